Context: an optimization exercise on an open-source flow, tuned for small area. The choices shown serve that exercise and are no tape-out recipe. At most, simulation tests tie the RTL to the original design; equivalence was not proved. Order is by start time. A run may have started before the one above it ended, and the first run may already hold edits. Some runs may be left out. An edit can pass the tests and still lose a function that they never use. For run 4, only the layout was checked, not whether the RTL still works. Power is estimated from default activity; no workload was simulated.

<file path="design/flow/design.v">
`timescale 1ns / 1ns
module mc6809i
#(
    parameter ILLEGAL_INSTRUCTIONS="GHOST"
) 
(
    input   clk,
    input   [7:0]  D,
    output  [7:0]  DOut,
    output  [15:0] ADDR,
    output  RnW,
    output  BS,
    output  BA,
    input   nIRQ,
    input   nFIRQ,
    input   nNMI,
    output  AVMA,
    output  BUSY,
    output  LIC,
    input   nHALT,
    input   nRESET,
    input   nDMABREQ
);
reg     [7:0]  DOutput;
assign DOut = DOutput;
reg     RnWOut;          
reg     rLIC;
assign LIC = rLIC;
reg     rAVMA;
assign AVMA = rAVMA;
reg     rBUSY;
assign BUSY = rBUSY;
assign RnW = RnWOut;
reg     [7:0]           a;
reg     [7:0]           b;
reg     [15:0]          x;
reg     [15:0]          y;
reg     [15:0]          u;
reg     [15:0]          s;
reg     [15:0]          pc;
reg     [7:0]           dp;
reg     [7:0]           cc;
reg     [15:0]          tmp;
reg     [15:0]          addr;
reg     [15:0]          ea;
reg     [7:0]           a_nxt;
reg     [7:0]           b_nxt;
reg     [15:0]          x_nxt;
reg     [15:0]          y_nxt;
reg     [15:0]          u_nxt;
reg     [15:0]          s_nxt;
reg     [15:0]          pc_nxt;
reg     [7:0]           dp_nxt;
reg     [7:0]           cc_nxt;
reg     [15:0]          addr_nxt;
reg     [15:0]          ea_nxt;
reg     [15:0]          tmp_nxt;
reg                     BS_nxt;
reg                     BA_nxt;
assign BS = BS_nxt;
assign BA = BA_nxt;
assign ADDR=addr_nxt;
localparam CC_E=  8'H80;
localparam CC_F=  8'H40;
localparam CC_H=  8'H20;
localparam CC_I=  8'H10;
localparam CC_N=  8'H08;
localparam CC_Z=  8'H04;
localparam CC_V=  8'H02;
localparam CC_C=  8'H01;
localparam CC_E_BIT=  3'd7;
localparam CC_F_BIT=  3'd6;
localparam CC_H_BIT=  3'd5;
localparam CC_I_BIT=  3'd4;
localparam CC_N_BIT=  3'd3;
localparam CC_Z_BIT=  3'd2;
localparam CC_V_BIT=  3'd1;
localparam CC_C_BIT=  3'd0;
reg     [15:0] pc_p1;
reg     [15:0] pc_p2;
reg     [15:0] pc_p3;
reg     [15:0] s_p1;
reg     [15:0] s_m1;
reg     [15:0] u_p1;
reg     [15:0] u_m1;
reg     [15:0] addr_p1;
reg     [15:0] ea_p1;
reg     NMIMask;
reg     NMILatched;
reg     NMISample;
reg     NMISample2;
reg     NMIClear;
reg     NMIClear_nxt;
wire    wNMIClear = NMIClear;
reg     IRQLatched;
reg     IRQSample;
reg     IRQSample2;
reg     FIRQLatched;
reg     FIRQSample;
reg     FIRQSample2;
reg     HALTLatched;
reg     HALTSample;
reg     HALTSample2;
reg     DMABREQLatched;
reg     DMABREQSample;
reg     DMABREQSample2;
localparam INTTYPE_NMI      = 3'H0 ;
localparam INTTYPE_IRQ      = 3'H1 ;
localparam INTTYPE_FIRQ     = 3'H2 ;
localparam INTTYPE_SWI      = 3'H3 ;
localparam INTTYPE_SWI2     = 3'H4 ;
localparam INTTYPE_SWI3     = 3'H5 ;
reg [2:0] IntType;
reg [2:0] IntType_nxt;
reg     InstPage2;
reg     InstPage3;
reg     InstPage2_nxt;
reg     InstPage3_nxt;
reg     [7:0]        Inst1;
reg     [7:0]        Inst2;
reg     [7:0]        Inst3;
reg     [7:0]        Inst1_nxt;
reg     [7:0]        Inst2_nxt;
reg     [7:0]        Inst3_nxt;
localparam CPUSTATE_RESET      =  7'd0;
localparam CPUSTATE_RESET0     =  7'd1;
localparam CPUSTATE_RESET2     =  7'd3;
localparam CPUSTATE_FETCH_I1   =  7'd4;
localparam CPUSTATE_FETCH_I1V2 =  7'd5;     
localparam CPUSTATE_FETCH_I2   =  7'd8;
localparam CPUSTATE_LBRA_OFFSETLOW =  7'd17;
localparam CPUSTATE_LBRA_DONTCARE  =  7'd18;
localparam CPUSTATE_LBRA_DONTCARE2 =  7'd19;
localparam CPUSTATE_BRA_DONTCARE   =  7'd20;
localparam CPUSTATE_BSR_DONTCARE1  =  7'd21;
localparam CPUSTATE_BSR_DONTCARE2  =  7'd22;
localparam CPUSTATE_BSR_RETURNLOW  =  7'd23;
localparam CPUSTATE_BSR_RETURNHIGH =  7'd24;
localparam CPUSTATE_TFR_DONTCARE1  =  7'd26;
localparam CPUSTATE_TFR_DONTCARE2  =  7'd27;
localparam CPUSTATE_TFR_DONTCARE3  =  7'd28;
localparam CPUSTATE_TFR_DONTCARE4  =  7'd29;
localparam CPUSTATE_EXG_DONTCARE1      =    7'd30;
localparam CPUSTATE_EXG_DONTCARE2      =    7'd31;
localparam CPUSTATE_EXG_DONTCARE3      =    7'd32;
localparam CPUSTATE_EXG_DONTCARE4      =    7'd33;
localparam CPUSTATE_EXG_DONTCARE5      =    7'd34;
localparam CPUSTATE_EXG_DONTCARE6      =    7'd35;
localparam CPUSTATE_ABX_DONTCARE       =    7'd36;
localparam  CPUSTATE_RTS_HI            =    7'd38;
localparam  CPUSTATE_RTS_LO            =    7'd39;     
localparam  CPUSTATE_RTS_DONTCARE2     =    7'd40;          
localparam  CPUSTATE_16IMM_LO          =    7'd41;
localparam CPUSTATE_ALU16_DONTCARE     =    7'd42;
localparam CPUSTATE_DIRECT_DONTCARE    =    7'd43;
localparam CPUSTATE_ALU_EA             =    7'd44;
localparam CPUSTATE_ALU_DONTCARE       =    7'd46;
localparam CPUSTATE_ALU_WRITEBACK      =    7'd47;
localparam CPUSTATE_LD16_LO            =    7'd48;
localparam CPUSTATE_ST16_LO            =    7'd49;
localparam CPUSTATE_ALU16_LO           =    7'd50;
localparam CPUSTATE_JSR_DONTCARE       =    7'd53;
localparam CPUSTATE_JSR_RETLO          =    7'd54;
localparam CPUSTATE_JSR_RETHI          =    7'd55;      
localparam CPUSTATE_EXTENDED_ADDRLO    =    7'd56;
localparam CPUSTATE_EXTENDED_DONTCARE  =    7'd57;      
localparam CPUSTATE_INDEXED_BASE       =    7'd58;                
localparam CPUSTATE_IDX_DONTCARE3      =    7'd60;
localparam CPUSTATE_IDX_OFFSET_LO      =    7'd61;
localparam CPUSTATE_IDX_16OFFSET_LO    =    7'd62;
localparam CPUSTATE_IDX_16OFF_DONTCARE0=    7'd63;
localparam CPUSTATE_IDX_16OFF_DONTCARE1=    7'd64;
localparam CPUSTATE_IDX_16OFF_DONTCARE2=    7'd65;
localparam CPUSTATE_IDX_16OFF_DONTCARE3=    7'd66;
localparam CPUSTATE_IDX_DOFF_DONTCARE1 =    7'd68;
localparam CPUSTATE_IDX_DOFF_DONTCARE2 =    7'd69;
localparam CPUSTATE_IDX_DOFF_DONTCARE3 =    7'd70;
localparam CPUSTATE_IDX_PC16OFF_DONTCARE =  7'd71;
localparam CPUSTATE_IDX_EXTIND_LO =         7'd72;
localparam CPUSTATE_IDX_EXTIND_DONTCARE =   7'd73;
localparam CPUSTATE_INDIRECT_HI         =   7'd74;
localparam CPUSTATE_INDIRECT_LO         =   7'd75;
localparam CPUSTATE_INDIRECT_DONTCARE   =   7'd76;
localparam CPUSTATE_MUL_ACTION          =   7'd77;
localparam CPUSTATE_PSH_DONTCARE1       =   7'd80;
localparam CPUSTATE_PSH_DONTCARE2       =   7'd81;
localparam CPUSTATE_PSH_DONTCARE3       =   7'd82;
localparam CPUSTATE_PSH_ACTION          =   7'd83;
localparam CPUSTATE_PUL_DONTCARE1       =   7'd84;
localparam CPUSTATE_PUL_DONTCARE2       =   7'd85;
localparam CPUSTATE_PUL_ACTION          =   7'd86;
localparam CPUSTATE_NMI_START           =   7'd87;
localparam CPUSTATE_IRQ_DONTCARE        =   7'd88;
localparam CPUSTATE_IRQ_START           =   7'd89;
localparam CPUSTATE_IRQ_DONTCARE2       =   7'd90;
localparam CPUSTATE_IRQ_VECTOR_HI       =   7'd91;
localparam CPUSTATE_IRQ_VECTOR_LO       =   7'd92;
localparam CPUSTATE_FIRQ_START          =   7'd93;
localparam CPUSTATE_CC_DONTCARE         =   7'd94;
localparam CPUSTATE_SWI_START           =   7'd95;
localparam CPUSTATE_TST_DONTCARE1       =   7'd96;
localparam CPUSTATE_TST_DONTCARE2       =   7'd97;
localparam CPUSTATE_DEBUG               =   7'd98;
localparam CPUSTATE_16IMM_DONTCARE      =   7'd99;
localparam CPUSTATE_HALTED              =  7'd100;
localparam CPUSTATE_HALT_EXIT2          =  7'd102;
localparam CPUSTATE_STOP                =  7'd105;
localparam CPUSTATE_STOP2               =  7'd106;
localparam CPUSTATE_STOP3               =  7'd107;
localparam CPUSTATE_CWAI                =  7'd108;
localparam CPUSTATE_CWAI_DONTCARE1      =  7'd109;
localparam CPUSTATE_CWAI_POST           =  7'd110;
localparam CPUSTATE_DMABREQ             =  7'd111;
localparam CPUSTATE_DMABREQ_EXIT        =  7'd112;
localparam CPUSTATE_SYNC                =  7'd113;
localparam CPUSTATE_SYNC_EXIT           =  7'd114;
localparam CPUSTATE_INT_DONTCARE        =  7'd115;
reg     [6:0]    CpuState;
reg     [6:0]    CpuState_nxt;
reg     [1:0]    NextState;
reg     [1:0]    NextState_nxt;
wire    [6:0]    PostIllegalState;
generate
if (ILLEGAL_INSTRUCTIONS=="STOP")
begin : postillegal
    assign PostIllegalState = CPUSTATE_STOP; 
end
else
begin
    assign PostIllegalState = CPUSTATE_FETCH_I1;
end
endgenerate
function [7:0] MapInstruction(input [7:0] i);
reg [3:0] topnyb;
reg [3:0] btmnyb;
reg [7:0] newinst;
begin
    newinst = i;
    topnyb = i[7:4];
    btmnyb = i[3:0];
    if ( (topnyb == 4'H0) || 
         (topnyb == 4'H4) || 
         (topnyb == 4'H5) || 
         (topnyb == 4'H6) ||
         (topnyb == 4'H7) 
        )
    begin
        if (btmnyb == 4'H1)
            newinst = {topnyb, 4'H0};
        if (btmnyb == 4'H2)
            newinst = {topnyb, 4'H3};
        if (btmnyb == 4'H5)
            newinst = {topnyb, 4'H4};
        if (btmnyb == 4'HB)
            newinst = {topnyb, 4'HA};
    end
    MapInstruction = newinst;
end
endfunction
wire [7:0] MappedInstruction;
generate
if (ILLEGAL_INSTRUCTIONS=="GHOST")
begin : ghost
    assign MappedInstruction = MapInstruction(D);  
end
else
begin
    assign MappedInstruction = D;
end
endgenerate
function IllegalInstruction(input [7:0] i);
reg [3:0] hi;
reg [3:0] lo;
reg       illegal;
begin
    illegal = 1'b0;
    hi = i[7:4];
    lo = i[3:0];
    if ( (hi == 4'H0) || (hi == 4'H4) || (hi == 4'H5) || (hi == 4'H6) || (hi == 4'H7) )
    begin
        if ( (lo == 4'H1) || (lo == 4'H2) || (lo == 4'H5) || (lo == 4'HB) )
            illegal = 1'b1;
        if (lo == 4'HE)
            if ( (hi == 4'H4) || (hi == 4'H5) )
                illegal = 1'b1;
    end
    if (hi == 4'H3)
    begin
        if ( (lo == 4'H8) || (lo == 4'HE) )
            illegal = 1'b1;
    end
    if (hi == 4'H1)
    begin
        if ( (lo == 4'H4) || (lo == 4'H5) || (lo == 4'H8) || (lo == 4'HB) )
            illegal = 1'b1;
    end
    if ( (hi == 4'H8) || (hi == 4'HC) )
    begin
        if ( (lo == 4'H7) || (lo == 4'HF) )
            illegal = 1'b1;
        if ( lo == 4'HD )
            if (hi == 4'HC)
                illegal = 1'b1;
    end
    IllegalInstruction = illegal;
end
endfunction
wire IsIllegalInstruction;
generate
if (ILLEGAL_INSTRUCTIONS=="GHOST")
begin : never_illegal
    assign IsIllegalInstruction = 1'b0; 
end
else
begin
    assign IsIllegalInstruction = IllegalInstruction(Inst1);
end
endgenerate
wire [6:0] IllegalInstructionState;
generate
if (ILLEGAL_INSTRUCTIONS=="IGNORE")
begin : illegal_state
    assign IllegalInstructionState = CPUSTATE_FETCH_I1;
end
else if (ILLEGAL_INSTRUCTIONS=="STOP")
begin
    assign IllegalInstructionState = CPUSTATE_STOP;
end
else
begin
    assign IllegalInstructionState = 7'd0;
end
endgenerate
reg rnRESET;  
reg     [15:0]  s_cmp;
reg             s_cmp_en;
wire    nmi_unmask = s_cmp_en && (s != s_cmp) && (CpuState != CPUSTATE_RESET);
wire NMIClear_new = rnRESET ? NMIClear_nxt : 1'b0;
wire NMIMask_new  = rnRESET ? (nmi_unmask ? 1'b0 : NMIMask) : 1'b1;
always @(posedge clk)
begin
    if (rnRESET == 0)
        NMILatched <= 1;
    else if (NMIClear_new == 1)
        NMILatched <= 1;
    else if ((NMISample2 == 1) && (NMISample == 0))
        NMILatched <= NMIMask_new;
end
always @(posedge clk)
begin
    NMISample <= nNMI;
    IRQSample <= nIRQ;
    FIRQSample <= nFIRQ;
    HALTSample <= nHALT;
    DMABREQSample <= nDMABREQ;
end
always @(posedge clk)
begin
    rnRESET <= nRESET;
    NMISample2 <= NMISample;
    IRQSample2 <= IRQSample;
    IRQLatched <= IRQSample2;
    FIRQSample2 <= FIRQSample;
    FIRQLatched <= FIRQSample2;
    HALTSample2 <= HALTSample;
    HALTLatched <= HALTSample2;
    DMABREQSample2 <= DMABREQSample;
    DMABREQLatched <= DMABREQSample2;
    a <= a_nxt;
    b <= b_nxt;
    x <= x_nxt;
    y <= y_nxt;
    s <= s_nxt;
    u <= u_nxt;
    cc <= cc_nxt;
    dp <= dp_nxt;
    pc <= pc_nxt;
    tmp <= tmp_nxt;
    ea <= ea_nxt;
    InstPage2 <= InstPage2_nxt;
    InstPage3 <= InstPage3_nxt;
    Inst1 <= Inst1_nxt;
    Inst2 <= Inst2_nxt;
    NextState <= NextState_nxt;
    IntType <= IntType_nxt;
    if (rnRESET == 1)
    begin
        CpuState <= CpuState_nxt;
        NMIClear <= NMIClear_nxt;
        if (nmi_unmask)
            NMIMask <= 1'b0;
    end
    else
    begin
        CpuState <= CPUSTATE_RESET; 
        NMIMask <= 1'b1;  
        NMIClear <= 1'b0;  
    end
end
localparam IDX_REG_X   =  3'd0;
localparam IDX_REG_Y   =  3'd1;
localparam IDX_REG_U   =  3'd2;
localparam IDX_REG_S   =  3'd3;
localparam IDX_REG_PC  =  3'd4;
localparam IDX_MODE_POSTINC1   =  4'd0;
localparam IDX_MODE_POSTINC2   =  4'd1;
localparam IDX_MODE_PREDEC1    =  4'd2;
localparam IDX_MODE_PREDEC2    =  4'd3;
localparam IDX_MODE_NOOFFSET   =  4'd4;
localparam IDX_MODE_B_OFFSET   =  4'd5;
localparam IDX_MODE_A_OFFSET   =  4'd6;
localparam IDX_MODE_5BIT_OFFSET=  4'd7;     
localparam IDX_MODE_8BIT_OFFSET=  4'd8;
localparam IDX_MODE_16BIT_OFFSET   =  4'd9;
localparam IDX_MODE_D_OFFSET       =  4'd11;
localparam IDX_MODE_8BIT_OFFSET_PC =  4'd12;
localparam IDX_MODE_16BIT_OFFSET_PC=  4'd13;
localparam IDX_MODE_EXTENDED_INDIRECT  =  4'd15;
function [7:0] IndexDecode(input   [7:0] postbyte);
reg     [2:0]  regnum;
reg     indirect;
reg     [3:0]  mode;
begin
    indirect   =  0;
    mode       =  0;
    if (postbyte[7] == 0)            
    begin
        mode   =  IDX_MODE_5BIT_OFFSET;
    end
    else
    begin
        mode   =  postbyte[3:0];
        indirect   =  postbyte[4];
    end            
    if ((mode != IDX_MODE_8BIT_OFFSET_PC) && (mode != IDX_MODE_16BIT_OFFSET_PC))
        regnum[2:0]    =  postbyte[6:5];
    else
        regnum[2:0]    =  IDX_REG_PC;
    IndexDecode    =  {indirect, mode, regnum};
end
endfunction
wire    [3:0]  IndexedMode;
wire    IndexedIndirect;
wire    [2:0]  IndexedRegister;
assign  {IndexedIndirect, IndexedMode, IndexedRegister}    =  IndexDecode(Inst2);
function IsJMP(input   [7:0] inst);
reg     [3:0] hi;
reg     [3:0] lo;
begin
    hi =  inst[7:4];
    lo =  inst[3:0];
    IsJMP  =  0;
    if ((hi == 4'H0) || (hi == 4'H6) || (hi == 4'H7))
        if (lo == 4'HE)
            IsJMP  =  1;
end
endfunction
localparam ST8_REG_A   =  1'b0;
localparam ST8_REG_B   =  1'b1;
function [1:0] IsST8(input   [7:0] inst);
reg     regnum;
reg     IsStore;
begin
    IsStore        =  1'b0;
    regnum =  1'b1;
    if ( (Inst1 == 8'H97) || (Inst1 == 8'HA7) || (Inst1 == 8'HB7) )
    begin
        IsStore    =  1'b1;
        regnum     =  1'b0;
    end
    else if ( (Inst1 == 8'HD7) || (Inst1 == 8'HE7) || (Inst1 == 8'HF7) )
    begin
        IsStore    =  1'b1;
        regnum     =  1'b1;
    end
    IsST8  =  {IsStore, regnum};
end
endfunction
wire    IsStore8;
wire    Store8RegisterNum;
assign  {IsStore8, Store8RegisterNum}  =  IsST8(Inst1);        
localparam ST16_REG_X  =  3'd0;
localparam ST16_REG_Y  =  3'd1;
localparam ST16_REG_U  =  3'd2;
localparam ST16_REG_S  =  3'd3;
localparam ST16_REG_D  =  3'd4;
function [3:0] IsST16(input   [7:0] inst);
reg     [3:0] hi;
reg     [3:0] lo;
reg     [2:0] regnum;
reg     IsStore;
begin
    hi =  inst[7:4];
    lo =  inst[3:0];
    IsStore    =  1'b0;
    regnum     =  3'b111;
    if ((inst == 8'H9F) || (inst == 8'HAF) || (inst == 8'HBF))
    begin
        IsStore    =  1;
        if (~InstPage2)
            regnum =  ST16_REG_X;
        else
            regnum =  ST16_REG_Y;
    end
    else if ((inst == 8'HDF) || (inst == 8'HEF) || (inst == 8'HFF))
    begin
        IsStore        =  1;
        if (~InstPage2)
            regnum =  ST16_REG_U;
        else
            regnum =  ST16_REG_S;
    end
    else if ((inst == 8'HDD) || (inst == 8'HED) || (inst == 8'HFD))
    begin
        IsStore        =  1;
        regnum =  ST16_REG_D;
    end
    IsST16 =  {IsStore, regnum};
end
endfunction
wire    IsStore16;
wire    [2:0] StoreRegisterNum;
assign  {IsStore16, StoreRegisterNum}  =  IsST16(Inst1);
function IsSpecialImm(input   [7:0] inst);
reg     is;
reg     [3:0] hi;
reg     [3:0] lo;
begin
    hi =  inst[7:4];
    lo =  inst[3:0];
    is =  0;
    if (hi == 4'H1)
    begin
        if ( (lo == 4'HA) || (lo == 4'HC) || (lo == 4'HE) || (lo == 4'HF) )      
            is =  1;
    end
    else if (hi == 4'H3)
    begin
        if ( (lo >= 4'H3) && (lo <= 4'H7) )      
            is =  1;
    end
    else
        is =  0;
    IsSpecialImm   =  is;
end
endfunction
wire    IsSpecialImmediate =  IsSpecialImm(Inst1);
function IsOneByteInstruction(input   [7:0] inst);
reg     is;
reg     [3:0] hi;
reg     [3:0] lo;
begin
    hi =  inst[7:4];
    lo =  inst[3:0];
    is = 1'b0;
    if ( (hi == 4'H4) || (hi == 4'H5) )
        is =  1'b1;
    else if ( hi == 4'H1)
    begin
        if ( (lo == 4'H2) || (lo == 4'H3) || (lo == 4'H9) || (lo == 4'HD) )
            is =  1'b1;
    end
    else if (hi == 4'H3)
    begin
        if ( (lo >= 4'H9) && (lo != 4'HC) )
            is =  1'b1;
    end
    else
        is =  1'b0;
    IsOneByteInstruction   =  is;           
end
endfunction 
localparam ALU16_REG_X =  3'd0;
localparam ALU16_REG_Y =  3'd1;
localparam ALU16_REG_U =  3'd2;
localparam ALU16_REG_S =  3'd3;
localparam ALU16_REG_D =  3'd4;
function [2:0] ALU16RegFromInst(input   Page2, input   Page3, input   [7:0] inst);
reg     [2:0] srcreg;
begin
    srcreg =  3'b111;        
    casex ({Page2, Page3, inst})  
        10'b1010xx0011:          
            srcreg =  ALU16_REG_D;
        10'b1010xx1100:          
            srcreg =  ALU16_REG_Y;
        10'b0110xx0011:          
            srcreg =  ALU16_REG_U;
        10'b0110xx1100:          
            srcreg =  ALU16_REG_S;
        10'b0010xx1100:          
            srcreg =  ALU16_REG_X;
        10'b0011xx0011:          
            srcreg =  ALU16_REG_D;
        10'b0011xx1100:          
            srcreg =  ALU16_REG_D;            
        10'b0010xx1110:          
            srcreg =  ALU16_REG_X;
        10'b0011xx1110:          
            srcreg =  ALU16_REG_U;        
        10'b1010xx1110:          
            srcreg =  ALU16_REG_Y;
        10'b1011xx1110:          
            srcreg =  ALU16_REG_S;               
        10'b0010xx0011:          
            srcreg =  ALU16_REG_D;
        10'H03A:                 
            srcreg =  ALU16_REG_X;
        10'H030:                 
            srcreg =  ALU16_REG_X;
        10'H031:                 
            srcreg =  ALU16_REG_Y;
        10'H032:                 
            srcreg =  ALU16_REG_S;
        10'H033:                 
            srcreg =  ALU16_REG_U;
        default:
            srcreg =  3'b111;
    endcase
    ALU16RegFromInst   =  srcreg;
end
endfunction
wire    [2:0] ALU16Reg     =  ALU16RegFromInst(InstPage2, InstPage3, Inst1);
localparam  ALUOP16_SUB        =  3'H0;
localparam  ALUOP16_ADD        =  3'H1;
localparam  ALUOP16_LD         =  3'H2;
localparam  ALUOP16_CMP        =  3'H3;
localparam  ALUOP16_LEA        =  3'H4;
localparam  ALUOP16_INVALID    =  3'H7;
function [3:0] ALU16OpFromInst(input   Page2, input   Page3, input   [7:0] inst);
reg     [2:0] aluop;
reg     writeback;
begin
    aluop  =  3'b111;
    writeback  =  1'b1;
    casex ({Page2, Page3, inst})
        10'b1010xx0011:          
        begin 
            aluop  =  ALUOP16_CMP;
            writeback  =  1'b0;
        end                
        10'b1010xx1100:          
        begin 
            aluop      =  ALUOP16_CMP;
            writeback  =  1'b0;
        end                
        10'b0110xx0011:          
        begin 
            aluop      =  ALUOP16_CMP;
            writeback  =  1'b0;
        end                
        10'b0110xx1100:          
        begin 
            aluop      =  ALUOP16_CMP;
            writeback  =  1'b0;
        end                
        10'b0010xx1100:          
        begin 
            aluop      =  ALUOP16_CMP;
            writeback  =  1'b0;
        end                
        10'b0011xx0011:          
            aluop  =  ALUOP16_ADD;
        10'b0011xx1100:          
            aluop  =  ALUOP16_LD;                
        10'b001xxx1110:          
            aluop  =  ALUOP16_LD;
        10'b101xxx1110:          
            aluop  =  ALUOP16_LD;
        10'b0010xx0011:          
            aluop  =  ALUOP16_SUB;
        10'H03A:                 
            aluop  =  ALUOP16_ADD;
        10'b00001100xx:          
            aluop  =  ALUOP16_LEA;
        default:
            aluop  =  ALUOP16_INVALID;
    endcase
    ALU16OpFromInst    =  {writeback, aluop};
end
endfunction
wire    ALU16OpWriteback;
wire    [2:0]  ALU16Opcode;
assign  {ALU16OpWriteback, ALU16Opcode}    =  ALU16OpFromInst(InstPage2, InstPage3, Inst1);  
wire    IsALU16Opcode  =  (ALU16Opcode != 3'b111);          
reg     [2:0]   ALU16_OP;
reg     [15:0]  ALU16_A;
reg     [15:0]  ALU16_B;
reg     [7:0]   ALU16_CC;     
reg     [23:0]  ALU16;
reg             alu16_sub;
reg     [15:0]  alu16_y;
reg     [16:0]  alu16_sum;
reg     [15:0]  alu16_fn;
reg     [7:0]   alu16_cc;
always @(*)
begin
    alu16_sub = (ALU16_OP == ALUOP16_SUB) || (ALU16_OP == ALUOP16_CMP);
    alu16_y   = alu16_sub ? ~ALU16_B : ALU16_B;
    alu16_sum = {1'b0, ALU16_A} + {1'b0, alu16_y} + {16'h0, alu16_sub};
    alu16_cc  = ALU16_CC;
    case (ALU16_OP)
        ALUOP16_ADD, ALUOP16_SUB, ALUOP16_CMP:
        begin
            alu16_fn = alu16_sum[15:0];
            alu16_cc[CC_C_BIT] = alu16_sum[16] ^ alu16_sub;
            alu16_cc[CC_V_BIT] = (ALU16_A[15] & alu16_y[15] & ~alu16_fn[15]) | (~ALU16_A[15] & ~alu16_y[15] & alu16_fn[15]);
        end
        ALUOP16_LD:
        begin
            alu16_fn = ALU16_B;
            alu16_cc[CC_V_BIT] = 1'b0;
        end
        ALUOP16_LEA:
            alu16_fn = ALU16_A;
        default:
            alu16_fn = 16'H0000;
    endcase
    alu16_cc[CC_Z_BIT] = (alu16_fn == 16'H0000);
    if (ALU16_OP != ALUOP16_LEA)
        alu16_cc[CC_N_BIT] = alu16_fn[15];
    ALU16 = {alu16_cc, alu16_fn};
end
localparam        ALUOP_NEG  =  5'd0;
localparam        ALUOP_COM  =  5'd3;
localparam        ALUOP_LSR  =  5'd4;
localparam        ALUOP_ROR  =  5'd6;
localparam        ALUOP_ASR  =  5'd7;
localparam        ALUOP_ASL  =  5'd8;
localparam        ALUOP_LSL  =  5'd8;
localparam        ALUOP_ROL  =  5'd9;
localparam        ALUOP_DEC  =  5'd10;
localparam        ALUOP_INC  =  5'd12;
localparam        ALUOP_TST  =  5'd13;
localparam        ALUOP_CLR  =  5'd15;
localparam        ALUOP_SUB  =  5'd16;
localparam        ALUOP_CMP  =  5'd17;
localparam        ALUOP_SBC  =  5'd18;
localparam        ALUOP_AND  =  5'd20;
localparam        ALUOP_BIT  =  5'd21;
localparam        ALUOP_LD   =  5'd22;
localparam        ALUOP_EOR  =  5'd24;
localparam        ALUOP_ADC  =  5'd25;
localparam        ALUOP_OR   =  5'd26;
localparam        ALUOP_ADD  =  5'd27;
function [5:0] ALUOpFromInst(input   [7:0] inst);
reg     [4:0] op;
reg     writeback;
begin
    op =  {inst[7], inst[3:0]};
    case (op)
        ALUOP_CMP:
            writeback  =  0;
        ALUOP_TST:
            writeback  =  0;
        ALUOP_BIT:
            writeback  =  0;
        default:
            writeback  =  1;
    endcase
    ALUOpFromInst  =  {writeback, op};                        
end
endfunction
wire    [4:0] ALU8Op;
wire    ALU8Writeback;
assign  {ALU8Writeback, ALU8Op}    =  ALUOpFromInst(Inst1);
reg     [7:0] ALU_A;
reg     [7:0] ALU_B;
reg     [7:0] ALU_CC;
reg     [4:0] ALU_OP;
reg     [15:0]  ALU;
reg     [7:0]   alu_x;
reg     [7:0]   alu_y;
reg             alu_cin;
reg             alu_sub;
reg             alu_arith;
reg     [8:0]   alu_sum;
reg     [7:0]   alu_fn;
reg     [7:0]   alu_cc;
always @(*)
begin
    alu_x   = ALU_A;
    alu_y   = ALU_B;
    alu_cin = 1'b0;
    alu_sub = 1'b0;
    case (ALU_OP)
        ALUOP_NEG: begin alu_x = 8'H00; alu_y = ~ALU_A; alu_cin = 1'b1; alu_sub = 1'b1; end
        ALUOP_SUB, ALUOP_CMP: begin alu_y = ~ALU_B; alu_cin = 1'b1; alu_sub = 1'b1; end
        ALUOP_SBC: begin alu_y = ~ALU_B; alu_cin = ~ALU_CC[CC_C_BIT]; alu_sub = 1'b1; end
        ALUOP_ADC: alu_cin = ALU_CC[CC_C_BIT];
        ALUOP_INC: begin alu_y = 8'H00; alu_cin = 1'b1; end
        ALUOP_DEC: alu_y = 8'HFF;
        default: ;
    endcase
    alu_sum = {1'b0, alu_x} + {1'b0, alu_y} + {8'h0, alu_cin};
    alu_cc = ALU_CC;
    case (ALU_OP)
        ALUOP_NEG, ALUOP_SUB, ALUOP_CMP, ALUOP_SBC, ALUOP_ADD, ALUOP_ADC:
        begin
            alu_fn = alu_sum[7:0];
            alu_cc[CC_C_BIT] = alu_sum[8] ^ alu_sub;
            alu_cc[CC_V_BIT] = (alu_x[7] & alu_y[7] & ~alu_fn[7]) | (~alu_x[7] & ~alu_y[7] & alu_fn[7]);
            if ((ALU_OP == ALUOP_ADD) || (ALU_OP == ALUOP_ADC))
                alu_cc[CC_H_BIT] = alu_x[4] ^ alu_y[4] ^ alu_fn[4];
        end
        ALUOP_INC, ALUOP_DEC:
        begin
            alu_fn = alu_sum[7:0];
            alu_cc[CC_V_BIT] = (alu_x[7] & alu_y[7] & ~alu_fn[7]) | (~alu_x[7] & ~alu_y[7] & alu_fn[7]);
        end
        ALUOP_LSL:
        begin
            {alu_cc[CC_C_BIT], alu_fn} = {ALU_A, 1'b0};
            alu_cc[CC_V_BIT] = ALU_A[7] ^ ALU_A[6];
        end
        ALUOP_ROL:
        begin
            {alu_cc[CC_C_BIT], alu_fn} = {ALU_A, ALU_CC[CC_C_BIT]};
            alu_cc[CC_V_BIT] = ALU_A[7] ^ ALU_A[6];
        end
        ALUOP_LSR: {alu_fn, alu_cc[CC_C_BIT]} = {1'b0, ALU_A};
        ALUOP_ASR: {alu_fn, alu_cc[CC_C_BIT]} = {ALU_A[7], ALU_A};
        ALUOP_ROR: {alu_fn, alu_cc[CC_C_BIT]} = {ALU_CC[CC_C_BIT], ALU_A};
        ALUOP_OR:  begin alu_fn = ALU_A | ALU_B; alu_cc[CC_V_BIT] = 1'b0; end
        ALUOP_AND, ALUOP_BIT: begin alu_fn = ALU_A & ALU_B; alu_cc[CC_V_BIT] = 1'b0; end
        ALUOP_EOR: begin alu_fn = ALU_A ^ ALU_B; alu_cc[CC_V_BIT] = 1'b0; end
        ALUOP_COM: begin alu_fn = ~ALU_A; alu_cc[CC_V_BIT] = 1'b0; alu_cc[CC_C_BIT] = 1'b1; end
        ALUOP_LD:  begin alu_fn = ALU_B; alu_cc[CC_V_BIT] = 1'b0; end
        ALUOP_CLR: begin alu_fn = 8'H00; alu_cc[CC_V_BIT] = 1'b0; alu_cc[CC_C_BIT] = 1'b0; end
        ALUOP_TST: begin alu_fn = ALU_A; alu_cc[CC_V_BIT] = 1'b0; end
        default:   alu_fn = 8'H00;
    endcase
    alu_cc[CC_N_BIT] = alu_fn[7];
    alu_cc[CC_Z_BIT] = (alu_fn == 8'H00);
    ALU = {alu_cc, alu_fn};
end
localparam TYPE_INHERENT   =  3'd0;
localparam TYPE_IMMEDIATE  =  3'd1;
localparam TYPE_DIRECT     =  3'd2;
localparam TYPE_RELATIVE   =  3'd3;
localparam TYPE_INDEXED    =  3'd4;
localparam TYPE_EXTENDED   =  3'd5;
localparam TYPE_INVALID    =  3'd7;
function [2:0] addressing_mode_type(input   [7:0] inst);
begin
    casex (inst)
    8'b0000???? :                 addressing_mode_type   =  TYPE_DIRECT;
    8'b0001???? :
    begin
        casex (inst[3:0])
        4'b0010:
            addressing_mode_type   =  TYPE_INHERENT;
        4'b0011:
            addressing_mode_type   =  TYPE_INHERENT;
        4'b1001:
            addressing_mode_type   =  TYPE_INHERENT;
        4'b1101:
            addressing_mode_type   =  TYPE_INHERENT;
        4'b0110:
            addressing_mode_type   =  TYPE_RELATIVE;
        4'b0111:
            addressing_mode_type   =  TYPE_RELATIVE;
        4'b1010:
            addressing_mode_type   =  TYPE_IMMEDIATE;
        4'b1100:
            addressing_mode_type   =  TYPE_IMMEDIATE;
        4'b1110:
            addressing_mode_type   =  TYPE_IMMEDIATE;
        4'b1111:
            addressing_mode_type   =  TYPE_IMMEDIATE;
        default:
            addressing_mode_type   =  TYPE_INVALID;
        endcase
    end
    8'b0010????:                     addressing_mode_type   =  TYPE_RELATIVE;
    8'b0011????:
    begin
        casex(inst[3:0])
        4'b00??:
            addressing_mode_type   =  TYPE_INDEXED;
        4'b01??:
            addressing_mode_type   =  TYPE_IMMEDIATE;
        4'b1001:
            addressing_mode_type   =  TYPE_INHERENT;
        4'b101?:
            addressing_mode_type   =  TYPE_INHERENT;
        4'b1100:
            addressing_mode_type   =  TYPE_INHERENT;
        4'b1101:
            addressing_mode_type   =  TYPE_INHERENT;
        4'b1111:
            addressing_mode_type   =  TYPE_INHERENT;
        default:
            addressing_mode_type   =  TYPE_INVALID;
        endcase
    end
    8'b010?????:                addressing_mode_type   =  TYPE_INHERENT;
    8'b0110????:                addressing_mode_type   =  TYPE_INDEXED;
    8'b0111????:                addressing_mode_type   =  TYPE_EXTENDED;
    8'b1000????:
    begin
        casex (inst[3:0])
        4'b0111:                addressing_mode_type   =  TYPE_INVALID;
        4'b1111:                addressing_mode_type   =  TYPE_INVALID;
        4'b1101:                addressing_mode_type   =  TYPE_RELATIVE;
        default:                addressing_mode_type   =  TYPE_IMMEDIATE;
        endcase
    end
    8'b1001????:                addressing_mode_type   =  TYPE_DIRECT;
    8'b1010????:                addressing_mode_type   =  TYPE_INDEXED;
    8'b1011????:                addressing_mode_type   =  TYPE_EXTENDED;
    8'b1100????:                addressing_mode_type   =  TYPE_IMMEDIATE;
    8'b1101????:                addressing_mode_type   =  TYPE_DIRECT;
    8'b1110????:                addressing_mode_type   =  TYPE_INDEXED;
    8'b1111????:                addressing_mode_type   =  TYPE_EXTENDED;
    endcase
end
endfunction
wire    [2:0]    AddrModeType   =  addressing_mode_type(Inst1);
localparam OPCODE_INH_ABX           =  8'H3A;
localparam OPCODE_INH_RTS           =  8'H39;
localparam OPCODE_INH_RTI           =  8'H3B;
localparam OPCODE_INH_CWAI          =  8'H3C;
localparam OPCODE_INH_MUL           =  8'H3D;
localparam OPCODE_INH_SWI           =  8'H3F;
localparam OPCODE_INH_SEX           =  8'H1D;
localparam OPCODE_INH_NOP           =  8'H12;
localparam OPCODE_INH_SYNC          =  8'H13;
localparam OPCODE_INH_DAA           =  8'H19;
localparam OPCODE_IMM_ORCC          =  8'H1A;
localparam OPCODE_IMM_ANDCC         =  8'H1C;
localparam OPCODE_IMM_EXG           =  8'H1E;
localparam OPCODE_IMM_TFR           =  8'H1F;
localparam OPCODE_IMM_PSHS          =  8'H34;
localparam OPCODE_IMM_PULS          =  8'H35;
localparam OPCODE_IMM_PSHU          =  8'H36;
localparam OPCODE_IMM_PULU          =  8'H37;
localparam OPCODE_IMM_SUBD          =  8'H83;
localparam OPCODE_IMM_CMPX          =  8'H8C;
localparam OPCODE_IMM_LDX           =  8'H8E;
localparam OPCODE_IMM_ADDD          =  8'HC3;
localparam OPCODE_IMM_LDD           =  8'HCC;
localparam OPCODE_IMM_LDU           =  8'HCE;
localparam OPCODE_IMM_CMPD          =  8'H83;     
localparam OPCODE_IMM_CMPY          =  8'H8C;     
localparam OPCODE_IMM_LDY           =  8'H8E;     
localparam OPCODE_IMM_LDS           =  8'HCE;     
localparam OPCODE_IMM_CMPU          =  8'H83;     
localparam OPCODE_IMM_CMPS          =  8'H8C;     
localparam EXGTFR_REG_D             =  4'H0;
localparam EXGTFR_REG_X             =  4'H1;
localparam EXGTFR_REG_Y             =  4'H2;
localparam EXGTFR_REG_U             =  4'H3;
localparam EXGTFR_REG_S             =  4'H4;
localparam EXGTFR_REG_PC            =  4'H5;
localparam EXGTFR_REG_A             =  4'H8;
localparam EXGTFR_REG_B             =  4'H9;
localparam EXGTFR_REG_CC            =  4'HA;
localparam EXGTFR_REG_DP            =  4'HB;
function IsALU8Set0(input   [7:0] instr);
reg     result;
reg     [3:0] hi;
reg     [3:0] lo;
begin
    hi =  instr[7:4];
    lo =  instr[3:0];
    if ( (hi == 4'H0) || (hi == 4'H4) || (hi == 4'H5) || (hi == 4'H6) || (hi == 4'H7) )
    begin
        if ( (lo != 4'H1) && (lo != 4'H2) && (lo != 4'H5) && (lo != 4'HB) && (lo != 4'HE) )      
            result =  1;
        else
            result =  0;
    end
    else
        result =  0;
    IsALU8Set0     =  result;            
end
endfunction    
function IsALU8Set1(input   [7:0] instr);
reg     result;
reg     [3:0] hi;
reg     [3:0] lo;
begin
    hi =  instr[7:4];
    lo =  instr[3:0];
    if ( (hi >= 4'H8) )
    begin
        if ( (lo <= 4'HB) && (lo != 4'H3) && (lo != 4'H7) )      
            result =  1;
        else
            result =  0;
    end
    else
        result =  0;
    IsALU8Set1     =  result;                
end
endfunction
function ALU8BitOp(input   [7:0] instr);
begin
    ALU8BitOp      =  IsALU8Set0(instr) | IsALU8Set1(instr);
end
endfunction
wire    Is8BitInst     =  ALU8BitOp(Inst1);
function IsRegA(input   [7:0] instr);
reg     result;
reg     [3:0]    hi;
begin
    hi =  instr[7:4];
    if ((hi == 4'H4) || (hi == 4'H8) || (hi == 4'H9) || (hi == 4'HA) || (hi == 4'HB) )
        result =  1;
    else
        result =  0;
    IsRegA =  result;
end
endfunction
wire    IsTargetRegA   =  IsRegA(Inst1);
localparam INST_LBRA   =  8'H16;                 
localparam INST_LBSR   =  8'H17;                
localparam INST_BRA    =  8'H20;            
localparam INST_BRN    =  8'H21;            
localparam INST_BHI    =  8'H22;            
localparam INST_BLS    =  8'H23;            
localparam INST_BCC    =  8'H24;            
localparam INST_BHS    =  8'H24;            
localparam INST_BCS    =  8'H25;            
localparam INST_BLO    =  8'H25;            
localparam INST_BNE    =  8'H26;            
localparam INST_BEQ    =  8'H27;            
localparam INST_BVC    =  8'H28;            
localparam INST_BVS    =  8'H29;            
localparam INST_BPL    =  8'H2A;            
localparam INST_BMI    =  8'H2B;            
localparam INST_BGE    =  8'H2C;            
localparam INST_BLT    =  8'H2D;            
localparam INST_BGT    =  8'H2E;            
localparam INST_BLE    =  8'H2F;            
localparam INST_BSR    =  8'H8D;            
localparam NYB_BRA     =  4'H0;             
localparam NYB_BRN     =  4'H1;             
localparam NYB_BHI     =  4'H2;             
localparam NYB_BLS     =  4'H3;             
localparam NYB_BCC     =  4'H4;             
localparam NYB_BHS     =  4'H4;             
localparam NYB_BCS     =  4'H5;             
localparam NYB_BLO     =  4'H5;             
localparam NYB_BNE     =  4'H6;             
localparam NYB_BEQ     =  4'H7;             
localparam NYB_BVC     =  4'H8;             
localparam NYB_BVS     =  4'H9;             
localparam NYB_BPL     =  4'HA;             
localparam NYB_BMI     =  4'HB;             
localparam NYB_BGE     =  4'HC;             
localparam NYB_BLT     =  4'HD;             
localparam NYB_BGT     =  4'HE;             
localparam NYB_BLE     =  4'HF;             
function take_branch(input   [7:0] Inst1, input   [7:0] cc);
begin
    take_branch    =  0;     
    if ( (Inst1 == INST_BSR) || (Inst1 == INST_LBSR) || (Inst1 == INST_LBRA) )
        take_branch    =  1;
    else
        case (Inst1[3:0])
            NYB_BRA:
                take_branch    =  1;
            NYB_BRN:
                take_branch    =  0;
            NYB_BHI:
                if ( ( cc[CC_Z_BIT] | cc[CC_C_BIT] ) == 0)
                    take_branch    =  1;
            NYB_BLS:
                if ( cc[CC_Z_BIT] | cc[CC_C_BIT] )
                    take_branch    =  1;
            NYB_BCC:
                if ( cc[CC_C_BIT] == 0 )
                    take_branch    =  1;
            NYB_BCS:
                if ( cc[CC_C_BIT] == 1 )
                    take_branch    =  1;
            NYB_BNE:
                if ( cc[CC_Z_BIT] == 0 )
                    take_branch    =  1;
            NYB_BEQ:
                if ( cc[CC_Z_BIT] == 1 )
                    take_branch    =  1;
            NYB_BVC:
                if ( cc[CC_V_BIT] == 0)
                    take_branch    =  1;
            NYB_BVS:
                if ( cc[CC_V_BIT] == 1)
                    take_branch    =  1;
            NYB_BPL:
                if ( cc[CC_N_BIT] == 0 )
                    take_branch    =  1;
            NYB_BMI:
                if (cc[CC_N_BIT] == 1)
                    take_branch    =  1;
            NYB_BGE:
                if ((cc[CC_N_BIT] ^ cc[CC_V_BIT]) == 0)
                    take_branch    =  1;
            NYB_BLT:
                if ((cc[CC_N_BIT] ^ cc[CC_V_BIT]) == 1)
                    take_branch    =  1;
            NYB_BGT:
                if ( ((cc[CC_N_BIT] ^ cc[CC_V_BIT]) == 0) & (cc[CC_Z_BIT] == 0) )
                    take_branch    =  1;
            NYB_BLE:
                if ( ((cc[CC_N_BIT] ^ cc[CC_V_BIT]) == 1) | (cc[CC_Z_BIT] == 1) )
                    take_branch    =  1;
    endcase
end
endfunction
wire    TakeBranch =  take_branch(Inst1, cc);
localparam NS_FETCH_I1  = 2'd0;
localparam NS_IRQ_DC2   = 2'd1;
localparam NS_CWAI_POST = 2'd2;
reg     [3:0]   rcode;
reg             rtmp;
reg     [15:0]  R16;
always @(*)
begin
    if (rtmp)
        R16 = tmp;
    else
        case (rcode)
            4'h0: R16 = {a, b};
            4'h1: R16 = x;
            4'h2: R16 = y;
            4'h3: R16 = u;
            4'h4: R16 = s;
            4'h5: R16 = pc;
            4'h8: R16 = {8'HFF, a};
            4'h9: R16 = {8'HFF, b};
            4'hA: R16 = {8'HFF, cc};
            4'hB: R16 = {8'HFF, dp};
            default: R16 = 16'H0000;
        endcase
end
reg             dhi;
always @(*) DOutput = dhi ? R16[15:8] : R16[7:0];
localparam B_ZERO   = 4'd0;
localparam B_SEXT5  = 4'd1;
localparam B_SEXTD  = 4'd2;
localparam B_SEXTA  = 4'd3;
localparam B_SEXTB  = 4'd4;
localparam B_DREG   = 4'd5;
localparam B_IDXK   = 4'd6;
localparam B_TMPD   = 4'd7;
localparam B_INST2D = 4'd8;
localparam B_SEXTI2 = 4'd9;
localparam B_LBRA   = 4'd10;
localparam B_ZB     = 4'd11;
localparam B_EA     = 4'd12;
localparam B_TWO    = 4'd13;
reg             add_azero;
reg     [3:0]   add_bsel;
reg             add_sub;
reg             add_cin;
reg     [15:0]  add_x;
reg     [15:0]  add_b;
reg     [15:0]  add_y;
reg     [16:0]  add_sum;
wire    [15:0]  add_out = add_sum[15:0];
always @(*)
begin
    add_x = add_azero ? 16'H0000 : R16;
    case (add_bsel)
        B_SEXT5:  add_b = {{11{Inst2[4]}}, Inst2[4:0]};
        B_SEXTD:  add_b = {{8{D[7]}}, D};
        B_SEXTA:  add_b = {{8{a[7]}}, a};
        B_SEXTB:  add_b = {{8{b[7]}}, b};
        B_DREG:   add_b = {a, b};
        B_IDXK:   add_b = Inst2[1] ? {15'h7FFF, ~Inst2[0]} : {14'h0, Inst2[0], ~Inst2[0]};
        B_TMPD:   add_b = {tmp[15:8], D};
        B_INST2D: add_b = {Inst2, D};
        B_SEXTI2: add_b = {{8{Inst2[7]}}, Inst2};
        B_LBRA:   add_b = {Inst2, ea[7:0]};
        B_ZB:     add_b = {8'H00, b};
        B_EA:     add_b = ea;
        B_TWO:    add_b = 16'H0002;
        default:  add_b = 16'H0000;
    endcase
    add_y = add_sub ? ~add_b : add_b;
    add_sum = {1'b0, add_x} + {1'b0, add_y} + {16'h0, add_cin};
end
wire    f16_N = add_out[15];
wire    f16_Z = (add_out == 16'H0000);
wire    f16_V = (add_x[15] & add_y[15] & ~add_out[15]) | (~add_x[15] & ~add_y[15] & add_out[15]);
wire    f16_C = add_sum[16] ^ add_sub;
localparam INC_PC = 2'd0;
localparam INC_EA = 2'd1;
localparam INC_SP = 2'd2;
reg     [1:0]   inc_sel;
reg             inc_dec;
reg             sp_u;            
wire    [15:0]  sp_val = sp_u ? u : s;
reg     [15:0]  inc_in;
always @(*)
    case (inc_sel)
        INC_EA:  inc_in = ea;
        INC_SP:  inc_in = sp_val;
        default: inc_in = pc;
    endcase
wire    [15:0]  inc_out = inc_in + (inc_dec ? 16'HFFFF : 16'H0001);
localparam WS_R16 = 3'd0;
localparam WS_D   = 3'd1;
localparam WS_ADD = 3'd2;
localparam WS_ALU = 3'd3;
localparam WS_MUL = 3'd4;
localparam WS_SEX = 3'd5;
reg     [3:0]   wcode;
reg             whi;
reg             wlo;
reg     [2:0]   wsrc;
reg     [15:0]  wval;
always @(*)
    case (wsrc)
        WS_D:    wval = {D, D};
        WS_ADD:  wval = add_out;
        WS_ALU:  wval = {ALU[7:0], ALU[7:0]};
        WS_MUL:  wval = {ALU[7:0], 1'b0, b[7:1]};
        WS_SEX:  wval = {16{b[7]}};
        default: wval = R16;
    endcase
function [3:0] Reg16Code(input [2:0] r);
begin
    case (r)
        3'd0: Reg16Code = 4'h1;
        3'd1: Reg16Code = 4'h2;
        3'd2: Reg16Code = 4'h3;
        3'd3: Reg16Code = 4'h4;
        3'd4: Reg16Code = 4'h0;
        default: Reg16Code = 4'hF;
    endcase
end
endfunction
wire [3:0] ALU16Code = Reg16Code(ALU16Reg);
wire [3:0] StoreCode = Reg16Code(StoreRegisterNum);
wire [3:0] IdxCode   = {1'b0, IndexedRegister} + 4'h1;
function [6:0] NSState(input [1:0] ns);
begin
    case (ns)
        NS_IRQ_DC2:   NSState = CPUSTATE_IRQ_DONTCARE2;
        NS_CWAI_POST: NSState = CPUSTATE_CWAI_POST;
        default:      NSState = CPUSTATE_FETCH_I1;
    endcase
end
endfunction
wire [6:0] NextStateFull = NSState(NextState);
reg     [3:0]   psh_code;
reg             psh_any;
reg             psh_16;
reg     [7:0]   psh_clr;         
always @(*)
begin
    psh_any = 1'b1;
    psh_16 = 1'b0;
    psh_code = 4'hF;
    psh_clr = tmp[7:0];
    if (tmp[7])      begin psh_code = 4'h5; psh_16 = 1'b1; psh_clr[7] = 1'b0; end
    else if (tmp[6]) begin psh_code = tmp[14] ? 4'h4 : 4'h3; psh_16 = 1'b1; psh_clr[6] = 1'b0; end
    else if (tmp[5]) begin psh_code = 4'h2; psh_16 = 1'b1; psh_clr[5] = 1'b0; end
    else if (tmp[4]) begin psh_code = 4'h1; psh_16 = 1'b1; psh_clr[4] = 1'b0; end
    else if (tmp[3]) begin psh_code = 4'hB; psh_clr[3] = 1'b0; end
    else if (tmp[2]) begin psh_code = 4'h9; psh_clr[2] = 1'b0; end
    else if (tmp[1]) begin psh_code = 4'h8; psh_clr[1] = 1'b0; end
    else if (tmp[0]) begin psh_code = 4'hA; psh_clr[0] = 1'b0; end
    else psh_any = 1'b0;
end
reg     [3:0]   pul_code;
reg             pul_any;
reg             pul_16;
reg     [7:0]   pul_clr;
always @(*)
begin
    pul_any = 1'b1;
    pul_16 = 1'b0;
    pul_code = 4'hF;
    pul_clr = tmp[7:0];
    if (tmp[0])      begin pul_code = 4'hA; pul_clr[0] = 1'b0; end
    else if (tmp[1]) begin pul_code = 4'h8; pul_clr[1] = 1'b0; end
    else if (tmp[2]) begin pul_code = 4'h9; pul_clr[2] = 1'b0; end
    else if (tmp[3]) begin pul_code = 4'hB; pul_clr[3] = 1'b0; end
    else if (tmp[4]) begin pul_code = 4'h1; pul_16 = 1'b1; pul_clr[4] = 1'b0; end
    else if (tmp[5]) begin pul_code = 4'h2; pul_16 = 1'b1; pul_clr[5] = 1'b0; end
    else if (tmp[6]) begin pul_code = tmp[14] ? 4'h4 : 4'h3; pul_16 = 1'b1; pul_clr[6] = 1'b0; end
    else if (tmp[7]) begin pul_code = 4'h5; pul_16 = 1'b1; pul_clr[7] = 1'b0; end
    else pul_any = 1'b0;
end
reg     pc_inc;          
reg     pc_ldadd;        
reg     pc_ldea;         
reg     sp_upd;          
reg     cc_alu8;         
reg     cc_alu16;        
reg     cc_ld16;
reg     cc_lea;          
reg     s_tfr;
reg     [15:0] s_tfr_val;
reg     s_tfr_tgt;
always @(*)
begin
    rLIC       =  1'b0;
    rAVMA      =  1'b1;
    rBUSY      =  1'b0;
    BS_nxt     =  1'b0;
    BA_nxt     =  1'b0;
    RnWOut     =  1'b1;
    addr_nxt   =  16'HFFFF;
    CpuState_nxt = CpuState;
    IntType_nxt = IntType;
    NMIClear_nxt = NMIClear;
    NextState_nxt = NextState;
    Inst1_nxt  =  Inst1;
    Inst2_nxt  =  Inst2;
    InstPage2_nxt  =  InstPage2;
    InstPage3_nxt  =  InstPage3;
    rcode = 4'h5;
    rtmp = 1'b0;
    dhi = 1'b0;
    add_azero = 1'b0;
    add_bsel = B_ZERO;
    add_sub = 1'b0;
    add_cin = 1'b0;
    inc_sel = INC_PC;
    inc_dec = 1'b0;
    sp_u = 1'b0;
    wcode = 4'hF;
    whi = 1'b0;
    wlo = 1'b0;
    wsrc = WS_R16;
    ALU_OP = ALU8Op;
    ALU_A  = IsTargetRegA ? a : b;
    ALU_B  = D;
    ALU_CC = cc;
    pc_inc = 1'b0;
    pc_ldadd = 1'b0;
    pc_ldea = 1'b0;
    sp_upd = 1'b0;
    cc_alu8 = 1'b0;
    cc_alu16 = 1'b0;
    cc_ld16 = 1'b0;
    cc_lea = 1'b0;
    s_tfr = 1'b0;
    s_tfr_val = R16;
    s_tfr_tgt = 1'b0;
    a_nxt = a;
    b_nxt = b;
    x_nxt = x;
    y_nxt = y;
    u_nxt = u;
    s_nxt = s;
    pc_nxt = pc;
    dp_nxt = dp;
    cc_nxt = cc;
    tmp_nxt = tmp;
    ea_nxt = ea;
    case (CpuState)
    CPUSTATE_RESET:
    begin
        NMIClear_nxt = 1'b0;
        IntType_nxt = 3'b111;
        CpuState_nxt = CPUSTATE_RESET0;
    end
    CPUSTATE_RESET0:
    begin
        addr_nxt = 16'HFFFE;
        rBUSY = 1'b1;
        wcode = 4'h5; whi = 1'b1; wsrc = WS_D;
        BS_nxt = 1'b1;
        rLIC = 1'b1;
        CpuState_nxt = CPUSTATE_RESET2;
    end
    CPUSTATE_RESET2:
    begin
        addr_nxt = 16'HFFFF;
        BS_nxt = 1'b1;
        wcode = 4'h5; wlo = 1'b1; wsrc = WS_D;
        rLIC = 1'b1;
        CpuState_nxt = CPUSTATE_FETCH_I1;
    end
    CPUSTATE_FETCH_I1:
    begin
        addr_nxt = pc;
        if (~DMABREQLatched)
        begin
            rAVMA = 1'b0;
            tmp_nxt[3:0] = 4'b1111;
            BS_nxt = 1'b1;
            BA_nxt = 1'b1;
            rLIC = 1'b1;
            CpuState_nxt = CPUSTATE_DMABREQ;
        end
        else if (~HALTLatched)
        begin
            rAVMA = 1'b0;
            BS_nxt = 1'b1;
            BA_nxt = 1'b1;
            rLIC = 1'b1;
            CpuState_nxt = CPUSTATE_HALTED;
        end
        else
        begin
            pc_inc = 1'b1;
            Inst1_nxt = MappedInstruction;
            InstPage2_nxt = 1'b0;
            InstPage3_nxt = 1'b0;
            if (NMILatched == 0)
            begin
                pc_inc = 1'b0;
                CpuState_nxt = CPUSTATE_NMI_START;
            end
            else if ((FIRQLatched == 0) && (cc[CC_F_BIT] == 0))
            begin
                pc_inc = 1'b0;
                CpuState_nxt = CPUSTATE_FIRQ_START;
            end
            else if ((IRQLatched == 0) && (cc[CC_I_BIT] == 0))
            begin
                pc_inc = 1'b0;
                CpuState_nxt = CPUSTATE_IRQ_START;
            end
            else if (MappedInstruction == 8'H10)
            begin
                InstPage2_nxt = 1'b1;
                CpuState_nxt = CPUSTATE_FETCH_I1V2;
            end
            else if (MappedInstruction == 8'H11)
            begin
                InstPage3_nxt = 1'b1;
                CpuState_nxt = CPUSTATE_FETCH_I1V2;
            end
            else
                CpuState_nxt = CPUSTATE_FETCH_I2;
        end
    end
    CPUSTATE_FETCH_I1V2:
    begin
        addr_nxt = pc;
        pc_inc = 1'b1;
        Inst1_nxt = MappedInstruction;
        if (MappedInstruction == 8'H10)
        begin
            if (InstPage3 == 0)
                InstPage2_nxt = 1'b1;
            CpuState_nxt = CPUSTATE_FETCH_I1V2;
        end
        else if (MappedInstruction == 8'H11)
        begin
            if (InstPage2 == 0)
                InstPage3_nxt = 1'b1;
            CpuState_nxt = CPUSTATE_FETCH_I1V2;
        end
        else
            CpuState_nxt = CPUSTATE_FETCH_I2;
    end
    CPUSTATE_FETCH_I2:
    begin
        addr_nxt = pc;
        pc_inc = 1'b1;
        Inst2_nxt = D;
        CpuState_nxt = CPUSTATE_FETCH_I1;
        case (AddrModeType)
            TYPE_INDEXED:
                CpuState_nxt = CPUSTATE_INDEXED_BASE;
            TYPE_EXTENDED:
            begin
                ea_nxt[15:8] = D;
                CpuState_nxt = CPUSTATE_EXTENDED_ADDRLO;
            end
            TYPE_DIRECT:
            begin
                ea_nxt = {dp, D};
                rAVMA = 1'b0;
                CpuState_nxt = CPUSTATE_DIRECT_DONTCARE;
            end
            TYPE_INHERENT:
            begin
                if (IsOneByteInstruction(Inst1))
                    pc_inc = 1'b0;
                if (Inst1 == OPCODE_INH_NOP)
                    rLIC = 1'b1;
                else if (Inst1 == OPCODE_INH_DAA)
                begin
                    ALU_OP = ALUOP_ADD;
                    ALU_A = a;
                    ALU_B[7:4] = ((cc[CC_C_BIT]) || (a[7:4] > 4'H9) || ((a[7:4] > 4'H8) && (a[3:0] > 4'H9))) ? 4'H6 : 4'H0;
                    ALU_B[3:0] = ((cc[CC_H_BIT]) || (a[3:0] > 4'H9)) ? 4'H6 : 4'H0;
                    wcode = 4'h8; wlo = 1'b1; wsrc = WS_ALU;
                    cc_nxt[CC_C_BIT] = cc[CC_C_BIT] | alu_sum[8];
                    cc_nxt[CC_N_BIT] = ALU[7];
                    cc_nxt[CC_Z_BIT] = (ALU[7:0] == 8'H00);
                    rLIC = 1'b1;
                end
                else if (Inst1 == OPCODE_INH_SYNC)
                begin
                    CpuState_nxt = CPUSTATE_SYNC;
                    rLIC = 1'b1;
                    rAVMA = 1'b0;
                end
                else if (Inst1 == OPCODE_INH_MUL)
                begin
                    tmp_nxt = 16'H0000;
                    ea_nxt = {8'H00, a};
                    a_nxt = 8'H08;
                    rAVMA = 1'b0;
                    CpuState_nxt = CPUSTATE_MUL_ACTION;
                end
                else if (Inst1 == OPCODE_INH_RTS)
                    CpuState_nxt = CPUSTATE_RTS_HI;
                else if (Inst1 == OPCODE_INH_RTI)
                begin
                    tmp_nxt = 16'H1001;
                    CpuState_nxt = CPUSTATE_PUL_ACTION;
                    NextState_nxt = NS_FETCH_I1;
                end
                else if (Inst1 == OPCODE_INH_SWI)
                    CpuState_nxt = CPUSTATE_SWI_START;
                else if (Inst1 == OPCODE_INH_CWAI)
                    CpuState_nxt = CPUSTATE_CWAI;
                else if (Inst1 == OPCODE_INH_SEX)
                begin
                    wcode = 4'h8; wlo = 1'b1; wsrc = WS_SEX;
                    rLIC = 1'b1;
                end
                else if (Inst1 == OPCODE_INH_ABX)
                begin
                    rcode = 4'h1;
                    add_bsel = B_ZB;
                    wcode = 4'h1; whi = 1'b1; wlo = 1'b1; wsrc = WS_ADD;
                    rAVMA = 1'b0;
                    CpuState_nxt = CPUSTATE_ABX_DONTCARE;
                end
                else
                begin
                    ALU_B = 8'H00;
                    cc_alu8 = 1'b1;
                    if (ALU8Writeback)
                    begin
                        wcode = IsTargetRegA ? 4'h8 : 4'h9; wlo = 1'b1; wsrc = WS_ALU;
                    end
                    rLIC = 1'b1;
                end
            end
            TYPE_IMMEDIATE:
            begin
                if (IsSpecialImmediate)
                begin
                    if (Inst1 == OPCODE_IMM_ANDCC)
                    begin
                        cc_nxt = cc & D;
                        CpuState_nxt = CPUSTATE_CC_DONTCARE;
                    end
                    else if (Inst1 == OPCODE_IMM_ORCC)
                    begin
                        cc_nxt = cc | D;
                        CpuState_nxt = CPUSTATE_CC_DONTCARE;
                    end
                    else if ((Inst1 == OPCODE_IMM_PSHS) | (Inst1 == OPCODE_IMM_PSHU))
                    begin
                        tmp_nxt = {1'b0, Inst1[1], 6'H00, D};
                        rAVMA = 1'b0;
                        CpuState_nxt = CPUSTATE_PSH_DONTCARE1;
                        NextState_nxt = NS_FETCH_I1;
                    end
                    else if ((Inst1 == OPCODE_IMM_PULS) | (Inst1 == OPCODE_IMM_PULU))
                    begin
                        tmp_nxt = {1'b0, Inst1[1], 6'H00, D};
                        rAVMA = 1'b0;
                        CpuState_nxt = CPUSTATE_PUL_DONTCARE1;
                        NextState_nxt = NS_FETCH_I1;
                    end
                    else if (Inst1 == OPCODE_IMM_TFR)
                    begin
                        rcode = D[7:4];
                        s_tfr = 1'b1;
                        s_tfr_val = (D[7:4] == 4'h5) ? inc_out : R16;
                        s_tfr_tgt = (D[3:0] == 4'h4);
                        rAVMA = 1'b0;
                        CpuState_nxt = CPUSTATE_TFR_DONTCARE1;
                    end
                    else if (Inst1 == OPCODE_IMM_EXG)
                    begin
                        rcode = (D[3:0] == 4'h4) ? D[7:4] : D[3:0];
                        s_tfr = 1'b1;
                        s_tfr_val = (rcode == 4'h5) ? inc_out : R16;
                        s_tfr_tgt = (D[3:0] == 4'h4) || (D[7:4] == 4'h4);
                        rAVMA = 1'b0;
                        CpuState_nxt = CPUSTATE_EXG_DONTCARE1;
                    end
                end
                else if (Is8BitInst)
                begin
                    cc_alu8 = 1'b1;
                    if (ALU8Writeback)
                    begin
                        wcode = IsTargetRegA ? 4'h8 : 4'h9; wlo = 1'b1; wsrc = WS_ALU;
                    end
                    rLIC = 1'b1;
                end
                else if (IsALU16Opcode)
                    CpuState_nxt = CPUSTATE_16IMM_LO;
            end
            TYPE_RELATIVE:
            begin
                if ((InstPage2) || (Inst1 == INST_LBRA) || (Inst1 == INST_LBSR))
                    CpuState_nxt = CPUSTATE_LBRA_OFFSETLOW;
                else
                begin
                    rAVMA = 1'b0;
                    CpuState_nxt = CPUSTATE_BRA_DONTCARE;
                end
            end
            default:
                CpuState_nxt = CPUSTATE_FETCH_I1;
        endcase
    end
    CPUSTATE_LBRA_OFFSETLOW:
    begin
        addr_nxt = pc;
        pc_inc = 1'b1;
        ea_nxt[7:0] = D;
        rAVMA = 1'b0;
        CpuState_nxt = CPUSTATE_LBRA_DONTCARE;
    end
    CPUSTATE_LBRA_DONTCARE:
    begin
        if (TakeBranch)
        begin
            rAVMA = 1'b0;
            CpuState_nxt = CPUSTATE_LBRA_DONTCARE2;
        end
        else
        begin
            rLIC = 1'b1;
            CpuState_nxt = CPUSTATE_FETCH_I1;
        end
    end
    CPUSTATE_BRA_DONTCARE:
    begin
        tmp_nxt = pc;
        rcode = 4'h5;
        add_bsel = B_SEXTI2;
        if (TakeBranch)
        begin
            pc_ldadd = 1'b1;
            if (Inst1 == INST_BSR)
                CpuState_nxt = CPUSTATE_BSR_DONTCARE1;
            else
            begin
                rLIC = 1'b1;
                CpuState_nxt = CPUSTATE_FETCH_I1;
            end
        end
        else
        begin
            rLIC = 1'b1;
            CpuState_nxt = CPUSTATE_FETCH_I1;
        end
    end
    CPUSTATE_LBRA_DONTCARE2:
    begin
        tmp_nxt = pc;
        rcode = 4'h5;
        add_bsel = B_LBRA;
        pc_ldadd = 1'b1;
        if (Inst1 == INST_LBSR)
            CpuState_nxt = CPUSTATE_BSR_DONTCARE1;
        else
        begin
            rLIC = 1'b1;
            CpuState_nxt = CPUSTATE_FETCH_I1;
        end
    end
    CPUSTATE_BSR_DONTCARE1:
    begin
        addr_nxt = pc;
        rAVMA = 1'b0;
        CpuState_nxt = CPUSTATE_BSR_DONTCARE2;
    end
    CPUSTATE_BSR_DONTCARE2:
        CpuState_nxt = CPUSTATE_BSR_RETURNLOW;
    CPUSTATE_BSR_RETURNLOW, CPUSTATE_JSR_RETLO:
    begin
        inc_sel = INC_SP; inc_dec = 1'b1; sp_upd = 1'b1;
        addr_nxt = inc_out;
        rtmp = 1'b1;
        RnWOut = 1'b0;
        CpuState_nxt = (CpuState == CPUSTATE_JSR_RETLO) ? CPUSTATE_JSR_RETHI : CPUSTATE_BSR_RETURNHIGH;
    end
    CPUSTATE_BSR_RETURNHIGH, CPUSTATE_JSR_RETHI:
    begin
        inc_sel = INC_SP; inc_dec = 1'b1; sp_upd = 1'b1;
        addr_nxt = inc_out;
        rtmp = 1'b1;
        dhi = 1'b1;
        RnWOut = 1'b0;
        rLIC = 1'b1;
        CpuState_nxt = CPUSTATE_FETCH_I1;
    end
    CPUSTATE_TFR_DONTCARE1:
    begin
        rcode = Inst2[7:4];
        wcode = Inst2[3:0]; whi = 1'b1; wlo = 1'b1; wsrc = WS_R16;
        rAVMA = 1'b0;
        CpuState_nxt = CPUSTATE_TFR_DONTCARE2;
    end
    CPUSTATE_TFR_DONTCARE2:
    begin
        rAVMA = 1'b0;
        CpuState_nxt = CPUSTATE_TFR_DONTCARE3;
    end
    CPUSTATE_TFR_DONTCARE3:
    begin
        rAVMA = 1'b0;
        CpuState_nxt = CPUSTATE_TFR_DONTCARE4;
    end
    CPUSTATE_TFR_DONTCARE4, CPUSTATE_EXG_DONTCARE6, CPUSTATE_ABX_DONTCARE, CPUSTATE_RTS_DONTCARE2,
    CPUSTATE_ALU16_DONTCARE, CPUSTATE_16IMM_DONTCARE, CPUSTATE_TST_DONTCARE2, CPUSTATE_INT_DONTCARE:
    begin
        rLIC = 1'b1;
        CpuState_nxt = CPUSTATE_FETCH_I1;
    end
    CPUSTATE_EXG_DONTCARE1:
    begin
        rcode = Inst2[7:4];
        tmp_nxt = R16;
        rAVMA = 1'b0;
        CpuState_nxt = CPUSTATE_EXG_DONTCARE2;
    end
    CPUSTATE_EXG_DONTCARE2:
    begin
        rcode = Inst2[3:0];
        wcode = Inst2[7:4]; whi = 1'b1; wlo = 1'b1; wsrc = WS_R16;
        rAVMA = 1'b0;
        CpuState_nxt = CPUSTATE_EXG_DONTCARE3;
    end
    CPUSTATE_EXG_DONTCARE3:
    begin
        rtmp = 1'b1;
        wcode = Inst2[3:0]; whi = 1'b1; wlo = 1'b1; wsrc = WS_R16;
        rAVMA = 1'b0;
        CpuState_nxt = CPUSTATE_EXG_DONTCARE4;
    end
    CPUSTATE_EXG_DONTCARE4:
    begin
        rAVMA = 1'b0;
        CpuState_nxt = CPUSTATE_EXG_DONTCARE5;
    end
    CPUSTATE_EXG_DONTCARE5:
    begin
        rAVMA = 1'b0;
        CpuState_nxt = CPUSTATE_EXG_DONTCARE6;
    end
    CPUSTATE_RTS_HI:
    begin
        addr_nxt = s;
        inc_sel = INC_SP; sp_upd = 1'b1;
        wcode = 4'h5; whi = 1'b1; wsrc = WS_D;
        CpuState_nxt = CPUSTATE_RTS_LO;
    end
    CPUSTATE_RTS_LO:
    begin
        addr_nxt = s;
        inc_sel = INC_SP; sp_upd = 1'b1;
        wcode = 4'h5; wlo = 1'b1; wsrc = WS_D;
        rAVMA = 1'b0;
        CpuState_nxt = CPUSTATE_RTS_DONTCARE2;
    end
    CPUSTATE_16IMM_LO, CPUSTATE_ALU16_LO:
    begin
        if (CpuState == CPUSTATE_16IMM_LO)
        begin
            addr_nxt = pc;
            pc_inc = 1'b1;
            add_bsel = B_INST2D;
        end
        else
        begin
            addr_nxt = ea;
            add_bsel = B_TMPD;
        end
        rcode = ALU16Code;
        if (ALU16Opcode == ALUOP16_LD)
        begin
            add_azero = 1'b1;
            cc_ld16 = 1'b1;
        end
        else
        begin
            add_sub = (ALU16Opcode != ALUOP16_ADD);
            add_cin = (ALU16Opcode != ALUOP16_ADD);
            cc_alu16 = 1'b1;
        end
        if (ALU16OpWriteback)
        begin
            wcode = ALU16Code; whi = 1'b1; wlo = 1'b1; wsrc = WS_ADD;
        end
        if ((CpuState == CPUSTATE_16IMM_LO) && (ALU16Opcode == ALUOP16_LD))
        begin
            rLIC = 1'b1;
            CpuState_nxt = CPUSTATE_FETCH_I1;
        end
        else
        begin
            rAVMA = 1'b0;
            CpuState_nxt = (CpuState == CPUSTATE_16IMM_LO) ? CPUSTATE_16IMM_DONTCARE : CPUSTATE_ALU16_DONTCARE;
        end
    end
    CPUSTATE_DIRECT_DONTCARE, CPUSTATE_EXTENDED_DONTCARE, CPUSTATE_INDIRECT_DONTCARE:
    begin
        if (IsJMP(Inst1))
        begin
            pc_ldea = 1'b1;
            rLIC = 1'b1;
            CpuState_nxt = CPUSTATE_FETCH_I1;
        end
        else
            CpuState_nxt = CPUSTATE_ALU_EA;
    end
    CPUSTATE_ALU_EA:
    begin
        if (IsALU8Set1(Inst1))
        begin
            addr_nxt = ea;
            cc_alu8 = 1'b1;
            if (ALU8Writeback)
            begin
                wcode = IsTargetRegA ? 4'h8 : 4'h9; wlo = 1'b1; wsrc = WS_ALU;
            end
            rLIC = 1'b1;
            CpuState_nxt = CPUSTATE_FETCH_I1;
        end
        else if (IsStore8)
        begin
            addr_nxt = ea;
            RnWOut = 1'b0;
            ALU_OP = ALUOP_LD;
            ALU_B = Store8RegisterNum ? b : a;
            rcode = Store8RegisterNum ? 4'h9 : 4'h8;
            cc_alu8 = 1'b1;
            rLIC = 1'b1;
            CpuState_nxt = CPUSTATE_FETCH_I1;
        end
        else if (IsALU16Opcode & (ALU16Opcode == ALUOP16_LD))
        begin
            addr_nxt = ea;
            inc_sel = INC_EA;
            ea_nxt = inc_out;
            wcode = ALU16Code; whi = 1'b1; wsrc = WS_D;
            tmp_nxt[15:8] = D;
            rBUSY = 1'b1;
            CpuState_nxt = CPUSTATE_LD16_LO;
        end
        else if (IsStore16)
        begin
            addr_nxt = ea;
            inc_sel = INC_EA;
            ea_nxt = inc_out;
            rcode = StoreCode;
            dhi = 1'b1;
            cc_ld16 = 1'b1;
            RnWOut = 1'b0;
            rBUSY = 1'b1;
            CpuState_nxt = CPUSTATE_ST16_LO;
        end
        else if (IsALU8Set0(Inst1))
        begin
            addr_nxt = ea;
            ALU_A = D;
            tmp_nxt[7:0] = ALU[7:0];
            cc_alu8 = 1'b1;
            rAVMA = 1'b0;
            if (ALU8Op == ALUOP_TST)
                CpuState_nxt = CPUSTATE_TST_DONTCARE1;
            else
            begin
                rBUSY = 1'b1;
                CpuState_nxt = CPUSTATE_ALU_DONTCARE;
            end
        end
        else if (IsALU16Opcode && (ALU16Opcode != ALUOP16_LD) && ((Inst1 < 8'H30) || (Inst1 > 8'H33)))
        begin
            addr_nxt = ea;
            inc_sel = INC_EA;
            ea_nxt = inc_out;
            tmp_nxt[15:8] = D;
            rBUSY = 1'b1;
            CpuState_nxt = CPUSTATE_ALU16_LO;
        end
        else if ((Inst1 == 8'H9D) || (Inst1 == 8'HAD) || (Inst1 == 8'HBD))
        begin
            pc_ldea = 1'b1;
            addr_nxt = ea;
            tmp_nxt = pc;
            rAVMA = 1'b0;
            CpuState_nxt = CPUSTATE_JSR_DONTCARE;
        end
        else if ((Inst1 >= 8'H30) && (Inst1 <= 8'H33))
        begin
            add_azero = 1'b1;
            add_bsel = B_EA;
            wcode = ALU16Code; whi = 1'b1; wlo = 1'b1; wsrc = WS_ADD;
            cc_lea = (ALU16Reg == ALU16_REG_X) || (ALU16Reg == ALU16_REG_Y);
            rLIC = 1'b1;
            CpuState_nxt = CPUSTATE_FETCH_I1;
        end
    end
    CPUSTATE_ALU_DONTCARE:
    begin
        rBUSY = 1'b1;
        CpuState_nxt = CPUSTATE_ALU_WRITEBACK;
    end
    CPUSTATE_ALU_WRITEBACK:
    begin
        addr_nxt = ea;
        RnWOut = 1'b0;
        rtmp = 1'b1;
        rLIC = 1'b1;
        CpuState_nxt = CPUSTATE_FETCH_I1;
    end
    CPUSTATE_LD16_LO:
    begin
        addr_nxt = ea;
        wcode = ALU16Code; wlo = 1'b1; wsrc = WS_D;
        add_azero = 1'b1;
        add_bsel = B_TMPD;
        cc_ld16 = 1'b1;
        rLIC = 1'b1;
        CpuState_nxt = CPUSTATE_FETCH_I1;
    end
    CPUSTATE_ST16_LO:
    begin
        addr_nxt = ea;
        inc_sel = INC_EA;
        ea_nxt = inc_out;
        rcode = StoreCode;
        RnWOut = 1'b0;
        rLIC = 1'b1;
        CpuState_nxt = CPUSTATE_FETCH_I1;
    end
    CPUSTATE_JSR_DONTCARE:
        CpuState_nxt = CPUSTATE_JSR_RETLO;
    CPUSTATE_EXTENDED_ADDRLO:
    begin
        addr_nxt = pc;
        pc_inc = 1'b1;
        ea_nxt[7:0] = D;
        rAVMA = 1'b0;
        CpuState_nxt = CPUSTATE_EXTENDED_DONTCARE;
    end
    CPUSTATE_INDEXED_BASE:
    begin
        addr_nxt = pc;
        rcode = IdxCode;
        add_cin = (IndexedRegister == IDX_REG_PC);
        case (IndexedMode)
            IDX_MODE_NOOFFSET:
            begin
                ea_nxt = add_out;
                if (IndexedIndirect)
                    CpuState_nxt = CPUSTATE_INDIRECT_HI;
                else if (IsJMP(Inst1))
                begin
                    pc_ldadd = 1'b1;
                    rLIC = 1'b1;
                    CpuState_nxt = CPUSTATE_FETCH_I1;
                end
                else
                    CpuState_nxt = CPUSTATE_ALU_EA;
            end
            IDX_MODE_5BIT_OFFSET:
            begin
                add_bsel = B_SEXT5;
                ea_nxt = add_out;
                rAVMA = 1'b0;
                CpuState_nxt = CPUSTATE_IDX_DONTCARE3;
            end
            IDX_MODE_8BIT_OFFSET_PC, IDX_MODE_8BIT_OFFSET:
            begin
                add_bsel = B_SEXTD;
                pc_inc = 1'b1;
                ea_nxt = add_out;
                rAVMA = 1'b0;
                CpuState_nxt = CPUSTATE_IDX_DONTCARE3;
            end
            IDX_MODE_A_OFFSET:
            begin
                add_bsel = B_SEXTA;
                ea_nxt = add_out;
                rAVMA = 1'b0;
                CpuState_nxt = CPUSTATE_IDX_DONTCARE3;
            end
            IDX_MODE_B_OFFSET:
            begin
                add_bsel = B_SEXTB;
                ea_nxt = add_out;
                rAVMA = 1'b0;
                CpuState_nxt = CPUSTATE_IDX_DONTCARE3;
            end
            IDX_MODE_D_OFFSET:
            begin
                add_bsel = B_DREG;
                ea_nxt = add_out;
                CpuState_nxt = CPUSTATE_IDX_DOFF_DONTCARE1;
            end
            IDX_MODE_POSTINC1, IDX_MODE_POSTINC2:
            begin
                add_bsel = B_IDXK;
                ea_nxt = R16;
                wcode = IdxCode; whi = 1'b1; wlo = 1'b1; wsrc = WS_ADD;
                rAVMA = 1'b0;
                CpuState_nxt = Inst2[0] ? CPUSTATE_IDX_16OFF_DONTCARE0 : CPUSTATE_IDX_16OFF_DONTCARE2;
            end
            IDX_MODE_PREDEC1, IDX_MODE_PREDEC2:
            begin
                add_bsel = B_IDXK;
                ea_nxt = add_out;
                wcode = IdxCode; whi = 1'b1; wlo = 1'b1; wsrc = WS_ADD;
                rAVMA = Inst2[0];
                CpuState_nxt = Inst2[0] ? CPUSTATE_IDX_16OFF_DONTCARE0 : CPUSTATE_IDX_16OFF_DONTCARE2;
            end
            IDX_MODE_16BIT_OFFSET_PC, IDX_MODE_16BIT_OFFSET:
            begin
                tmp_nxt[15:8] = D;
                pc_inc = 1'b1;
                CpuState_nxt = CPUSTATE_IDX_16OFFSET_LO;
            end
            IDX_MODE_EXTENDED_INDIRECT:
            begin
                ea_nxt[15:8] = D;
                pc_inc = 1'b1;
                CpuState_nxt = CPUSTATE_IDX_EXTIND_LO;
            end
            default:
            begin
                rLIC = 1'b1;
                CpuState_nxt = CPUSTATE_FETCH_I1;
            end
        endcase
    end
    CPUSTATE_IDX_16OFFSET_LO:
    begin
        addr_nxt = pc;
        pc_inc = 1'b1;
        rcode = IdxCode;
        add_cin = (IndexedRegister == IDX_REG_PC);
        add_bsel = B_TMPD;
        ea_nxt = add_out;
        CpuState_nxt = CPUSTATE_IDX_16OFF_DONTCARE1;
    end
    CPUSTATE_IDX_16OFF_DONTCARE1:
    begin
        addr_nxt = pc;
        rAVMA = 1'b0;
        CpuState_nxt = CPUSTATE_IDX_16OFF_DONTCARE2;
    end
    CPUSTATE_IDX_16OFF_DONTCARE0:
    begin
        rAVMA = 1'b0;
        CpuState_nxt = CPUSTATE_IDX_16OFF_DONTCARE2;
    end
    CPUSTATE_IDX_16OFF_DONTCARE2:
    begin
        rAVMA = 1'b0;
        if (IndexedRegister == IDX_REG_PC)
            CpuState_nxt = CPUSTATE_IDX_PC16OFF_DONTCARE;
        else
            CpuState_nxt = CPUSTATE_IDX_16OFF_DONTCARE3;
    end
    CPUSTATE_IDX_PC16OFF_DONTCARE:
    begin
        rAVMA = 1'b0;
        CpuState_nxt = CPUSTATE_IDX_16OFF_DONTCARE3;
    end
    CPUSTATE_IDX_DONTCARE3, CPUSTATE_IDX_16OFF_DONTCARE3, CPUSTATE_IDX_EXTIND_DONTCARE:
    begin
        if (CpuState == CPUSTATE_IDX_EXTIND_DONTCARE)
            addr_nxt = pc;
        if (IndexedIndirect)
            CpuState_nxt = CPUSTATE_INDIRECT_HI;
        else if (IsJMP(Inst1))
        begin
            pc_ldea = 1'b1;
            rLIC = 1'b1;
            CpuState_nxt = CPUSTATE_FETCH_I1;
        end
        else
            CpuState_nxt = CPUSTATE_ALU_EA;
    end
    CPUSTATE_IDX_DOFF_DONTCARE1:
    begin
        addr_nxt = inc_out;
        CpuState_nxt = CPUSTATE_IDX_DOFF_DONTCARE2;
    end
    CPUSTATE_IDX_DOFF_DONTCARE2:
    begin
        rcode = 4'h5;
        add_bsel = B_TWO;
        addr_nxt = add_out;
        rAVMA = 1'b0;
        CpuState_nxt = CPUSTATE_IDX_16OFF_DONTCARE2;
    end
    CPUSTATE_IDX_EXTIND_LO:
    begin
        ea_nxt[7:0] = D;
        addr_nxt = pc;
        pc_inc = 1'b1;
        CpuState_nxt = CPUSTATE_IDX_EXTIND_DONTCARE;
    end
    CPUSTATE_INDIRECT_HI:
    begin
        addr_nxt = ea;
        tmp_nxt[15:8] = D;
        rBUSY = 1'b1;
        CpuState_nxt = CPUSTATE_INDIRECT_LO;
    end
    CPUSTATE_INDIRECT_LO:
    begin
        inc_sel = INC_EA;
        addr_nxt = inc_out;
        add_azero = 1'b1;
        add_bsel = B_TMPD;
        ea_nxt = add_out;
        rAVMA = 1'b0;
        CpuState_nxt = CPUSTATE_INDIRECT_DONTCARE;
    end
    CPUSTATE_MUL_ACTION:
    begin
        rAVMA = 1'b0;
        rtmp = 1'b1;
        if (a != 8'H00)
        begin
            add_bsel = B_EA;
            if (b[0])
                tmp_nxt = add_out;
            ea_nxt = {ea[14:0], 1'b0};
            ALU_OP = ALUOP_DEC;
            ALU_A = a;
            wcode = 4'h0; whi = 1'b1; wlo = 1'b1; wsrc = WS_MUL;
        end
        else
        begin
            wcode = 4'h0; whi = 1'b1; wlo = 1'b1; wsrc = WS_R16;
            cc_nxt[CC_Z_BIT] = (tmp == 16'H0000);
            cc_nxt[CC_C_BIT] = tmp[7];
            rLIC = 1'b1;
            rAVMA = 1'b1;
            CpuState_nxt = CPUSTATE_FETCH_I1;
        end
    end
    CPUSTATE_PSH_DONTCARE1, CPUSTATE_PUL_DONTCARE1:
    begin
        rAVMA = 1'b0;
        CpuState_nxt = (CpuState == CPUSTATE_PSH_DONTCARE1) ? CPUSTATE_PSH_DONTCARE2 : CPUSTATE_PUL_DONTCARE2;
    end
    CPUSTATE_PSH_DONTCARE2:
        CpuState_nxt = CPUSTATE_PSH_DONTCARE3;
    CPUSTATE_PUL_DONTCARE2:
        CpuState_nxt = CPUSTATE_PUL_ACTION;
    CPUSTATE_PSH_DONTCARE3:
    begin
        sp_u = tmp[14];
        addr_nxt = sp_val;
        CpuState_nxt = CPUSTATE_PSH_ACTION;
    end
    CPUSTATE_PSH_ACTION:
    begin
        sp_u = tmp[14];
        inc_sel = INC_SP;
        inc_dec = 1'b1;
        rcode = psh_code;
        dhi = tmp[15];
        if (psh_any)
        begin
            addr_nxt = inc_out;
            sp_upd = 1'b1;
            RnWOut = 1'b0;
            if (psh_16 & ~tmp[15])
                tmp_nxt[15] = 1'b1;
            else
            begin
                tmp_nxt[7:0] = psh_clr;
                tmp_nxt[15] = 1'b0;
            end
        end
        if (tmp[13])
            rLIC = 1'b1;
        if (tmp_nxt[7:0] == 8'H00)
        begin
            if (NextState == NS_FETCH_I1)
                rLIC = 1'b1;
            else
                rAVMA = 1'b0;
            CpuState_nxt = NextStateFull;
        end
    end
    CPUSTATE_PUL_ACTION:
    begin
        sp_u = tmp[14];
        inc_sel = INC_SP;
        addr_nxt = sp_val;
        if (pul_any)
        begin
            sp_upd = 1'b1;
            wcode = pul_code; wsrc = WS_D;
            whi = pul_16 & ~tmp[15];
            wlo = ~(pul_16 & ~tmp[15]);
            if (pul_16 & ~tmp[15])
                tmp_nxt[15] = 1'b1;
            else
            begin
                tmp_nxt[7:0] = pul_clr;
                tmp_nxt[15] = 1'b0;
            end
            if (tmp[0] & tmp[12])
                tmp_nxt[7:0] = D[CC_E_BIT] ? 8'HFE : 8'H80;
        end
        else
        begin
            if (NextState == NS_FETCH_I1)
                rLIC = 1'b1;
            else
                rAVMA = 1'b0;
            CpuState_nxt = NextStateFull;
        end
    end
    CPUSTATE_NMI_START, CPUSTATE_IRQ_START, CPUSTATE_FIRQ_START, CPUSTATE_SWI_START:
    begin
        addr_nxt = pc;
        NextState_nxt = NS_IRQ_DC2;
        CpuState_nxt = CPUSTATE_IRQ_DONTCARE;
        cc_nxt[CC_E_BIT] = 1'b1;
        case (CpuState)
            CPUSTATE_NMI_START:
            begin
                NMIClear_nxt = 1'b1;
                tmp_nxt = 16'H20FF;
                rAVMA = 1'b0;
                IntType_nxt = INTTYPE_NMI;
            end
            CPUSTATE_IRQ_START:
            begin
                tmp_nxt = 16'H20FF;
                IntType_nxt = INTTYPE_IRQ;
            end
            CPUSTATE_FIRQ_START:
            begin
                tmp_nxt = 16'H2081;
                IntType_nxt = INTTYPE_FIRQ;
                cc_nxt[CC_E_BIT] = 1'b0;
            end
            default:
            begin
                tmp_nxt = 16'H00FF;
                IntType_nxt = InstPage2 ? INTTYPE_SWI2 : INTTYPE_SWI;
            end
        endcase
    end
    CPUSTATE_IRQ_DONTCARE:
    begin
        NMIClear_nxt = 1'b0;
        CpuState_nxt = CPUSTATE_PSH_ACTION;
    end
    CPUSTATE_IRQ_DONTCARE2:
    begin
        rLIC = 1'b1;
        CpuState_nxt = CPUSTATE_IRQ_VECTOR_HI;
    end
    CPUSTATE_IRQ_VECTOR_HI:
    begin
        case (IntType)
            INTTYPE_NMI:  begin addr_nxt = 16'HFFFC;  BS_nxt = 1'b1; end
            INTTYPE_SWI:  addr_nxt = 16'HFFFA;
            INTTYPE_FIRQ: begin addr_nxt = 16'HFFF6; BS_nxt = 1'b1; end
            INTTYPE_SWI2: addr_nxt = 16'HFFF4;
            INTTYPE_SWI3: addr_nxt = 16'HFFF2;
            default:      begin addr_nxt = 16'HFFF8;  BS_nxt = 1'b1; end
        endcase
        wcode = 4'h5; whi = 1'b1; wsrc = WS_D;
        rBUSY = 1'b1;
        rLIC = 1'b1;
        CpuState_nxt = CPUSTATE_IRQ_VECTOR_LO;
    end
    CPUSTATE_IRQ_VECTOR_LO:
    begin
        case (IntType)
            INTTYPE_NMI:
            begin
                addr_nxt = 16'HFFFC+16'H1;
                cc_nxt[CC_I_BIT] = 1'b1;
                cc_nxt[CC_F_BIT] = 1'b1;
                BS_nxt = 1'b1;
            end
            INTTYPE_IRQ:
            begin
                addr_nxt = 16'HFFF8+16'H1;
                cc_nxt[CC_I_BIT] = 1'b1;
                BS_nxt = 1'b1;
            end
            INTTYPE_SWI:
            begin
                addr_nxt = 16'HFFFA+16'H1;
                cc_nxt[CC_F_BIT] = 1'b1;
                cc_nxt[CC_I_BIT] = 1'b1;
            end
            INTTYPE_FIRQ:
            begin
                addr_nxt = 16'HFFF6+16'H1;
                cc_nxt[CC_F_BIT] = 1'b1;
                cc_nxt[CC_I_BIT] = 1'b1;
                BS_nxt = 1'b1;
            end
            INTTYPE_SWI2: addr_nxt = 16'HFFF4+16'H1;
            INTTYPE_SWI3: addr_nxt = 16'HFFF2+16'H1;
            default: ;
        endcase
        wcode = 4'h5; wlo = 1'b1; wsrc = WS_D;
        rLIC = 1'b1;
        CpuState_nxt = CPUSTATE_INT_DONTCARE;
    end
    CPUSTATE_CC_DONTCARE:
    begin
        addr_nxt = pc;
        rLIC = 1'b1;
        CpuState_nxt = CPUSTATE_FETCH_I1;
    end
    CPUSTATE_TST_DONTCARE1:
    begin
        rAVMA = 1'b0;
        CpuState_nxt = CPUSTATE_TST_DONTCARE2;
    end
    CPUSTATE_SYNC:
    begin
        BA_nxt = 1'b1;
        rLIC = 1'b1;
        rAVMA = 1'b0;
        if (~(NMILatched & FIRQLatched & IRQLatched))
            CpuState_nxt = CPUSTATE_SYNC_EXIT;
    end
    CPUSTATE_SYNC_EXIT:
    begin
        BA_nxt = 1'b1;
        rLIC = 1'b1;
        CpuState_nxt = CPUSTATE_FETCH_I1;
    end
    CPUSTATE_DMABREQ:
    begin
        rAVMA = 1'b0;
        BS_nxt = 1'b1;
        BA_nxt = 1'b1;
        rLIC = 1'b1;
        tmp_nxt[3:0] = tmp[3:0] - 1'b1;
        if ((tmp[3:0] == 4'H0) | (DMABREQSample2))
            CpuState_nxt = CPUSTATE_DMABREQ_EXIT;
    end
    CPUSTATE_DMABREQ_EXIT, CPUSTATE_HALT_EXIT2:
        CpuState_nxt = CPUSTATE_FETCH_I1;
    CPUSTATE_HALTED:
    begin
        rAVMA = 1'b0;
        BS_nxt = 1'b1;
        BA_nxt = 1'b1;
        rLIC = 1'b1;
        if (HALTSample2)
            CpuState_nxt = CPUSTATE_HALT_EXIT2;
    end
    CPUSTATE_CWAI:
    begin
        addr_nxt = pc;
        cc_nxt = {1'b1, (cc[6:0] & Inst2[6:0])};
        tmp_nxt = 16'H00FF;
        NextState_nxt = NS_CWAI_POST;
        rAVMA = 1'b0;
        CpuState_nxt = CPUSTATE_CWAI_DONTCARE1;
    end
    CPUSTATE_CWAI_DONTCARE1:
        CpuState_nxt = CPUSTATE_PSH_ACTION;
    CPUSTATE_CWAI_POST:
    begin
        rAVMA = 1'b0;
        if (NMILatched == 0)
        begin
            rAVMA = 1'b1;
            IntType_nxt = INTTYPE_NMI;
            cc_nxt[CC_F_BIT] = 1'b1;
            cc_nxt[CC_I_BIT] = 1'b1;
            CpuState_nxt = CPUSTATE_IRQ_VECTOR_HI;
        end
        else if ((FIRQLatched == 0) && (cc[CC_F_BIT] == 0))
        begin
            rAVMA = 1'b1;
            cc_nxt[CC_F_BIT] = 1'b1;
            cc_nxt[CC_I_BIT] = 1'b1;
            IntType_nxt = INTTYPE_FIRQ;
            CpuState_nxt = CPUSTATE_IRQ_VECTOR_HI;
        end
        else if ((IRQLatched == 0) && (cc[CC_I_BIT] == 0))
        begin
            rAVMA = 1'b1;
            cc_nxt[CC_I_BIT] = 1'b1;
            IntType_nxt = INTTYPE_IRQ;
            CpuState_nxt = CPUSTATE_IRQ_VECTOR_HI;
        end
    end
    default:
        CpuState_nxt = CPUSTATE_FETCH_I1;
    endcase
    if (cc_alu8)
        cc_nxt = ALU[15:8];
    if (cc_alu16 | cc_ld16)
    begin
        cc_nxt[CC_N_BIT] = f16_N;
        cc_nxt[CC_Z_BIT] = f16_Z;
        cc_nxt[CC_V_BIT] = cc_ld16 ? 1'b0 : f16_V;
        if (cc_alu16)
            cc_nxt[CC_C_BIT] = f16_C;
    end
    if (cc_lea)
        cc_nxt[CC_Z_BIT] = f16_Z;
    if (pc_inc)
        pc_nxt = inc_out;
    if (pc_ldadd)
        pc_nxt = add_out;
    if (pc_ldea)
        pc_nxt = ea;
    if (sp_upd)
    begin
        if (sp_u)
            u_nxt = inc_out;
        else
            s_nxt = inc_out;
    end
    case (wcode)
        4'h0: begin if (whi) a_nxt = wval[15:8]; if (wlo) b_nxt = wval[7:0]; end
        4'h1: begin if (whi) x_nxt[15:8] = wval[15:8]; if (wlo) x_nxt[7:0] = wval[7:0]; end
        4'h2: begin if (whi) y_nxt[15:8] = wval[15:8]; if (wlo) y_nxt[7:0] = wval[7:0]; end
        4'h3: begin if (whi) u_nxt[15:8] = wval[15:8]; if (wlo) u_nxt[7:0] = wval[7:0]; end
        4'h4: begin if (whi) s_nxt[15:8] = wval[15:8]; if (wlo) s_nxt[7:0] = wval[7:0]; end
        4'h5: begin if (whi) pc_nxt[15:8] = wval[15:8]; if (wlo) pc_nxt[7:0] = wval[7:0]; end
        4'h8: if (wlo) a_nxt = wval[7:0];
        4'h9: if (wlo) b_nxt = wval[7:0];
        4'hA: if (wlo) cc_nxt = wval[7:0];
        4'hB: if (wlo) dp_nxt = wval[7:0];
        default: ;
    endcase
    if (CpuState == CPUSTATE_RESET)
    begin
        a_nxt = 8'H00;
        b_nxt = 8'H00;
        x_nxt = 16'H0000;
        y_nxt = 16'H0000;
        s_nxt = 16'HFFFD;
        u_nxt = 16'H0000;
        cc_nxt = CC_F | CC_I;
        dp_nxt = 8'H00;
        ea_nxt = 16'HFFFF;
    end
    if (s_tfr)
    begin
        s_cmp = s_tfr_val;
        s_cmp_en = s_tfr_tgt;
    end
    else
    begin
        s_cmp = s_nxt;
        s_cmp_en = 1'b1;
    end
end
endmodule
</file>
<file path="design/flow/run.sh">
#!/bin/bash
# synth_recipe.tcl (not shown) runs the flow's synth.tcl, then flattens the netlist and writes it again
# the make line also repeats each setting of config.mk as NAME=value (left out here)
make -C /OpenROAD-flow-scripts/flow DESIGN_CONFIG=/design/flow/config.mk WORK_HOME=/design/flow/orfs CLKGATE_MAP_FILE= SYNTH_SCRIPT=/design/flow/synth_recipe.tcl finish
</file>
<file path="design/flow/config.mk">
export PLATFORM = sky130hd
export DESIGN_NAME = mc6809i
export DESIGN_NICKNAME = mc6809i
export VERILOG_FILES = /design/flow/design.v
export SDC_FILE = /design/flow/constraint.sdc
export NUM_CORES = 4
export LEC_CHECK = 0
export CAP_MARGIN = 20
export CORE_MARGIN = 2
export CORE_UTILIZATION = 25
export PLACE_DENSITY = 0.45
export SLEW_MARGIN = 20
</file>
<file path="design/flow/constraint.sdc">
create_clock -name core_clock -period 15.0 [get_ports {clk}]
set_input_delay 3.0000 -clock core_clock [delete_from_list [all_inputs] [get_ports {clk}]]
set_output_delay 3.0000 -clock core_clock [all_outputs]
set_load 0.01 [all_outputs]
</file>
==> results of run 1 <==
## cells by family (layout without fill, tap and decap cells)
kind of cell	after synthesis	in the layout	share of synthesized area
buffers and inverters	385	399	0.0640
DFF	195	195	0.171
muxes	161	161	0.0661
AOI/OAI and AO/OA	1305	1305	0.358
adders and majority gates	73	73	0.0377
xor gates and xnor gates	67	67	0.0236
and+or+nand+nor	1437	1437	0.280
other	0	5	0
## stage by stage
stage                     worst slack (ps)  instances  hold slack (ps)  power (mW)  utilization
final                                 1550       4940              334        5.43        0.284
after global routing                  1250       4935              339        5.49        0.284
after CTS                             1730       4935              338        5.21        0.284
after detailed placement              1760       4904              315        4.69        0.278
after global placement                1800       4903              316        4.72        0.278
after floorplan                       4110       3623              310        2.61            -
## path summary, 6_finish.rpt
path | slack (ps) | cells past startpoint | end | start
max | 1550 | 24 | ADDR[14] | D[7]
min | 330 | 0 | DMABREQSample2 | DMABREQSample
max reg2reg | 4430 | 27 | NMILatched | CpuState[3]
min reg2reg | 330 | 0 | DMABREQSample2 | DMABREQSample
## routing by layer
layer | vias up | wire (microns) | track usage
li1 | 13800 | - | -
met1 | 16200 | 75100 | 0.461
met2 | 2664 | 77900 | 0.518
met3 | 629 | 24000 | 0.111
met4 | 10 | 14800 | 0.233
met5 | - | 61 | 0
## worst max-delay path, stage by stage
cell	delay, ps
clkdlybuf4s50_1	550
nand2b_1	90
o311ai_0	910
o2111ai_1	230
or4_1	660
and2_1	460
mux2_2	370
a2111oi_0	440
a21oi_1	310
nor2b_1	240
fa_1	450
inv_1	90
fa_1	210
nor2b_1	60
o21a_1	180
o21ai_0	270
a21oi_1	170
o2111ai_1	330
a311oi_1	190
or4_1	430
nand3_1	100
a21oi_1	70
nand2_1	100
clkdlybuf4s50_1	530
## where the power goes
group / internal, mW / switching, mW
combinational: 1.18 / 2.89
sequential: 0.625 / 0.228
clock: 0.237 / 0.275
total: 2.04 / 3.39
## layout by cell type (no fill, tap or decap), drive strengths merged, types with 29 or more instances in the layout
cell and instances:
xnor2 38, o211ai 48, a22oi 73, o21ai 301
a211oi 71, nand3 142, xor2 29, nor2 428
ha 67, a31oi 33, nor2b 35, nand2b 41
clkdlybuf4s50 44, o22ai 40, a21oi 285, buf 225
inv 103, nor4 49, edfxtp 39, mux2 42
a221oi 56, dfxtp 156, a222oi 30, nand2 409
mux2i 119, and3 30, nor3 81, nand4 48
## flip-flops by register name, indices dropped and copies added (netlist names), 2 cells and up, named ones only
register	count
NextState	2
b	8
y	16
pc	16
Inst1	8
CpuState	7
x	16
a	8
IntType	3
u	16
ea	16
cc	8
Inst2	8
s	16
tmp	16
dp	8
## layout make-up
class,count,area (sq um),area share
flip-flops and latches,195,4290,0.151
clock inverters,14,175,0.00616
diodes,5,12.5,0.000440
multi-input cells,3043,19400,0.682
repair buffers,269,2130,0.0750
clock buffers,17,425,0.0150
inverters,99,372,0.0131
well taps,1298,1620,0.0571
==> results_dict.tcl, run 1 <==
set metrics [dict create \
    outcome "finished clean" \
    synth.distinct_cells 122 \
    grt_max_degree 53 \
    htree_levels 4 \
    synth_top_area_cell "dfxtp_1" \
    drt-vias-per-instance 6.76 \
    first_iter_violations 5954 \
    nets 3712 \
    cts_resized 0 \
    start_util 0.252 \
    hold_violations 0 \
    synth_cells 3623 \
    postCtsHoldBufs 0 \
    grt_pass1_wl_mm 260 \
    ioPinCount 45 \
    setup_violations 0 \
    cts_root_buf "clkbuf_16" \
    die_area_sq_um 103000 \
    core_sq_um 100000 \
    grt_pass1_vias 30400 \
    syn_area_sq_um 25200 \
    critPathKind "input pin to output port" \
    clockBufferDepth 2 \
    crit_path_end_kind "output port" \
    crit_required_ps 12000 \
    yosys-top-cells-count "427 x nor2_1, 408 x nand2_1, 290 x o21ai_0, 284 x a21oi_1, 203 x clkbuf_1" \
    drive_gt1_frac 0.108 \
    hpwl_mm 147 \
    path_clk_slew_ps 80 \
    hold_class "register to register" \
    fp-row-count 116 \
    cp_data_arrival_time_ps 10450 \
    cts_buffers 17 \
    start_kind "input pin" \
    antenna_found_initial 14 \
    synth_most_common_cell "nor2_1" \
    antenna_left 0 \
    ys_warn_count 1 \
    cts_sinks 195 \
    grt_overflow 0 \
    ys_seq_area_frac 0.171 \
    fmax_mhz 74.3 \
    clkLatencyLatePin_ps 570 \
    vias 33400 \
    synth_top_cell_area_share 0.124 \
    fin_skew_ps 39.9 \
    setup_tns_ps 0 \
    cts_setup_buffers 0 \
    rsz0062_at_grt "false" \
    drv_cap 0 \
    portBuffers 44 \
    relSlewSlack 0.188 \
    period_share 0.897 \
    area_delta_synth_final_pct 13.0 \
    finalMaxSlewViolations 0 \
    fillers 11100 \
    ir_drop_mv 0.112 \
    synthFlopType "dfxtp_1" \
    synthArstFlopShare 0 \
    chipWidth_microns 321 \
    syn_avg_cell_area_sq_um 6.95 \
    drc 0 \
    synthTopCellsByArea "dfxtp_1 12%, nor2_1 6.4%, nand2_1 6.1%" \
    tightest_slew_ps 1220 \
    fp.dieH_microns 321 \
    synthesis.nets 3710 \
    fin_area_sq_um 28400 \
    routedWlPerCell_microns 38.8 \
    synth_seq_cells 195 \
    period_minus_slack_ps 13450 \
    synth_edf_count 39 \
    gr-usage-all-layers 0.360 \
    power_density_nw_per_um2 191 \
    cts_tree "done" \
    wirelength_mm 192 \
    drtPass1Iterations 10 \
    routabilityCongestion 1.08 \
    leakagePower_nw 10.5 \
    crit_fanout 15 \
    placed_area_sq_um 27800 \
]
==> run 2, diff against run 1 <==
--- a/design/flow/design.v
+++ b/design/flow/design.v
@@ -1120,5 +1120,5 @@
 begin
     if (rtmp)
-        R16 = tmp;
+        R16 = {ea[15:8], tmp[7:0]};
     else
         case (rcode)
@@ -1171,5 +1171,5 @@
         B_DREG:   add_b = {a, b};
         B_IDXK:   add_b = Inst2[1] ? {15'h7FFF, ~Inst2[0]} : {14'h0, Inst2[0], ~Inst2[0]};
-        B_TMPD:   add_b = {tmp[15:8], D};
+        B_TMPD:   add_b = {ea[15:8], D};
         B_INST2D: add_b = {Inst2, D};
         B_SEXTI2: add_b = {{8{Inst2[7]}}, Inst2};
@@ -1177,5 +1177,4 @@
         B_ZB:     add_b = {8'H00, b};
         B_EA:     add_b = ea;
-        B_TWO:    add_b = 16'H0002;
         default:  add_b = 16'H0000;
     endcase
@@ -1192,4 +1191,5 @@
 reg     [1:0]   inc_sel;
 reg             inc_dec;
+reg             inc_two;         
 reg             sp_u;            
 wire    [15:0]  sp_val = sp_u ? u : s;
@@ -1201,5 +1201,5 @@
         default: inc_in = pc;
     endcase
-wire    [15:0]  inc_out = inc_in + (inc_dec ? 16'HFFFF : 16'H0001);
+wire    [15:0]  inc_out = inc_in + (inc_dec ? 16'HFFFF : {14'H0000, inc_two, ~inc_two});
 localparam WS_R16 = 3'd0;
 localparam WS_D   = 3'd1;
@@ -1218,5 +1218,5 @@
         WS_ADD:  wval = add_out;
         WS_ALU:  wval = {ALU[7:0], ALU[7:0]};
-        WS_MUL:  wval = {ALU[7:0], 1'b0, b[7:1]};
+        WS_MUL:  wval = {8'H00, alu_sum[0], b[7:1]};
         WS_SEX:  wval = {16{b[7]}};
         default: wval = R16;
@@ -1324,4 +1324,5 @@
     inc_sel = INC_PC;
     inc_dec = 1'b0;
+    inc_two = 1'b0;
     sp_u = 1'b0;
     wcode = 4'hF;
@@ -1381,5 +1382,5 @@
     CPUSTATE_FETCH_I1:
     begin
-        addr_nxt = pc;
+        addr_nxt = inc_in;
         if (~DMABREQLatched)
         begin
@@ -1436,5 +1437,5 @@
     CPUSTATE_FETCH_I1V2:
     begin
-        addr_nxt = pc;
+        addr_nxt = inc_in;
         pc_inc = 1'b1;
         Inst1_nxt = MappedInstruction;
@@ -1456,5 +1457,5 @@
     CPUSTATE_FETCH_I2:
     begin
-        addr_nxt = pc;
+        addr_nxt = inc_in;
         pc_inc = 1'b1;
         Inst2_nxt = D;
@@ -1500,7 +1501,6 @@
                 else if (Inst1 == OPCODE_INH_MUL)
                 begin
-                    tmp_nxt = 16'H0000;
-                    ea_nxt = {8'H00, a};
-                    a_nxt = 8'H08;
+                    ea_nxt[15:8] = 8'H80;    
+                    tmp_nxt[7:0] = 8'H00;    
                     rAVMA = 1'b0;
                     CpuState_nxt = CPUSTATE_MUL_ACTION;
@@ -1529,5 +1529,5 @@
                     wcode = 4'h1; whi = 1'b1; wlo = 1'b1; wsrc = WS_ADD;
                     rAVMA = 1'b0;
-                    CpuState_nxt = CPUSTATE_ABX_DONTCARE;
+                    CpuState_nxt = CPUSTATE_TFR_DONTCARE4;
                 end
                 else
@@ -1617,5 +1617,5 @@
     CPUSTATE_LBRA_OFFSETLOW:
     begin
-        addr_nxt = pc;
+        addr_nxt = inc_in;
         pc_inc = 1'b1;
         ea_nxt[7:0] = D;
@@ -1638,14 +1638,16 @@
     CPUSTATE_BRA_DONTCARE:
     begin
-        tmp_nxt = pc;
         rcode = 4'h5;
         add_bsel = B_SEXTI2;
         if (TakeBranch)
         begin
-            pc_ldadd = 1'b1;
             if (Inst1 == INST_BSR)
+            begin
+                ea_nxt = add_out;        
                 CpuState_nxt = CPUSTATE_BSR_DONTCARE1;
+            end
             else
             begin
+                pc_ldadd = 1'b1;
                 rLIC = 1'b1;
                 CpuState_nxt = CPUSTATE_FETCH_I1;
@@ -1660,12 +1662,14 @@
     CPUSTATE_LBRA_DONTCARE2:
     begin
-        tmp_nxt = pc;
         rcode = 4'h5;
         add_bsel = B_LBRA;
-        pc_ldadd = 1'b1;
         if (Inst1 == INST_LBSR)
+        begin
+            ea_nxt = add_out;
             CpuState_nxt = CPUSTATE_BSR_DONTCARE1;
+        end
         else
         begin
+            pc_ldadd = 1'b1;
             rLIC = 1'b1;
             CpuState_nxt = CPUSTATE_FETCH_I1;
@@ -1674,5 +1678,6 @@
     CPUSTATE_BSR_DONTCARE1:
     begin
-        addr_nxt = pc;
+        inc_sel = INC_EA;
+        addr_nxt = inc_in;
         rAVMA = 1'b0;
         CpuState_nxt = CPUSTATE_BSR_DONTCARE2;
@@ -1680,18 +1685,19 @@
     CPUSTATE_BSR_DONTCARE2:
         CpuState_nxt = CPUSTATE_BSR_RETURNLOW;
-    CPUSTATE_BSR_RETURNLOW, CPUSTATE_JSR_RETLO:
+    CPUSTATE_BSR_RETURNLOW:
     begin
         inc_sel = INC_SP; inc_dec = 1'b1; sp_upd = 1'b1;
         addr_nxt = inc_out;
-        rtmp = 1'b1;
+        rcode = 4'h5;
         RnWOut = 1'b0;
-        CpuState_nxt = (CpuState == CPUSTATE_JSR_RETLO) ? CPUSTATE_JSR_RETHI : CPUSTATE_BSR_RETURNHIGH;
+        CpuState_nxt = CPUSTATE_BSR_RETURNHIGH;
     end
-    CPUSTATE_BSR_RETURNHIGH, CPUSTATE_JSR_RETHI:
+    CPUSTATE_BSR_RETURNHIGH:
     begin
         inc_sel = INC_SP; inc_dec = 1'b1; sp_upd = 1'b1;
         addr_nxt = inc_out;
-        rtmp = 1'b1;
+        rcode = 4'h5;
         dhi = 1'b1;
+        pc_ldea = 1'b1;
         RnWOut = 1'b0;
         rLIC = 1'b1;
@@ -1715,6 +1721,5 @@
         CpuState_nxt = CPUSTATE_TFR_DONTCARE4;
     end
-    CPUSTATE_TFR_DONTCARE4, CPUSTATE_EXG_DONTCARE6, CPUSTATE_ABX_DONTCARE, CPUSTATE_RTS_DONTCARE2,
-    CPUSTATE_ALU16_DONTCARE, CPUSTATE_16IMM_DONTCARE, CPUSTATE_TST_DONTCARE2, CPUSTATE_INT_DONTCARE:
+    CPUSTATE_TFR_DONTCARE4:
     begin
         rLIC = 1'b1;
@@ -1724,5 +1729,6 @@
     begin
         rcode = Inst2[7:4];
-        tmp_nxt = R16;
+        ea_nxt[15:8] = R16[15:8];
+        tmp_nxt[7:0] = R16[7:0];
         rAVMA = 1'b0;
         CpuState_nxt = CPUSTATE_EXG_DONTCARE2;
@@ -1740,19 +1746,9 @@
         wcode = Inst2[3:0]; whi = 1'b1; wlo = 1'b1; wsrc = WS_R16;
         rAVMA = 1'b0;
-        CpuState_nxt = CPUSTATE_EXG_DONTCARE4;
-    end
-    CPUSTATE_EXG_DONTCARE4:
-    begin
-        rAVMA = 1'b0;
-        CpuState_nxt = CPUSTATE_EXG_DONTCARE5;
-    end
-    CPUSTATE_EXG_DONTCARE5:
-    begin
-        rAVMA = 1'b0;
-        CpuState_nxt = CPUSTATE_EXG_DONTCARE6;
+        CpuState_nxt = CPUSTATE_TFR_DONTCARE2;
     end
     CPUSTATE_RTS_HI:
     begin
-        addr_nxt = s;
+        addr_nxt = inc_in;
         inc_sel = INC_SP; sp_upd = 1'b1;
         wcode = 4'h5; whi = 1'b1; wsrc = WS_D;
@@ -1761,9 +1757,9 @@
     CPUSTATE_RTS_LO:
     begin
-        addr_nxt = s;
+        addr_nxt = inc_in;
         inc_sel = INC_SP; sp_upd = 1'b1;
         wcode = 4'h5; wlo = 1'b1; wsrc = WS_D;
         rAVMA = 1'b0;
-        CpuState_nxt = CPUSTATE_RTS_DONTCARE2;
+        CpuState_nxt = CPUSTATE_TFR_DONTCARE4;
     end
     CPUSTATE_16IMM_LO, CPUSTATE_ALU16_LO:
@@ -1771,5 +1767,5 @@
         if (CpuState == CPUSTATE_16IMM_LO)
         begin
-            addr_nxt = pc;
+            addr_nxt = inc_in;
             pc_inc = 1'b1;
             add_bsel = B_INST2D;
@@ -1777,6 +1773,6 @@
         else
         begin
-            addr_nxt = ea;
-            add_bsel = B_TMPD;
+            inc_sel = INC_EA; addr_nxt = inc_in;
+            add_bsel = B_INST2D;
         end
         rcode = ALU16Code;
@@ -1804,8 +1800,8 @@
         begin
             rAVMA = 1'b0;
-            CpuState_nxt = (CpuState == CPUSTATE_16IMM_LO) ? CPUSTATE_16IMM_DONTCARE : CPUSTATE_ALU16_DONTCARE;
+            CpuState_nxt = (CpuState == CPUSTATE_16IMM_LO) ? CPUSTATE_TFR_DONTCARE4 : CPUSTATE_TFR_DONTCARE4;
         end
     end
-    CPUSTATE_DIRECT_DONTCARE, CPUSTATE_EXTENDED_DONTCARE, CPUSTATE_INDIRECT_DONTCARE:
+    CPUSTATE_DIRECT_DONTCARE:
     begin
         if (IsJMP(Inst1))
@@ -1822,5 +1818,5 @@
         if (IsALU8Set1(Inst1))
         begin
-            addr_nxt = ea;
+            inc_sel = INC_EA; addr_nxt = inc_in;
             cc_alu8 = 1'b1;
             if (ALU8Writeback)
@@ -1833,5 +1829,5 @@
         else if (IsStore8)
         begin
-            addr_nxt = ea;
+            inc_sel = INC_EA; addr_nxt = inc_in;
             RnWOut = 1'b0;
             ALU_OP = ALUOP_LD;
@@ -1844,9 +1840,9 @@
         else if (IsALU16Opcode & (ALU16Opcode == ALUOP16_LD))
         begin
-            addr_nxt = ea;
+            inc_sel = INC_EA; addr_nxt = inc_in;
             inc_sel = INC_EA;
             ea_nxt = inc_out;
             wcode = ALU16Code; whi = 1'b1; wsrc = WS_D;
-            tmp_nxt[15:8] = D;
+            Inst2_nxt = D;
             rBUSY = 1'b1;
             CpuState_nxt = CPUSTATE_LD16_LO;
@@ -1854,5 +1850,5 @@
         else if (IsStore16)
         begin
-            addr_nxt = ea;
+            inc_sel = INC_EA; addr_nxt = inc_in;
             inc_sel = INC_EA;
             ea_nxt = inc_out;
@@ -1866,5 +1862,5 @@
         else if (IsALU8Set0(Inst1))
         begin
-            addr_nxt = ea;
+            inc_sel = INC_EA; addr_nxt = inc_in;
             ALU_A = D;
             tmp_nxt[7:0] = ALU[7:0];
@@ -1881,8 +1877,8 @@
         else if (IsALU16Opcode && (ALU16Opcode != ALUOP16_LD) && ((Inst1 < 8'H30) || (Inst1 > 8'H33)))
         begin
-            addr_nxt = ea;
+            inc_sel = INC_EA; addr_nxt = inc_in;
             inc_sel = INC_EA;
             ea_nxt = inc_out;
-            tmp_nxt[15:8] = D;
+            Inst2_nxt = D;
             rBUSY = 1'b1;
             CpuState_nxt = CPUSTATE_ALU16_LO;
@@ -1890,9 +1886,7 @@
         else if ((Inst1 == 8'H9D) || (Inst1 == 8'HAD) || (Inst1 == 8'HBD))
         begin
-            pc_ldea = 1'b1;
-            addr_nxt = ea;
-            tmp_nxt = pc;
+            inc_sel = INC_EA; addr_nxt = inc_in;
             rAVMA = 1'b0;
-            CpuState_nxt = CPUSTATE_JSR_DONTCARE;
+            CpuState_nxt = CPUSTATE_BSR_DONTCARE2;
         end
         else if ((Inst1 >= 8'H30) && (Inst1 <= 8'H33))
@@ -1913,5 +1907,5 @@
     CPUSTATE_ALU_WRITEBACK:
     begin
-        addr_nxt = ea;
+        inc_sel = INC_EA; addr_nxt = inc_in;
         RnWOut = 1'b0;
         rtmp = 1'b1;
@@ -1921,8 +1915,8 @@
     CPUSTATE_LD16_LO:
     begin
-        addr_nxt = ea;
+        inc_sel = INC_EA; addr_nxt = inc_in;
         wcode = ALU16Code; wlo = 1'b1; wsrc = WS_D;
         add_azero = 1'b1;
-        add_bsel = B_TMPD;
+        add_bsel = B_INST2D;
         cc_ld16 = 1'b1;
         rLIC = 1'b1;
@@ -1931,5 +1925,5 @@
     CPUSTATE_ST16_LO:
     begin
-        addr_nxt = ea;
+        inc_sel = INC_EA; addr_nxt = inc_in;
         inc_sel = INC_EA;
         ea_nxt = inc_out;
@@ -1939,17 +1933,15 @@
         CpuState_nxt = CPUSTATE_FETCH_I1;
     end
-    CPUSTATE_JSR_DONTCARE:
-        CpuState_nxt = CPUSTATE_JSR_RETLO;
     CPUSTATE_EXTENDED_ADDRLO:
     begin
-        addr_nxt = pc;
+        addr_nxt = inc_in;
         pc_inc = 1'b1;
         ea_nxt[7:0] = D;
         rAVMA = 1'b0;
-        CpuState_nxt = CPUSTATE_EXTENDED_DONTCARE;
+        CpuState_nxt = CPUSTATE_DIRECT_DONTCARE;
     end
     CPUSTATE_INDEXED_BASE:
     begin
-        addr_nxt = pc;
+        addr_nxt = inc_in;
         rcode = IdxCode;
         add_cin = (IndexedRegister == IDX_REG_PC);
@@ -2022,5 +2014,5 @@
             IDX_MODE_16BIT_OFFSET_PC, IDX_MODE_16BIT_OFFSET:
             begin
-                tmp_nxt[15:8] = D;
+                ea_nxt[15:8] = D;
                 pc_inc = 1'b1;
                 CpuState_nxt = CPUSTATE_IDX_16OFFSET_LO;
@@ -2041,5 +2033,5 @@
     CPUSTATE_IDX_16OFFSET_LO:
     begin
-        addr_nxt = pc;
+        addr_nxt = inc_in;
         pc_inc = 1'b1;
         rcode = IdxCode;
@@ -2051,5 +2043,5 @@
     CPUSTATE_IDX_16OFF_DONTCARE1:
     begin
-        addr_nxt = pc;
+        addr_nxt = inc_in;
         rAVMA = 1'b0;
         CpuState_nxt = CPUSTATE_IDX_16OFF_DONTCARE2;
@@ -2066,15 +2058,15 @@
             CpuState_nxt = CPUSTATE_IDX_PC16OFF_DONTCARE;
         else
-            CpuState_nxt = CPUSTATE_IDX_16OFF_DONTCARE3;
+            CpuState_nxt = CPUSTATE_IDX_DONTCARE3;
     end
     CPUSTATE_IDX_PC16OFF_DONTCARE:
     begin
         rAVMA = 1'b0;
-        CpuState_nxt = CPUSTATE_IDX_16OFF_DONTCARE3;
+        CpuState_nxt = CPUSTATE_IDX_DONTCARE3;
     end
-    CPUSTATE_IDX_DONTCARE3, CPUSTATE_IDX_16OFF_DONTCARE3, CPUSTATE_IDX_EXTIND_DONTCARE:
+    CPUSTATE_IDX_DONTCARE3, CPUSTATE_IDX_EXTIND_DONTCARE:
     begin
         if (CpuState == CPUSTATE_IDX_EXTIND_DONTCARE)
-            addr_nxt = pc;
+            addr_nxt = inc_in;
         if (IndexedIndirect)
             CpuState_nxt = CPUSTATE_INDIRECT_HI;
@@ -2095,7 +2087,6 @@
     CPUSTATE_IDX_DOFF_DONTCARE2:
     begin
-        rcode = 4'h5;
-        add_bsel = B_TWO;
-        addr_nxt = add_out;
+        inc_two = 1'b1;
+        addr_nxt = inc_out;
         rAVMA = 1'b0;
         CpuState_nxt = CPUSTATE_IDX_16OFF_DONTCARE2;
@@ -2104,5 +2095,5 @@
     begin
         ea_nxt[7:0] = D;
-        addr_nxt = pc;
+        addr_nxt = inc_in;
         pc_inc = 1'b1;
         CpuState_nxt = CPUSTATE_IDX_EXTIND_DONTCARE;
@@ -2110,6 +2101,6 @@
     CPUSTATE_INDIRECT_HI:
     begin
-        addr_nxt = ea;
-        tmp_nxt[15:8] = D;
+        inc_sel = INC_EA; addr_nxt = inc_in;
+        Inst2_nxt = D;
         rBUSY = 1'b1;
         CpuState_nxt = CPUSTATE_INDIRECT_LO;
@@ -2120,8 +2111,8 @@
         addr_nxt = inc_out;
         add_azero = 1'b1;
-        add_bsel = B_TMPD;
+        add_bsel = B_INST2D;
         ea_nxt = add_out;
         rAVMA = 1'b0;
-        CpuState_nxt = CPUSTATE_INDIRECT_DONTCARE;
+        CpuState_nxt = CPUSTATE_DIRECT_DONTCARE;
     end
     CPUSTATE_MUL_ACTION:
@@ -2129,19 +2120,18 @@
         rAVMA = 1'b0;
         rtmp = 1'b1;
-        if (a != 8'H00)
+        if (ea[15:8] != 8'H00)
         begin
-            add_bsel = B_EA;
-            if (b[0])
-                tmp_nxt = add_out;
-            ea_nxt = {ea[14:0], 1'b0};
-            ALU_OP = ALUOP_DEC;
-            ALU_A = a;
-            wcode = 4'h0; whi = 1'b1; wlo = 1'b1; wsrc = WS_MUL;
+            ALU_OP = ALUOP_ADD;
+            ALU_A = tmp[7:0];
+            ALU_B = b[0] ? a : 8'H00;
+            tmp_nxt[7:0] = alu_sum[8:1];
+            ea_nxt[15:8] = {1'b0, ea[15:9]};
+            wcode = 4'h9; wlo = 1'b1; wsrc = WS_MUL;
         end
         else
         begin
-            wcode = 4'h0; whi = 1'b1; wlo = 1'b1; wsrc = WS_R16;
-            cc_nxt[CC_Z_BIT] = (tmp == 16'H0000);
-            cc_nxt[CC_C_BIT] = tmp[7];
+            wcode = 4'h8; wlo = 1'b1; wsrc = WS_R16;
+            cc_nxt[CC_Z_BIT] = ({tmp[7:0], b} == 16'H0000);
+            cc_nxt[CC_C_BIT] = b[7];
             rLIC = 1'b1;
             rAVMA = 1'b1;
@@ -2161,5 +2151,6 @@
     begin
         sp_u = tmp[14];
-        addr_nxt = sp_val;
+        inc_sel = INC_SP;
+        addr_nxt = inc_in;
         CpuState_nxt = CPUSTATE_PSH_ACTION;
     end
@@ -2199,5 +2190,5 @@
         sp_u = tmp[14];
         inc_sel = INC_SP;
-        addr_nxt = sp_val;
+        addr_nxt = inc_in;
         if (pul_any)
         begin
@@ -2227,5 +2218,5 @@
     CPUSTATE_NMI_START, CPUSTATE_IRQ_START, CPUSTATE_FIRQ_START, CPUSTATE_SWI_START:
     begin
-        addr_nxt = pc;
+        addr_nxt = inc_in;
         NextState_nxt = NS_IRQ_DC2;
         CpuState_nxt = CPUSTATE_IRQ_DONTCARE;
@@ -2317,9 +2308,9 @@
         wcode = 4'h5; wlo = 1'b1; wsrc = WS_D;
         rLIC = 1'b1;
-        CpuState_nxt = CPUSTATE_INT_DONTCARE;
+        CpuState_nxt = CPUSTATE_TFR_DONTCARE4;
     end
     CPUSTATE_CC_DONTCARE:
     begin
-        addr_nxt = pc;
+        addr_nxt = inc_in;
         rLIC = 1'b1;
         CpuState_nxt = CPUSTATE_FETCH_I1;
@@ -2328,5 +2319,5 @@
     begin
         rAVMA = 1'b0;
-        CpuState_nxt = CPUSTATE_TST_DONTCARE2;
+        CpuState_nxt = CPUSTATE_TFR_DONTCARE4;
     end
     CPUSTATE_SYNC:
@@ -2352,7 +2343,7 @@
         tmp_nxt[3:0] = tmp[3:0] - 1'b1;
         if ((tmp[3:0] == 4'H0) | (DMABREQSample2))
-            CpuState_nxt = CPUSTATE_DMABREQ_EXIT;
+            CpuState_nxt = CPUSTATE_HALT_EXIT2;
     end
-    CPUSTATE_DMABREQ_EXIT, CPUSTATE_HALT_EXIT2:
+    CPUSTATE_HALT_EXIT2:
         CpuState_nxt = CPUSTATE_FETCH_I1;
     CPUSTATE_HALTED:
@@ -2367,5 +2358,5 @@
     CPUSTATE_CWAI:
     begin
-        addr_nxt = pc;
+        addr_nxt = inc_in;
         cc_nxt = {1'b1, (cc[6:0] & Inst2[6:0])};
         tmp_nxt = 16'H00FF;
==> design/flow/flow/run.sh (new file) <==
#!/bin/bash
# Own flow: the standard layout, with the synthesis step's ABC mapping script
# replaced by an area-oriented one (see synth_area.tcl). Everything after synthesis
# is standard.sh unchanged.
set -euo pipefail
W=$(pwd)
export AREA_ABC_SCRIPT=$W/flow/area.abc
# standard.sh with its synthesis script pointed at flow/synth_area.tcl
sed "s#SYNTH_SCRIPT=[^ ]*#SYNTH_SCRIPT=$W/flow/synth_area.tcl #" standard.sh > area_standard.sh
grep -q "synth_area.tcl" area_standard.sh
bash area_standard.sh synth > synth.log 2>&1
bash standard.sh > layout.log 2>&1
test -f out/final.def
==> design/flow/flow/area.abc (new file) <==
strash
ifraig
scorr
dc2
dretime
strash
&get -n
&dch -f
&nf -R 1000
&put
strash
ifraig
dc2
strash
&get -n
&dch -f
&nf -R 1000
&put
==> design/flow/flow/synth_area.tcl (new file) <==
# The standard synthesis (synth_recipe.tcl), with one change: the technology mapping runs
# an area-oriented ABC script (flow/area.abc) in place of ORFS's abc_*.script.
# Registers come from the steps before ABC, so they are the standard synthesis's.
proc synth {args} { yosys synth -nofsm -noshare {*}$args }
proc abc {args} {
  set i [lsearch -exact $args -script]
  if {$i >= 0} {
    lset args [expr {$i + 1}] $::env(AREA_ABC_SCRIPT)
  }
  yosys abc {*}$args
}
source $::env(SCRIPTS_DIR)/synth.tcl
# left out here: clear keep_hierarchy, flatten, clean up, hide names made inside functions, write 1_2_yosys.v
==> design/flow/standard.sh (new file) <==
#!/bin/bash
# synth_recipe.tcl (not shown) runs the flow's synth.tcl, then flattens the netlist and writes it again
# the make line also repeats each setting of config.mk as NAME=value (left out here)
make -C /OpenROAD-flow-scripts/flow DESIGN_CONFIG=/design/flow/config.mk WORK_HOME=/design/flow/orfs CLKGATE_MAP_FILE= SYNTH_SCRIPT=/design/flow/synth_recipe.tcl "${@:-finish}"
--- a/design/flow/config.mk
+++ b/design/flow/config.mk
@@ -8,5 +8,5 @@
 export CAP_MARGIN = 20
 export CORE_MARGIN = 2
-export CORE_UTILIZATION = 25
-export PLACE_DENSITY = 0.45
+export CORE_UTILIZATION = 40
+export PLACE_DENSITY = 0.55
 export SLEW_MARGIN = 20
removed: design/flow/run.sh
==> results_dict.tcl, run 2 <==
set metrics [dict create \
    drive_gt1_frac 0.0470 \
    routabilityCongestion 1.21 \
    grt_overflow 0 \
    r2r_cells 48 \
    portBuffers 44 \
    start_util 0.405 \
    fin_skew_ps 17.9 \
    clockBufferDepth 2 \
    cts_sinks 191 \
    critical_path.slowest_cell "edfxtp_1" \
    ir_drop_mv 0.181 \
    ys_seq_area_frac 0.222 \
    synth_top_area_cell "dfxtp_1" \
    clkLatencyLatePin_ps 530 \
    grt_pass1_wl_mm 171 \
    synth_edf_count 35 \
    cts_setup_buffers 0 \
    grt_pass1_vias 24300 \
    start_kind "register" \
    synth.distinct_cells 63 \
    antenna_left 0 \
    drc 0 \
    syn_avg_cell_area_sq_um 6.76 \
    timing.rr.end "NMILatched" \
    post-route-worst-setup-slack_ps 2590 \
    drtPass1Iterations 14 \
    use_met3 0.236 \
    crit_path_end_kind "output port" \
    antenna_found_initial 7 \
    drt-vias-per-instance 7.51 \
    hold_class "register to register" \
    grt_max_degree 62 \
    hpwl_mm 93.6 \
    fp-row-count 79 \
    cts_tree "done" \
    synth_cells 2788 \
    core_sq_um 46600 \
    setup_violations 0 \
    first_iter_violations 5762 \
    wirelength_mm 122 \
    cp_data_arrival_time_ps 9410 \
    synth_top_cell_area_share 0.166 \
    hold_end "FIRQSample2" \
    drv_cap 0 \
    slowest_delay_ps 900 \
    yosys-top-cells-count "397 x nor2_1, 367 x nand2_1, 336 x a21oi_1, 330 x o21ai_0, 156 x dfxtp_1" \
    die_area_sq_um 48800 \
    synthFlopType "dfxtp_1" \
    chipWidth_microns 221 \
    hp-start "FIRQSample" \
    synthArstFlopShare 0 \
    area_delta_synth_final_pct 13.6 \
    rsz0062_at_grt "false" \
    power_density_nw_per_um2 217 \
    top_usage_layer "met2" \
    crit_fanout 23 \
    postCtsHoldBufs 0 \
    fp.dieH_microns 221 \
    crit_required_ps 12000 \
    ys_warn_count 1 \
    relSlewSlack 0.115 \
    synthTopCellsByArea "dfxtp_1 17%, a21oi_1 8.9%, o21ai_0 8.8%" \
    r2r-start "Inst1[6]" \
    fin_cells 3567 \
    hold_depth 0 \
    r2r_slack_ps 3030 \
    ioPinCount 45 \
    synth_most_common_cell "nor2_1" \
    pre_cts_slack_ps 3490 \
    use_met1 0.606 \
    synth_seq_cells 191 \
    crit_top_cell "a21oi_1" \
    finalMaxSlewViolations 0 \
    htree_levels 4 \
    period_share 0.828 \
    cts_buffers 17 \
    routedWlPerCell_microns 34.2 \
    hold_violations 0 \
    nets 3030 \
    cts_resized 0 \
    cts_root_buf "clkbuf_16" \
    syn_area_sq_um 18800 \
    leakagePower_nw 7.88 \
    outcome "finished clean" \
    path_clk_slew_ps 90 \
    layout_common_cells "390 x nor2_1, 366 x nand2_1, 335 x a21oi_1, 330 x o21ai_0, 156 x dfxtp_1" \
    period_minus_slack_ps 12410 \
    cp_num_buf_inv 3 \
    dp.cells 3528 \
    tightest_slew_ps 1320 \
    fmax_mhz 80.5 \
    crit_family "compound AO/OA/AOI/OAI gates" \
    vias 26800 \
    gr-usage-all-layers 0.476 \
    critPathKind "register to output port" \
    synthesis.nets 2876 \
    setup_tns_ps 0 \
    use_met2 0.634 \
    final_common_cell "nor2_1" \
]
-- run 2: cell count changes after synthesis, sizes merged, moves of 41 or more --
cell,before,now
nand3,142,101
clkbuf,205,0
buf,81,3
mux2i,119,19
clkinv,1,104
nand2,409,367
a21oi,285,336
inv,98,0
-- run 2: cell families (layout without fill, tap and decap cells) --
group                      count (synthesis)  after routing  synth area share
muxes                                     24             24            0.0131
AOI/OAI and AO/OA                       1117           1117             0.372
and+or+nand+nor                         1203           1203             0.288
adders and majority gates                 73             73            0.0505
DFF                                      191            191             0.222
xor gates and xnor gates                  73             73            0.0339
other                                      0              5                 0
buffers and inverters                    107            274            0.0213
-- run 2: per-stage QoR --
step	hold slack, ps	power [mW]	cell area (sq um)	util
CTS	331	4.38	21400	0.459
detailed placement	317	3.87	20700	0.446
finish	331	4.64	21400	0.460
floorplan	310	2.36	18800	-
global placement	311	3.85	20700	0.446
global route	338	4.70	21400	0.459
-- run 2: where the power goes --
part           switching (mW)  total (mW)  internal, mW
registers               0.242       0.868         0.626
logic                    2.29        3.26         0.979
clock network           0.273       0.507         0.234
total                    2.80        4.64          1.84
-- run 2: worst max path at each step --
stage / startpoint / endpoint / slack, ps / cells past startpoint
4_1_cts: Inst1[7] / ADDR[15] / 2860 / 34
6_report: Inst1[7] / ADDR[15] / 2590 / 34
3_3_place_gp: D[3] / NMILatched / 3670 / 43
5_1_grt: Inst1[7] / ADDR[15] / 2090 / 34
3_5_place_dp: Inst1[7] / ADDR[15] / 3490 / 34
2_1_floorplan: Inst1[7] / ADDR[15] / 5600 / 32
-- run 2: cell type report --
cell class                 instances  area (sq um)
antenna                            5          12.5
clock buffer                      18           450
clock inverter                    14           164
fill                            4899         25200
inverter                         104           390
multi-input combinational       2490         14300
sequential                       191          4170
tap                              607           759
timing repair buffer             138          1140
-- run 2: metal layers --
metal	part of all wire	wire, microns
met5	0.00027	33
met4	0.076	9260
met3	0.18	21900
met2	0.38	45800
met1	0.37	44900
==> run 3, diff against run 2 <==
==> design/flow/run.sh (new file) <==
#!/bin/bash
# synth_recipe.tcl (not shown) runs the flow's synth.tcl, then flattens the netlist and writes it again
# the make line also repeats each setting of config.mk as NAME=value (left out here)
make -C /OpenROAD-flow-scripts/flow DESIGN_CONFIG=/design/flow/config.mk WORK_HOME=/design/flow/orfs CLKGATE_MAP_FILE= SYNTH_SCRIPT=/design/flow/synth_recipe.tcl finish
--- a/design/flow/config.mk
+++ b/design/flow/config.mk
@@ -8,5 +8,5 @@
 export CAP_MARGIN = 20
 export CORE_MARGIN = 2
-export CORE_UTILIZATION = 40
-export PLACE_DENSITY = 0.55
+export CORE_UTILIZATION = 30
+export PLACE_DENSITY = 0.5
 export SLEW_MARGIN = 20
removed: design/flow/flow/run.sh
removed: design/flow/flow/area.abc
removed: design/flow/flow/synth_area.tcl
removed: design/flow/standard.sh
==> results_dict.tcl, run 3 <==
set metrics [dict create \
    final_common_cell "nor2_1" \
    vias 30300 \
    cts_buffers 17 \
    crit_top_cell "o21ai_0" \
    crit_required_ps 12000 \
    rsz0062_at_grt "false" \
    cts_setup_buffers 0 \
    chipWidth_microns 285 \
    cts_tree "done" \
    synthTopCellsByArea "dfxtp_1 13%, nor2_1 6.5%, nand2_1 6.2%" \
    synth_seq_cells 191 \
    period_minus_slack_ps 12220 \
    clockBufferDepth 2 \
    area_delta_synth_final_pct 10.7 \
    start_kind "register" \
    synth_edf_count 35 \
    fmax_mhz 81.8 \
    placed_area_sq_um 25600 \
    routabilityCongestion 1.07 \
    synth.distinct_cells 117 \
    synth_top_cell_area_share 0.132 \
    cts_sinks 191 \
    drive_gt1_frac 0.0970 \
    ys_warn_count 1 \
    drtPass1Iterations 8 \
    first_iter_violations 5244 \
    nets 3436 \
    start_util 0.301 \
    drt-vias-per-instance 6.85 \
    cp_data_arrival_time_ps 9220 \
    postCtsHoldBufs 0 \
    synthArstFlopShare 0 \
    portBuffers 44 \
    synthesis.nets 3494 \
    layout_common_cells "407 x nor2_1, 391 x nand2_1, 281 x a21oi_1, 244 x o21ai_0, 156 x dfxtp_1" \
    hpwl_mm 121 \
    syn_avg_cell_area_sq_um 6.96 \
    antenna_found_initial 18 \
    syn_area_sq_um 23700 \
    clkLatencyLatePin_ps 560 \
    crit_family "compound AO/OA/AOI/OAI gates" \
    outcome "finished clean" \
    gr-usage-all-layers 0.379 \
    fp-row-count 103 \
    ioPinCount 45 \
    ys_seq_area_frac 0.176 \
    ir_drop_mv 0.0950 \
    core_sq_um 78600 \
    cp_num_buf_inv 5 \
    drv_cap 0 \
    cts_resized 0 \
    slowest_delay_ps 800 \
    tightest_slew_ps 1230 \
    fin_skew_ps 44.5 \
    path_clk_slew_ps 110 \
    period_share 0.815 \
    yosys-top-cells-count "410 x nor2_1, 391 x nand2_1, 281 x a21oi_1, 246 x o21ai_0, 192 x clkbuf_1" \
    grt_pass1_wl_mm 221 \
    finalMaxSlewViolations 0 \
    critical_path.slowest_cell "a311oi_2" \
    crit_path_end_kind "output port" \
    setup_violations 0 \
    r2r_slack_ps 4280 \
    power_density_nw_per_um2 200 \
    routedWlPerCell_microns 36.1 \
    htree_levels 4 \
    crit_fanout 57 \
    relSlewSlack 0.173 \
    grt_overflow 0 \
    grt_max_degree 73 \
    wirelength_mm 160 \
    leakagePower_nw 9.95 \
    fin_area_sq_um 26200 \
    hold_class "register to register" \
    hold_violations 0 \
    drc 0 \
    setup_tns_ps 0 \
    cts_root_buf "clkbuf_16" \
    antenna_left 0 \
    synth_most_common_cell "nor2_1" \
    synth_top_area_cell "dfxtp_1" \
    critPathKind "register to output port" \
    synth_cells 3406 \
    grt_pass1_vias 27500 \
    fp.dieH_microns 285 \
    die_area_sq_um 81300 \
    synthFlopType "dfxtp_1" \
]
## run 3: cell count changes after synthesis, sizes merged, moves of 24 or more
cell / previous run / this run
a22o: 7 / 31
clkbuf: 0 / 193
o211ai: 29 / 54
clkinv: 104 / 2
mux2i: 19 / 129
a21oi: 336 / 281
nand2: 367 / 391
o21ai: 330 / 264
buf: 3 / 83
inv: 0 / 86
mux2: 5 / 50
a222oi: 67 / 26
## run 3: final timing paths
kind / start / end / cells past startpoint
worst min register to register: DMABREQSample / DMABREQSample2 / 0
worst max register to register: Inst1[1] / NMILatched / 31
worst max-delay path: Inst1[2] / ADDR[15] / 26
worst min-delay path: DMABREQSample / DMABREQSample2 / 0
## run 3: area by class of cell
cell class                      instances  area (sq um)
Inverter                               88           330
Antenna cell                            9          22.5
Clock inverter                         15           216
Timing Repair Buffer                  199          1600
Fill cell                            8639         52400
Multi-Input combinational cell       2851         18200
Sequential cell                       191          4170
Clock buffer                           17           425
Tap cell                             1050          1310
## run 3: metrics by stage
| step | hold slack [ps] | cells | setup slack [ps] | total power, mW | utilization |
|---|---|---|---|---|---|
| after global routing | 347 | 4412 | 2520 | 5.35 | 0.334 |
| final | 319 | 4420 | 2780 | 5.25 | 0.334 |
| after global placement | 312 | 4377 | 3200 | 4.52 | 0.325 |
| after detailed placement | 312 | 4377 | 3050 | 4.50 | 0.325 |
| after floorplan | 310 | 3406 | 5850 | 2.75 | - |
| after CTS | 314 | 4409 | 3090 | 5.04 | 0.333 |
## run 3: logic make-up after synthesis
kind of cell             Yosys count  share of synthesized area
AO/OA/AOI/OAI                   1153                      0.333
adder cells (fa/ha/maj)           73                     0.0401
XOR/XNOR                          77                     0.0285
multiplexers                     179                     0.0783
AND/OR/NAND/NOR                 1369                      0.281
flip-flops                       191                      0.176
buffers and inverters            364                     0.0626
## run 3: power by group
group / leakage, nW / internal (mW) / total, mW / switching (mW)
Sequential: 1.58 / 0.624 / 0.819 / 0.195
Combinational: 8.07 / 1.14 / 3.89 / 2.76
Clock: 0.309 / 0.236 / 0.539 / 0.304
Total: 9.95 / 2.00 / 5.25 / 3.25
## run 3: metal layers
metal,wire [microns],global-route usage,vias to the layer above
li1,-,-,12700
met1,62300,0.481,14600
met2,64500,0.538,2355
met3,19500,0.127,637
met4,13200,0.256,22
met5,163,0.00698,-
==> run 4, diff against run 3 <==
--- a/design/flow/design.v
+++ b/design/flow/design.v
@@ -333,7 +333,8 @@
 endgenerate
 reg rnRESET;  
-reg     [15:0]  s_cmp;
-reg             s_cmp_en;
-wire    nmi_unmask = s_cmp_en && (s != s_cmp) && (CpuState != CPUSTATE_RESET);
+wire    nmi_unmask = (s_nxt != 16'HFFFD) && (CpuState != CPUSTATE_RESET);
+wire    nmi_edge = (NMISample2 == 1) && (NMISample == 0);
+reg     NMIPend;
+reg     tfr_window;
 wire NMIClear_new = rnRESET ? NMIClear_nxt : 1'b0;
 wire NMIMask_new  = rnRESET ? (nmi_unmask ? 1'b0 : NMIMask) : 1'b1;
@@ -344,6 +345,9 @@
     else if (NMIClear_new == 1)
         NMILatched <= 1;
-    else if ((NMISample2 == 1) && (NMISample == 0))
+    else if (nmi_edge)
         NMILatched <= NMIMask_new;
+    else if (nmi_unmask && NMIPend)
+        NMILatched <= 0;
+    NMIPend <= tfr_window & (NMIPend | (nmi_edge & NMIMask));
 end
 always @(posedge clk)
@@ -1247,4 +1251,6 @@
 endfunction
 wire [6:0] NextStateFull = NSState(NextState);
+wire    stk_u   = (NextState == NS_FETCH_I1) && (Inst1[7:2] == 6'b001101) && Inst1[1];
+wire    stk_irq = (NextState == NS_IRQ_DC2) && ~IntType[2] && ~(IntType[1] & IntType[0]);
 reg     [3:0]   psh_code;
 reg             psh_any;
@@ -1258,5 +1264,5 @@
     psh_clr = tmp[7:0];
     if (tmp[7])      begin psh_code = 4'h5; psh_16 = 1'b1; psh_clr[7] = 1'b0; end
-    else if (tmp[6]) begin psh_code = tmp[14] ? 4'h4 : 4'h3; psh_16 = 1'b1; psh_clr[6] = 1'b0; end
+    else if (tmp[6]) begin psh_code = stk_u ? 4'h4 : 4'h3; psh_16 = 1'b1; psh_clr[6] = 1'b0; end
     else if (tmp[5]) begin psh_code = 4'h2; psh_16 = 1'b1; psh_clr[5] = 1'b0; end
     else if (tmp[4]) begin psh_code = 4'h1; psh_16 = 1'b1; psh_clr[4] = 1'b0; end
@@ -1283,5 +1289,5 @@
     else if (tmp[4]) begin pul_code = 4'h1; pul_16 = 1'b1; pul_clr[4] = 1'b0; end
     else if (tmp[5]) begin pul_code = 4'h2; pul_16 = 1'b1; pul_clr[5] = 1'b0; end
-    else if (tmp[6]) begin pul_code = tmp[14] ? 4'h4 : 4'h3; pul_16 = 1'b1; pul_clr[6] = 1'b0; end
+    else if (tmp[6]) begin pul_code = stk_u ? 4'h4 : 4'h3; pul_16 = 1'b1; pul_clr[6] = 1'b0; end
     else if (tmp[7]) begin pul_code = 4'h5; pul_16 = 1'b1; pul_clr[7] = 1'b0; end
     else pul_any = 1'b0;
@@ -1295,7 +1301,4 @@
 reg     cc_ld16;
 reg     cc_lea;          
-reg     s_tfr;
-reg     [15:0] s_tfr_val;
-reg     s_tfr_tgt;
 always @(*)
 begin
@@ -1342,7 +1345,6 @@
     cc_ld16 = 1'b0;
     cc_lea = 1'b0;
-    s_tfr = 1'b0;
-    s_tfr_val = R16;
-    s_tfr_tgt = 1'b0;
+    tfr_window = (CpuState == CPUSTATE_TFR_DONTCARE1) || (CpuState == CPUSTATE_EXG_DONTCARE1) ||
+                 (CpuState == CPUSTATE_EXG_DONTCARE2);
     a_nxt = a;
     b_nxt = b;
@@ -1517,5 +1519,10 @@
                     CpuState_nxt = CPUSTATE_SWI_START;
                 else if (Inst1 == OPCODE_INH_CWAI)
+                begin
+                    ALU_OP = ALUOP_AND;
+                    ALU_A = cc;
+                    wcode = 4'hA; wlo = 1'b1; wsrc = WS_ALU;
                     CpuState_nxt = CPUSTATE_CWAI;
+                end
                 else if (Inst1 == OPCODE_INH_SEX)
                 begin
@@ -1548,10 +1555,14 @@
                     if (Inst1 == OPCODE_IMM_ANDCC)
                     begin
-                        cc_nxt = cc & D;
+                        ALU_OP = ALUOP_AND;
+                        ALU_A = cc;
+                        wcode = 4'hA; wlo = 1'b1; wsrc = WS_ALU;
                         CpuState_nxt = CPUSTATE_CC_DONTCARE;
                     end
                     else if (Inst1 == OPCODE_IMM_ORCC)
                     begin
-                        cc_nxt = cc | D;
+                        ALU_OP = ALUOP_OR;
+                        ALU_A = cc;
+                        wcode = 4'hA; wlo = 1'b1; wsrc = WS_ALU;
                         CpuState_nxt = CPUSTATE_CC_DONTCARE;
                     end
@@ -1572,8 +1583,5 @@
                     else if (Inst1 == OPCODE_IMM_TFR)
                     begin
-                        rcode = D[7:4];
-                        s_tfr = 1'b1;
-                        s_tfr_val = (D[7:4] == 4'h5) ? inc_out : R16;
-                        s_tfr_tgt = (D[3:0] == 4'h4);
+                        tfr_window = 1'b1;
                         rAVMA = 1'b0;
                         CpuState_nxt = CPUSTATE_TFR_DONTCARE1;
@@ -1581,8 +1589,5 @@
                     else if (Inst1 == OPCODE_IMM_EXG)
                     begin
-                        rcode = (D[3:0] == 4'h4) ? D[7:4] : D[3:0];
-                        s_tfr = 1'b1;
-                        s_tfr_val = (rcode == 4'h5) ? inc_out : R16;
-                        s_tfr_tgt = (D[3:0] == 4'h4) || (D[7:4] == 4'h4);
+                        tfr_window = 1'b1;
                         rAVMA = 1'b0;
                         CpuState_nxt = CPUSTATE_EXG_DONTCARE1;
@@ -2150,5 +2155,5 @@
     CPUSTATE_PSH_DONTCARE3:
     begin
-        sp_u = tmp[14];
+        sp_u = stk_u;
         inc_sel = INC_SP;
         addr_nxt = inc_in;
@@ -2157,5 +2162,5 @@
     CPUSTATE_PSH_ACTION:
     begin
-        sp_u = tmp[14];
+        sp_u = stk_u;
         inc_sel = INC_SP;
         inc_dec = 1'b1;
@@ -2175,5 +2180,5 @@
             end
         end
-        if (tmp[13])
+        if (stk_irq)
             rLIC = 1'b1;
         if (tmp_nxt[7:0] == 8'H00)
@@ -2188,5 +2193,5 @@
     CPUSTATE_PUL_ACTION:
     begin
-        sp_u = tmp[14];
+        sp_u = stk_u;
         inc_sel = INC_SP;
         addr_nxt = inc_in;
@@ -2204,5 +2209,5 @@
                 tmp_nxt[15] = 1'b0;
             end
-            if (tmp[0] & tmp[12])
+            if (tmp[0] & (Inst1 == OPCODE_INH_RTI))
                 tmp_nxt[7:0] = D[CC_E_BIT] ? 8'HFE : 8'H80;
         end
@@ -2359,5 +2364,5 @@
     begin
         addr_nxt = inc_in;
-        cc_nxt = {1'b1, (cc[6:0] & Inst2[6:0])};
+        cc_nxt[CC_E_BIT] = 1'b1;
         tmp_nxt = 16'H00FF;
         NextState_nxt = NS_CWAI_POST;
@@ -2447,14 +2452,4 @@
         ea_nxt = 16'HFFFF;
     end
-    if (s_tfr)
-    begin
-        s_cmp = s_tfr_val;
-        s_cmp_en = s_tfr_tgt;
-    end
-    else
-    begin
-        s_cmp = s_nxt;
-        s_cmp_en = 1'b1;
-    end
 end
 endmodule
==> design/flow/flow/run.sh (new file) <==
#!/bin/bash
# Own flow: the standard layout (standard.sh) with two changes:
#  - synthesis maps with an area-oriented ABC script (synth_area.tcl, area.abc);
#    everything before ABC, and so every register, is the standard synthesis's;
#  - the port buffers that placement inserts on every input and output are buf_1.
# Each step's full tool output is in orfs/logs/; make's output in synth.log and layout.log.
set -euo pipefail
W=$(pwd)
export AREA_ABC_SCRIPT=$W/flow/area.abc
export BUFFER_PORTS_ARGS="-buffer_cell sky130_fd_sc_hd__buf_1"
sed "s#SYNTH_SCRIPT=[^ ]*#SYNTH_SCRIPT=$W/flow/synth_area.tcl #" standard.sh > area_standard.sh
grep -q "synth_area.tcl" area_standard.sh
bash area_standard.sh synth > synth.log 2>&1
bash standard.sh > layout.log 2>&1
test -f out/final.def
==> design/flow/flow/area.abc (new file) <==
strash
ifraig
scorr
dc2
dretime
strash
ifraig
dc2
strash
&get -n
&dch -f
&nf -R 1000
&put
strash
ifraig
dc2
strash
&get -n
&dch -f
&nf -R 1000
&put
strash
ifraig
dc2
strash
&get -n
&dch -f
&nf -R 1000
&put
strash
ifraig
dc2
strash
&get -n
&dch -f
&nf -R 1000
&put
strash
ifraig
dc2
strash
&get -n
&dch -f
&nf -R 1000
&put
==> design/flow/flow/synth_area.tcl (new file) <==
# The standard synthesis (synth_recipe.tcl), with one change: the technology mapping runs
# an area-oriented ABC script (flow/area.abc) in place of ORFS's abc_*.script.
# Registers come from the steps before ABC, so they are the standard synthesis's.
proc synth {args} { yosys synth -nofsm -noshare {*}$args }
proc abc {args} {
  set i [lsearch -exact $args -script]
  if {$i >= 0} {
    lset args [expr {$i + 1}] $::env(AREA_ABC_SCRIPT)
  }
  yosys abc {*}$args
}
source $::env(SCRIPTS_DIR)/synth.tcl
# left out here: clear keep_hierarchy, flatten, clean up, hide names made inside functions, write 1_2_yosys.v
==> design/flow/standard.sh (new file) <==
#!/bin/bash
# synth_recipe.tcl (not shown) runs the flow's synth.tcl, then flattens the netlist and writes it again
# the make line also repeats each setting of config.mk as NAME=value (left out here)
make -C /OpenROAD-flow-scripts/flow DESIGN_CONFIG=/design/flow/config.mk WORK_HOME=/design/flow/orfs CLKGATE_MAP_FILE= SYNTH_SCRIPT=/design/flow/synth_recipe.tcl "${@:-finish}"
--- a/design/flow/config.mk
+++ b/design/flow/config.mk
@@ -8,5 +8,7 @@
 export CAP_MARGIN = 20
 export CORE_MARGIN = 2
-export CORE_UTILIZATION = 30
-export PLACE_DENSITY = 0.5
+export CORE_UTILIZATION = 45
+export CTS_BUF_LIST = sky130_fd_sc_hd__clkbuf_8
+export GPL_TIMING_DRIVEN = 0
+export PLACE_DENSITY = 0.6
 export SLEW_MARGIN = 20
removed: design/flow/run.sh
==> results_dict.tcl, run 4 <==
set metrics [dict create \
    cts_buffers 17 \
    cts_root_buf "clkbuf_8" \
    first_iter_violations 5358 \
    r2r-start "Inst1[3]" \
    synth_edf_count 32 \
    clkLatencyLatePin_ps 600 \
    syn_avg_cell_area_sq_um 6.82 \
    cts_tree "done" \
    hp-start "FIRQSample" \
    syn_area_sq_um 18000 \
    drc 0 \
    die_area_sq_um 41700 \
    synth_top_area_cell "dfxtp_1" \
    synth.distinct_cells 66 \
    grt_pass1_vias 22400 \
    gr-usage-all-layers 0.515 \
    ys_seq_area_frac 0.227 \
    layout_common_cells "412 x nor2_1, 306 x nand2_1, 305 x o21ai_0, 270 x a21oi_1, 156 x dfxtp_1" \
    synth_most_common_cell "nor2_1" \
    tightest_slew_ps 1280 \
    period_minus_slack_ps 13770 \
    drt-vias-per-instance 7.61 \
    critical_path.slowest_cell "ha_1" \
    cp_data_arrival_time_ps 10770 \
    drv_cap 0 \
    cts_setup_buffers 0 \
    chipWidth_microns 204 \
    wirelength_mm 110 \
    slowest_delay_ps 970 \
    synthFlopType "dfxtp_1" \
    synth_cells 2645 \
    cts_sinks 189 \
    fp-row-count 73 \
    path_clk_slew_ps 100 \
    vias 24900 \
    hold_class "register to register" \
    start_kind "register" \
    crit_fanout 31 \
    timing.rr.end "NMILatched" \
    power_density_nw_per_um2 191 \
    grt_overflow 0 \
    hold_depth 0 \
    start_util 0.455 \
    crit_top_cell "a21oi_1" \
    outcome "finished clean" \
    antenna_left 0 \
    crit_path_end_kind "output port" \
    r2r_slack_ps 2320 \
    setup_tns_ps 0 \
    area_delta_synth_final_pct 9.10 \
    synth_top_cell_area_share 0.174 \
    routabilityCongestion 1.11 \
    nets 2818 \
    r2r_cells 38 \
    synthArstFlopShare 0 \
    fmax_mhz 72.6 \
    period_share 0.918 \
    drive_gt1_frac 0.0376 \
    total_power_mw 3.76 \
    postCtsHoldBufs 0 \
    leakagePower_nw 7.18 \
    critPathKind "register to output port" \
    hpwl_mm 84.3 \
    fp.dieH_microns 204 \
    rsz0062_at_grt "false" \
    hold_end "FIRQSample2" \
    final_common_cell "nor2_1" \
    ir_drop_mv 0.120 \
    antenna_found_initial 4 \
    hold_violations 0 \
    cts_resized 0 \
    routedWlPerCell_microns 33.6 \
    relSlewSlack 0.136 \
    fin_skew_ps 24.8 \
    setup_violations 0 \
    finalMaxSlewViolations 0 \
    core_sq_um 39600 \
    grt_pass1_wl_mm 156 \
    synth_seq_cells 189 \
    portBuffers 44 \
    ys_warn_count 1 \
    htree_levels 4 \
    clockBufferDepth 2 \
    drtPass1Iterations 11 \
    synthesis.nets 2733 \
    crit_required_ps 12000 \
    yosys-top-cells-count "428 x nor2_1, 309 x o21ai_0, 307 x nand2_1, 274 x a21oi_1, 157 x dfxtp_1" \
    grt_max_degree 69 \
    ioPinCount 45 \
    synthTopCellsByArea "dfxtp_1 17%, nor2_1 8.9%, o21ai_0 8.6%" \
]
## run 4: cell count changes in the layout (fill, tap and decap cells not counted), moves of 25 or more
cell             before  now
o21ai_0             244  305
a222oi_1             26   59
clkinv_1              2  102
mux2i_1             129   16
buf_4               154    8
nor3_1               87   62
a22o_1               30    3
inv_1                85    1
clkdlybuf4s50_1      44    0
mux2_2               50    0
buf_1                 0   47
nand2_1             391  306
## run 4: stage by stage
step | area (sq um) | setup slack, ps | utilization | hold WS [ps] | std cells
finish | 19700 | 1230 | 0.497 | 338 | 3270
floorplan | 18000 | 5560 | - | 310 | 2645
global placement | 18900 | 2370 | 0.476 | 311 | 3214
CTS | 19600 | 1840 | 0.495 | 341 | 3266
global route | 19700 | 986 | 0.496 | 349 | 3269
detailed placement | 19300 | 2520 | 0.486 | 314 | 3234
## run 4: kinds of logic after synthesis
logic type	after synthesis	synth area share
AOI/OAI and AO/OA	1025	0.360
and+or+nand+nor	1179	0.300
buffers and inverters	105	0.0218
adders and majority gates	73	0.0527
xor gates and xnor gates	54	0.0262
DFF	189	0.227
muxes	20	0.0114
## run 4: layout make-up
cell class / instances / area [sq um]
inverter: 102 / 383
antenna: 2 / 5.00
fill: 4169 / 20000
tap: 525 / 657
sequential: 189 / 4110
clock inverter: 15 / 148
clock buffer: 17 / 234
multi-input combinational: 2351 / 13800
buffer: 3 / 11.3
timing repair buffer: 66 / 368
## run 4: where the power goes
group,internal [mW],switching (mW),total [mW],leakage [nW]
Combinational,0.687,1.79,2.48,5.42
Clock,0.137,0.227,0.364,0.195
Sequential,0.622,0.290,0.912,1.56
## run 4: worst max-delay path by stage
stage                            from         end  slack, ps  depth (start not counted)
after detailed placement     Inst1[0]    ADDR[15]       2520                         31
final                        Inst1[0]    ADDR[15]       1230                         31
after global placement    CpuState[2]  NMILatched       2370                         35
after global routing         Inst1[0]    ADDR[15]        990                         31
after floorplan              Inst1[7]    ADDR[15]       5560                         29
after CTS                    Inst1[0]    ADDR[15]       1840                         31
## run 4: worst max-delay path: cells and delay by family (launching register included)
kind	cells	cell delay, ps
compound gates	20	4620
simple gates	5	2220
fa+ha+maj	2	1300
buf+inv	3	840
flops	1	810
xor+xnor	1	370
## run 4: routing by layer
layer	wire [microns]	track usage	vias to the layer above
met4	10700	0.379	3
met3	16900	0.190	652
met1	38300	0.631	11500
li1	-	-	10300
met5	139	0	-
met2	43800	0.737	2435
==> run 5, diff against run 4 <==
--- a/design/flow/design.v
+++ b/design/flow/design.v
@@ -380,5 +380,5 @@
     dp <= dp_nxt;
     pc <= pc_nxt;
-    tmp <= tmp_nxt;
+    tmp <= {tmp_nxt[15], 7'h00, tmp_nxt[7:0]};    
     ea <= ea_nxt;
     InstPage2 <= InstPage2_nxt;
@@ -852,28 +852,12 @@
     8'b0001???? :
     begin
-        casex (inst[3:0])
-        4'b0010:
+        if ((inst[3:0] == 4'b0010) || (inst[3:0] == 4'b0011) || (inst[3:0] == 4'b1001) || (inst[3:0] == 4'b1101))
             addressing_mode_type   =  TYPE_INHERENT;
-        4'b0011:
-            addressing_mode_type   =  TYPE_INHERENT;
-        4'b1001:
-            addressing_mode_type   =  TYPE_INHERENT;
-        4'b1101:
-            addressing_mode_type   =  TYPE_INHERENT;
-        4'b0110:
+        else if ((inst[3:0] == 4'b0110) || (inst[3:0] == 4'b0111))
             addressing_mode_type   =  TYPE_RELATIVE;
-        4'b0111:
-            addressing_mode_type   =  TYPE_RELATIVE;
-        4'b1010:
-            addressing_mode_type   =  TYPE_IMMEDIATE;
-        4'b1100:
+        else if ((inst[3:0] == 4'b1010) || (inst[3:0] == 4'b1100) || (inst[3:0] == 4'b1110) || (inst[3:0] == 4'b1111))
             addressing_mode_type   =  TYPE_IMMEDIATE;
-        4'b1110:
-            addressing_mode_type   =  TYPE_IMMEDIATE;
-        4'b1111:
-            addressing_mode_type   =  TYPE_IMMEDIATE;
-        default:
+        else
             addressing_mode_type   =  TYPE_INVALID;
-        endcase
     end
     8'b0010????:                     addressing_mode_type   =  TYPE_RELATIVE;
--- a/design/flow/config.mk
+++ b/design/flow/config.mk
@@ -8,7 +8,6 @@
 export CAP_MARGIN = 20
 export CORE_MARGIN = 2
-export CORE_UTILIZATION = 45
-export CTS_BUF_LIST = sky130_fd_sc_hd__clkbuf_8
+export CORE_UTILIZATION = 40
 export GPL_TIMING_DRIVEN = 0
-export PLACE_DENSITY = 0.6
+export PLACE_DENSITY = 0.55
 export SLEW_MARGIN = 20
==> results_dict.tcl, run 5 <==
set metrics [dict create \
    tightest_slew_ps 1390 \
    outcome "finished clean" \
    synthTopCellsByArea "dfxtp_1 17%, a21oi_1 8.3%, o21ai_0 8.0%" \
    clkLatencyLatePin_ps 520 \
    period_share 0.842 \
    r2r_cells 34 \
    layout_common_cells "362 x nand2_1, 354 x nor2_1, 295 x a21oi_1, 278 x o21ai_0, 154 x dfxtp_1" \
    postCtsHoldBufs 0 \
    setup_tns_ps 0 \
    dp.cells 3280 \
    cts_root_buf "clkbuf_16" \
    synth_most_common_cell "nor2_1" \
    nets 2796 \
    start_util 0.405 \
    drt-vias-per-instance 7.46 \
    routedWlPerCell_microns 34.8 \
    crit_path_end_kind "output port" \
    synthesis.nets 2709 \
    leakagePower_nw 7.31 \
    grt_overflow 0 \
    relSlewSlack 0.0659 \
    hpwl_mm 89.4 \
    synthArstFlopShare 0 \
    die_area_sq_um 46400 \
    cts_setup_buffers 0 \
    total_power_mw 3.90 \
    crit_family "simple AND/OR/NAND/NOR gates" \
    ioPinCount 45 \
    cts_sinks 186 \
    cp_data_arrival_time_ps 9630 \
    finalMaxSlewViolations 0 \
    ir_drop_mv 0.122 \
    fin_skew_ps 20.5 \
    cts_tree "done" \
    area_delta_synth_final_pct 11.0 \
    clockBufferDepth 2 \
    crit_top_cell "a21oi_1" \
    drive_gt1_frac 0.0360 \
    path_clk_slew_ps 80 \
    syn_area_sq_um 17900 \
    critical_path.slowest_cell "ha_1" \
    fmax_mhz 79.2 \
    antenna_left 0 \
    synth_top_cell_area_share 0.173 \
    start_kind "register" \
    antenna_found_initial 6 \
    yosys-top-cells-count "371 x nor2_1, 363 x nand2_1, 296 x a21oi_1, 286 x o21ai_0, 154 x dfxtp_1" \
    fp-row-count 77 \
    gr-usage-all-layers 0.485 \
    synth.distinct_cells 67 \
    crit_required_ps 12000 \
    wirelength_mm 116 \
    hold_violations 0 \
    drv_cap 0 \
    first_iter_violations 4989 \
    ys_seq_area_frac 0.226 \
    drtPass1Iterations 10 \
    hold_end "HALTSample2" \
    setup_violations 0 \
    vias 24800 \
    final_common_cell "nand2_1" \
    synth_edf_count 32 \
    critPathKind "register to output port" \
    synth_seq_cells 186 \
    power_density_nw_per_um2 197 \
    grt_pass1_vias 23000 \
    hold_class "register to register" \
    r2r-start "CpuState[5]" \
    syn_avg_cell_area_sq_um 6.81 \
    drc 0 \
    hold_depth 0 \
    portBuffers 44 \
    timing.rr.end "NMILatched" \
    period_minus_slack_ps 12630 \
    core_sq_um 44100 \
    synthFlopType "dfxtp_1" \
    fp.dieH_microns 215 \
    cts_buffers 17 \
    hp-start "HALTSample" \
    ys_warn_count 1 \
    r2r_slack_ps 2900 \
    crit_fanout 17 \
    rsz0062_at_grt "false" \
    cts_resized 0 \
    grt_pass1_wl_mm 165 \
    grt_max_degree 73 \
    synth_cells 2623 \
    routabilityCongestion 1.13 \
    cp_num_buf_inv 1 \
    fin_cells 3321 \
    slowest_delay_ps 970 \
    synth_top_area_cell "dfxtp_1" \
    htree_levels 4 \
    chipWidth_microns 215 \
]
## run 5: changes by cell type in the layout (fill, tap and decap cells not counted), sizes merged, moves of 14 or more
| cell | delta |
|---|---|
| a21oi | +22 |
| o21ai | -23 |
| nor2 | -57 |
| o31ai | -14 |
| nand2 | +56 |
| nand3 | +21 |
| xor2 | +18 |
| xnor2 | -16 |
## run 5: cell families after synthesis
kind of cell | synth area share
and+or+nand+nor | 0.300
AOI/OAI and AO/OA | 0.355
DFF | 0.226
buffers and inverters | 0.0208
adders and majority gates | 0.0518
xor gates and xnor gates | 0.0275
muxes | 0.0191
## run 5: worst max path at each step
stage                      end  slack, ps   startpoint  cells after the start
finish                ADDR[14]       2370     Inst1[6]                     31
floorplan             ADDR[14]       5720     Inst1[3]                     32
global route          ADDR[14]       1970     Inst1[6]                     31
detailed placement    ADDR[14]       3300     Inst1[3]                     33
CTS                   ADDR[14]       2710     Inst1[3]                     33
global placement    NMILatched        530  CpuState[3]                     26
## run 5: layout make-up
class / count / area, sq um
Sequential cell: 186 / 4040
Multi-Input combinational cell: 2338 / 13600
Inverter: 96 / 360
Buffer: 3 / 11.3
Tap cell: 592 / 741
Fill cell: 4757 / 24300
Timing Repair Buffer: 68 / 419
Antenna cell: 6 / 15.0
Clock buffer: 19 / 443
Clock inverter: 13 / 149
## run 5: per-stage QoR
stage / instance area, sq um / setup WS, ps / utilization / hold WS [ps]
detailed placement: 19200 / 3300 / 0.434 / 318
global route: 19800 / 1970 / 0.449 / 343
CTS: 19800 / 2710 / 0.448 / 339
finish: 19800 / 2370 / 0.449 / 336
global placement: 18800 / 529 / 0.425 / 311
floorplan: 17900 / 5720 / - / 310
## run 5: routing by layer
| layer | up-vias | GRT usage | part of all wire |
|---|---|---|---|
| met3 | 548 | 0.168 | 0.15 |
| li1 | 10200 | - | - |
| met2 | 2327 | 0.687 | 0.40 |
| met4 | 6 | 0.300 | 0.074 |
| met5 | - | 0.0104 | 0.00089 |
| met1 | 11700 | 0.625 | 0.38 |
## run 5: power breakdown
part           internal [mW]  switching (mW)  total [mW]  leakage [nW]
combinational          0.699            1.90        2.60          5.49
clock                  0.242           0.263       0.504         0.290
sequential             0.587           0.207       0.795          1.53
total                   1.53            2.37        3.90          7.31
==> run 6, diff against run 5 <==
--- a/design/flow/config.mk
+++ b/design/flow/config.mk
@@ -8,6 +8,8 @@
 export CAP_MARGIN = 20
 export CORE_MARGIN = 2
-export CORE_UTILIZATION = 40
+export CORE_UTILIZATION = 45
+export CTS_CLUSTER_DIAMETER = 100
+export CTS_CLUSTER_SIZE = 40
 export GPL_TIMING_DRIVEN = 0
-export PLACE_DENSITY = 0.55
+export PLACE_DENSITY = 0.6
 export SLEW_MARGIN = 20
==> results_dict.tcl, run 6 <==
set metrics [dict create \
    synth_most_common_cell "nor2_1" \
    setup_violations 0 \
    dp.cells 3201 \
    cts_root_buf "clkbuf_16" \
    register_area_sq_um 4040 \
    routedWlPerCell_microns 34.6 \
    total_power_mw 3.98 \
    core_sq_um 38900 \
    fp-row-count 72 \
    htree_levels 4 \
    drc 0 \
    multi_input_area_sq_um 13600 \
    drive_gt1_frac 0.0353 \
    hold_class "register to register" \
    whs_ps 331 \
    first_iter_violations 5578 \
    crit_top_cell "a21oi_1" \
    synthesis.nets 2709 \
    yosys-top-cells-count "371 x nor2_1, 363 x nand2_1, 296 x a21oi_1, 286 x o21ai_0, 154 x dfxtp_1" \
    ioPinCount 45 \
    crit_required_ps 12000 \
    critical_path.slowest_cell "edfxtp_1" \
    setup_tns_ps 0 \
    fin_skew_ps 10.9 \
    start_kind "register" \
    cts_sinks 186 \
    outcome "finished clean" \
    drt-vias-per-instance 7.83 \
    cts_tree "done" \
    drtPass1Iterations 17 \
    path_clk_slew_ps 90 \
    start_util 0.459 \
    antenna_found_initial 3 \
    final_common_cell "nand2_1" \
    cts_setup_buffers 0 \
    synth_top_cell_area_share 0.173 \
    clockBufferDepth 2 \
    routabilityCongestion 1.13 \
    gr-usage-all-layers 0.530 \
    fp.dieH_microns 203 \
    finalMaxSlewViolations 0 \
    slowest_delay_ps 870 \
    synth_edf_count 32 \
    power_density_nw_per_um2 202 \
    grt_pass1_vias 23100 \
    crit_family "simple AND/OR/NAND/NOR gates" \
    area_delta_synth_final_pct 10.4 \
    critPathKind "register to output port" \
    tightest_slew_ps 1330 \
    portBuffers 44 \
    relSlewSlack 0.0930 \
    cp_data_arrival_time_ps 9570 \
    syn_area_sq_um 17900 \
    ys_warn_count 1 \
    synthTopCellsByArea "dfxtp_1 17%, a21oi_1 8.3%, o21ai_0 8.0%" \
    vias 25400 \
    clkLatencyLatePin_ps 530 \
    synth_cells 2623 \
    rsz0062_at_grt "false" \
    antenna_left 0 \
    crit_fanout 17 \
    synth_seq_cells 186 \
    die_area_sq_um 41300 \
    fin_cells 3243 \
    period_share 0.838 \
    drv_cap 0 \
    grt_max_degree 73 \
    hold_violations 0 \
    fmax_mhz 79.6 \
    grt_overflow 0 \
    cp_num_buf_inv 1 \
    syn_avg_cell_area_sq_um 6.81 \
    grt_pass1_wl_mm 159 \
    period_minus_slack_ps 12570 \
    synthArstFlopShare 0 \
    nets 2790 \
    synthFlopType "dfxtp_1" \
    synth.distinct_cells 67 \
    chipWidth_microns 203 \
    synth_top_area_cell "dfxtp_1" \
    ys_seq_area_frac 0.226 \
    fillers 3998 \
    layout_common_cells "362 x nand2_1, 351 x nor2_1, 295 x a21oi_1, 278 x o21ai_0, 154 x dfxtp_1" \
    ir_drop_mv 0.137 \
    cts_resized 0 \
    crit_path_end_kind "output port" \
    cts_buffers 17 \
    postCtsHoldBufs 0 \
    hpwl_mm 85.5 \
    leakagePower_nw 7.28 \
    wirelength_mm 112 \
]
-- run 6: cell counts after synthesis --
No cell type changed its count.
-- run 6: routing by layer --
layer	wire, microns	vias to the layer above	share of wire	global-route usage
li1	-	10200	-	-
met1	39400	11700	0.35	0.643
met2	41700	2715	0.37	0.705
met3	21300	721	0.19	0.294
met4	9910	4	0.088	0.355
met5	83	-	0.00074	0.00476
-- run 6: cell families after synthesis --
| group | share of synthesized area |
|---|---|
| buffers and inverters | 0.0208 |
| XOR/XNOR | 0.0275 |
| AO/OA/AOI/OAI | 0.355 |
| adder cells (fa/ha/maj) | 0.0518 |
| flip-flops | 0.226 |
| AND/OR/NAND/NOR | 0.300 |
| multiplexers | 0.0191 |
-- run 6: final cells by class --
type	count	area share
diodes	8	0.00102
plain buffers	3	0.000571
clock buffers	18	0.0223
clock inverters	14	0.0104
inverters	96	0.0183
multi-input cells	2338	0.692
flip-flops and latches	186	0.205
well taps	518	0.0329
repair buffers	62	0.0171
-- run 6: through the flow --
step	util	worst slack, ps	instance area [sq um]
2_1_floorplan	-	5720	17900
3_3_place_gp	0.480	853	18700
3_5_place_dp	0.488	3500	19000
4_1_cts	0.504	2880	19600
5_1_grt	0.506	2090	19700
6_report	0.507	2430	19700
-- run 6: path summary, 6_finish.rpt --
check             slack [ps]      start         end  depth (start not counted)
setup / recovery        2430   Inst1[6]    ADDR[14]                         31
hold / removal           330  IRQSample  IRQSample2                          0
setup reg to reg        2560   Inst1[6]  NMILatched                         37
hold reg to reg          330  IRQSample  IRQSample2                          0
-- run 6: report_power, final --
part	leakage, nW	internal, mW	switching [mW]
Combinational	5.43	0.688	1.98
Sequential	1.53	0.587	0.196
Clock	0.318	0.274	0.263
-- run 6: worst reg2reg max path: cells and delay by family (launching register included) --
kind | cells | cell delay, ps
xor gates and xnor gates | 1 | 320
and+or+nand+nor | 12 | 3560
DFF | 1 | 730
adders and majority gates | 1 | 560
AOI/OAI and AO/OA | 23 | 7160
==> run 7, diff against run 6 <==
--- a/design/flow/flow/run.sh
+++ b/design/flow/flow/run.sh
@@ -1,5 +1,6 @@
 #!/bin/bash
 # Own flow: the standard layout (standard.sh) with two changes:
-#  - synthesis maps with an area-oriented ABC script (synth_area.tcl, area.abc);
+#  - synthesis maps with an area-oriented ABC script and no adder pre-mapping
+#    (synth_area.tcl, area.abc);
 #    everything before ABC, and so every register, is the standard synthesis's;
 #  - the port buffers that placement inserts on every input and output are buf_1.
==> design/flow/flow/synth_area.tcl (replaced) <==
# The standard synthesis (synth_recipe.tcl), with two changes to the combinational
# mapping only: adders are left to ABC instead of being pre-mapped to full/half-adder
# cells (ADDER_MAP_FILE unset), and ABC runs an area-oriented script (flow/area.abc)
# in place of ORFS's abc_*.script. Registers come from the steps before ABC, so they
# are the standard synthesis's.
proc synth {args} { yosys synth -nofsm -noshare {*}$args }
proc abc {args} {
  set i [lsearch -exact $args -script]
  if {$i >= 0} {
    lset args [expr {$i + 1}] $::env(AREA_ABC_SCRIPT)
  }
  yosys abc {*}$args
}
unset -nocomplain ::env(ADDER_MAP_FILE)
source $::env(SCRIPTS_DIR)/synth.tcl
# left out here: clear keep_hierarchy, flatten, clean up, hide names made inside functions, write 1_2_yosys.v
--- a/design/flow/config.mk
+++ b/design/flow/config.mk
@@ -8,8 +8,6 @@
 export CAP_MARGIN = 20
 export CORE_MARGIN = 2
-export CORE_UTILIZATION = 45
-export CTS_CLUSTER_DIAMETER = 100
-export CTS_CLUSTER_SIZE = 40
+export CORE_UTILIZATION = 40
 export GPL_TIMING_DRIVEN = 0
-export PLACE_DENSITY = 0.6
+export PLACE_DENSITY = 0.55
 export SLEW_MARGIN = 20
==> results_dict.tcl, run 7 <==
set metrics [dict create \
    hold_violations 0 \
    ys_warn_count 1 \
    synth_edf_count 32 \
    synthArstFlopShare 0 \
    cts_tree "done" \
    hold_depth 0 \
    hp-start "FIRQSample" \
    core_sq_um 41900 \
    synth_top_area_cell "dfxtp_1" \
    fin_cells 3172 \
    postCtsHoldBufs 0 \
    synth_compound_area_frac 0.366 \
    hold_class "register to register" \
    synth_cells 2533 \
    grt_overflow 0 \
    use_met3 0.161 \
    hold_end "FIRQSample2" \
    cts_sinks 186 \
    relSlewSlack 0.165 \
    chipWidth_microns 210 \
    finalMaxSlewViolations 0 \
    routedWlPerCell_microns 33.9 \
    synth_top_cell_area_share 0.182 \
    synthFlopType "dfxtp_1" \
    yosys-top-cells-count "404 x nand2_1, 368 x nor2_1, 272 x a21oi_1, 260 x o21ai_0, 154 x dfxtp_1" \
    fmax_mhz 75.3 \
    syn_area_sq_um 17000 \
    cp_data_arrival_time_ps 10290 \
    synth.distinct_cells 68 \
    antenna_found_initial 6 \
    leakagePower_nw 6.80 \
    drtPass1Iterations 13 \
    utilization 0.449 \
    drv_cap 0 \
    setup_tns_ps 0 \
    first_iter_violations 4717 \
    synthTopCellsByArea "dfxtp_1 18%, nand2_1 8.9%, nor2_1 8.1%" \
    synth_top_family_by_area "compound AO/OA/AOI/OAI gates" \
    yosys.area_share.simple 0.331 \
    final_common_cell "nand2_1" \
    r2r_cells 50 \
    r2r-start "Inst1[7]" \
    outcome "finished clean" \
    dp.cells 3132 \
    hpwl_mm 82.2 \
    crit_required_ps 12000 \
    antenna_left 0 \
    top_usage_layer "met2" \
    synth_most_common_cell "nand2_1" \
    fp-row-count 75 \
    synthesis.nets 2548 \
    drc 0 \
    layout_common_cells "403 x nand2_1, 345 x nor2_1, 272 x a21oi_1, 254 x o21ai_0, 154 x dfxtp_1" \
    synthAdderAreaFrac 0.00413 \
    rsz0062_at_grt "false" \
    portBuffers 44 \
    timing.rr.end "NMILatched" \
    synth_seq_cells 186 \
    synthMuxAreaShare 0.0150 \
    path_clk_slew_ps 80 \
    vias 23800 \
    use_met2 0.689 \
    grt_pass1_wl_mm 152 \
    clockBufferDepth 2 \
    use_met1 0.598 \
    wirelength_mm 108 \
    crit_top_cell "nand2_1" \
    ioPinCount 45 \
    cts_buffers 17 \
    nets 2632 \
    clkLatencyLatePin_ps 520 \
    cts_setup_buffers 0 \
    syn_avg_cell_area_sq_um 6.70 \
    start_util 0.405 \
    drt-vias-per-instance 7.52 \
    critPathKind "register to output port" \
    whs_ps 331 \
    slowest_delay_ps 990 \
    fin_skew_ps 32.0 \
    area_delta_synth_final_pct 10.9 \
    htree_levels 4 \
    crit_fanout 22 \
    cts_root_buf "clkbuf_16" \
    fp.dieH_microns 210 \
    die_area_sq_um 44100 \
    cts_resized 0 \
    grt_pass1_vias 21600 \
    r2r_slack_ps 1820 \
    routabilityCongestion 1.13 \
    power_density_nw_per_um2 231 \
    total_power_mw 4.35 \
    crit_path_end_kind "output port" \
    ys_seq_area_frac 0.238 \
    synth-xor-area-share 0.0375 \
    period_minus_slack_ps 13290 \
    start_kind "register" \
    drive_gt1_frac 0.0384 \
    gr-usage-all-layers 0.474 \
    ir_drop_mv 0.139 \
    grt_max_degree 70 \
    critical_path.slowest_cell "nor3_1" \
    period_share 0.886 \
    setup_violations 0 \
    tightest_slew_ps 1250 \
]
run 7: how the worst max path moves through the flow:
stage	end	from	slack [ps]
2_1_floorplan	ADDR[14]	Inst1[7]	5500
3_3_place_gp	NMILatched	Inst1[7]	1260
4_1_cts	NMILatched	Inst1[7]	2260
5_1_grt	NMILatched	Inst1[7]	870
6_report	ADDR[14]	Inst1[7]	1710
3_5_place_dp	NMILatched	Inst1[7]	2300
run 7: per-stage QoR:
step	area, sq um	worst slack, ps
final	18800	1710
after global routing	18800	872
after CTS	18800	2260
after detailed placement	18200	2300
after global placement	17800	1260
after floorplan	17000	5500
run 7: kinds of logic (layout without fill, tap and decap cells):
group	after synthesis	count (layout)
simple gates	1241	1241
compound gates	964	964
flops	186	186
xor+xnor	71	71
buf+inv	39	136
mux	25	25
fa+ha+maj	7	7
other cells	0	3
run 7: critical path: cells and delay by family (launching register included):
kind | cells | cell delay, ps
buffers and inverters | 1 | 160
xor gates and xnor gates | 1 | 630
muxes | 1 | 110
adders and majority gates | 2 | 790
AOI/OAI and AO/OA | 12 | 2700
and+or+nand+nor | 17 | 4610
DFF | 1 | 710
run 7: area by class of cell:
cell class              count  area, sq um
plain buffers               3         11.3
repair buffers             65          397
flip-flops and latches    186         4040
clock inverters            13          128
inverters                  36          135
diodes                      3         7.51
fillers                  4452        23100
well taps                 539          674
multi-input cells        2308        13000
clock buffers              19          453
run 7: report_power, final:
group          leakage (nW)  internal, mW  switching, mW
registers              1.54         0.620          0.271
clock network         0.290         0.229          0.250
logic                  4.98         0.780           2.20
total                  6.80          1.63           2.72
run 7: metal layers:
| metal | up-vias | part of all wire |
|---|---|---|
| met4 | 4 | 0.081 |
| met3 | 564 | 0.15 |
| met5 | - | 0.00023 |
| met1 | 11100 | 0.37 |
| met2 | 2194 | 0.40 |
| li1 | 9956 | - |
==> run 8, diff against run 7 <==
--- a/design/flow/design.v
+++ b/design/flow/design.v
@@ -1318,5 +1318,5 @@
     wsrc = WS_R16;
     ALU_OP = ALU8Op;
-    ALU_A  = IsTargetRegA ? a : b;
+    ALU_A  = R16[7:0];
     ALU_B  = D;
     ALU_CC = cc;
@@ -1443,4 +1443,5 @@
     CPUSTATE_FETCH_I2:
     begin
+        rcode = IsTargetRegA ? 4'h8 : 4'h9;       
         addr_nxt = inc_in;
         pc_inc = 1'b1;
@@ -1470,5 +1471,5 @@
                 begin
                     ALU_OP = ALUOP_ADD;
-                    ALU_A = a;
+                    rcode = 4'h8;
                     ALU_B[7:4] = ((cc[CC_C_BIT]) || (a[7:4] > 4'H9) || ((a[7:4] > 4'H8) && (a[3:0] > 4'H9))) ? 4'H6 : 4'H0;
                     ALU_B[3:0] = ((cc[CC_H_BIT]) || (a[3:0] > 4'H9)) ? 4'H6 : 4'H0;
@@ -1505,5 +1506,5 @@
                 begin
                     ALU_OP = ALUOP_AND;
-                    ALU_A = cc;
+                    rcode = 4'hA;
                     wcode = 4'hA; wlo = 1'b1; wsrc = WS_ALU;
                     CpuState_nxt = CPUSTATE_CWAI;
@@ -1540,5 +1541,5 @@
                     begin
                         ALU_OP = ALUOP_AND;
-                        ALU_A = cc;
+                        rcode = 4'hA;
                         wcode = 4'hA; wlo = 1'b1; wsrc = WS_ALU;
                         CpuState_nxt = CPUSTATE_CC_DONTCARE;
@@ -1547,5 +1548,5 @@
                     begin
                         ALU_OP = ALUOP_OR;
-                        ALU_A = cc;
+                        rcode = 4'hA;
                         wcode = 4'hA; wlo = 1'b1; wsrc = WS_ALU;
                         CpuState_nxt = CPUSTATE_CC_DONTCARE;
@@ -1562,5 +1563,5 @@
                         tmp_nxt = {1'b0, Inst1[1], 6'H00, D};
                         rAVMA = 1'b0;
-                        CpuState_nxt = CPUSTATE_PUL_DONTCARE1;
+                        CpuState_nxt = CPUSTATE_PSH_DONTCARE1;
                         NextState_nxt = NS_FETCH_I1;
                     end
@@ -1807,4 +1808,5 @@
         if (IsALU8Set1(Inst1))
         begin
+            rcode = IsTargetRegA ? 4'h8 : 4'h9;
             inc_sel = INC_EA; addr_nxt = inc_in;
             cc_alu8 = 1'b1;
@@ -1820,6 +1822,5 @@
             inc_sel = INC_EA; addr_nxt = inc_in;
             RnWOut = 1'b0;
-            ALU_OP = ALUOP_LD;
-            ALU_B = Store8RegisterNum ? b : a;
+            ALU_OP = ALUOP_TST;          
             rcode = Store8RegisterNum ? 4'h9 : 4'h8;
             cc_alu8 = 1'b1;
@@ -1857,5 +1858,5 @@
             rAVMA = 1'b0;
             if (ALU8Op == ALUOP_TST)
-                CpuState_nxt = CPUSTATE_TST_DONTCARE1;
+                CpuState_nxt = CPUSTATE_TFR_DONTCARE3;
             else
             begin
@@ -2112,5 +2113,4 @@
         begin
             ALU_OP = ALUOP_ADD;
-            ALU_A = tmp[7:0];
             ALU_B = b[0] ? a : 8'H00;
             tmp_nxt[7:0] = alu_sum[8:1];
@@ -2128,13 +2128,11 @@
         end
     end
-    CPUSTATE_PSH_DONTCARE1, CPUSTATE_PUL_DONTCARE1:
+    CPUSTATE_PSH_DONTCARE1:              
     begin
         rAVMA = 1'b0;
-        CpuState_nxt = (CpuState == CPUSTATE_PSH_DONTCARE1) ? CPUSTATE_PSH_DONTCARE2 : CPUSTATE_PUL_DONTCARE2;
+        CpuState_nxt = CPUSTATE_PSH_DONTCARE2;
     end
     CPUSTATE_PSH_DONTCARE2:
-        CpuState_nxt = CPUSTATE_PSH_DONTCARE3;
-    CPUSTATE_PUL_DONTCARE2:
-        CpuState_nxt = CPUSTATE_PUL_ACTION;
+        CpuState_nxt = Inst1[0] ? CPUSTATE_PUL_ACTION : CPUSTATE_PSH_DONTCARE3;
     CPUSTATE_PSH_DONTCARE3:
     begin
@@ -2305,9 +2303,4 @@
         CpuState_nxt = CPUSTATE_FETCH_I1;
     end
-    CPUSTATE_TST_DONTCARE1:
-    begin
-        rAVMA = 1'b0;
-        CpuState_nxt = CPUSTATE_TFR_DONTCARE4;
-    end
     CPUSTATE_SYNC:
     begin
@@ -2352,8 +2345,6 @@
         NextState_nxt = NS_CWAI_POST;
         rAVMA = 1'b0;
-        CpuState_nxt = CPUSTATE_CWAI_DONTCARE1;
+        CpuState_nxt = CPUSTATE_IRQ_DONTCARE;
     end
-    CPUSTATE_CWAI_DONTCARE1:
-        CpuState_nxt = CPUSTATE_PSH_ACTION;
     CPUSTATE_CWAI_POST:
     begin
==> design/flow/flow/run.sh (replaced) <==
#!/bin/bash
# Own flow: the standard layout (standard.sh) with two changes.
#  - Synthesis (synth_area.tcl): the standard synthesis script, except that adders are
#    not pre-mapped to full/half-adder cells and ABC maps with an area-oriented script
#    (area.abc) instead of ORFS's abc_*.script. Only the combinational mapping changes;
#    the registers (names, count, cell types) are the standard synthesis's.
#  - The port buffers that placement inserts on every input and output are buf_1.
# Each step's full tool output is in orfs/logs/; make's output in synth.log and layout.log.
set -euo pipefail
W=$(pwd)
export AREA_ABC_SCRIPT=$W/flow/area.abc
export BUFFER_PORTS_ARGS="-buffer_cell sky130_fd_sc_hd__buf_1"
sed "s#SYNTH_SCRIPT=[^ ]*#SYNTH_SCRIPT=$W/flow/synth_area.tcl #" standard.sh > area_standard.sh
grep -q "synth_area.tcl" area_standard.sh
bash area_standard.sh synth > synth.log 2>&1
bash standard.sh > layout.log 2>&1
test -f out/final.def
--- a/design/flow/flow/area.abc
+++ b/design/flow/flow/area.abc
@@ -44,2 +44,58 @@
 &nf -R 1000
 &put
+strash
+ifraig
+dc2
+strash
+&get -n
+&dch -f
+&nf -R 1000
+&put
+strash
+ifraig
+dc2
+strash
+&get -n
+&dch -f
+&nf -R 1000
+&put
+strash
+ifraig
+dc2
+strash
+&get -n
+&dch -f
+&nf -R 1000
+&put
+strash
+ifraig
+dc2
+strash
+&get -n
+&dch -f
+&nf -R 1000
+&put
+strash
+ifraig
+dc2
+strash
+&get -n
+&dch -f
+&nf -R 1000
+&put
+strash
+ifraig
+dc2
+strash
+&get -n
+&dch -f
+&nf -R 1000
+&put
+strash
+ifraig
+dc2
+strash
+&get -n
+&dch -f
+&nf -R 1000
+&put
==> results_dict.tcl, run 8 <==
set metrics [dict create \
    synth_top_family_by_area "compound AO/OA/AOI/OAI gates" \
    routabilityCongestion 1.09 \
    start_kind "register" \
    clkLatencyLatePin_ps 530 \
    r2r-start "CpuState[2]" \
    synth_compound_area_frac 0.388 \
    synthFlopType "dfxtp_1" \
    period_minus_slack_ps 13650 \
    gr-usage-all-layers 0.475 \
    final_common_cell "nor2_1" \
    cts_resized 0 \
    synth_seq_cells 186 \
    yosys.area_share.simple 0.310 \
    cts_buffers 17 \
    wirelength_mm 103 \
    tightest_slew_ps 1160 \
    synthTopCellsByArea "dfxtp_1 19%, a21oi_1 9.2%, o21ai_0 8.1%" \
    synthesis.nets 2423 \
    start_util 0.403 \
    setup_violations 0 \
    vias 22900 \
    synth_top_area_cell "dfxtp_1" \
    finalMaxSlewViolations 0 \
    drc 0 \
    drt-vias-per-instance 7.52 \
    ir_drop_mv 0.150 \
    first_iter_violations 4635 \
    grt_overflow 0 \
    layout_common_cells "329 x nor2_1, 317 x nand2_1, 299 x a21oi_1, 263 x o21ai_0, 154 x dfxtp_1" \
    fin_skew_ps 23.8 \
    crit_path_end_kind "register" \
    synthArstFlopShare 0 \
    chipWidth_microns 206 \
    synth_top_cell_area_share 0.189 \
    antenna_found_initial 3 \
    cts_sinks 186 \
    fmax_mhz 73.3 \
    period_share 0.910 \
    portBuffers 44 \
    synth.distinct_cells 64 \
    ys_seq_area_frac 0.248 \
    setup_tns_ps 0 \
    grt_pass1_wl_mm 144 \
    drv_cap 0 \
    core_sq_um 40600 \
    synthMuxAreaShare 0.00712 \
    grt_max_degree 71 \
    drive_gt1_frac 0.0431 \
    power_density_nw_per_um2 227 \
    routedWlPerCell_microns 33.8 \
    antenna_left 0 \
    critPathKind "register to register" \
    synth-xor-area-share 0.0343 \
    cts_tree "done" \
    syn_avg_cell_area_sq_um 6.78 \
    rsz0062_at_grt "false" \
    r2r_slack_ps 1350 \
    whs_ps 330 \
    clockBufferDepth 2 \
    path_clk_slew_ps 80 \
    fin_cells 3041 \
    outcome "finished clean" \
    fp.dieH_microns 206 \
    area_delta_synth_final_pct 11.7 \
    die_area_sq_um 42500 \
    grt_pass1_vias 20500 \
    slowest_delay_ps 930 \
    htree_levels 4 \
    cp_data_arrival_time_ps 14040 \
    timing.rr.end "NMILatched" \
    hp-start "FIRQSample" \
    dp.cells 3005 \
    pre_cts_slack_ps 2120 \
    cts_root_buf "clkbuf_16" \
    crit_fanout 22 \
    hold_end "FIRQSample2" \
    hold_depth 0 \
    fp-row-count 74 \
    critical_path.slowest_cell "dfxtp_1" \
    syn_area_sq_um 16300 \
    postCtsHoldBufs 0 \
    r2r_cells 40 \
    crit_top_cell "nand2_1" \
    hold_violations 0 \
    yosys-top-cells-count "347 x nor2_1, 319 x nand2_1, 301 x a21oi_1, 266 x o21ai_0, 154 x dfxtp_1" \
    synth_edf_count 32 \
    synthAdderAreaFrac 0.00306 \
    drtPass1Iterations 9 \
    post-route-worst-setup-slack_ps 1350 \
    hold_class "register to register" \
    nets 2509 \
    synth_cells 2408 \
    leakagePower_nw 6.31 \
    ioPinCount 45 \
    crit_required_ps 15400 \
    synth_most_common_cell "nor2_1" \
    ys_warn_count 1 \
    relSlewSlack 0.221 \
    cts_setup_buffers 0 \
    hpwl_mm 78.0 \
    utilization 0.450 \
]
[run 8: cell types whose count changed in the layout (fill, tap and decap cells not counted), moves of 10 or more]
cell      change
nand2_1      -86
a22oi_1      -28
a21oi_1      +27
nand3_1      -21
mux2i_1      -16
nor2_1       -16
nor4_1       -11
a221oi_1     -10
o221ai_1     -10
[run 8: cell families after synthesis]
logic type,after synthesis
fa+ha+maj,5
flops,186
buf+inv,43
xor+xnor,64
compound gates,992
simple gates,1107
mux,11
[run 8: critical path, delay by kind of cell (launching register included)]
| family | cells | cell delay [ps] |
|---|---|---|
| simple gates | 21 | 6460 |
| buf+inv | 1 | 280 |
| compound gates | 14 | 4070 |
| flops | 1 | 930 |
| mux | 1 | 370 |
| fa+ha+maj | 2 | 900 |
| xor+xnor | 1 | 500 |
[run 8: layer usage]
layer,routed length (microns),GRT usage,vias to the layer above
met1,39500,0.622,10900
met2,39700,0.647,1997
met3,16000,0.183,459
met4,7570,0.295,2
met5,13,0,-
li1,-,-,9522
[run 8: area by class of cell]
cell class / instances / area, sq um
tap: 532 / 666
timing repair buffer: 67 / 412
clock inverter: 13 / 153
antenna: 2 / 5.00
multi-input combinational: 2179 / 12400
sequential: 186 / 4040
clock buffer: 19 / 453
fill: 4342 / 22300
buffer: 3 / 11.3
inverter: 40 / 150
[run 8: worst max path at each step]
stage / start / end
3_3_place_gp: CpuState[2] / NMILatched
6_report: CpuState[2] / NMILatched
5_1_grt: CpuState[2] / NMILatched
2_1_floorplan: Inst1[7] / ADDR[14]
4_1_cts: CpuState[2] / NMILatched
3_5_place_dp: CpuState[2] / NMILatched
[run 8: report_power, final]
| group | internal, mW | total, mW | switching (mW) | leakage, nW |
|---|---|---|---|---|
| combinational | 0.739 | 2.89 | 2.15 | 4.48 |
| clock | 0.245 | 0.498 | 0.254 | 0.299 |
| sequential | 0.594 | 0.764 | 0.169 | 1.53 |
[run 8: through the flow]
| stage | power (mW) | area (sq um) |
|---|---|---|
| after floorplan | 2.24 | 16300 |
| after global placement | 3.33 | 17200 |
| after detailed placement | 3.42 | 17600 |
| after CTS | 3.91 | 18200 |
| after global routing | 4.24 | 18300 |
| final | 4.15 | 18300 |
==> run 9, diff against run 8 <==
==> design/flow/flow/area.abc (replaced) <==
strash
ifraig
scorr
dc2
dretime
strash
ifraig
dc2
strash
&get -n
&dch -f
&nf -R 1000 -E 100 -p -F 8 -C 32
&put
strash
ifraig
dc2
strash
&get -n
&dch -f
&nf -R 1000 -E 100 -p -F 8 -C 32
&put
strash
ifraig
dc2
strash
&get -n
&dch -f
&nf -R 1000 -E 100 -p -F 8 -C 32
&put
strash
ifraig
dc2
strash
&get -n
&dch -f
&nf -R 1000 -E 100 -p -F 8 -C 32
&put
strash
ifraig
dc2
strash
&get -n
&dch -f
&nf -R 1000 -E 100 -p -F 8 -C 32
&put
strash
ifraig
dc2
strash
&get -n
&dch -f
&nf -R 1000 -E 100 -p -F 8 -C 32
&put
strash
ifraig
dc2
strash
&get -n
&dch -f
&nf -R 1000 -E 100 -p -F 8 -C 32
&put
strash
ifraig
dc2
strash
&get -n
&dch -f
&nf -R 1000 -E 100 -p -F 8 -C 32
&put
strash
ifraig
dc2
strash
&get -n
&dch -f
&nf -R 1000 -E 100 -p -F 8 -C 32
&put
strash
ifraig
dc2
strash
&get -n
&dch -f
&nf -R 1000 -E 100 -p -F 8 -C 32
&put
strash
ifraig
dc2
strash
&get -n
&dch -f
&nf -R 1000 -E 100 -p -F 8 -C 32
&put
strash
ifraig
dc2
strash
&get -n
&dch -f
&nf -R 1000 -E 100 -p -F 8 -C 32
&put
==> results_dict.tcl, run 9 <==
set metrics [dict create \
    synth_seq_cells 186 \
    p_comb_frac 0.681 \
    ys_seq_area_frac 0.251 \
    htree_levels 4 \
    power_density_nw_per_um2 225 \
    grt_pass1_vias 20200 \
    drv_cap 0 \
    first_iter_violations 4649 \
    synth_cells 2282 \
    ir_drop_mv 0.137 \
    path_clk_slew_ps 90 \
    intPower_mw 1.55 \
    grt_overflow 0 \
    start_kind "register" \
    outcome "finished clean" \
    crit_required_ps 15360 \
    hold_class "register to register" \
    syn_avg_cell_area_sq_um 7.05 \
    fmax_mhz 69.4 \
    die_area_sq_um 41800 \
    fp-row-count 73 \
    area_delta_synth_final_pct 11.7 \
    finalMaxSlewViolations 0 \
    r2r_slack_ps 580 \
    synthFlopType "dfxtp_1" \
    leakagePower_nw 6.05 \
    grt_max_degree 50 \
    hpwl_mm 76.8 \
    period_share 0.961 \
    rsz0062_at_grt "false" \
    cts_sinks 186 \
    dp.cells 2873 \
    period_minus_slack_ps 14420 \
    routedWlPerCell_microns 34.8 \
    critPathKind "register to register" \
    critical_path.slowest_cell "a41oi_1" \
    num_antenna_cells 0 \
    syn_area_sq_um 16100 \
    nets 2382 \
    synth_edf_count 32 \
    pwr-share-seq 0.194 \
    synth_top_cell_area_share 0.192 \
    crit_fanout 22 \
    highest_layer "met5" \
    crit_path_end_kind "register" \
    cts_resized 0 \
    cts_setup_buffers 0 \
    cts_buffers 17 \
    post-route-worst-setup-slack_ps 582 \
    setup_violations 0 \
    tightest_slew_ps 1250 \
    clockBufferDepth 2 \
    fin_cells 2905 \
    synth_top_area_cell "dfxtp_1" \
    wl_met3_mm 15.9 \
    synthesis.nets 2297 \
    cp_data_arrival_time_ps 14780 \
    antenna_left 0 \
    postCtsHoldBufs 0 \
    portBuffers 44 \
    pre_cts_slack_ps 1480 \
    chipWidth_microns 205 \
    wl_met1_mm 38.7 \
    total_power_mw 4.04 \
    antenna_found_initial 3 \
    synth.distinct_cells 67 \
    routabilityCongestion 1.06 \
    dr_wl_met2_mm 39.7 \
    layout_common_cells "276 x nand2_1, 263 x nor2_1, 252 x a21oi_1, 239 x o21ai_0, 154 x dfxtp_1" \
    hold_violations 0 \
    start_util 0.405 \
    clkLatencyLatePin_ps 490 \
    slowest_delay_ps 1050 \
    drc 0 \
    synthTopCellsByArea "dfxtp_1 19%, a21oi_1 7.9%, o21ai_0 7.7%" \
    pwr-share-clk 0.126 \
    netSwitchingFraction 0.617 \
    fillers 4184 \
    drive_gt1_frac 0.0429 \
    final_common_cell "nand2_1" \
    vias 22400 \
    synthArstFlopShare 0 \
    core_sq_um 39700 \
    ys_warn_count 1 \
    fin_skew_ps 15.9 \
    grt_pass1_wl_mm 143 \
    drtPass1Iterations 11 \
    fp.dieH_microns 205 \
    cts_root_buf "clkbuf_16" \
    setup_tns_ps 0 \
    p_switching_mw 2.49 \
    relSlewSlack 0.153 \
    whs_ps 331 \
    ioPinCount 45 \
    gr-usage-all-layers 0.472 \
    yosys-top-cells-count "279 x nor2_1, 277 x nand2_1, 254 x a21oi_1, 247 x o21ai_0, 154 x dfxtp_1" \
    cts_tree "done" \
    wirelength_mm 101 \
    drt-vias-per-instance 7.70 \
    synth_most_common_cell "nor2_1" \
]
## run 9: changes by cell type after synthesis, moves of 11 or more
cell | before | now
a31oi_1 | 26 | 37
o21ai_0 | 266 | 247
and3_1 | 16 | 27
nor2_1 | 347 | 279
o21a_1 | 20 | 8
mux2i_1 | 6 | 17
a211oi_1 | 65 | 32
o221ai_1 | 6 | 26
a21oi_1 | 301 | 254
a21boi_0 | 8 | 24
a222oi_1 | 65 | 78
nand2_1 | 319 | 277
nor3_1 | 92 | 66
## run 9: worst paths after layout
check                              startpoint             end  depth (start not counted)
worst max-delay path                 Inst1[1]      NMILatched                         44
worst min-delay path            DMABREQSample  DMABREQSample2                          0
worst max register to register       Inst1[1]      NMILatched                         44
worst min register to register  DMABREQSample  DMABREQSample2                          0
## run 9: cell families after synthesis
group                      count (synthesis)  share of synthesized area
adders and majority gates                  9                    0.00560
xor gates and xnor gates                  68                     0.0379
buffers and inverters                     53                     0.0124
muxes                                     20                     0.0127
and+or+nand+nor                         1000                      0.293
DFF                                      186                      0.251
AOI/OAI and AO/OA                        946                      0.386
## run 9: worst max-delay path: cells and delay by family, from the launching register on
kind,cells,cell delay (ps)
fa+ha+maj,5,1660
compound gates,15,4570
xor+xnor,1,530
flops,1,1000
buf+inv,2,150
simple gates,21,6310
## run 9: power groups by stage
stage	Clock (mW)	Combinational, mW	Sequential (mW)
finish	0.507	2.75	0.782
global route	0.515	2.80	0.779
CTS	0.502	2.56	0.762
detailed placement	0	2.55	0.773
global placement	0	2.45	0.771
floorplan	0	1.48	0.681
## run 9: area by class of cell
class,count,area (sq um),share of cell area
buffer,3,11.3,0.000627
clock buffer,17,425,0.0237
clock inverter,15,203,0.0113
inverter,50,188,0.0104
multi-input combinational,2043,12100,0.671
sequential,186,4040,0.225
tap,525,657,0.0366
timing repair buffer,66,388,0.0216
## run 9: per-layer routing
metal  vias up  track usage
met5         -            0
met4         6        0.267
li1       9224            -
met2      2127        0.660
met3       463        0.178
met1     10500        0.619
## run 9: metrics by stage
step,utilization,area [sq um]
after floorplan,-,16100
after global placement,0.425,16900
after detailed placement,0.436,17300
after CTS,0.451,17900
after global routing,0.452,18000
final,0.452,18000
==> run 10, diff against run 9 <==
--- a/design/flow/design.v
+++ b/design/flow/design.v
@@ -333,5 +333,7 @@
 endgenerate
 reg rnRESET;  
-wire    nmi_unmask = (s_nxt != 16'HFFFD) && (CpuState != CPUSTATE_RESET);
+reg     s_wval_new;
+wire    s_chg = (sp_upd & ~sp_u) | ((wcode == 4'h4) & s_wval_new);
+wire    nmi_unmask = s_chg && (CpuState != CPUSTATE_RESET);
 wire    nmi_edge = (NMISample2 == 1) && (NMISample == 0);
 reg     NMIPend;
@@ -1210,4 +1212,10 @@
         default: wval = R16;
     endcase
+always @(*)
+    case (wsrc)
+        WS_D:    s_wval_new = (whi & (D != 8'HFF)) | (wlo & (D != 8'HFD));
+        WS_ADD:  s_wval_new = add_azero ? ((whi & (add_b[15:8] != 8'HFF)) | (wlo & (add_b[7:0] != 8'HFD))) : (whi | wlo);
+        default: s_wval_new = (whi & (R16[15:8] != 8'HFF)) | (wlo & (R16[7:0] != 8'HFD));
+    endcase
 function [3:0] Reg16Code(input [2:0] r);
 begin
==> results_dict.tcl, run 10 <==
set metrics [dict create \
    outcome "finished clean" \
    cp_data_arrival_time_ps 10790 \
    chipWidth_microns 205 \
    crit_path_end_kind "output port" \
    drt-vias-per-instance 7.51 \
    drc 0 \
    synthFlopType "dfxtp_1" \
    cts_tree "done" \
    r2r_slack_ps 1570 \
    vias 22400 \
    fp.dieH_microns 205 \
    grt_pass1_vias 20200 \
    yosys-top-cells-count "298 x nand2_1, 281 x nor2_1, 280 x a21oi_1, 259 x o21ai_0, 154 x dfxtp_1" \
    hold_violations 0 \
    postCtsHoldBufs 0 \
    fin_cells 2984 \
    fp-row-count 73 \
    synth.distinct_cells 62 \
    start_util 0.407 \
    finalMaxSlewViolations 0 \
    hold_depth 0 \
    path_clk_slew_ps 70 \
    drive_gt1_frac 0.0529 \
    power_density_nw_per_um2 199 \
    portBuffers 44 \
    gr-usage-all-layers 0.460 \
    core_sq_um 39800 \
    fmax_mhz 72.5 \
    period_share 0.919 \
    hpwl_mm 75.0 \
    die_area_sq_um 42100 \
    crit_family "compound AO/OA/AOI/OAI gates" \
    timing.rr.end "s[15]" \
    cts_setup_buffers 0 \
    hold_class "register to register" \
    grt_overflow 0 \
    nets 2459 \
    synth_top_cell_area_share 0.190 \
    cts_sinks 186 \
    synthArstFlopShare 0 \
    setup_tns_ps 0 \
    routabilityCongestion 1.07 \
    r2r-start "Inst1[3]" \
    clockBufferDepth 2 \
    synth_edf_count 32 \
    crit_required_ps 12000 \
    hp-start "IRQSample2" \
    crit_top_cell "nand2_1" \
    rsz0062_at_grt "false" \
    final_common_cell "nand2_1" \
    cts_resized 0 \
    setup_violations 0 \
    crit_fanout 22 \
    cts_root_buf "clkbuf_16" \
    drtPass1Iterations 11 \
    cp_num_buf_inv 2 \
    synthTopCellsByArea "dfxtp_1 19%, a21oi_1 8.6%, o21ai_0 8.0%" \
    ys_seq_area_frac 0.250 \
    r2r_cells 44 \
    relSlewSlack 0.143 \
    first_iter_violations 4057 \
    leakagePower_nw 6.28 \
    antenna_found_initial 3 \
    area_delta_synth_final_pct 13.0 \
    period_minus_slack_ps 13790 \
    grt_pass1_wl_mm 141 \
    antenna_left 0 \
    slowest_delay_ps 910 \
    start_kind "register" \
    synth_cells 2340 \
    htree_levels 4 \
    ys_warn_count 1 \
    fillers 4238 \
    critical_path.slowest_cell "nor3_1" \
    tightest_slew_ps 1270 \
    syn_avg_cell_area_sq_um 6.93 \
    cts_buffers 17 \
    synth_seq_cells 186 \
    synth_most_common_cell "nand2_1" \
    drv_cap 0 \
    grt_max_degree 76 \
    synthesis.nets 2355 \
    critPathKind "register to output port" \
    dp.cells 2950 \
    layout_common_cells "297 x nand2_1, 278 x a21oi_1, 272 x nor2_1, 248 x o21ai_0, 154 x dfxtp_1" \
    hold_end "IRQLatched" \
    fin_skew_ps 14.8 \
    synth_top_area_cell "dfxtp_1" \
    routedWlPerCell_microns 33.1 \
    clkLatencyLatePin_ps 520 \
    syn_area_sq_um 16200 \
    wirelength_mm 98.7 \
    ir_drop_mv 0.133 \
    ioPinCount 45 \
]
==> run 10: worst reg2reg max path: cells and delay by family, from the launching register on <==
kind	cells	cell delay [ps]
xor+xnor	1	580
fa+ha+maj	4	1600
flops	1	820
compound gates	20	5520
buf+inv	2	320
simple gates	17	4480
==> run 10: cell families after synthesis <==
kind of cell,Yosys count,synth area share
compound gates,979,0.391
flops,186,0.250
buf+inv,67,0.0155
mux,11,0.00695
xor+xnor,65,0.0351
fa+ha+maj,8,0.00494
simple gates,1024,0.297
==> run 10: worst max-delay path by stage <==
stage,slack [ps],startpoint,end,cells past startpoint
after floorplan,5140,Inst1[7],ADDR[15],27
after global placement,1350,CpuState[0],s[15],41
after detailed placement,2360,Inst1[3],ADDR[15],30
after CTS,1810,Inst1[3],ADDR[15],30
after global routing,1220,Inst1[3],s[15],44
final,1210,Inst1[3],ADDR[15],30
==> run 10: routing by layer <==
metal | track usage | wire (microns)
met1 | 0.584 | 36600
met4 | 0.288 | 7190
met3 | 0.144 | 13900
met5 | 0 | 16
met2 | 0.676 | 41000
==> run 10: report_power, final <==
part           internal [mW]  switching (mW)
sequential             0.589           0.187
combinational          0.665            1.71
clock                  0.252           0.243
==> run 10: final cells by class <==
type | count | area (sq um) | share of cell area
clock buffers | 17 | 425 | 0.0232
well taps | 525 | 657 | 0.0359
flip-flops and latches | 186 | 4040 | 0.221
diodes | 2 | 5.00 | 0.000273
clock inverters | 15 | 178 | 0.00970
repair buffers | 85 | 581 | 0.0317
plain buffers | 3 | 11.3 | 0.000615
multi-input cells | 2087 | 12200 | 0.665
inverters | 64 | 240 | 0.0131
==> run 10: through the flow <==
step | worst slack (ps) | util | hold WS [ps] | power (mW) | area [sq um]
after global routing | 1220 | 0.460 | 333 | 3.74 | 18300
after detailed placement | 2360 | 0.444 | 316 | 3.01 | 17700
after global placement | 1350 | 0.428 | 310 | 2.87 | 17000
after CTS | 1810 | 0.460 | 332 | 3.51 | 18300
final | 1210 | 0.460 | 330 | 3.65 | 18300
after floorplan | 5140 | - | 310 | 1.97 | 16200
==> run 11, diff against run 10 <==
--- a/design/flow/design.v
+++ b/design/flow/design.v
@@ -333,7 +333,5 @@
 endgenerate
 reg rnRESET;  
-reg     s_wval_new;
-wire    s_chg = (sp_upd & ~sp_u) | ((wcode == 4'h4) & s_wval_new);
-wire    nmi_unmask = s_chg && (CpuState != CPUSTATE_RESET);
+wire    nmi_unmask = (s_nxt != 16'HFFFD) && (CpuState != CPUSTATE_RESET);
 wire    nmi_edge = (NMISample2 == 1) && (NMISample == 0);
 reg     NMIPend;
@@ -1212,10 +1210,4 @@
         default: wval = R16;
     endcase
-always @(*)
-    case (wsrc)
-        WS_D:    s_wval_new = (whi & (D != 8'HFF)) | (wlo & (D != 8'HFD));
-        WS_ADD:  s_wval_new = add_azero ? ((whi & (add_b[15:8] != 8'HFF)) | (wlo & (add_b[7:0] != 8'HFD))) : (whi | wlo);
-        default: s_wval_new = (whi & (R16[15:8] != 8'HFF)) | (wlo & (R16[7:0] != 8'HFD));
-    endcase
 function [3:0] Reg16Code(input [2:0] r);
 begin
--- a/design/flow/config.mk
+++ b/design/flow/config.mk
@@ -9,5 +9,4 @@
 export CORE_MARGIN = 2
 export CORE_UTILIZATION = 40
-export GPL_TIMING_DRIVEN = 0
 export PLACE_DENSITY = 0.55
 export SLEW_MARGIN = 20
==> results_dict.tcl, run 11 <==
set metrics [dict create \
    postCtsHoldBufs 0 \
    critPathKind "register to output port" \
    start_util 0.405 \
    synthAdderAreaFrac 0.00560 \
    drive_gt1_frac 0.0583 \
    period_share 0.896 \
    pre_cts_slack_ps 2400 \
    hold_class "register to register" \
    routedWlPerCell_microns 34.5 \
    crit_family "simple AND/OR/NAND/NOR gates" \
    synth_top_area_cell "dfxtp_1" \
    setup_violations 0 \
    synthFlopType "dfxtp_1" \
    core_sq_um 39700 \
    drc 0 \
    slowest_delay_ps 850 \
    routabilityCongestion 1.09 \
    layout_common_cells "277 x nand2_1, 276 x nor2_1, 254 x a21oi_1, 244 x o21ai_0, 154 x dfxtp_1" \
    power_density_nw_per_um2 223 \
    synthTopCellsByArea "dfxtp_1 19%, a21oi_1 7.9%, o21ai_0 7.7%" \
    wirelength_mm 103 \
    rsz0062_at_grt "false" \
    nets 2455 \
    drtPass1Iterations 13 \
    fin_cells 2981 \
    top_usage_layer "met2" \
    syn_avg_cell_area_sq_um 7.05 \
    critical_path.slowest_cell "nor2b_1" \
    chipWidth_microns 205 \
    post-route-worst-setup-slack_ps 1570 \
    fp.dieH_microns 205 \
    fin_skew_ps 24.4 \
    vias 22800 \
    final_common_cell "nand2_1" \
    hpwl_mm 78.0 \
    cts_tree "done" \
    synthArstFlopShare 0 \
    crit_required_ps 12000 \
    clockBufferDepth 2 \
    period_minus_slack_ps 13430 \
    ys_seq_area_frac 0.251 \
    first_iter_violations 4713 \
    use_met1 0.627 \
    placed_area_sq_um 17700 \
    cp_num_buf_inv 3 \
    total_power_mw 4.08 \
    synth_top_cell_area_share 0.192 \
    synthMuxAreaShare 0.0127 \
    cts_buffers 17 \
    synthesis.nets 2297 \
    die_area_sq_um 41800 \
    cts_sinks 186 \
    path_clk_slew_ps 80 \
    grt_pass1_vias 20800 \
    clkLatencyLatePin_ps 520 \
    cts_resized 0 \
    ioPinCount 45 \
    crit_path_end_kind "output port" \
    cts_root_buf "clkbuf_16" \
    antenna_left 0 \
    fp-row-count 73 \
    hold_violations 0 \
    use_met2 0.667 \
    portBuffers 44 \
    gr-usage-all-layers 0.481 \
    synth_compound_area_frac 0.386 \
    ir_drop_mv 0.143 \
    yosys.area_share.simple 0.293 \
    synth-xor-area-share 0.0379 \
    synth_seq_cells 186 \
    yosys-top-cells-count "279 x nor2_1, 277 x nand2_1, 254 x a21oi_1, 247 x o21ai_0, 154 x dfxtp_1" \
    synth_edf_count 32 \
    dp.cells 2946 \
    grt_max_degree 73 \
    drv_cap 0 \
    grt_overflow 0 \
    finalMaxSlewViolations 0 \
    synth_most_common_cell "nor2_1" \
    whs_ps 331 \
    outcome "finished clean" \
    utilization 0.462 \
    tightest_slew_ps 1250 \
    fin_area_sq_um 18300 \
    htree_levels 4 \
    drt-vias-per-instance 7.64 \
    fmax_mhz 74.4 \
    cts_setup_buffers 0 \
    cp_data_arrival_time_ps 10430 \
    ys_warn_count 1 \
    relSlewSlack 0.160 \
    r2r_slack_ps 2490 \
    start_kind "register" \
    setup_tns_ps 0 \
    antenna_found_initial 5 \
    synth.distinct_cells 67 \
    synth_top_family_by_area "compound AO/OA/AOI/OAI gates" \
    synth_cells 2282 \
    syn_area_sq_um 16100 \
    use_met3 0.199 \
    crit_fanout 17 \
    leakagePower_nw 6.39 \
    area_delta_synth_final_pct 14.1 \
    grt_pass1_wl_mm 146 \
]
run 11: cell types whose count changed in the layout (fill, tap and decap cells not counted), sizes merged, moves of 9 or more:
cell / before / now
xor2: 25 / 15
buf: 87 / 142
a21o: 16 / 6
clkinv: 67 / 57
xnor2: 40 / 52
a222oi: 54 / 78
a31oi: 28 / 37
a21boi: 9 / 24
nor3: 82 / 66
o21ai: 259 / 247
nand2: 298 / 277
nand3: 86 / 104
a21oi: 280 / 254
a221oi: 66 / 48
run 11: path summary, 6_finish.rpt:
| path | startpoint | end | cells after the start |
|---|---|---|---|
| max | Inst1[2] | ADDR[15] | 38 |
| max reg2reg | Inst1[2] | NMILatched | 45 |
| min reg2reg | FIRQSample | FIRQSample2 | 0 |
| min | FIRQSample | FIRQSample2 | 0 |
run 11: cell families (layout without fill, tap and decap cells):
group,Yosys count,count (layout)
and+or+nand+nor,1000,1000
AOI/OAI and AO/OA,946,946
DFF,186,186
xor gates and xnor gates,68,68
buffers and inverters,53,224
muxes,20,20
adders and majority gates,9,9
other,0,3
run 11: area by class of cell:
| class | instances | area [sq um] |
|---|---|---|
| fillers | 4152 | 21400 |
| multi-input cells | 2043 | 11900 |
| flip-flops and latches | 186 | 4040 |
| repair buffers | 142 | 901 |
| well taps | 525 | 657 |
| clock buffers | 18 | 450 |
| clock inverters | 14 | 195 |
| inverters | 50 | 188 |
| diodes | 3 | 7.51 |
run 11: power by group:
group | switching, mW | internal, mW
Combinational | 2.05 | 0.778
Sequential | 0.158 | 0.593
Clock | 0.258 | 0.252
Total | 2.46 | 1.62
run 11: metal layers:
layer	routed length (microns)	up-vias	share of wire
li1	-	9379	-
met1	38900	10700	0.38
met2	40100	2227	0.39
met3	17000	502	0.17
met4	6830	6	0.066
met5	97	-	0.00094
==> run 12, diff against run 11 <==
==> design/flow/flow/area.abc (replaced) <==
strash
ifraig
scorr
dc2
dretime
strash
ifraig
dc2
strash
&get -n
&dch -f
&nf -R 1000 -E 100 -F 8 -C 32
&put
strash
ifraig
dc2
strash
&get -n
&dch -f
&nf -R 1000 -E 100 -F 8 -C 32
&put
strash
ifraig
dc2
strash
&get -n
&dch -f
&nf -R 1000 -E 100 -F 8 -C 32
&put
strash
ifraig
dc2
strash
&get -n
&dch -f
&nf -R 1000 -E 100 -F 8 -C 32
&put
strash
ifraig
dc2
strash
&get -n
&dch -f
&nf -R 1000 -E 100 -F 8 -C 32
&put
strash
ifraig
dc2
strash
&get -n
&dch -f
&nf -R 1000 -E 100 -F 8 -C 32
&put
strash
ifraig
dc2
strash
&get -n
&dch -f
&nf -R 1000 -E 100 -F 8 -C 32
&put
strash
ifraig
dc2
strash
&get -n
&dch -f
&nf -R 1000 -E 100 -F 8 -C 32
&put
strash
ifraig
dc2
strash
&get -n
&dch -f
&nf -R 1000 -E 100 -F 8 -C 32
&put
strash
ifraig
dc2
strash
&get -n
&dch -f
&nf -R 1000 -E 100 -F 8 -C 32
&put
strash
ifraig
dc2
strash
&get -n
&dch -f
&nf -R 1000 -E 100 -F 8 -C 32
&put
strash
ifraig
dc2
strash
&get -n
&dch -f
&nf -R 1000 -E 100 -F 8 -C 32
&put
--- a/design/flow/config.mk
+++ b/design/flow/config.mk
@@ -9,4 +9,5 @@
 export CORE_MARGIN = 2
 export CORE_UTILIZATION = 40
+export GPL_TIMING_DRIVEN = 0
 export PLACE_DENSITY = 0.55
 export SLEW_MARGIN = 20
==> results_dict.tcl, run 12 <==
set metrics [dict create \
    p_comb_frac 0.681 \
    vias 22400 \
    crit_required_ps 15460 \
    drv_cap 0 \
    drt-vias-per-instance 7.59 \
    synth_edf_count 32 \
    path_clk_slew_ps 90 \
    drtPass1Iterations 14 \
    cp.depth 48 \
    first_iter_violations 4607 \
    grt_pass1_vias 20500 \
    syn_area_sq_um 16200 \
    area_delta_synth_final_pct 13.0 \
    fin_skew_ps 20.5 \
    grt_max_degree 78 \
    synthArstFlopShare 0 \
    synth_cells 2317 \
    ir_drop_mv 0.143 \
    htree_levels 4 \
    pre_cts_slack_ps 1230 \
    synthTopCellsByArea "dfxtp_1 19%, a21oi_1 8.5%, o21ai_0 7.2%" \
    finalMaxSlewViolations 0 \
    synth_most_common_cell "nor2_1" \
    power_density_nw_per_um2 221 \
    cp_data_arrival_time_ps 14640 \
    slowest_delay_ps 1040 \
    core_sq_um 39900 \
    chipWidth_microns 205 \
    fp.dieH_microns 205 \
    start_kind "register" \
    critPathKind "register to register" \
    syn_avg_cell_area_sq_um 7.00 \
    outcome "finished clean" \
    cp_num_buf_inv 3 \
    cts_buffers 17 \
    cts_root_buf "clkbuf_16" \
    ys_warn_count 1 \
    routedWlPerCell_microns 33.9 \
    leakagePower_nw 6.17 \
    portBuffers 44 \
    grt_overflow 0 \
    p_switching_mw 2.48 \
    yosys-top-cells-count "293 x nor2_1, 276 x a21oi_1, 268 x nand2_1, 234 x o21ai_0, 154 x dfxtp_1" \
    intPower_mw 1.58 \
    grt_pass1_wl_mm 144 \
    relSlewSlack 0.156 \
    layout_common_cells "279 x nor2_1, 276 x a21oi_1, 266 x nand2_1, 231 x o21ai_0, 153 x dfxtp_1" \
    wirelength_mm 100 \
    fp-row-count 73 \
    die_area_sq_um 42200 \
    clkLatencyLatePin_ps 520 \
    routabilityCongestion 1.06 \
    period_minus_slack_ps 14190 \
    r2r_cells 48 \
    post-route-worst-setup-slack_ps 813 \
    hold_depth 0 \
    nets 2432 \
    synthesis.nets 2332 \
    drive_gt1_frac 0.0490 \
    pwr-share-clk 0.125 \
    synth.distinct_cells 69 \
    crit_top_cell "nand2_1" \
    fmax_mhz 70.5 \
    synth_top_area_cell "dfxtp_1" \
    hpwl_mm 76.4 \
    drc 0 \
    cts_setup_buffers 0 \
    ys_seq_area_frac 0.249 \
    final_common_cell "nor2_1" \
    clockBufferDepth 2 \
    synthFlopType "dfxtp_1" \
    period_share 0.946 \
    synth_top_cell_area_share 0.190 \
    hold_violations 0 \
    whs_ps 316 \
    cts_resized 0 \
    gr-usage-all-layers 0.470 \
    critical_path.slowest_cell "a41oi_1" \
    antenna_left 0 \
    postCtsHoldBufs 0 \
    ioPinCount 45 \
    synth_seq_cells 186 \
    hold_class "register to register" \
    cts_tree "done" \
    tightest_slew_ps 1260 \
    netSwitchingFraction 0.610 \
    antenna_found_initial 2 \
    num_antenna_cells 0 \
    start_util 0.407 \
    pwr-share-seq 0.194 \
    cts_sinks 186 \
    r2r_slack_ps 810 \
    crit_family "compound AO/OA/AOI/OAI gates" \
    rsz0062_at_grt "false" \
    crit_fanout 27 \
    crit_path_end_kind "register" \
    setup_violations 0 \
]
## run 12: cell count changes after synthesis, sizes merged, moves of 14 or more
cell / change
nor2: +14
o221ai: +15
nand2b: -18
clkinv: +30
a21oi: +22
## run 12: cell families after synthesis
group,after synthesis,synth area share
xor+xnor,72,0.0397
buf+inv,83,0.0192
fa+ha+maj,10,0.00617
simple gates,978,0.282
compound gates,971,0.393
flops,186,0.249
mux,17,0.0107
## run 12: final cells by class
class	instances	area, sq um
Buffer	3	11.3
Timing Repair Buffer	81	557
Clock buffer	17	425
Tap cell	525	657
Inverter	80	300
Fill cell	4134	21600
Sequential cell	186	4050
Clock inverter	15	200
Multi-Input combinational cell	2048	12100
## run 12: worst reg2reg max path, delay by kind of cell, from the launching register on
kind / cells / cell delay [ps]
buffers and inverters: 3 / 630
flip-flops: 1 / 960
AND/OR/NAND/NOR: 22 / 4610
XOR/XNOR: 1 / 540
adder cells (fa/ha/maj): 5 / 1830
AO/OA/AOI/OAI: 17 / 5580
## run 12: per-layer routing
metal,vias up,track usage,wire (microns)
li1,9371,-,-
met1,10600,0.617,38400
met2,1974,0.675,40200
met3,443,0.154,15200
met4,2,0.259,6420
met5,-,0,13
## run 12: metrics by stage
| stage | power (mW) | TNS, ps | instance area [sq um] | util | cells |
|---|---|---|---|---|---|
| detailed placement | 3.35 | 0 | 17700 | 0.443 | 2919 |
| global placement | 3.24 | -3700 | 17000 | 0.427 | 2886 |
| global route | 4.15 | 0 | 18300 | 0.460 | 2955 |
| CTS | 3.86 | 0 | 18300 | 0.458 | 2951 |
| finish | 4.06 | 0 | 18300 | 0.460 | 2955 |
| floorplan | 2.21 | 0 | 16200 | - | 2317 |
## run 12: power by group through the flow
stage | registers [mW] | logic, mW | clock network (mW)
floorplan | 0.685 | 1.52 | 0
global placement | 0.777 | 2.47 | 0
detailed placement | 0.777 | 2.57 | 0
CTS | 0.767 | 2.59 | 0.509
global route | 0.786 | 2.85 | 0.522
finish | 0.788 | 2.77 | 0.507
## run 12: worst paths after layout
check / to / startpoint
setup / recovery: NMILatched / Inst1[3]
setup reg to reg: NMILatched / Inst1[3]
hold / removal: IRQSample2 / IRQSample
hold reg to reg: IRQSample2 / IRQSample
==> run 13, diff against run 12 <==
==> design/flow/flow/area.abc (replaced) <==
strash
ifraig
scorr
dc2
dretime
strash
ifraig
dc2
strash
&get -n
&dch -f
&nf -R 1000 -E 100 -p -F 8 -C 32
&put
strash
ifraig
dc2
strash
&get -n
&dch -f
&nf -R 1000 -E 100 -p -F 8 -C 32
&put
strash
ifraig
dc2
strash
&get -n
&dch -f
&nf -R 1000 -E 100 -p -F 8 -C 32
&put
strash
ifraig
dc2
strash
&get -n
&dch -f
&nf -R 1000 -E 100 -p -F 8 -C 32
&put
strash
ifraig
dc2
strash
&get -n
&dch -f
&nf -R 1000 -E 100 -p -F 8 -C 32
&put
strash
ifraig
dc2
strash
&get -n
&dch -f
&nf -R 1000 -E 100 -p -F 8 -C 32
&put
strash
ifraig
dc2
strash
&get -n
&dch -f
&nf -R 1000 -E 100 -p -F 8 -C 32
&put
strash
ifraig
dc2
strash
&get -n
&dch -f
&nf -R 1000 -E 100 -p -F 8 -C 32
&put
strash
ifraig
dc2
strash
&get -n
&dch -f
&nf -R 1000 -E 100 -p -F 8 -C 32
&put
strash
ifraig
dc2
strash
&get -n
&dch -f
&nf -R 1000 -E 100 -p -F 8 -C 32
&put
strash
ifraig
dc2
strash
&get -n
&dch -f
&nf -R 1000 -E 100 -p -F 8 -C 32
&put
strash
ifraig
dc2
strash
&get -n
&dch -f
&nf -R 1000 -E 100 -p -F 8 -C 32
&put
--- a/design/flow/config.mk
+++ b/design/flow/config.mk
@@ -9,4 +9,5 @@
 export CORE_MARGIN = 2
 export CORE_UTILIZATION = 40
+export CTS_BUF_LIST = sky130_fd_sc_hd__clkbuf_8 sky130_fd_sc_hd__clkbuf_16
 export GPL_TIMING_DRIVEN = 0
 export PLACE_DENSITY = 0.55
==> results_dict.tcl, run 13 <==
set metrics [dict create \
    outcome "finished clean" \
    drv_cap 0 \
    slowest_delay_ps 1050 \
    synth-xor-area-share 0.0379 \
    synth_cells 2282 \
    synth_top_cell_area_share 0.192 \
    hold_violations 0 \
    fin_cells 2905 \
    synth_most_common_cell "nor2_1" \
    first_iter_violations 4649 \
    ys_seq_area_frac 0.251 \
    nets 2382 \
    routedWlPerCell_microns 34.8 \
    cts_sinks 186 \
    vias 22400 \
    gr-usage-all-layers 0.472 \
    synthMuxAreaShare 0.0127 \
    antenna_left 0 \
    antenna_found_initial 3 \
    period_minus_slack_ps 14420 \
    grt_pass1_wl_mm 143 \
    fp-row-count 73 \
    synth_seq_cells 186 \
    synthFlopType "dfxtp_1" \
    postCtsHoldBufs 0 \
    dp.cells 2873 \
    portBuffers 44 \
    leakagePower_nw 6.05 \
    power_density_nw_per_um2 225 \
    drt-vias-per-instance 7.70 \
    setup_violations 0 \
    synthesis.nets 2297 \
    fp.dieH_microns 205 \
    total_power_mw 4.04 \
    syn_avg_cell_area_sq_um 7.05 \
    grt_max_degree 50 \
    yosys.area_share.simple 0.293 \
    ys_warn_count 1 \
    cts_tree "done" \
    synth.distinct_cells 67 \
    cts_buffers 17 \
    layout_common_cells "276 x nand2_1, 263 x nor2_1, 252 x a21oi_1, 239 x o21ai_0, 154 x dfxtp_1" \
    area_delta_synth_final_pct 11.7 \
    start_util 0.405 \
    utilization 0.452 \
    setup_tns_ps 0 \
    fmax_mhz 69.4 \
    start_kind "register" \
    tightest_slew_ps 1250 \
    finalMaxSlewViolations 0 \
    relSlewSlack 0.153 \
    cts_root_buf "clkbuf_16" \
    crit_required_ps 15360 \
    pwr-share-clk 0.126 \
    final_common_cell "nand2_1" \
    syn_area_sq_um 16100 \
    rsz0062_at_grt "false" \
    ir_drop_mv 0.137 \
    hold_class "register to register" \
    crit_fanout 22 \
    cts_resized 0 \
    htree_levels 4 \
    drive_gt1_frac 0.0429 \
    ioPinCount 45 \
    synthArstFlopShare 0 \
    period_share 0.961 \
    grt_pass1_vias 20200 \
    synthAdderAreaFrac 0.00560 \
    synth_top_family_by_area "compound AO/OA/AOI/OAI gates" \
    fin_skew_ps 15.9 \
    synth_compound_area_frac 0.386 \
    clockBufferDepth 2 \
    crit_path_end_kind "register" \
    netSwitchingFraction 0.617 \
    num_antenna_cells 0 \
    wirelength_mm 101 \
    hpwl_mm 76.8 \
    drtPass1Iterations 11 \
    pwr-share-seq 0.194 \
    clkLatencyLatePin_ps 490 \
    synth_edf_count 32 \
    p_comb_frac 0.681 \
    cp_data_arrival_time_ps 14780 \
    core_sq_um 39700 \
    chipWidth_microns 205 \
    synthTopCellsByArea "dfxtp_1 19%, a21oi_1 7.9%, o21ai_0 7.7%" \
    die_area_sq_um 41800 \
    path_clk_slew_ps 90 \
    grt_overflow 0 \
    routabilityCongestion 1.06 \
    critical_path.slowest_cell "a41oi_1" \
    cts_setup_buffers 0 \
    drc 0 \
    p_switching_mw 2.49 \
    synth_top_area_cell "dfxtp_1" \
    intPower_mw 1.55 \
    critPathKind "register to register" \
    yosys-top-cells-count "279 x nor2_1, 277 x nand2_1, 254 x a21oi_1, 247 x o21ai_0, 154 x dfxtp_1" \
]
[run 13: critical path, delay by kind of cell, from the launching register on]
| kind | cells | cell delay, ps |
|---|---|---|
| buffers and inverters | 2 | 150 |
| xor gates and xnor gates | 1 | 530 |
| DFF | 1 | 1000 |
| AOI/OAI and AO/OA | 15 | 4570 |
| adders and majority gates | 5 | 1660 |
| and+or+nand+nor | 21 | 6310 |
[run 13: through the flow]
stage          instance area (sq um)  setup WS (ps)  hold slack, ps
2_1_floorplan                  16100           4520             310
3_3_place_gp                   16900          -1610             310
3_5_place_dp                   17300           1480             315
4_1_cts                        17900           1070             334
5_1_grt                        18000            201             346
6_report                       18000            582             331
[run 13: cell families after synthesis]
family	Yosys count
buf+inv	53
mux	20
xor+xnor	68
fa+ha+maj	9
flops	186
simple gates	1000
compound gates	946
[run 13: area by class of cell]
| type | instances | area, sq um |
|---|---|---|
| flip-flops and latches | 186 | 4040 |
| clock inverters | 15 | 203 |
| plain buffers | 3 | 11.3 |
| multi-input cells | 2043 | 12100 |
| repair buffers | 66 | 388 |
| well taps | 525 | 657 |
| clock buffers | 17 | 425 |
| fillers | 4184 | 21800 |
| inverters | 50 | 188 |
[run 13: worst paths after layout]
check        cells after the start  slack, ps             end          start
max reg2reg                     44        580      NMILatched       Inst1[1]
max                             44        580      NMILatched       Inst1[1]
min reg2reg                      0        330  DMABREQSample2  DMABREQSample
min                              0        330  DMABREQSample2  DMABREQSample
[run 13: per-layer routing]
layer  vias up  GRT usage  routed length (microns)
li1       9224          -                        -
met1     10500      0.619                    38700
met2      2127      0.660                    39700
met3       463      0.178                    15900
met4         6      0.267                     6920
met5         -          0                       26
[run 13: power by group through the flow]
stage | logic (mW) | clock network, mW | registers, mW
after CTS | 2.56 | 0.502 | 0.762
after global placement | 2.45 | 0 | 0.771
after detailed placement | 2.55 | 0 | 0.773
after global routing | 2.80 | 0.515 | 0.779
final | 2.75 | 0.507 | 0.782
after floorplan | 1.48 | 0 | 0.681
==> run 14, diff against run 13 <==
--- a/design/flow/config.mk
+++ b/design/flow/config.mk
@@ -9,6 +9,5 @@
 export CORE_MARGIN = 2
 export CORE_UTILIZATION = 40
-export CTS_BUF_LIST = sky130_fd_sc_hd__clkbuf_8 sky130_fd_sc_hd__clkbuf_16
 export GPL_TIMING_DRIVEN = 0
-export PLACE_DENSITY = 0.55
+export PLACE_DENSITY = 0.7
 export SLEW_MARGIN = 20
==> results_dict.tcl, run 14 <==
set metrics [dict create \
    routedWlPerCell_microns 33.5 \
    core_sq_um 39700 \
    fin_skew_ps 15.2 \
    period_share 0.970 \
    synth.distinct_cells 67 \
    drc 0 \
    synthTopCellsByArea "dfxtp_1 19%, a21oi_1 7.9%, o21ai_0 7.7%" \
    first_iter_violations 4844 \
    final_common_cell "nand2_1" \
    synthFlopType "dfxtp_1" \
    hp-start "IRQSample" \
    r2r_cells 40 \
    drive_gt1_frac 0.0436 \
    antenna_found_initial 3 \
    tightest_slew_ps 1300 \
    pwr-share-clk 0.122 \
    ys_seq_area_frac 0.251 \
    multi_input_area_sq_um 12100 \
    synthArstFlopShare 0 \
    clkLatencyLatePin_ps 520 \
    cts_sinks 186 \
    cts_setup_buffers 0 \
    setup_violations 0 \
    synth_top_area_cell "dfxtp_1" \
    synthMuxAreaShare 0.0127 \
    cp_data_arrival_time_ps 14960 \
    fp.dieH_microns 205 \
    vias 22400 \
    synthAdderAreaFrac 0.00560 \
    grt_pass1_wl_mm 139 \
    power_density_nw_per_um2 221 \
    area_delta_synth_final_pct 11.7 \
    synth_top_cell_area_share 0.192 \
    crit_fanout 16 \
    synth_most_common_cell "nor2_1" \
    synth_compound_area_frac 0.386 \
    grt_overflow 0 \
    drt-vias-per-instance 7.70 \
    gr-usage-all-layers 0.455 \
    fmax_mhz 68.7 \
    cts_tree "done" \
    ir_drop_mv 0.178 \
    p_switching_mw 2.41 \
    wirelength_mm 97.3 \
    start_util 0.405 \
    layout_common_cells "276 x nand2_1, 264 x nor2_1, 252 x a21oi_1, 239 x o21ai_0, 154 x dfxtp_1" \
    grt_max_degree 60 \
    hpwl_mm 73.5 \
    critical_path.slowest_cell "a41oi_1" \
    synth-xor-area-share 0.0379 \
    pre_cts_slack_ps 1350 \
    syn_avg_cell_area_sq_um 7.05 \
    synth_top_family_by_area "compound AO/OA/AOI/OAI gates" \
    antenna_left 0 \
    cts_root_buf "clkbuf_16" \
    synth_cells 2282 \
    htree_levels 4 \
    die_area_sq_um 41800 \
    utilization 0.452 \
    r2r_slack_ps 440 \
    cts_resized 0 \
    synth_edf_count 32 \
    timing.rr.end "NMILatched" \
    yosys.area_share.simple 0.293 \
    slowest_delay_ps 1110 \
    p_comb_frac 0.682 \
    crit_path_end_kind "register" \
    routabilityCongestion 1.09 \
    yosys-top-cells-count "279 x nor2_1, 277 x nand2_1, 254 x a21oi_1, 247 x o21ai_0, 154 x dfxtp_1" \
    setup_tns_ps 0 \
    r2r-start "CpuState[1]" \
    ioPinCount 45 \
    portBuffers 44 \
    hold_class "register to register" \
    dp.cells 2875 \
    leakagePower_nw 6.04 \
    finalMaxSlewViolations 0 \
    postCtsHoldBufs 0 \
    placed_area_sq_um 17300 \
    fillers 4203 \
    relSlewSlack 0.124 \
    syn_area_sq_um 16100 \
    chipWidth_microns 205 \
    pwr-share-seq 0.196 \
    fin_cells 2910 \
    outcome "finished clean" \
    total_power_mw 3.96 \
    intPower_mw 1.55 \
    whs_ps 332 \
    crit_required_ps 15410 \
    drtPass1Iterations 9 \
    nets 2386 \
    clockBufferDepth 2 \
    netSwitchingFraction 0.609 \
    fin_area_sq_um 18000 \
    synth_seq_cells 186 \
    start_kind "register" \
    ys_warn_count 1 \
    fp-row-count 73 \
    critPathKind "register to register" \
    hold_depth 0 \
    period_minus_slack_ps 14560 \
    register_area_sq_um 4040 \
    synthesis.nets 2297 \
    drv_cap 0 \
    cts_buffers 17 \
    grt_pass1_vias 20200 \
    path_clk_slew_ps 80 \
    hold_end "IRQSample2" \
    hold_violations 0 \
    rsz0062_at_grt "false" \
    post-route-worst-setup-slack_ps 445 \
]
-- run 14: cell families (layout without fill, tap and decap cells) --
| group | count (synthesis) | count (layout) |
|---|---|---|
| AOI/OAI and AO/OA | 946 | 946 |
| xor gates and xnor gates | 68 | 68 |
| adders and majority gates | 9 | 9 |
| buffers and inverters | 53 | 155 |
| DFF | 186 | 186 |
| muxes | 20 | 20 |
| other | 0 | 1 |
| and+or+nand+nor | 1000 | 1000 |
-- run 14: per-layer routing --
layer,part of all wire,vias to the layer above,global-route usage
met1,0.37,10500,0.602
met4,0.071,4,0.255
met5,0.00026,-,0
met3,0.16,477,0.150
li1,-,9236,-
met2,0.39,2179,0.644
-- run 14: cell type report --
class                      instances  share of cell area
antenna                            1            0.000139
clock buffer                      18              0.0245
tap                              525              0.0366
inverter                          50              0.0105
clock inverter                    14             0.00871
multi-input combinational       2043               0.671
timing repair buffer              70              0.0226
sequential                       186               0.225
buffer                             3            0.000627
-- run 14: worst max-delay path, delay by kind of cell (launching register included) --
kind	cells	cell delay, ps
buf+inv	2	380
fa+ha+maj	5	1660
compound gates	15	5090
simple gates	17	5890
xor+xnor	1	580
flops	1	820
-- run 14: worst max-delay path by stage --
stage	slack [ps]	from	cells past startpoint	endpoint
finish	440	CpuState[1]	40	NMILatched
global route	320	CpuState[1]	40	NMILatched
floorplan	4520	Inst1[7]	36	ADDR[15]
global placement	-1760	Inst1[2]	31	NMILatched
CTS	1200	Inst1[3]	35	ADDR[15]
detailed placement	1350	CpuState[1]	41	NMILatched
-- run 14: power groups by stage --
stage               clock network, mW  logic [mW]  registers (mW)
detailed placement                  0        2.50           0.769
finish                          0.482        2.70           0.779
global placement                    0        2.38           0.767
global route                    0.495        2.76           0.775
floorplan                           0        1.48           0.681
CTS                             0.478        2.51           0.759

==> static timing again, ports no longer ideal <==
The flow's constraints put no driver on any port. The routed layouts listed below were extracted and timed again, unchanged, in two steps. Step 1 (the two cells are an assumption about what drives the block):
set clk [get_ports {clk}]
set_driving_cell -lib_cell sky130_fd_sc_hd__clkbuf_16 $clk
set_driving_cell -lib_cell sky130_fd_sc_hd__buf_2 [delete_from_list [all_inputs] $clk]
Step 2 also shifts input and output timing later by t, the mid clock arrival at the registers, as if the neighbouring blocks saw the same clock. Slacks: ideal ports / drivers / drivers and shift; pairs: ideal ports / drivers.
| run | t, ns | slack for setup (ns) | clock arrival spread, ns |
|---|---|---|---|
| run 1 | 0.614 | 1.546 / 1.516 / 1.516 | 0.040 / 0.040 |
| run 2 | 0.588 | 2.585 / 2.519 / 2.926 | 0.018 / 0.018 |
| run 3 | 0.611 | 2.781 / 2.707 / 2.611 | 0.044 / 0.044 |
| run 4 | 0.643 | 1.234 / 1.177 / 1.821 | 0.025 / 0.025 |
| run 5 | 0.578 | 2.366 / 2.301 / 2.879 | 0.021 / 0.020 |
| run 6 | 0.587 | 2.431 / 2.372 / 2.556 | 0.012 / 0.012 |
| run 7 | 0.565 | 1.713 / 1.654 / 1.822 | 0.032 / 0.032 |
| run 8 | 0.573 | 1.353 / 1.353 / 1.353 | 0.023 / 0.024 |
| run 9 | 0.544 | 0.582 / 0.582 / 0.582 | 0.016 / 0.016 |
| run 10 | 0.563 | 1.214 / 1.160 / 1.571 | 0.015 / 0.014 |
| run 11 | 0.572 | 1.566 / 1.506 / 2.078 | 0.024 / 0.024 |
| run 12 | 0.575 | 0.813 / 0.813 / 0.813 | 0.021 / 0.021 |
| run 13 | 0.544 | 0.582 / 0.582 / 0.582 | 0.016 / 0.016 |
| run 14 | 0.566 | 0.445 / 0.445 / 0.445 | 0.016 / 0.015 |
After both steps every run listed still meets setup and hold. For run 3, which loses most, drivers alone change the setup slack by -0.074 ns; drivers and shift together by -0.170 ns.
